This is an optimization exercise on Yosys and OpenROAD, whose aim is small area, not a production implementation.
RTL that was checked went through simulation tests only; none was proved equivalent to the original.
Order is by start time. A run may have started before the one above it ended, and the first run may already hold edits.
The series may have gaps, and a smaller design here may also do less where the tests do not look.
No functional check of the RTL was part of runs 3 and 6.
The clock port is modelled as an ideal driver; clocking choices that lean on that would not hold on a real chip.

==> flow/design.v <==
module  blog ( input clk, Reset, frame_clk,
               output int  blog1x, blog1y,
									blog2x, blog2y,
									blog3x, blog3y,
									blog4x, blog4y,
									blog5x, blog5y,
									blog6x, blog6y,
									blog7x, blog7y,
									blog8x, blog8y,
									blog9x, blog9y,
					output blog1dir,
							 blog2dir,
							 blog3dir,
							 blog4dir,
							 blog5dir,
							 blog6dir,
							 blog7dir,
							 blog8dir,
							 blog9dir);
    int Ball_X_Pos, Ball_X_Motion, Ball_Y_Pos, Ball_Y_Motion;
	logic[7:0] lastkey;
    parameter [9:0] blog1startx=0; 
    parameter [9:0] blog1starty=72; 
	 parameter [9:0] blog2startx=96; 
    parameter [9:0] blog2starty=72; 
	 parameter [9:0] blog3startx=288; 
    parameter [9:0] blog3starty=72; 
	 parameter [9:0] blog4startx=96; 
    parameter [9:0] blog4starty=120; 
	 parameter [9:0] blog5startx=384; 
    parameter [9:0] blog5starty=120; 
	 parameter [9:0] blog6startx=480; 
    parameter [9:0] blog6starty=120; 
	 parameter [9:0] blog7startx=48; 
    parameter [9:0] blog7starty=144; 
	 parameter [9:0] blog8startx=144; 
    parameter [9:0] blog8starty=144; 
	 parameter [9:0] blog9startx=432; 
    parameter [9:0] blog9starty=144; 
    parameter [9:0] Ball_X_Min=0;        
    parameter [9:0] Ball_X_Max=639;      
    parameter [9:0] Ball_Y_Min=0;        
    parameter [9:0] Ball_Y_Max=479;      
    parameter [9:0] blogxstep=1;       
    always_ff @ (posedge clk )
    begin: Move_Ball
        if (Reset)   
        begin 
				blog1x <= blog1startx;
				blog1y <= blog1starty;
				blog2x <= blog2startx;
				blog2y <= blog2starty;
				blog3x <= blog3startx;
				blog3y <= blog3starty;
				blog4x <= blog4startx;
				blog4y <= blog4starty;
				blog5x <= blog5startx;
				blog5y <= blog5starty;
				blog6x <= blog6startx;
				blog6y <= blog6starty;
				blog7x <= blog7startx;
				blog7y <= blog7starty;
				blog8x <= blog8startx;
				blog8y <= blog8starty;
				blog9x <= blog9startx;
				blog9y <= blog9starty;
				blog1dir <= 8'd0;
				blog2dir <= 8'd0;
				blog3dir <= 8'd0;
				blog4dir <= 8'd0;
				blog5dir <= 8'd0;
				blog6dir <= 8'd0;
				blog7dir <= 8'd0;
				blog8dir <= 8'd0;
				blog9dir <= 8'd0;
        end
        else if (frame_clk) 
        begin 
				 if (blog1x -23 > 640)                       
				 begin
					blog1x <= -16;               
				 end 
				 else
				 begin
					blog1x <= (blog1x + (blogxstep));   
					end
				if (blog2x -23 > 640)                       
				 begin
					blog2x <= -16;               
				 end 
				 else
				 begin
					blog2x <= (blog2x + (blogxstep));   
					end
				if (blog3x -23 > 640)                       
				 begin
					blog3x <= -16;               
				 end 
				 else
				 begin
					blog3x <= (blog3x + (blogxstep));   
					end
				if (blog4x -23 > 640)                       
				 begin
					blog4x <= -16;               
				 end 
				 else
				 begin
					blog4x <= (blog4x + (blogxstep));   
					end
				if (blog5x -23 > 640)                       
				 begin
					blog5x <= -16;               
				 end 
				 else
				 begin
					blog5x <= (blog5x + (blogxstep));   
					end
				if (blog6x -23 > 640)                       
				 begin
					blog6x <= -16;               
				 end 
				 else
				 begin
					blog6x <= (blog6x + (blogxstep));   
					end
				if (blog7x -23 > 640)                       
				 begin
					blog7x <= -16;               
				 end 
				 else
				 begin
					blog7x <= (blog7x + (blogxstep));   
					end
				if (blog8x -23 > 640)                       
				 begin
					blog8x <= -16;               
				 end 
				 else
				 begin
					blog8x <= (blog8x + (blogxstep));   
					end
				if (blog9x -23 > 640)                       
				 begin
					blog9x <= -16;               
				 end 
				 else
				 begin
					blog9x <= (blog9x + (blogxstep));   
					end
		end  
    end
endmodule
module  slog ( input clk, Reset, frame_clk,
               output int  slog1x, slog1y,
					slog2x, slog2y,
					slog3x, slog3y,
					slog4x, slog4y,
					slog5x, slog5y,
					slog6x, slog6y,
					slog7x, slog7y,
					slog8x, slog8y,
					slog9x, slog9y,
					slog10x, slog10y,
					slog11x, slog11y,
					slog12x, slog12y,
					slog13x, slog13y,
					slog14x, slog14y,
					slog15x, slog15y,
					slog16x, slog16y,
					slog17x, slog17y,
					slog18x, slog18y,
					slog19x, slog19y,
					slog20x, slog20y,
					slog21x, slog21y,
					slog22x, slog22y,
					slog23x, slog23y,
					slog24x, slog24y,
					output slog1dir,
					slog2dir,
					slog3dir,
					slog4dir,
					slog5dir,
					slog6dir,
					slog7dir,
					slog9dir,
					slog10dir,
					slog11dir,
					slog12dir,
					slog13dir,
					slog14dir,
					slog15dir,
					slog16dir,
					slog17dir,
					slog18dir,
					slog19dir,
					slog20dir,
					slog21dir,
					slog22dir,
					slog23dir,
					slog24dir,
					slog8dir);
    int Ball_X_Pos, Ball_X_Motion, Ball_Y_Pos, Ball_Y_Motion;
	logic[7:0] lastkey;
    parameter [9:0] slog1startx=0; 
    parameter [9:0] slog1starty=48; 
	 parameter [9:0] slog2startx=48; 
    parameter [9:0] slog2starty=48; 
	 parameter [9:0] slog3startx=96; 
    parameter [9:0] slog3starty=48; 
	 parameter [9:0] slog4startx=192; 
    parameter [9:0] slog4starty=48; 
	 parameter [9:0] slog5startx=288; 
    parameter [9:0] slog5starty=48; 
	 parameter [9:0] slog6startx=336; 
    parameter [9:0] slog6starty=48; 
	 parameter [9:0] slog7startx=384; 
    parameter [9:0] slog7starty=48; 
	 parameter [9:0] slog8startx=528; 
    parameter [9:0] slog8starty=48; 
	 parameter [9:0] slog9startx=0; 
    parameter [9:0] slog9starty=96; 
	 parameter [9:0] slog10startx=96; 
    parameter [9:0] slog10starty=96; 
	 parameter [9:0] slog11startx=144; 
    parameter [9:0] slog11starty=96; 
	 parameter [9:0] slog12startx=192; 
    parameter [9:0] slog12starty=96; 
	 parameter [9:0] slog13startx=240; 
    parameter [9:0] slog13starty=96; 
	 parameter [9:0] slog14startx=336; 
    parameter [9:0] slog14starty=96; 
	 parameter [9:0] slog15startx=384; 
    parameter [9:0] slog15starty=96; 
	 parameter [9:0] slog16startx=528; 
    parameter [9:0] slog16starty=96; 
	 parameter [9:0] slog17startx=144; 
    parameter [9:0] slog17starty=168; 
	 parameter [9:0] slog18startx=192; 
    parameter [9:0] slog18starty=168; 
	 parameter [9:0] slog19startx=288; 
    parameter [9:0] slog19starty=168; 
	 parameter [9:0] slog20startx=336; 
    parameter [9:0] slog20starty=168; 
	 parameter [9:0] slog21startx=432; 
    parameter [9:0] slog21starty=168; 
	 parameter [9:0] slog22startx=480; 
    parameter [9:0] slog22starty=168; 
	 parameter [9:0] slog23startx=528; 
    parameter [9:0] slog23starty=168; 
	 parameter [9:0] slog24startx=576; 
    parameter [9:0] slog24starty=168; 
    parameter [9:0] Ball_X_Min=0;        
    parameter [9:0] Ball_X_Max=639;      
    parameter [9:0] Ball_Y_Min=0;        
    parameter [9:0] Ball_Y_Max=479;      
    parameter [9:0] slogxstep=1;       
    always_ff @ (posedge clk )
    begin: Move_Ball
        if (Reset)   
        begin 
				slog1x <= slog1startx;
				slog1y <= slog1starty;
				slog1dir <= 8'd0;
				slog2x <= slog2startx;
				slog2y <= slog2starty;
				slog2dir <= 8'd0;
				slog3x <= slog3startx;
				slog3y <= slog3starty;
				slog3dir <= 8'd0;
				slog4x <= slog4startx;
				slog4y <= slog4starty;
				slog4dir <= 8'd0;
				slog5x <= slog5startx;
				slog5y <= slog5starty;
				slog5dir <= 8'd0;
				slog6x <= slog6startx;
				slog6y <= slog6starty;
				slog6dir <= 8'd0;
				slog7x <= slog7startx;
				slog7y <= slog7starty;
				slog7dir <= 8'd0;
				slog8x <= slog8startx;
				slog8y <= slog8starty;
				slog8dir <= 8'd0;
				slog9x <= slog9startx;
				slog9y <= slog9starty;
				slog9dir <= 8'd0;
				slog10x <= slog10startx;
				slog10y <= slog10starty;
				slog10dir <= 8'd0;
				slog11x <= slog11startx;
				slog11y <= slog11starty;
				slog11dir <= 8'd0;
				slog12x <= slog12startx;
				slog12y <= slog12starty;
				slog12dir <= 8'd0;
				slog13x <= slog13startx;
				slog13y <= slog13starty;
				slog13dir <= 8'd0;
				slog14x <= slog14startx;
				slog14y <= slog14starty;
				slog14dir <= 8'd0;
				slog15x <= slog15startx;
				slog15y <= slog15starty;
				slog15dir <= 8'd0;
				slog16x <= slog16startx;
				slog16y <= slog16starty;
				slog16dir <= 8'd0;
				slog17x <= slog17startx;
				slog17y <= slog17starty;
				slog17dir <= 8'd0;
				slog18x <= slog18startx;
				slog18y <= slog18starty;
				slog18dir <= 8'd0;
				slog19x <= slog19startx;
				slog19y <= slog19starty;
				slog19dir <= 8'd0;
				slog20x <= slog20startx;
				slog20y <= slog20starty;
				slog20dir <= 8'd0;
				slog21x <= slog21startx;
				slog21y <= slog21starty;
				slog21dir <= 8'd0;
				slog22x <= slog22startx;
				slog22y <= slog22starty;
				slog22dir <= 8'd0;
				slog23x <= slog23startx;
				slog23y <= slog23starty;
				slog23dir <= 8'd0;
				slog24x <= slog24startx;
				slog24y <= slog24starty;
				slog24dir <= 8'd0;
        end
        else if (frame_clk) 
        begin 			 
				 if (slog1x < -47)                       
				 begin
					slog1x <= 646;               
				 end 
				 else
				 begin
					slog1x <= (slog1x + ~ (slogxstep) + 1'b1);   
					end
				 if (slog2x < -47)                       
				 begin
					slog2x <= 646;               
				 end 
				 else
				 begin
					slog2x <= (slog2x + ~ (slogxstep) + 1'b1);   
					end
				 if (slog3x < -47)                       
				 begin
					slog3x <= 646;               
				 end 
				 else
				 begin
					slog3x <= (slog3x + ~ (slogxstep) + 1'b1);   
					end
				 if (slog4x < -47)                       
				 begin
					slog4x <= 646;               
				 end 
				 else
				 begin
					slog4x <= (slog4x + ~ (slogxstep) + 1'b1);   
					end
				 if (slog5x < -47)                       
				 begin
					slog5x <= 646;               
				 end 
				 else
				 begin
					slog5x <= (slog5x + ~ (slogxstep) + 1'b1);   
					end
				 if (slog6x < -47)                       
				 begin
					slog6x <= 646;               
				 end 
				 else
				 begin
					slog6x <= (slog6x + ~ (slogxstep) + 1'b1);   
					end
				 if (slog7x < -47)                       
				 begin
					slog7x <= 646;               
				 end 
				 else
				 begin
					slog7x <= (slog7x + ~ (slogxstep) + 1'b1);   
					end
				 if (slog8x < -47)                       
				 begin
					slog8x <= 646;               
				 end 
				 else
				 begin
					slog8x <= (slog8x + ~ (slogxstep) + 1'b1);   
					end
				 if (slog9x < -47)                       
				 begin
					slog9x <= 646;               
				 end 
				 else
				 begin
					slog9x <= (slog9x + ~ (slogxstep) + 1'b1);   
					end
				 if (slog10x < -47)                       
				 begin
					slog10x <= 646;               
				 end 
				 else
				 begin
					slog10x <= (slog10x + ~ (slogxstep) + 1'b1);   
					end
				 if (slog11x < -47)                       
				 begin
					slog11x <= 646;               
				 end 
				 else
				 begin
					slog11x <= (slog11x + ~ (slogxstep) + 1'b1);   
					end
				 if (slog12x < -47)                       
				 begin
					slog12x <= 646;               
				 end 
				 else
				 begin
					slog12x <= (slog12x + ~ (slogxstep) + 1'b1);   
					end
				 if (slog13x < -47)                       
				 begin
					slog13x <= 646;               
				 end 
				 else
				 begin
					slog13x <= (slog13x + ~ (slogxstep) + 1'b1);   
					end
				 if (slog14x < -47)                       
				 begin
					slog14x <= 646;               
				 end 
				 else
				 begin
					slog14x <= (slog14x + ~ (slogxstep) + 1'b1);   
					end
				 if (slog15x < -47)                       
				 begin
					slog15x <= 646;               
				 end 
				 else
				 begin
					slog15x <= (slog15x + ~ (slogxstep) + 1'b1);   
					end
				 if (slog16x < -47)                       
				 begin
					slog16x <= 646;               
				 end 
				 else
				 begin
					slog16x <= (slog16x + ~ (slogxstep) + 1'b1);   
					end
				 if (slog17x < -47)                       
				 begin
					slog17x <= 646;               
				 end 
				 else
				 begin
					slog17x <= (slog17x + ~ (slogxstep) + 1'b1);   
					end
				 if (slog18x < -47)                       
				 begin
					slog18x <= 646;               
				 end 
				 else
				 begin
					slog18x <= (slog18x + ~ (slogxstep) + 1'b1);   
					end
				 if (slog19x < -47)                       
				 begin
					slog19x <= 646;               
				 end 
				 else
				 begin
					slog19x <= (slog19x + ~ (slogxstep) + 1'b1);   
					end
				 if (slog20x < -47)                       
				 begin
					slog20x <= 646;               
				 end 
				 else
				 begin
					slog20x <= (slog20x + ~ (slogxstep) + 1'b1);   
					end
				 if (slog21x < -47)                       
				 begin
					slog21x <= 646;               
				 end 
				 else
				 begin
					slog21x <= (slog21x + ~ (slogxstep) + 1'b1);   
					end
				 if (slog22x < -47)                       
				 begin
					slog22x <= 646;               
				 end 
				 else
				 begin
					slog22x <= (slog22x + ~ (slogxstep) + 1'b1);   
					end
				 if (slog23x < -47)                       
				 begin
					slog23x <= 646;               
				 end 
				 else
				 begin
					slog23x <= (slog23x + ~ (slogxstep) + 1'b1);   
					end
				 if (slog24x < -47)                       
				 begin
					slog24x <= 646;               
				 end 
				 else
				 begin
					slog24x <= (slog24x + ~ (slogxstep) + 1'b1);   
					end
		end  
    end
endmodule
module  trucks ( input clk, Reset, frame_clk,
               output int  truck1x, truck1y, 
									truck2x, truck2y,
									truck3x, truck3y,
									truck4x, truck4y,
									truck5x, truck5y,
									truck6x, truck6y,
									truck7x, truck7y,
									truck8x, truck8y,
					output truck1dir,
							 truck2dir,
							 truck3dir,
							 truck4dir,
							 truck5dir,
							 truck6dir,
							 truck7dir,
							 truck8dir);
    int Ball_X_Pos, Ball_X_Motion, Ball_Y_Pos, Ball_Y_Motion;
	logic[7:0] lastkey;
    parameter [9:0] truck1startx=0; 
    parameter [9:0] truck1starty=336; 
	 parameter [9:0] truck2startx=120; 
    parameter [9:0] truck2starty=336; 
	 parameter [9:0] truck3startx=240; 
    parameter [9:0] truck3starty=336; 
	 parameter [9:0] truck4startx=360; 
    parameter [9:0] truck4starty=336; 
	 parameter [9:0] truck5startx=20; 
    parameter [9:0] truck5starty=384; 
	 parameter [9:0] truck6startx=140; 
    parameter [9:0] truck6starty=384; 
	 parameter [9:0] truck7startx=260; 
    parameter [9:0] truck7starty=384; 
	 parameter [9:0] truck8startx=380; 
    parameter [9:0] truck8starty=384; 
    parameter [9:0] Ball_X_Min=-48;        
    parameter [9:0] Ball_X_Max=639;      
    parameter [9:0] Ball_Y_Min=0;        
    parameter [9:0] Ball_Y_Max=479;      
    parameter [9:0] truckxstep=1;       
    always_ff @ (posedge clk )
    begin: Move_Ball
        if (Reset)   
        begin 
				truck1y <= truck1starty;
				truck1x <= truck1startx;
				truck2y <= truck2starty;
				truck2x <= truck2startx;
				truck3y <= truck3starty;
				truck3x <= truck3startx;
				truck4y <= truck4starty;
				truck4x <= truck4startx;
				truck5y <= truck5starty;
				truck5x <= truck5startx;
				truck6y <= truck6starty;
				truck6x <= truck6startx;
				truck7y <= truck7starty;
				truck7x <= truck7startx;
				truck8y <= truck8starty;
				truck8x <= truck8startx;
				truck1dir <= 8'd0;
				truck2dir <= 8'd0;
				truck3dir <= 8'd0;
				truck4dir <= 8'd0;
				truck5dir <= 8'd1;
				truck6dir <= 8'd1;
				truck7dir <= 8'd1;
				truck8dir <= 8'd1;
        end
        else if (frame_clk) 
        begin 
				 if (truck1x < -48 )                       
				 begin
					truck1x <= 646;               
				 end 
				 else
				 begin
					truck1x <= (truck1x + ~(truckxstep)+1);   
					end
				 if (truck2x < -48 )                       
				 begin
					truck2x <= 646;               
				 end 
				 else
				 begin
					truck2x <= (truck2x + ~(truckxstep)+1);   
					end
				 if (truck3x < -48 )                       
				 begin
					truck3x <= 646;               
				 end 
				 else
				 begin
					truck3x <= (truck3x + ~(truckxstep)+1);   
					end
				 if (truck4x < -48 )                       
				 begin
					truck4x <= 646;               
				 end 
				 else
				 begin
					truck4x <= (truck4x + ~(truckxstep)+1);   
					end
				 if (truck5x -48>640 )                       
				 begin
					truck5x <= -16;               
				 end 
				 else
				 begin
					truck5x <= (truck5x + (truckxstep)+1);   
					end
				 if (truck6x -48>640 )                       
				 begin
					truck6x <= -16;               
				 end 
				 else
				 begin
					truck6x <= (truck6x + (truckxstep)+1);   
					end
				 if (truck7x -48>640 )                       
				 begin
					truck7x <= -16;               
				 end 
				 else
				 begin
					truck7x <= (truck7x + (truckxstep)+1);   
					end
				 if (truck8x -48 > 640 )                       
				 begin
					truck8x <= -16;               
				 end 
				 else
				 begin
					truck8x <= (truck8x + (truckxstep)+1);   
					end
		end  
    end
endmodule
module  carleft ( input clk, Reset, frame_clk,
               output int  carleft1x, carleft1y,
					carleft2x, carleft2y,
					carleft3x, carleft3y,
					carleft4x, carleft4y,
					carleft5x, carleft5y,
					carleft6x, carleft6y,
					output carleft1dir,
					carleft2dir,
					carleft3dir,
					carleft4dir,
					carleft5dir,
					carleft6dir);
    int Ball_X_Pos, Ball_X_Motion, Ball_Y_Pos, Ball_Y_Motion;
	logic[7:0] lastkey;
    parameter [9:0] carleft1startx=412; 
    parameter [9:0] carleft1starty=408; 
	 parameter [9:0] carleft2startx=64; 
    parameter [9:0] carleft2starty=408; 
	 parameter [9:0] carleft3startx=244; 
    parameter [9:0] carleft3starty=408; 
	 parameter [9:0] carleft4startx=100; 
    parameter [9:0] carleft4starty=264; 
	 parameter [9:0] carleft5startx=440; 
    parameter [9:0] carleft5starty=264; 
	 parameter [9:0] carleft6startx=192; 
    parameter [9:0] carleft6starty=264; 
    parameter [9:0] Ball_X_Min=0;        
    parameter [9:0] Ball_X_Max=639;      
    parameter [9:0] Ball_Y_Min=0;        
    parameter [9:0] Ball_Y_Max=479;      
    parameter [9:0] carleftxstep=1;       
    always_ff @ (posedge clk )
    begin: Move_Ball
        if (Reset)   
        begin 
				carleft1x <= carleft1startx;
				carleft1y <= carleft1starty;
				carleft1dir <= 8'd0;
				carleft2x <= carleft2startx;
				carleft2y <= carleft2starty;
				carleft2dir <= 8'd0;
				carleft3x <= carleft3startx;
				carleft3y <= carleft3starty;
				carleft3dir <= 8'd0;
				carleft4x <= carleft4startx;
				carleft4y <= carleft4starty;
				carleft4dir <= 8'd0;
				carleft5x <= carleft5startx;
				carleft5y <= carleft5starty;
				carleft5dir <= 8'd0;
				carleft6x <= carleft6startx;
				carleft6y <= carleft6starty;
				carleft6dir <= 8'd0;
        end
        else if (frame_clk) 
        begin 
				 if (carleft1x < - 23)                       
				 begin
					carleft1x <= 646;               
				 end 
				 else
				 begin
					carleft1x <= (carleft1x + ~(carleftxstep)+1);   
					end
				 if (carleft2x < - 23)                       
				 begin
					carleft2x <= 646;               
				 end 
				 else
				 begin
					carleft2x <= (carleft2x + ~(carleftxstep)+1);   
					end
				 if (carleft3x < - 23)                       
				 begin
					carleft3x <= 646;               
				 end 
				 else
				 begin
					carleft3x <= (carleft3x + ~(carleftxstep)+1);   
					end
				 if (carleft4x < - 23)                       
				 begin
					carleft4x <= 646;               
				 end 
				 else
				 begin
					carleft4x <= (carleft4x + ~(carleftxstep));   
					end
				 if (carleft5x < - 23)                       
				 begin
					carleft5x <= 646;               
				 end 
				 else
				 begin
					carleft5x <= (carleft5x + ~(carleftxstep));   
					end
				 if (carleft6x < - 23)                       
				 begin
					carleft6x <= 646;               
				 end 
				 else
				 begin
					carleft6x <= (carleft6x + ~(carleftxstep));   
					end
		end  
    end
endmodule
module  carright ( input clk, Reset, frame_clk,
               output int  carright1x, carright1y,
									carright2x, carright2y,
									carright3x, carright3y,
									carright4x, carright4y,
									carright5x, carright5y,
									carright6x, carright6y,
									carright7x, carright7y,
									carright8x, carright8y,
					output carright1dir,
							 carright2dir,
							 carright3dir,
							 carright4dir,
							 carright5dir,
							 carright6dir,
							 carright7dir,
							 carright8dir);
    int Ball_X_Pos, Ball_X_Motion, Ball_Y_Pos, Ball_Y_Motion;
	logic[7:0] lastkey;
    parameter [9:0] carright1startx=0; 
    parameter [9:0] carright1starty=288; 
	 parameter [9:0] carright2startx=240; 
    parameter [9:0] carright2starty=288; 
	 parameter [9:0] carright3startx=350; 
    parameter [9:0] carright3starty=288; 
	 parameter [9:0] carright4startx=470; 
    parameter [9:0] carright4starty=288; 
	 parameter [9:0] carright5startx=30; 
    parameter [9:0] carright5starty=360; 
	 parameter [9:0] carright6startx=270; 
    parameter [9:0] carright6starty=360; 
	 parameter [9:0] carright7startx=380; 
    parameter [9:0] carright7starty=360; 
	 parameter [9:0] carright8startx=478; 
    parameter [9:0] carright8starty=360; 
    parameter [9:0] Ball_X_Min=0;        
    parameter [9:0] Ball_X_Max=639;      
    parameter [9:0] Ball_Y_Min=0;        
    parameter [9:0] Ball_Y_Max=479;      
    parameter [9:0] carrightxstep=1;       
    always_ff @ (posedge clk )
    begin: Move_Ball
        if (Reset)   
        begin 
				carright1x <= carright1startx;
				carright1y <= carright1starty;
				carright2x <= carright2startx;
				carright2y <= carright2starty;
				carright3x <= carright3startx;
				carright3y <= carright3starty;
				carright4x <= carright4startx;
				carright4y <= carright4starty;
				carright5x <= carright5startx;
				carright5y <= carright5starty;
				carright6x <= carright6startx;
				carright6y <= carright6starty;
				carright7x <= carright7startx;
				carright7y <= carright7starty;
				carright8x <= carright8startx;
				carright8y <= carright8starty;
				carright1dir <= 8'd0;
				carright2dir <= 8'd0;
				carright3dir <= 8'd0;
				carright4dir <= 8'd0;
				carright5dir <= 8'd0;
				carright6dir <= 8'd0;
				carright7dir <= 8'd0;
				carright8dir <= 8'd0;
        end
        else if (frame_clk) 
        begin 
				 if (carright1x -23 > 640)                       
				 begin
					carright1x <= -16;               
				 end 
				 else
				 begin
					carright1x <= (carright1x + (carrightxstep));   
					end
				if (carright2x -23 > 640)                       
				 begin
					carright2x <= -16;               
				 end 
				 else
				 begin
					carright2x <= (carright2x + (carrightxstep));   
					end
				if (carright3x -23 > 640)                       
				 begin
					carright3x <= -16;               
				 end 
				 else
				 begin
					carright3x <= (carright3x + (carrightxstep));   
					end
				if (carright4x -23 > 640)                       
				 begin
					carright4x <= -16;               
				 end 
				 else
				 begin
					carright4x <= (carright4x + (carrightxstep));   
					end
				if (carright5x -23 > 640)                       
				 begin
					carright5x <= -16;               
				 end 
				 else
				 begin
					carright5x <= (carright5x + (carrightxstep));   
					end
				if (carright6x -23 > 640)                       
				 begin
					carright6x <= -16;               
				 end 
				 else
				 begin
					carright6x <= (carright6x + (carrightxstep));   
					end
				if (carright7x -23 > 640)                       
				 begin
					carright7x <= -16;               
				 end 
				 else
				 begin
					carright7x <= (carright7x + (carrightxstep));   
					end
				if (carright8x -23 > 640)                       
				 begin
					carright8x <= -16;               
				 end 
				 else
				 begin
					carright8x <= (carright8x + (carrightxstep));   
					end
		end  
    end
endmodule
module  othercarright ( input clk, Reset, frame_clk,
               output int  othercarright1x, othercarright1y,
					othercarright2x, othercarright2y,
					othercarright3x, othercarright3y,
					othercarright4x, othercarright4y,
					output othercarright1dir,
					othercarright2dir,
					othercarright3dir,
					othercarright4dir);
    int Ball_X_Pos, Ball_X_Motion, Ball_Y_Pos, Ball_Y_Motion;
	logic[7:0] lastkey;
    parameter [9:0] othercarright1startx=144; 
    parameter [9:0] othercarright1starty=312; 
	 parameter [9:0] othercarright2startx=0; 
    parameter [9:0] othercarright2starty=312; 
	 parameter [9:0] othercarright3startx=432; 
    parameter [9:0] othercarright3starty=312; 
	 parameter [9:0] othercarright4startx=288; 
    parameter [9:0] othercarright4starty=312; 
    parameter [9:0] Ball_X_Min=0;        
    parameter [9:0] Ball_X_Max=639;      
    parameter [9:0] Ball_Y_Min=0;        
    parameter [9:0] Ball_Y_Max=479;      
    parameter [9:0] othercarrightxstep=2;       
    always_ff @ (posedge clk )
    begin: Move_Ball
        if (Reset)   
        begin 
				othercarright1x <= othercarright1startx;
				othercarright1y <= othercarright1starty;
				othercarright2x <= othercarright2startx;
				othercarright2y <= othercarright2starty;
				othercarright3x <= othercarright3startx;
				othercarright3y <= othercarright3starty;
				othercarright4x <= othercarright4startx;
				othercarright4y <= othercarright4starty;
				othercarright1dir <= 8'd0;
				othercarright2dir <= 8'd0;
				othercarright3dir <= 8'd0;
				othercarright4dir <= 8'd0;
        end
        else if (frame_clk) 
        begin 
				 if (othercarright1x > 640)                       
				 begin
					othercarright1x <= -32;               
				 end 
				 else
				 begin
					othercarright1x <= (othercarright1x + (othercarrightxstep) );   
					end
				if (othercarright2x > 640)                       
				 begin
					othercarright2x <= -32;               
				 end 
				 else
				 begin
					othercarright2x <= (othercarright2x + (othercarrightxstep) );   
					end
				if (othercarright3x > 640)                       
				 begin
					othercarright3x <= -32;               
				 end 
				 else
				 begin
					othercarright3x <= (othercarright3x + (othercarrightxstep) );   
					end
				if (othercarright4x > 640)                       
				 begin
					othercarright4x <= -32;               
				 end 
				 else
				 begin
					othercarright4x <= (othercarright4x + (othercarrightxstep) );   
					end
		end  
    end
endmodule
module  ball ( input clk, Reset, frame_clk, dead, win, wall,
					input int rightlog, leftlog,
					input [7:0] KEYCODE,
					output [9:0]  BallX, BallY, BallS,
					output [2:0] direction,
					output unpaused, manualreset,
					output [7:0] counter);
    logic [9:0] Ball_X_Pos, Ball_X_Motion, Ball_Y_Pos, Ball_Y_Motion, Ball_Size;
	logic[7:0] lastkey;
    parameter [9:0] Ball_X_Center=320; 
    parameter [9:0] Ball_Y_Center=432; 
    parameter [9:0] Ball_X_Min=0;        
    parameter [9:0] Ball_X_Max=639;      
    parameter [9:0] Ball_Y_Min=0;        
    parameter [9:0] Ball_Y_Max=479;      
    parameter [9:0] Ball_X_Step=1;       
    parameter [9:0] Ball_Y_Step=1;       
    assign Ball_Size = 4;   
    always_ff @ (posedge clk )
    begin: Move_Ball
        if (Reset)   
        begin 
            Ball_Y_Motion <= 10'd0;  
				Ball_X_Motion <= 10'd0;  
				Ball_Y_Pos <= Ball_Y_Center;
				Ball_X_Pos <= Ball_X_Center;
				counter <= 8'hff;
				direction <= 8'd0;
				unpaused <= 1'b0;
				manualreset <= 0;
				lastkey <= 8'd0;
        end
			 else if (!frame_clk)
			 begin
			 end
			 else if (dead || win > 0 || manualreset)
			 begin
			 Ball_Y_Motion <= 10'd0;  
				Ball_X_Motion <= 10'd0;  
				Ball_Y_Pos <= Ball_Y_Center;
				Ball_X_Pos <= Ball_X_Center;
				counter <= 8'hff;
				direction <= 8'd0;
				manualreset <= 0;
			 end
        else 
        begin 
				lastkey	<= KEYCODE;
				 if (counter > 0 && counter <= 30)
				 begin
					counter <= counter - 1;
				end
				 if (counter == 0)
				begin
					direction <= direction - 4;
					counter <= ~(8'd1)+1;
				end
				 if (lastkey == 8'd0 && KEYCODE == 8'h29)	 
				 begin
					unpaused <= ~unpaused;
				 end
				 else if (lastkey == 8'd0 && KEYCODE == 8'h15)	 
				 begin
					manualreset <= 1'b1;
				 end
				 else if (lastkey == 8'd0 && KEYCODE == 8'b00000111 && unpaused == 1'b1)	 
				 begin
					Ball_X_Motion <= 10'd24+ rightlog + leftlog;
					counter <= 8'd15;                       
					direction <= 5;
					 if ( (Ball_X_Pos + 24) >= Ball_X_Max )   
						Ball_X_Motion <= 0 ;   
					Ball_Y_Motion <= 10'd0;
				 end
				 else if (lastkey == 8'd0 &&KEYCODE == 8'b00000100&& unpaused == 1'b1)	 
				 begin
					Ball_X_Motion <= ~(10'd24)+1+ rightlog + leftlog;
					counter <= 8'd15;                       
					direction <= 7;
					 if (((Ball_X_Pos - 24) < Ball_X_Min) ||  ((Ball_X_Pos - 24) >= Ball_X_Max))   
						Ball_X_Motion <= 0;
					Ball_Y_Motion <= 10'd0;
				 end
				 else if (lastkey == 8'd0 &&KEYCODE == 8'b00010110&& unpaused == 1'b1)	 
				 begin
					Ball_Y_Motion <= 10'd24;
					counter <= 8'd15;                       
					direction <= 6;
					if ( (Ball_Y_Pos + 24) >= Ball_Y_Max )   
					  Ball_Y_Motion <= 0;   
					Ball_X_Motion <= 10'd0;
				 end
				 else if (lastkey == 8'd0 && KEYCODE == 8'b00011010&& unpaused == 1'b1)	 
				 begin
					Ball_Y_Motion <= ~(10'd24)+1;
					counter <= 8'd15;                       
					direction <= 4;                      
					if ( ((Ball_Y_Pos - 24) < Ball_Y_Min)  || ((Ball_Y_Pos - 24) >= Ball_Y_Max))
						begin
							Ball_Y_Motion <= 0;
					   end
					else if (((BallY == 48) && ( (0 <= BallX && BallX <= 62) || (91 <= BallX && BallX <= 177) || (206 <= BallX && BallX <= 294) || (324 <= BallX && BallX <= 410) || (440 <= BallX && BallX <= 526) )))   
						begin
							Ball_Y_Motion <= 0;
						end
					Ball_X_Motion <= 10'd0;
					end
					else if (unpaused == 1'b0)     
					begin
						Ball_X_Motion <= 0;
						Ball_Y_Motion <= 0;
					end
					else
						begin
						Ball_X_Motion <= 0+ rightlog + leftlog;
						Ball_Y_Motion <= 0;
					end
				Ball_Y_Pos <= (Ball_Y_Pos + Ball_Y_Motion);   
				Ball_X_Pos <= (Ball_X_Pos + Ball_X_Motion);
		end  
    end
    assign BallX = Ball_X_Pos;
    assign BallY = Ball_Y_Pos;
    assign BallS = Ball_Size;
endmodule
module  collision ( 		input clk, rst, Reset, Clk,
								input        [9:0] BallX, BallY, Ball_size, 
								input int slog1x, slog1y,
									slog2x, slog2y,
									slog3x, slog3y,
									slog4x, slog4y,
									slog5x, slog5y,
									slog6x, slog6y,
									slog7x, slog7y,
									slog8x, slog8y,
									slog9x, slog16y,
									slog10x, slog9y,
									slog11x, slog10y,
									slog12x, slog11y,
									slog13x, slog12y,
									slog14x, slog13y,
									slog15x, slog14y,
									slog16x, slog15y,
									slog17x, slog17y,
									slog18x, slog18y,
									slog19x, slog19y,
									slog20x, slog20y,
									slog21x, slog21y,
									slog22x, slog22y,
									slog23x, slog23y,
									slog24x, slog24y,
									blog1x, blog1y,
									blog2x, blog2y,
									blog3x, blog3y,
									blog4x, blog4y,
									blog5x, blog5y,
									blog6x, blog6y,
									blog7x, blog7y,
									blog8x, blog8y,
									blog9x, blog9y,
								 truck1x, truck1y, 
								 truck2x, truck2y,
								 truck3x, truck3y,
								 truck4x, truck4y,
								 truck5x, truck5y,
								 truck6x, truck6y,
								 truck7x, truck7y, 
								 truck8x, truck8y,
								carright1x, carright1y,
								carright2x, carright2y,
								carright3x, carright3y,
								carright4x, carright4y,
								carright5x, carright5y,
								carright6x, carright6y,
								carright7x, carright7y,
								carright8x, carright8y,
								othercarright1x, othercarright1y,
								othercarright2x, othercarright2y,
								othercarright3x, othercarright3y,
								othercarright4x, othercarright4y,
								carleft1x, carleft1y,
								carleft2x, carleft2y,
								carleft3x, carleft3y,
								carleft4x, carleft4y,
								carleft5x, carleft5y,
								carleft6x, carleft6y,
                       output logic dead, pad1, pad2, pad3, pad4, pad5, wall, win,
							  output int leftlog, rightlog, deathcount);
    assign wall = 1'b0;
    logic slog1hit, slog2hit, slog3hit, slog4hit, slog5hit, slog6hit, slog7hit, slog8hit,
	 slog9hit, slog10hit, slog11hit, slog12hit, slog13hit, slog14hit, slog15hit, slog16hit,
	 slog17hit, slog18hit, slog19hit, slog20hit, slog21hit, slog22hit, slog23hit, slog24hit,
	 blog1hit, blog2hit, blog3hit, blog4hit, blog5hit, blog6hit, blog7hit, blog8hit, blog9hit,
	 truck1hit, truck2hit, truck3hit, truck4hit, truck5hit, truck6hit, truck7hit, truck8hit, 
	 carleft1hit, carleft2hit, carleft3hit, carleft4hit, carleft5hit, carleft6hit, 
	 carright1hit, carright2hit, carright3hit, carright4hit, carright5hit, carright6hit, carright7hit, carright8hit, 
	 othercarright1hit, othercarright2hit, othercarright3hit, othercarright4hit;           
	 always_comb
    begin:pacmanJr_on_proc
			if (BallY == truck1y &&(BallX <= truck1x + 10'd38) && (BallX >= truck1x + ~(10'd15)+1))
            truck1hit = 1'b1 ;
        else 
				truck1hit = 1'b0;
		 if (BallY == truck2y &&(BallX <= truck2x + 10'd38) && (BallX >= truck2x + ~(10'd15)+1))
            truck2hit = 1'b1 ;
        else 
				truck2hit = 1'b0;
		if (BallY == truck3y &&(BallX <= truck3x + 10'd38) && (BallX >= truck3x + ~(10'd15)+1))
            truck3hit = 1'b1 ;
        else 
				truck3hit = 1'b0;
		if (BallY == truck4y &&(BallX <= truck4x + 10'd38) && (BallX >= truck4x + ~(10'd15)+1))
            truck4hit = 1'b1 ;
        else 
				truck4hit = 1'b0;
		  if (BallY == truck5y &&(BallX <= truck5x + 10'd39) && (BallX >= truck5x + ~(10'd14)+1))
            truck5hit = 1'b1 ;
        else 
				truck5hit = 1'b0;
		  if (BallY == truck6y &&(BallX <= truck6x + 10'd39) && (BallX >= truck6x + ~(10'd14)+1))
            truck6hit = 1'b1 ;
        else 
				truck6hit = 1'b0;
		if (BallY == truck7y &&(BallX <= truck7x + 10'd39) && (BallX >= truck7x + ~(10'd14)+1))
            truck7hit = 1'b1 ;
        else 
				truck7hit = 1'b0;
		if (BallY == truck8y &&(BallX <= truck8x + 10'd39) && (BallX >= truck8x + ~(10'd14)+1))
            truck8hit = 1'b1 ;
        else 
				truck8hit = 1'b0;
		if (BallY == carleft1y &&(BallX <= carleft1x + 10'd17) && (BallX >= carleft1x + ~(10'd14)+1))
            carleft1hit = 1'b1 ;
        else 
				carleft1hit = 1'b0;
		if (BallY == carleft2y &&(BallX <= carleft2x + 10'd17) && (BallX >= carleft2x + ~(10'd14)+1))
            carleft2hit = 1'b1 ;
        else 
				carleft2hit = 1'b0;
		if (BallY == carleft3y &&(BallX <= carleft3x + 10'd17) && (BallX >= carleft3x + ~(10'd14)+1))
            carleft3hit = 1'b1 ;
        else 
				carleft3hit = 1'b0;
		if (BallY == carleft4y &&(BallX <= carleft4x + 10'd17) && (BallX >= carleft4x + ~(10'd14)+1))
            carleft4hit = 1'b1 ;
        else 
				carleft4hit = 1'b0;
		if (BallY == carleft5y &&(BallX <= carleft5x + 10'd17) && (BallX >= carleft5x + ~(10'd14)+1))
            carleft5hit = 1'b1 ;
        else 
				carleft5hit = 1'b0;
		if (BallY == carleft6y &&(BallX <= carleft6x + 10'd17) && (BallX >= carleft6x + ~(10'd14)+1))
            carleft6hit = 1'b1 ;
        else 
				carleft6hit = 1'b0;
		if (BallY == carright1y &&(BallX <= carright1x + 10'd14) && (BallX >= carright1x + ~(10'd17)+1))
            carright1hit = 1'b1 ;
        else 
				carright1hit = 1'b0;
		if (BallY == carright2y &&(BallX <= carright2x + 10'd14) && (BallX >= carright2x + ~(10'd17)+1))
            carright2hit = 1'b1 ;
        else 
				carright2hit = 1'b0;
		if (BallY == carright3y &&(BallX <= carright3x + 10'd14) && (BallX >= carright3x + ~(10'd17)+1))
            carright3hit = 1'b1 ;
        else 
				carright3hit = 1'b0;
		if (BallY == carright4y &&(BallX <= carright4x + 10'd14) && (BallX >= carright4x + ~(10'd17)+1))
            carright4hit = 1'b1 ;
        else 
				carright4hit = 1'b0;
		if (BallY == carright5y &&(BallX <= carright5x + 10'd14) && (BallX >= carright5x + ~(10'd17)+1))
            carright5hit = 1'b1 ;
        else 
				carright5hit = 1'b0;
		if (BallY == carright6y &&(BallX <= carright6x + 10'd14) && (BallX >= carright6x + ~(10'd17)+1))
            carright6hit = 1'b1 ;
        else 
				carright6hit = 1'b0;
		if (BallY == carright7y &&(BallX <= carright7x + 10'd14) && (BallX >= carright7x + ~(10'd17)+1))
            carright7hit = 1'b1 ;
        else 
				carright7hit = 1'b0;
		if (BallY == carright8y &&(BallX <= carright8x + 10'd14) && (BallX >= carright8x + ~(10'd17)+1))
            carright8hit = 1'b1 ;
        else 
				carright8hit = 1'b0;
		if (BallY == othercarright1y &&(BallX <= othercarright1x + 10'd17) && (BallX >= othercarright1x + ~(10'd18)+1))
            othercarright1hit = 1'b1 ;
        else 
				othercarright1hit = 1'b0;
		if (BallY == othercarright2y &&(BallX <= othercarright2x + 10'd17) && (BallX >= othercarright2x + ~(10'd18)+1))
            othercarright2hit = 1'b1 ;
        else 
				othercarright2hit = 1'b0;
		if (BallY == othercarright3y &&(BallX <= othercarright3x + 10'd17) && (BallX >= othercarright3x + ~(10'd18)+1))
            othercarright3hit = 1'b1 ;
        else 
				othercarright3hit = 1'b0;
		if (BallY == othercarright4y &&(BallX <= othercarright4x + 10'd17) && (BallX >= othercarright4x + ~(10'd18)+1))
            othercarright4hit = 1'b1 ;
        else 
				othercarright4hit = 1'b0;
		if (BallY == slog1y &&(BallX <= slog1x + 10'd37) && (BallX >= slog1x + ~(10'd10)+1))
            slog1hit = 1'b1 ;
        else 
				slog1hit = 1'b0;
		if (BallY == slog2y &&(BallX <= slog2x + 10'd37) && (BallX >= slog2x + ~(10'd10)+1))
            slog2hit = 1'b1 ;
        else 
				slog2hit = 1'b0;
		if (BallY == slog3y &&(BallX <= slog3x + 10'd37) && (BallX >= slog3x + ~(10'd10)+1))
            slog3hit = 1'b1 ;
        else 
				slog3hit = 1'b0;
		if (BallY == slog4y &&(BallX <= slog4x + 10'd37) && (BallX >= slog4x + ~(10'd10)+1))
            slog4hit = 1'b1 ;
        else 
				slog4hit = 1'b0;
		if (BallY == slog5y &&(BallX <= slog5x + 10'd37) && (BallX >= slog5x + ~(10'd10)+1))
            slog5hit = 1'b1 ;
        else 
				slog5hit = 1'b0;
		if (BallY == slog6y &&(BallX <= slog6x + 10'd37) && (BallX >= slog6x + ~(10'd10)+1))
            slog6hit = 1'b1 ;
        else 
				slog6hit = 1'b0;
		if (BallY == slog7y &&(BallX <= slog7x + 10'd37) && (BallX >= slog7x + ~(10'd10)+1))
            slog7hit = 1'b1 ;
        else 
				slog7hit = 1'b0;
		if (BallY == slog8y &&(BallX <= slog8x + 10'd37) && (BallX >= slog8x + ~(10'd10)+1))
            slog8hit = 1'b1 ;
        else 
				slog8hit = 1'b0;
		if (BallY == slog9y &&(BallX <= slog9x + 10'd37) && (BallX >= slog9x + ~(10'd10)+1))
            slog9hit = 1'b1 ;
        else 
				slog9hit = 1'b0;
		if (BallY == slog10y &&(BallX <= slog10x + 10'd37) && (BallX >= slog10x + ~(10'd10)+1))
            slog10hit = 1'b1 ;
        else 
				slog10hit = 1'b0;
		if (BallY == slog11y &&(BallX <= slog11x + 10'd37) && (BallX >= slog11x + ~(10'd10)+1))
            slog11hit = 1'b1 ;
        else 
				slog11hit = 1'b0;
		if (BallY == slog12y &&(BallX <= slog12x + 10'd37) && (BallX >= slog12x + ~(10'd10)+1))
            slog12hit = 1'b1 ;
        else 
				slog12hit = 1'b0;
		if (BallY == slog13y &&(BallX <= slog13x + 10'd37) && (BallX >= slog13x + ~(10'd10)+1))
            slog13hit = 1'b1 ;
        else 
				slog13hit = 1'b0;
		if (BallY == slog14y &&(BallX <= slog14x + 10'd37) && (BallX >= slog14x + ~(10'd10)+1))
            slog14hit = 1'b1 ;
        else 
				slog14hit = 1'b0;
		if (BallY == slog15y &&(BallX <= slog15x + 10'd37) && (BallX >= slog15x + ~(10'd10)+1))
            slog15hit = 1'b1 ;
        else 
				slog15hit = 1'b0;
		if (BallY == slog16y &&(BallX <= slog16x + 10'd37) && (BallX >= slog16x + ~(10'd10)+1))
            slog16hit = 1'b1 ;
        else 
				slog16hit = 1'b0;
		if (BallY == slog17y &&(BallX <= slog17x + 10'd37) && (BallX >= slog17x + ~(10'd10)+1))
            slog17hit = 1'b1 ;
        else 
				slog17hit = 1'b0;
		if (BallY == slog18y &&(BallX <= slog18x + 10'd37) && (BallX >= slog18x + ~(10'd10)+1))
            slog18hit = 1'b1 ;
        else 
				slog18hit = 1'b0;
		if (BallY == slog19y &&(BallX <= slog19x + 10'd37) && (BallX >= slog19x + ~(10'd10)+1))
            slog19hit = 1'b1 ;
        else 
				slog19hit = 1'b0;
		if (BallY == slog20y &&(BallX <= slog20x + 10'd37) && (BallX >= slog20x + ~(10'd10)+1))
            slog20hit = 1'b1 ;
        else 
				slog20hit = 1'b0;
		if (BallY == slog21y &&(BallX <= slog21x + 10'd37) && (BallX >= slog21x + ~(10'd10)+1))
            slog21hit = 1'b1 ;
        else 
				slog21hit = 1'b0;
		if (BallY == slog22y &&(BallX <= slog22x + 10'd37) && (BallX >= slog22x + ~(10'd10)+1))
            slog22hit = 1'b1 ;
        else 
				slog22hit = 1'b0;
		if (BallY == slog23y &&(BallX <= slog23x + 10'd37) && (BallX >= slog23x + ~(10'd10)+1))
            slog23hit = 1'b1 ;
        else 
				slog23hit = 1'b0;
		if (BallY == slog24y &&(BallX <= slog24x + 10'd37) && (BallX >= slog24x + ~(10'd10)+1))
            slog24hit = 1'b1 ;
        else 
				slog24hit = 1'b0;
		if (BallY == blog1y &&(BallX <= blog1x + 10'd84) && (BallX >= blog1x + ~(10'd10)+1))
            blog1hit = 1'b1 ;
        else 
				blog1hit = 1'b0;
		if (BallY == blog2y &&(BallX <= blog2x + 10'd84) && (BallX >= blog2x + ~(10'd10)+1))
            blog2hit = 1'b1 ;
        else 
				blog2hit = 1'b0;
		if (BallY == blog3y &&(BallX <= blog3x + 10'd84) && (BallX >= blog3x + ~(10'd10)+1))
            blog3hit = 1'b1 ;
        else 
				blog3hit = 1'b0;
		if (BallY == blog4y &&(BallX <= blog4x + 10'd84) && (BallX >= blog4x + ~(10'd10)+1))
            blog4hit = 1'b1 ;
        else 
				blog4hit = 1'b0;
		if (BallY == blog5y &&(BallX <= blog5x + 10'd84) && (BallX >= blog5x + ~(10'd10)+1))
            blog5hit = 1'b1 ;
        else 
				blog5hit = 1'b0;
		if (BallY == blog6y &&(BallX <= blog6x + 10'd84) && (BallX >= blog6x + ~(10'd10)+1))
            blog6hit = 1'b1 ;
        else 
				blog6hit = 1'b0;
		if (BallY == blog7y &&(BallX <= blog7x + 10'd84) && (BallX >= blog7x + ~(10'd10)+1))
            blog7hit = 1'b1 ;
        else 
				blog7hit = 1'b0;
		if (BallY == blog8y &&(BallX <= blog8x + 10'd84) && (BallX >= blog8x + ~(10'd10)+1))
            blog8hit = 1'b1 ;
        else 
				blog8hit = 1'b0;
		if (BallY == blog9y &&(BallX <= blog9x + 10'd84) && (BallX >= blog9x + ~(10'd10)+1))
            blog9hit = 1'b1 ;
        else 
				blog9hit = 1'b0;	
     end 
    always_ff @ (posedge clk )
			begin:RGB_Display
        if (rst)
        begin
            dead <= 0;
            win <= 0;
            leftlog <= 0;
            rightlog <= 0;
            pad1 <= 0;
            pad2 <= 0;
            pad3 <= 0;
            pad4 <= 0;
            pad5 <= 0;
            deathcount <= 5;
        end
        else if (Reset)
        begin 
            pad1 <= 0;
				pad2 <= 0;
				pad3 <= 0;
				pad4 <= 0;
				pad5 <= 0;
				deathcount <= 5;
			end
			else if (!Clk)
			begin
			end
			else if (deathcount == 0)
			begin
				 pad1 <= 0;
				pad2 <= 0;
				pad3 <= 0;
				pad4 <= 0;
				pad5 <= 0;
				deathcount <= 5;
			end
       else if (truck1hit == 1'b1)            
			begin
			dead <= 1;
			rightlog <= 0;
			leftlog <= 0;
			win <= 0;
			deathcount <= deathcount - 1;
			end
        else if (truck2hit == 1'b1)            
			begin
			dead <= 1;
			rightlog <= 0;
			leftlog <= 0;
			win <= 0;
			deathcount <= deathcount - 1;
			end
			else if (truck3hit == 1'b1)            
			begin
			dead <= 1;
			rightlog <= 0;
			leftlog <= 0;
			win <= 0;
			deathcount <= deathcount - 1;
			end
			else if (truck4hit == 1'b1)            
			begin
			dead <= 1;
			rightlog <= 0;
			leftlog <= 0;
			win <= 0;
			deathcount <= deathcount - 1;
			end    
			else if (truck5hit == 1'b1)            
			begin
			dead <= 1;
			rightlog <= 0;
			leftlog <= 0;
			win <= 0;
			deathcount <= deathcount - 1;
			end   
			else if (truck6hit == 1'b1)            
			begin
			dead <= 1;
			rightlog <= 0;
			leftlog <= 0;
			win <= 0;
			deathcount <= deathcount - 1;
			end   
			else if (truck7hit == 1'b1)            
			begin
			dead <= 1;
			rightlog <= 0;
			leftlog <= 0;
			win <= 0;
			deathcount <= deathcount - 1;
			end   
			else if (truck8hit == 1'b1)            
			begin
			dead <= 1;
			rightlog <= 0;
			leftlog <= 0;
			win <= 0;
			deathcount <= deathcount - 1;
			end   
			else if (carleft1hit == 1'b1)            
			begin
			dead <= 1;
			rightlog <= 0;
			leftlog <= 0;
			win <= 0;
			deathcount <= deathcount - 1;
			end   
		else if (carleft2hit == 1'b1)            
			begin
			dead <= 1;
			rightlog <= 0;
			leftlog <= 0;
			win <= 0;
			deathcount <= deathcount - 1;
			end 
			else if (carleft3hit == 1'b1)            
			begin
			dead <= 1;
			rightlog <= 0;
			leftlog <= 0;
			win <= 0;
			deathcount <= deathcount - 1;
			end 
			else if (carleft4hit == 1'b1)            
			begin
			dead <= 1;
			rightlog <= 0;
			leftlog <= 0;
			win <= 0;
			deathcount <= deathcount - 1;
			end 
			else if (carleft5hit == 1'b1)            
			begin
			dead <= 1;
			rightlog <= 0;
			leftlog <= 0;
			win <= 0;
			deathcount <= deathcount - 1;
			end 
			else if (carleft6hit == 1'b1)            
			begin
			dead <= 1;
			rightlog <= 0;
			leftlog <= 0;
			win <= 0;
			deathcount <= deathcount - 1;
			end 
			else if (carright1hit == 1'b1)            
			begin
			dead <= 1;
			rightlog <= 0;
			leftlog <= 0;
			win <= 0;
			deathcount <= deathcount - 1;
			end 
			else if (carright2hit == 1'b1)            
			begin
			dead <= 1;
			rightlog <= 0;
			leftlog <= 0;
			win <= 0;
			deathcount <= deathcount - 1;
			end 
			else if (carright3hit == 1'b1)            
			begin
			dead <= 1;
			rightlog <= 0;
			leftlog <= 0;
			win <= 0;
			deathcount <= deathcount - 1;
			end 
			else if (carright4hit == 1'b1)            
			begin
			dead <= 1;
			rightlog <= 0;
			leftlog <= 0;
			win <= 0;
			deathcount <= deathcount - 1;
			end 
			else if (carright5hit == 1'b1)            
			begin
			dead <= 1;
			rightlog <= 0;
			leftlog <= 0;
			win <= 0;
			deathcount <= deathcount - 1;
			end 
			else if (carright6hit == 1'b1)            
			begin
			dead <= 1;
			rightlog <= 0;
			leftlog <= 0;
			win <= 0;
			deathcount <= deathcount - 1;
			end 
			else if (carright7hit == 1'b1)            
			begin
			dead <= 1;
			rightlog <= 0;
			leftlog <= 0;
			win <= 0;
			deathcount <= deathcount - 1;
			end 
			else if (carright8hit == 1'b1)            
			begin
			dead <= 1;
			rightlog <= 0;
			leftlog <= 0;
			win <= 0;
			deathcount <= deathcount - 1;
			end 
			else if (othercarright1hit == 1'b1)            
			begin
			dead <= 1;
			rightlog <= 0;
			leftlog <= 0;
			win <= 0;
			deathcount <= deathcount - 1;
			end 
			else if (othercarright2hit == 1'b1)            
			begin
			dead <= 1;
			rightlog <= 0;
			leftlog <= 0;
			win <= 0;
			deathcount <= deathcount - 1;
			end 
			else if (othercarright3hit == 1'b1)            
			begin
			dead <= 1;
			rightlog <= 0;
			leftlog <= 0;
			win <= 0;
			deathcount <= deathcount - 1;
			end 
			else if (othercarright4hit == 1'b1)            
			begin
			dead <= 1;
			rightlog <= 0;
			leftlog <= 0;
			win <= 0;
			deathcount <= deathcount - 1;
			end 
			else if (slog1hit == 1'b1)            
			begin
			dead <= 0;
			rightlog <= 0;
			leftlog <= -1;
			win <= 0;
			end 
			else if (slog2hit == 1'b1)            
			begin
			dead <= 0;
			rightlog <= 0;
			leftlog <= -1;
			win <= 0;
			end 
			else if (slog3hit == 1'b1)            
			begin
			dead <= 0;
			rightlog <= 0;
			leftlog <= -1;
			win <= 0;
			end 
			else if (slog4hit == 1'b1)            
			begin
			dead <= 0;
			rightlog <= 0;
			leftlog <= -1;
			win <= 0;
			end 
			else if (slog5hit == 1'b1)            
			begin
			dead <= 0;
			rightlog <= 0;
			leftlog <= -1;
			win <= 0;
			end 
			else if (slog6hit == 1'b1)            
			begin
			dead <= 0;
			rightlog <= 0;
			leftlog <= -1;
			win <= 0;
			end 
			else if (slog7hit == 1'b1)            
			begin
			dead <= 0;
			rightlog <= 0;
			leftlog <= -1;
			win <= 0;
			end 
			else if (slog8hit == 1'b1)            
			begin
			dead <= 0;
			rightlog <= 0;
			leftlog <= -1;
			win <= 0;
			end 
			else if (slog9hit == 1'b1)            
			begin
			dead <= 0;
			rightlog <= 0;
			leftlog <= -1;
			win <= 0;
			end 
			else if (slog10hit == 1'b1)            
			begin
			dead <= 0;
			rightlog <= 0;
			leftlog <= -1;
			win <= 0;
			end 
			else if (slog11hit == 1'b1)            
			begin
			dead <= 0;
			rightlog <= 0;
			leftlog <= -1;
			win <= 0;
			end 
			else if (slog12hit == 1'b1)            
			begin
			dead <= 0;
			rightlog <= 0;
			leftlog <= -1;
			win <= 0;
			end
			else if (slog13hit == 1'b1)            
			begin
			dead <= 0;
			rightlog <= 0;
			leftlog <= -1;
			win <= 0;
			end 
			else if (slog14hit == 1'b1)            
			begin
			dead <= 0;
			rightlog <= 0;
			leftlog <= -1;
			win <= 0;
			end 
			else if (slog15hit == 1'b1)            
			begin
			dead <= 0;
			rightlog <= 0;
			leftlog <= -1;
			win <= 0;
			end 
			else if (slog16hit == 1'b1)            
			begin
			dead <= 0;
			rightlog <= 0;
			leftlog <= -1;
			win <= 0;
			end 
			else if (slog17hit == 1'b1)            
			begin
			dead <= 0;
			rightlog <= 0;
			leftlog <= -1;
			win <= 0;
			end 
			else if (slog18hit == 1'b1)            
			begin
			dead <= 0;
			rightlog <= 0;
			leftlog <= -1;
			win <= 0;
			end
			else if (slog19hit == 1'b1)            
			begin
			dead <= 0;
			rightlog <= 0;
			leftlog <= -1;
			win <= 0;
			end 
			else if (slog20hit == 1'b1)            
			begin
			dead <= 0;
			rightlog <= 0;
			leftlog <= -1;
			win <= 0;
			end 
			else if (slog21hit == 1'b1)            
			begin
			dead <= 0;
			rightlog <= 0;
			leftlog <= -1;
			win <= 0;
			end 
			else if (slog22hit == 1'b1)            
			begin
			dead <= 0;
			rightlog <= 0;
			leftlog <= -1;
			win <= 0;
			end 
			else if (slog23hit == 1'b1)            
			begin
			dead <= 0;
			rightlog <= 0;
			leftlog <= -1;
			win <= 0;
			end 
			else if (slog24hit == 1'b1)            
			begin
			dead <= 0;
			rightlog <= 0;
			leftlog <= -1;
			win <= 0;
			end
			else if (blog1hit == 1'b1)            
			begin
			dead <= 0;
			rightlog <= 1;
			leftlog <= 0;
			win <= 0;
			end
			else if (blog2hit == 1'b1)            
			begin
			dead <= 0;
			rightlog <= 1;
			leftlog <= 0;
			win <= 0;
			end
			else if (blog3hit == 1'b1)            
			begin
			dead <= 0;
			rightlog <= 1;
			leftlog <= 0;
			win <= 0;
			end
			else if (blog4hit == 1'b1)            
			begin
			dead <= 0;
			rightlog <= 1;
			leftlog <= 0;
			win <= 0;
			end
			else if (blog5hit == 1'b1)            
			begin
			dead <= 0;
			rightlog <= 1;
			leftlog <= 0;
			win <= 0;
			end
			else if (blog6hit == 1'b1)            
			begin
			dead <= 0;
			rightlog <= 1;
			leftlog <= 0;
			win <= 0;
			end
			else if (blog7hit == 1'b1)            
			begin
			dead <= 0;
			rightlog <= 1;
			leftlog <= 0;
			win <= 0;
			end
			else if (blog8hit == 1'b1)            
			begin
			dead <= 0;
			rightlog <= 1;
			leftlog <= 0;
			win <= 0;
			end
			else if (blog9hit == 1'b1)            
			begin
			dead <= 0;
			rightlog <= 1;
			leftlog <= 0;
			win <= 0;
			end
			else                              
			begin
			if (BallY >= 192)          
				begin
					dead <= 0;
					leftlog <= 0;
					rightlog <= 0;
					win <= 0;
				end
			else if (BallY < 48 )
				begin
					if((63 <= BallX && BallX<= 90))
					begin
						dead <= 0;
						leftlog <= 0;
						rightlog <= 0;
						win <= 1;
						pad1 <=1'b1;
					end
					else if(178 <= BallX && BallX <= 205)
					begin
						dead <= 0;
						leftlog <= 0;
						rightlog <= 0;
						win <= 1;
						pad2 <= 1'b1;
					end
					else if(295 <= BallX && BallX<= 323)
					begin
						dead <= 0;
						leftlog <= 0;
						rightlog <= 0;
						win <= 1;
						pad3 <= 1'b1;
					end
					else if (411 <= BallX && BallX<= 439)
					begin
						dead <= 0;
						leftlog <= 0;
						rightlog <= 0;
						win <= 1;
						pad4 <= 1'b1;
					end
					else if(527 <= BallX && BallX<= 555)
					begin
						dead <= 0;
						leftlog <= 0;
						rightlog <= 0;
						win <= 1;
						pad5 <= 1'b1;
					end
				end
			else                         
			begin
				dead <= 1;
				leftlog <= 0;
				rightlog <= 0;
				win <= 0;
				deathcount <= deathcount - 1;
			end
		end
    end 
endmodule
module froge_core (
    input  logic       clk,
    input  logic       rst,           
    input  logic       frame,         
    input  logic [7:0] keycode,
    output logic [9:0] frog_x,
    output logic [9:0] frog_y,
    output logic [2:0] frog_dir,
    output logic       unpaused,
    output logic [7:0] lives,
    output logic [4:0] pads,
    output logic       dead,
    output logic       win,
    output logic [7:0] log_x
);
    logic [9:0] ballsizesig;
    logic [7:0] dircounter;
    logic manualwire, wallwire, pad1wire, pad2wire, pad3wire, pad4wire, pad5wire;
    int rightlogwire, leftlogwire, deathcountwire;
    logic objreset, objframe;
    assign objreset = rst || manualwire;
    assign objframe = frame && unpaused;
    int blog1x, blog1y;
    logic blog1dir;
    int blog2x, blog2y;
    logic blog2dir;
    int blog3x, blog3y;
    logic blog3dir;
    int blog4x, blog4y;
    logic blog4dir;
    int blog5x, blog5y;
    logic blog5dir;
    int blog6x, blog6y;
    logic blog6dir;
    int blog7x, blog7y;
    logic blog7dir;
    int blog8x, blog8y;
    logic blog8dir;
    int blog9x, blog9y;
    logic blog9dir;
    int slog1x, slog1y;
    logic slog1dir;
    int slog2x, slog2y;
    logic slog2dir;
    int slog3x, slog3y;
    logic slog3dir;
    int slog4x, slog4y;
    logic slog4dir;
    int slog5x, slog5y;
    logic slog5dir;
    int slog6x, slog6y;
    logic slog6dir;
    int slog7x, slog7y;
    logic slog7dir;
    int slog8x, slog8y;
    logic slog8dir;
    int slog9x, slog9y;
    logic slog9dir;
    int slog10x, slog10y;
    logic slog10dir;
    int slog11x, slog11y;
    logic slog11dir;
    int slog12x, slog12y;
    logic slog12dir;
    int slog13x, slog13y;
    logic slog13dir;
    int slog14x, slog14y;
    logic slog14dir;
    int slog15x, slog15y;
    logic slog15dir;
    int slog16x, slog16y;
    logic slog16dir;
    int slog17x, slog17y;
    logic slog17dir;
    int slog18x, slog18y;
    logic slog18dir;
    int slog19x, slog19y;
    logic slog19dir;
    int slog20x, slog20y;
    logic slog20dir;
    int slog21x, slog21y;
    logic slog21dir;
    int slog22x, slog22y;
    logic slog22dir;
    int slog23x, slog23y;
    logic slog23dir;
    int slog24x, slog24y;
    logic slog24dir;
    int truck1x, truck1y;
    logic truck1dir;
    int truck2x, truck2y;
    logic truck2dir;
    int truck3x, truck3y;
    logic truck3dir;
    int truck4x, truck4y;
    logic truck4dir;
    int truck5x, truck5y;
    logic truck5dir;
    int truck6x, truck6y;
    logic truck6dir;
    int truck7x, truck7y;
    logic truck7dir;
    int truck8x, truck8y;
    logic truck8dir;
    int carleft1x, carleft1y;
    logic carleft1dir;
    int carleft2x, carleft2y;
    logic carleft2dir;
    int carleft3x, carleft3y;
    logic carleft3dir;
    int carleft4x, carleft4y;
    logic carleft4dir;
    int carleft5x, carleft5y;
    logic carleft5dir;
    int carleft6x, carleft6y;
    logic carleft6dir;
    int carright1x, carright1y;
    logic carright1dir;
    int carright2x, carright2y;
    logic carright2dir;
    int carright3x, carright3y;
    logic carright3dir;
    int carright4x, carright4y;
    logic carright4dir;
    int carright5x, carright5y;
    logic carright5dir;
    int carright6x, carright6y;
    logic carright6dir;
    int carright7x, carright7y;
    logic carright7dir;
    int carright8x, carright8y;
    logic carright8dir;
    int othercarright1x, othercarright1y;
    logic othercarright1dir;
    int othercarright2x, othercarright2y;
    logic othercarright2dir;
    int othercarright3x, othercarright3y;
    logic othercarright3dir;
    int othercarright4x, othercarright4y;
    logic othercarright4dir;
    blog blog_instance (.clk(clk), .Reset(objreset), .frame_clk(objframe),
        .blog1x(blog1x), .blog1y(blog1y), .blog1dir(blog1dir),
        .blog2x(blog2x), .blog2y(blog2y), .blog2dir(blog2dir),
        .blog3x(blog3x), .blog3y(blog3y), .blog3dir(blog3dir),
        .blog4x(blog4x), .blog4y(blog4y), .blog4dir(blog4dir),
        .blog5x(blog5x), .blog5y(blog5y), .blog5dir(blog5dir),
        .blog6x(blog6x), .blog6y(blog6y), .blog6dir(blog6dir),
        .blog7x(blog7x), .blog7y(blog7y), .blog7dir(blog7dir),
        .blog8x(blog8x), .blog8y(blog8y), .blog8dir(blog8dir),
        .blog9x(blog9x), .blog9y(blog9y), .blog9dir(blog9dir));
    slog slog_instance (.clk(clk), .Reset(objreset), .frame_clk(objframe),
        .slog1x(slog1x), .slog1y(slog1y), .slog1dir(slog1dir),
        .slog2x(slog2x), .slog2y(slog2y), .slog2dir(slog2dir),
        .slog3x(slog3x), .slog3y(slog3y), .slog3dir(slog3dir),
        .slog4x(slog4x), .slog4y(slog4y), .slog4dir(slog4dir),
        .slog5x(slog5x), .slog5y(slog5y), .slog5dir(slog5dir),
        .slog6x(slog6x), .slog6y(slog6y), .slog6dir(slog6dir),
        .slog7x(slog7x), .slog7y(slog7y), .slog7dir(slog7dir),
        .slog8x(slog8x), .slog8y(slog8y), .slog8dir(slog8dir),
        .slog9x(slog9x), .slog9y(slog9y), .slog9dir(slog9dir),
        .slog10x(slog10x), .slog10y(slog10y), .slog10dir(slog10dir),
        .slog11x(slog11x), .slog11y(slog11y), .slog11dir(slog11dir),
        .slog12x(slog12x), .slog12y(slog12y), .slog12dir(slog12dir),
        .slog13x(slog13x), .slog13y(slog13y), .slog13dir(slog13dir),
        .slog14x(slog14x), .slog14y(slog14y), .slog14dir(slog14dir),
        .slog15x(slog15x), .slog15y(slog15y), .slog15dir(slog15dir),
        .slog16x(slog16x), .slog16y(slog16y), .slog16dir(slog16dir),
        .slog17x(slog17x), .slog17y(slog17y), .slog17dir(slog17dir),
        .slog18x(slog18x), .slog18y(slog18y), .slog18dir(slog18dir),
        .slog19x(slog19x), .slog19y(slog19y), .slog19dir(slog19dir),
        .slog20x(slog20x), .slog20y(slog20y), .slog20dir(slog20dir),
        .slog21x(slog21x), .slog21y(slog21y), .slog21dir(slog21dir),
        .slog22x(slog22x), .slog22y(slog22y), .slog22dir(slog22dir),
        .slog23x(slog23x), .slog23y(slog23y), .slog23dir(slog23dir),
        .slog24x(slog24x), .slog24y(slog24y), .slog24dir(slog24dir));
    trucks trucks_instance (.clk(clk), .Reset(objreset), .frame_clk(objframe),
        .truck1x(truck1x), .truck1y(truck1y), .truck1dir(truck1dir),
        .truck2x(truck2x), .truck2y(truck2y), .truck2dir(truck2dir),
        .truck3x(truck3x), .truck3y(truck3y), .truck3dir(truck3dir),
        .truck4x(truck4x), .truck4y(truck4y), .truck4dir(truck4dir),
        .truck5x(truck5x), .truck5y(truck5y), .truck5dir(truck5dir),
        .truck6x(truck6x), .truck6y(truck6y), .truck6dir(truck6dir),
        .truck7x(truck7x), .truck7y(truck7y), .truck7dir(truck7dir),
        .truck8x(truck8x), .truck8y(truck8y), .truck8dir(truck8dir));
    carleft carleft_instance (.clk(clk), .Reset(objreset), .frame_clk(objframe),
        .carleft1x(carleft1x), .carleft1y(carleft1y), .carleft1dir(carleft1dir),
        .carleft2x(carleft2x), .carleft2y(carleft2y), .carleft2dir(carleft2dir),
        .carleft3x(carleft3x), .carleft3y(carleft3y), .carleft3dir(carleft3dir),
        .carleft4x(carleft4x), .carleft4y(carleft4y), .carleft4dir(carleft4dir),
        .carleft5x(carleft5x), .carleft5y(carleft5y), .carleft5dir(carleft5dir),
        .carleft6x(carleft6x), .carleft6y(carleft6y), .carleft6dir(carleft6dir));
    carright carright_instance (.clk(clk), .Reset(objreset), .frame_clk(objframe),
        .carright1x(carright1x), .carright1y(carright1y), .carright1dir(carright1dir),
        .carright2x(carright2x), .carright2y(carright2y), .carright2dir(carright2dir),
        .carright3x(carright3x), .carright3y(carright3y), .carright3dir(carright3dir),
        .carright4x(carright4x), .carright4y(carright4y), .carright4dir(carright4dir),
        .carright5x(carright5x), .carright5y(carright5y), .carright5dir(carright5dir),
        .carright6x(carright6x), .carright6y(carright6y), .carright6dir(carright6dir),
        .carright7x(carright7x), .carright7y(carright7y), .carright7dir(carright7dir),
        .carright8x(carright8x), .carright8y(carright8y), .carright8dir(carright8dir));
    othercarright othercarright_instance (.clk(clk), .Reset(objreset), .frame_clk(objframe),
        .othercarright1x(othercarright1x), .othercarright1y(othercarright1y), .othercarright1dir(othercarright1dir),
        .othercarright2x(othercarright2x), .othercarright2y(othercarright2y), .othercarright2dir(othercarright2dir),
        .othercarright3x(othercarright3x), .othercarright3y(othercarright3y), .othercarright3dir(othercarright3dir),
        .othercarright4x(othercarright4x), .othercarright4y(othercarright4y), .othercarright4dir(othercarright4dir));
    ball ball_instance (.clk(clk), .Reset(rst), .frame_clk(frame), .dead(dead), .win(win),
        .rightlog(rightlogwire), .wall(wallwire), .leftlog(leftlogwire), .KEYCODE(keycode),
        .BallX(frog_x), .BallY(frog_y), .BallS(ballsizesig),
        .direction(frog_dir), .counter(dircounter), .unpaused(unpaused),
        .manualreset(manualwire));
    collision collision_instance (.clk(clk), .rst(rst), .Reset(objreset), .Clk(objframe),
        .BallX(frog_x), .BallY(frog_y), .Ball_size(ballsizesig),
        .blog1x(blog1x), .blog1y(blog1y),
        .blog2x(blog2x), .blog2y(blog2y),
        .blog3x(blog3x), .blog3y(blog3y),
        .blog4x(blog4x), .blog4y(blog4y),
        .blog5x(blog5x), .blog5y(blog5y),
        .blog6x(blog6x), .blog6y(blog6y),
        .blog7x(blog7x), .blog7y(blog7y),
        .blog8x(blog8x), .blog8y(blog8y),
        .blog9x(blog9x), .blog9y(blog9y),
        .slog1x(slog1x), .slog1y(slog1y),
        .slog2x(slog2x), .slog2y(slog2y),
        .slog3x(slog3x), .slog3y(slog3y),
        .slog4x(slog4x), .slog4y(slog4y),
        .slog5x(slog5x), .slog5y(slog5y),
        .slog6x(slog6x), .slog6y(slog6y),
        .slog7x(slog7x), .slog7y(slog7y),
        .slog8x(slog8x), .slog8y(slog8y),
        .slog9x(slog9x), .slog9y(slog9y),
        .slog10x(slog10x), .slog10y(slog10y),
        .slog11x(slog11x), .slog11y(slog11y),
        .slog12x(slog12x), .slog12y(slog12y),
        .slog13x(slog13x), .slog13y(slog13y),
        .slog14x(slog14x), .slog14y(slog14y),
        .slog15x(slog15x), .slog15y(slog15y),
        .slog16x(slog16x), .slog16y(slog16y),
        .slog17x(slog17x), .slog17y(slog17y),
        .slog18x(slog18x), .slog18y(slog18y),
        .slog19x(slog19x), .slog19y(slog19y),
        .slog20x(slog20x), .slog20y(slog20y),
        .slog21x(slog21x), .slog21y(slog21y),
        .slog22x(slog22x), .slog22y(slog22y),
        .slog23x(slog23x), .slog23y(slog23y),
        .slog24x(slog24x), .slog24y(slog24y),
        .truck1x(truck1x), .truck1y(truck1y),
        .truck2x(truck2x), .truck2y(truck2y),
        .truck3x(truck3x), .truck3y(truck3y),
        .truck4x(truck4x), .truck4y(truck4y),
        .truck5x(truck5x), .truck5y(truck5y),
        .truck6x(truck6x), .truck6y(truck6y),
        .truck7x(truck7x), .truck7y(truck7y),
        .truck8x(truck8x), .truck8y(truck8y),
        .carleft1x(carleft1x), .carleft1y(carleft1y),
        .carleft2x(carleft2x), .carleft2y(carleft2y),
        .carleft3x(carleft3x), .carleft3y(carleft3y),
        .carleft4x(carleft4x), .carleft4y(carleft4y),
        .carleft5x(carleft5x), .carleft5y(carleft5y),
        .carleft6x(carleft6x), .carleft6y(carleft6y),
        .carright1x(carright1x), .carright1y(carright1y),
        .carright2x(carright2x), .carright2y(carright2y),
        .carright3x(carright3x), .carright3y(carright3y),
        .carright4x(carright4x), .carright4y(carright4y),
        .carright5x(carright5x), .carright5y(carright5y),
        .carright6x(carright6x), .carright6y(carright6y),
        .carright7x(carright7x), .carright7y(carright7y),
        .carright8x(carright8x), .carright8y(carright8y),
        .othercarright1x(othercarright1x), .othercarright1y(othercarright1y),
        .othercarright2x(othercarright2x), .othercarright2y(othercarright2y),
        .othercarright3x(othercarright3x), .othercarright3y(othercarright3y),
        .othercarright4x(othercarright4x), .othercarright4y(othercarright4y),
        .deathcount(deathcountwire),
        .pad1(pad1wire), .pad2(pad2wire), .pad3(pad3wire), .pad4(pad4wire), .pad5(pad5wire),
        .wall(wallwire), .dead(dead), .win(win), .rightlog(rightlogwire), .leftlog(leftlogwire));
    assign lives = deathcountwire[7:0];
    assign pads  = {pad5wire, pad4wire, pad3wire, pad2wire, pad1wire};
    assign log_x = slog10x[7:0];
endmodule
==> flow/run.sh <==
#!/bin/bash
# synth_recipe.tcl (not shown) runs the flow's synth.tcl, then flattens the netlist and writes it again
# the make line also repeats each setting of config.mk as NAME=value (left out here)
make -C /OpenROAD-flow-scripts/flow DESIGN_CONFIG=/design/flow/config.mk WORK_HOME=/design/flow/orfs CLKGATE_MAP_FILE= SYNTH_SCRIPT=/design/flow/synth_recipe.tcl finish
==> flow/config.mk <==
export PLATFORM = sky130hd
export DESIGN_NAME = froge_core
export DESIGN_NICKNAME = froge_core
export VERILOG_FILES = /design/flow/design.v
export SDC_FILE = /design/flow/constraint.sdc
export NUM_CORES = 4
export LEC_CHECK = 0
export CAP_MARGIN = 20
export CORE_MARGIN = 2
export CORE_UTILIZATION = 40
export SLEW_MARGIN = 20
==> flow/constraint.sdc <==
create_clock -name core_clock -period 20.0 [get_ports {clk}]
set_input_delay 4.0000 -clock core_clock [delete_from_list [all_inputs] [get_ports {clk}]]
set_output_delay 4.0000 -clock core_clock [all_outputs]
set_load 0.01 [all_outputs]
==> results of run 1 <==
## worst min path at each step
stage / depth (start not counted) / endpoint / from
6_report: 2 / ball_instance.lastkey[4] / ball_instance.lastkey[4]
4_1_cts: 2 / ball_instance.lastkey[6] / ball_instance.lastkey[6]
3_3_place_gp: 2 / ball_instance.lastkey[3] / ball_instance.lastkey[3]
2_1_floorplan: 2 / ball_instance.lastkey[3] / ball_instance.lastkey[3]
3_5_place_dp: 2 / ball_instance.lastkey[6] / ball_instance.lastkey[6]
5_1_grt: 2 / ball_instance.lastkey[7] / ball_instance.lastkey[7]
## cell usage after synthesis, drive strengths merged (36+ instances only)
| library cell | count |
|---|---|
| xor2 | 1442 |
| a21boi | 52 |
| ha | 1480 |
| nor3b | 92 |
| o41ai | 46 |
| buf | 281 |
| a21oi | 1650 |
| a41oi | 65 |
| nand4b | 63 |
| or2 | 163 |
| nand3 | 1123 |
| and4 | 158 |
| nand4 | 740 |
| nand2 | 2170 |
| nand2b | 189 |
| and3 | 289 |
| xnor2 | 1842 |
| or3 | 431 |
| o22ai | 58 |
| o211ai | 128 |
| dfxtp | 1964 |
| o21a | 143 |
| a311oi | 52 |
| nor2 | 2791 |
| nor3 | 1237 |
| o2111ai | 84 |
| a2111oi | 137 |
| a211o | 49 |
| mux2i | 121 |
| o21bai | 47 |
| nor4 | 736 |
| o32ai | 36 |
| a21o | 147 |
| clkbuf | 1758 |
| nor2b | 198 |
| o31ai | 107 |
| a211oi | 166 |
| inv | 541 |
| or4 | 256 |
| a31oi | 257 |
| nor4b | 75 |
| o21ai | 945 |
| and2 | 174 |
| o31a | 45 |
| nand3b | 76 |
## metal layers
layer / vias up / share of wire [%] / global-route usage [%]
li1: 86101 / - / -
met1: 82298 / 47 / 31.3
met2: 4370 / 45 / 36.4
met3: 756 / 5.0 / 2.19
met4: 2 / 2.9 / 6.51
met5: - / 0.0026 / 0
## metrics by stage
stage	setup slack, ns	std cells
final	12.03	29591
after global routing	11.75	29588
after CTS	12.10	29587
after detailed placement	11.02	29133
after global placement	11.05	29132
after floorplan	12.85	25034
## layout by cell type, fill, tap and decap left out, types with 58 or more instances in the layout
cell / count
nor2_1: 2790
nand2_1: 2168
dfxtp_1: 1954
xnor2_1: 1842
a21oi_1: 1650
ha_1: 1480
xor2_1: 1442
nor3_1: 1233
nand3_1: 1122
o21ai_0: 931
nand4_1: 736
nor4_1: 731
inv_1: 540
or3_1: 431
and3_1: 289
or4_1: 255
a31oi_1: 255
clkbuf_16: 247
nor2b_1: 198
nand2b_1: 189
a211oi_1: 164
and2_1: 159
and4_1: 158
or2_2: 157
a21o_1: 147
o21a_1: 143
o211ai_1: 128
a2111oi_0: 126
mux2i_1: 121
o31ai_1: 107
buf_4: 92
nor3b_1: 91
o2111ai_1: 84
nand3b_1: 76
nor4b_1: 73
a41oi_1: 65
nand4b_1: 63
o22ai_1: 58
## cell type report
| class | count | area, µm² |
|---|---|---|
| fillers | 46458 | 261000 |
| multi-input cells | 20482 | 133000 |
| flip-flops and latches | 1964 | 39400 |
| well taps | 5976 | 7480 |
| clock buffers | 308 | 6750 |
| inverters | 549 | 2070 |
| clock inverters | 146 | 2050 |
| repair buffers | 162 | 1540 |
| diodes | 4 | 10.0 |
## cell families after synthesis
kind of cell,synth area share [%]
AND/OR/NAND/NOR,30.5
AO/OA/AOI/OAI,15.5
buffers and inverters,5.48
XOR/XNOR,15.8
other,0.00206
adder cells (fa/ha/maj),10.2
flip-flops,21.6
multiplexers,0.809
## tightest hold or removal path, delay by kind of cell (launching register included)
family             cells  cell delay [ns]
and+or+nand+nor        1             0.05
DFF                    1             0.31
AOI/OAI and AO/OA      1             0.05
==> notes.md, run 1 <==
vias in the first global route 161027; Levels on crit path 14; critical path class input port to register; CP Launch Point frame; Worst EP arrival 8.80 ns; die span in y 678 µm; CP Cell Sequence buf_2 -> buf_4 -> and2_4 -> buf_4 -> buf_12 -> nand3_1 -> or3_1 -> or4b_2 -> or3_1 -> inv_1 -> nand2_1 -> nor4b_1 -> xnor2_1 -> nor2_1; first-pass GRT wire length 879 mm; Die Wd 678 µm; Yosys top cell by area dfxtp_1; antenna-violating nets left 0; Min Hold Slack 0.457 ns; Clock transition at path regs 0.06 ns; Final Net Count 24897; buffers and inverters on the worst path 5; CTS tree done; Post-DP Area 0.183 mm²; Async SR Flop Fraction 0%; CTS Buffer Depth 4; Final min period 7.97 ns; io pins between 50 and 60; crit path capture slog_instance.slog24x[21]; Max Freq 125 MHz; vias 173527; Post-Route WL between 500 and 600 mm; synth warn 87; total CTS buffers roughly 250; worst path required time 20.83 ns; Slew @ Worst Pin 1.31 ns; GRT Util Overall 22.4%; endpoints failing setup 0; Hold Vio Cnt, Final 0; largest net degree at the start of global routing 178; Design Area, Final 0.192 mm²; final core utilization 42.4%; Netlist cell types 108; level count of the clock H-tree 4; setup TNS 0 ns; Crit path max-delay family simple AND/OR/NAND/NOR gates; Gates resized, CTS repair 0; dpl hpwl 378 mm; initial antenna violation count 8; setup repair bufs after CTS 0; Slew Limit Headroom 11.4%; Syn Std Cell Area roughly 0.18 mm²; Port Buffers between 50 and 60; FP Rows 247; clock latency on the worst-skew pair 0.99 ns; Tcrit/Tclk final 39.8%; post-synth top area share 21.6%; Synth Register Bits just under 2000; unrepaired setup endpoints after global routing no; Primary FF master, synth dfxtp_1; initial core utilization about two fifths; top cells by area, synth dfxtp_1 22%, ha_1 10%, xnor2_1 8.9%, xor2_1 6.9%, nor2_1 5.8%; path depth of the worst reg2reg path 19; Hold Path Class register to register; register area share after synthesis 21.6%; Die ar. 0.460 mm²; wire per inst 18.3 µm; grt ovf 0; Max Cap Viol 0; DR iter-0 viols 13646; Core Footprint between 0.4 and 0.5 mm²; Area growth syn-to-layout 5.53%; Syn Inst Count 25032; Remaining DRCs 0; Final GP Congestion 0.916; clk_skew 0.0592 ns; hold_buf cts 0; CP peak stage delay 0.78 ns; CTS sink count 1964; status finished clean; root buffer cell clkbuf_16; Final Max Slew Viols 0; largest fanout on the critical path 84; r2r startpoint slog_instance.slog9x[0]; CP Capture Type register; drt first pass iters 9; Slowest-stage cell, CP or4b_2; number of synthesized flops with an enable pin 0; type of origin of the critical path input port; Reg2Reg Setup Slack 12.74 ns; RR Endpoint collision_instance.deathcount[6]; mean post-synth cell area 7.26 µm²; vias per cell 5.86; layout cells sized above 1 3.54%
Power of run 1 is not shown: the default activity estimate is doubtful for this run.
==> inputs of run 2 (changes only) <==
==> flow/design.v (replaced) <==
module froge_core (
    input  logic       clk,
    input  logic       rst,           
    input  logic       frame,         
    input  logic [7:0] keycode,
    output logic [9:0] frog_x,
    output logic [9:0] frog_y,
    output logic [2:0] frog_dir,
    output logic       unpaused,
    output logic [7:0] lives,
    output logic [4:0] pads,
    output logic       dead,
    output logic       win,
    output logic [7:0] log_x
);
    logic [9:0] fx;           
    logic [5:0] fy;           
    logic       mxp, mxn;     
    logic       mlp, mln;     
    logic       myu, myd;     
    logic       cidle;        
    logic [3:0] cnt;          
    logic [2:0] dir;
    logic       unp, mres, lk0;
    logic       rl, ll;       
    logic [4:0] padr;
    logic [2:0] dc;           
    logic       hit;          
    logic       srow, brow, vrow;    
    logic [2:0] grow;                
    logic [6:0] vrw;                 
    logic [6:0] wrw;                 
    always_comb begin
        srow = 1'b0; brow = 1'b0; vrow = 1'b0; grow = 3'd0; vrw = 7'd0; wrw = 7'd0;
        case (fy)
            6'd6, 6'd12, 6'd21:        begin srow = 1'b1; vrw = 7'd58; wrw = 7'd47; end
            6'd9, 6'd15, 6'd18:        begin brow = 1'b1; grow = 3'd0; vrw = 7'd26; wrw = 7'd94; end
            6'd36, 6'd45:              begin vrow = 1'b1; grow = 3'd0; vrw = 7'd33; wrw = 7'd31; end
            6'd48:                     begin vrow = 1'b1; grow = 3'd1; vrw = 7'd30; wrw = 7'd53; end
            6'd39:                     begin vrow = 1'b1; grow = 3'd2; vrw = 7'd50; wrw = 7'd35; end
            6'd51:                     begin vrow = 1'b1; grow = 3'd3; vrw = 7'd38; wrw = 7'd31; end
            6'd33:                     begin vrow = 1'b1; grow = 3'd4; vrw = 7'd38; wrw = 7'd31; end
            6'd42:                     begin vrow = 1'b1; grow = 3'd5; vrw = 7'd64; wrw = 7'd53; end
            default: ;
        endcase
    end
    logic [2:0] jj;
    logic [9:0] roff;
    always_comb begin
        roff = 10'd0;
        case ({fy, jj})
            {6'd6, 3'd0}:  roff = 10'd599;  {6'd6, 3'd1}:  roff = 10'd647;
            {6'd6, 3'd2}:  roff = 10'd0;    {6'd6, 3'd3}:  roff = 10'd96;
            {6'd6, 3'd4}:  roff = 10'd192;  {6'd6, 3'd5}:  roff = 10'd240;
            {6'd6, 3'd6}:  roff = 10'd288;  {6'd6, 3'd7}:  roff = 10'd432;
            {6'd12, 3'd0}: roff = 10'd599;  {6'd12, 3'd1}: roff = 10'd0;
            {6'd12, 3'd2}: roff = 10'd48;   {6'd12, 3'd3}: roff = 10'd96;
            {6'd12, 3'd4}: roff = 10'd144;  {6'd12, 3'd5}: roff = 10'd240;
            {6'd12, 3'd6}: roff = 10'd288;  {6'd12, 3'd7}: roff = 10'd432;
            {6'd21, 3'd0}: roff = 10'd48;   {6'd21, 3'd1}: roff = 10'd96;
            {6'd21, 3'd2}: roff = 10'd192;  {6'd21, 3'd3}: roff = 10'd240;
            {6'd21, 3'd4}: roff = 10'd336;  {6'd21, 3'd5}: roff = 10'd384;
            {6'd21, 3'd6}: roff = 10'd432;  {6'd21, 3'd7}: roff = 10'd480;
            {6'd9, 3'd0}:  roff = 10'd16;   {6'd9, 3'd1}:  roff = 10'd112;
            {6'd9, 3'd2}:  roff = 10'd304;  {6'd9, 3'd3}:  roff = 10'd304;
            {6'd15, 3'd0}: roff = 10'd112;  {6'd15, 3'd1}: roff = 10'd400;
            {6'd15, 3'd2}: roff = 10'd496;  {6'd15, 3'd3}: roff = 10'd496;
            {6'd18, 3'd0}: roff = 10'd64;   {6'd18, 3'd1}: roff = 10'd160;
            {6'd18, 3'd2}: roff = 10'd448;  {6'd18, 3'd3}: roff = 10'd448;
            {6'd36, 3'd0}: roff = 10'd16;   {6'd36, 3'd1}: roff = 10'd256;
            {6'd36, 3'd2}: roff = 10'd366;  {6'd36, 3'd3}: roff = 10'd486;
            {6'd45, 3'd0}: roff = 10'd46;   {6'd45, 3'd1}: roff = 10'd286;
            {6'd45, 3'd2}: roff = 10'd396;  {6'd45, 3'd3}: roff = 10'd494;
            {6'd48, 3'd0}: roff = 10'd36;   {6'd48, 3'd1}: roff = 10'd156;
            {6'd48, 3'd2}: roff = 10'd276;  {6'd48, 3'd3}: roff = 10'd396;
            {6'd39, 3'd0}: roff = 10'd176;  {6'd39, 3'd1}: roff = 10'd32;
            {6'd39, 3'd2}: roff = 10'd464;  {6'd39, 3'd3}: roff = 10'd320;
            {6'd51, 3'd0}: roff = 10'd436;  {6'd51, 3'd1}: roff = 10'd88;
            {6'd51, 3'd2}: roff = 10'd268;  {6'd51, 3'd3}: roff = 10'd268;
            {6'd33, 3'd0}: roff = 10'd124;  {6'd33, 3'd1}: roff = 10'd464;
            {6'd33, 3'd2}: roff = 10'd216;  {6'd33, 3'd3}: roff = 10'd216;
            {6'd42, 3'd0}: roff = 10'd49;   {6'd42, 3'd1}: roff = 10'd169;
            {6'd42, 3'd2}: roff = 10'd289;  {6'd42, 3'd3}: roff = 10'd409;
            default: ;
        endcase
    end
    logic [9:0] s;                   
    logic [5:0][9:0] ring;
    logic [2:0] ph;
    logic [5:0] n;                   
    logic       adv, resf;
    wire  [9:0] tail = ring[5];
    wire        zero = rst | resf | mres;
    logic [9:0]  aa, ca, ma;
    logic [10:0] t;
    logic [11:0] t2;
    logic [9:0]  uk;
    always_comb begin
        if (n < 6'd6) begin
            aa = tail;
            case (ph)
                3'd0: begin ca = 10'd1;   ma = 10'd681; end
                3'd1: begin ca = 10'd2;   ma = 10'd708; end
                3'd2: begin ca = 10'd2;   ma = 10'd676; end
                3'd3: begin ca = 10'd670; ma = 10'd671; end
                3'd4: begin ca = 10'd670; ma = 10'd672; end
                default: begin ca = 10'd695; ma = 10'd696; end
            endcase
        end else if (n == 6'd6) begin
            aa = s; ca = 10'd694; ma = 10'd695;
        end else begin
            aa = srow ? s : tail;
            ca = roff;
            if (srow) ma = 10'd695;
            else case (grow)
                3'd0: ma = 10'd681;
                3'd1: ma = 10'd708;
                3'd2: ma = 10'd676;
                3'd3: ma = 10'd671;
                3'd4: ma = 10'd672;
                default: ma = 10'd696;
            endcase
        end
        t  = {1'b0, aa} + {1'b0, ca};
        t2 = {1'b0, t} - {2'b0, ma};
        uk = t2[11] ? t[9:0] : t2[9:0];
    end
    assign jj = srow ? n[2:0] : {1'b0, n[4:3]};
    logic [11:0] e;
    logic        hitk, scan;
    always_comb begin
        e    = {2'b0, fx} + {5'b0, vrw} - {2'b0, uk};
        hitk = !e[11] && (e[10:0] <= {4'b0, wrw}) && (uk >= {3'b0, vrw});
        scan = srow ? (n[5:3] == 3'd1)
                    : ((brow | vrow) && n >= 6'd8 && n < 6'd40 && ph == grow);
    end
    always_ff @(posedge clk) begin
        ph <= (ph >= 3'd5) ? 3'd0 : ph + 3'd1;
        for (int i = 5; i > 0; i--) ring[i] <= ring[i-1];
        if (zero)                   ring[0] <= 10'd0;
        else if (adv && n < 6'd6)   ring[0] <= uk;
        else                        ring[0] <= tail;
        if (rst | mres)             s <= 10'd144;
        else if (adv && n == 6'd6)  s <= uk;
        if (rst | frame)            n <= 6'd0;
        else if (n != 6'd63)        n <= n + 6'd1;
        if (rst)                    begin resf <= 1'b1; adv <= 1'b0; end
        else if (frame)             begin resf <= 1'b0; adv <= unp & ~mres; end
        if (n < 6'd8)               hit <= 1'b0;
        else if (scan && hitk)      hit <= 1'b1;
    end
    logic [9:0] xm;
    always_comb begin
        case ({mxp, mxn, mlp, mln})
            4'b0010: xm = 10'd1;
            4'b0001: xm = 10'h3FF;
            4'b1000: xm = 10'd24;
            4'b1010: xm = 10'd25;
            4'b1001: xm = 10'd23;
            4'b0100: xm = 10'h3E8;      
            4'b0110: xm = 10'h3E9;      
            4'b0101: xm = 10'h3E7;      
            default: xm = 10'd0;
        endcase
    end
    wire k0   = lk0;
    wire kp   = k0 && keycode == 8'h29;
    wire kr   = k0 && keycode == 8'h15;
    wire kR   = k0 && keycode == 8'h07 && unp;
    wire kL   = k0 && keycode == 8'h04 && unp;
    wire kD   = k0 && keycode == 8'h16 && unp;
    wire kU   = k0 && keycode == 8'h1A && unp;
    wire padblk = (fx <= 10'd62) || (fx >= 10'd91 && fx <= 10'd177) ||
                  (fx >= 10'd206 && fx <= 10'd294) || (fx >= 10'd324 && fx <= 10'd410) ||
                  (fx >= 10'd440 && fx <= 10'd526);
    always_ff @(posedge clk) begin
        if (rst) begin
            mxp <= 1'b0; mxn <= 1'b0; mlp <= 1'b0; mln <= 1'b0; myu <= 1'b0; myd <= 1'b0;
            fy <= 6'd54; fx <= 10'd320; cidle <= 1'b1; cnt <= 4'd0; dir <= 3'd0;
            unp <= 1'b0; mres <= 1'b0; lk0 <= 1'b1;
        end else if (frame) begin
            if (dead || win || mres) begin
                mxp <= 1'b0; mxn <= 1'b0; mlp <= 1'b0; mln <= 1'b0; myu <= 1'b0; myd <= 1'b0;
                fy <= 6'd54; fx <= 10'd320; cidle <= 1'b1; dir <= 3'd0; mres <= 1'b0;
            end else begin
                lk0 <= (keycode == 8'h00);
                if (!cidle && cnt != 4'd0) cnt <= cnt - 4'd1;
                if (!cidle && cnt == 4'd0) begin dir <= dir ^ 3'b100; cidle <= 1'b1; end
                if (kp) unp <= ~unp;
                else if (kr) mres <= 1'b1;
                else if (kR) begin
                    cidle <= 1'b0; cnt <= 4'd15; dir <= 3'd5;
                    if (fx >= 10'd615) begin mxp <= 1'b0; mlp <= 1'b0; mln <= 1'b0; end
                    else begin mxp <= 1'b1; mlp <= rl; mln <= ll; end
                    mxn <= 1'b0; myu <= 1'b0; myd <= 1'b0;
                end else if (kL) begin
                    cidle <= 1'b0; cnt <= 4'd15; dir <= 3'd7;
                    if (fx < 10'd24 || fx >= 10'd663) begin mxn <= 1'b0; mlp <= 1'b0; mln <= 1'b0; end
                    else begin mxn <= 1'b1; mlp <= rl; mln <= ll; end
                    mxp <= 1'b0; myu <= 1'b0; myd <= 1'b0;
                end else if (kD) begin
                    cidle <= 1'b0; cnt <= 4'd15; dir <= 3'd6;
                    myd <= (fy != 6'd57); myu <= 1'b0;
                    mxp <= 1'b0; mxn <= 1'b0; mlp <= 1'b0; mln <= 1'b0;
                end else if (kU) begin
                    cidle <= 1'b0; cnt <= 4'd15; dir <= 3'd4;
                    myu <= !(fy == 6'd0 || (fy == 6'd6 && padblk)); myd <= 1'b0;
                    mxp <= 1'b0; mxn <= 1'b0; mlp <= 1'b0; mln <= 1'b0;
                end else if (!unp) begin
                    mxp <= 1'b0; mxn <= 1'b0; mlp <= 1'b0; mln <= 1'b0; myu <= 1'b0; myd <= 1'b0;
                end else begin
                    mxp <= 1'b0; mxn <= 1'b0; mlp <= rl; mln <= ll; myu <= 1'b0; myd <= 1'b0;
                end
                fx <= fx + xm;
                fy <= myd ? fy + 6'd3 : myu ? fy - 6'd3 : fy;
            end
        end
    end
    always_ff @(posedge clk) begin
        if (rst) begin
            dead <= 1'b0; win <= 1'b0; ll <= 1'b0; rl <= 1'b0; padr <= 5'd0; dc <= 3'd5;
        end else if (mres) begin
            padr <= 5'd0; dc <= 3'd5;
        end else if (frame && unp) begin
            if (dc == 3'd0) begin
                padr <= 5'd0; dc <= 3'd5;
            end else if (hit && vrow) begin
                dead <= 1'b1; rl <= 1'b0; ll <= 1'b0; win <= 1'b0; dc <= dc - 3'd1;
            end else if (hit && srow) begin
                dead <= 1'b0; rl <= 1'b0; ll <= 1'b1; win <= 1'b0;
            end else if (hit && brow) begin
                dead <= 1'b0; rl <= 1'b1; ll <= 1'b0; win <= 1'b0;
            end else if (fy >= 6'd24) begin
                dead <= 1'b0; rl <= 1'b0; ll <= 1'b0; win <= 1'b0;
            end else if (fy < 6'd6) begin
                if (fx >= 10'd63 && fx <= 10'd90) begin
                    dead <= 1'b0; rl <= 1'b0; ll <= 1'b0; win <= 1'b1; padr[0] <= 1'b1;
                end else if (fx >= 10'd178 && fx <= 10'd205) begin
                    dead <= 1'b0; rl <= 1'b0; ll <= 1'b0; win <= 1'b1; padr[1] <= 1'b1;
                end else if (fx >= 10'd295 && fx <= 10'd323) begin
                    dead <= 1'b0; rl <= 1'b0; ll <= 1'b0; win <= 1'b1; padr[2] <= 1'b1;
                end else if (fx >= 10'd411 && fx <= 10'd439) begin
                    dead <= 1'b0; rl <= 1'b0; ll <= 1'b0; win <= 1'b1; padr[3] <= 1'b1;
                end else if (fx >= 10'd527 && fx <= 10'd555) begin
                    dead <= 1'b0; rl <= 1'b0; ll <= 1'b0; win <= 1'b1; padr[4] <= 1'b1;
                end
            end else begin
                dead <= 1'b1; rl <= 1'b0; ll <= 1'b0; win <= 1'b0; dc <= dc - 3'd1;
            end
        end
    end
    assign frog_x   = fx;
    assign frog_y   = {1'b0, fy, 3'b000};
    assign frog_dir = dir;
    assign unpaused = unp;
    assign lives    = {5'b0, dc};
    assign pads     = padr;
    assign log_x    = s[7:0] - 8'd48;
endmodule
==> run 2 against run 1 <==
Effect of this change: die area is 94% lower; via count fell by 95%; worst setup slack got worse by 0.52 ns; register-to-register slack lost 1.2 ns; global-route usage shrank 0.58 points; critical path type is now register to register; sequential share of layout area increased by 6.8 points; area after synthesis decreased by 95%; sequential cell count down 1813; critical path depth grew 18; non-clock buffer count down 109; largest cell class unchanged; cell area shrank 94%; highest routed layer is now met4.
==> notes.md, run 2 <==
status finished clean; grt ovf 0 (unchanged); drt first pass iters 8 (-1); layout cells sized above 1 6.26% (+2.7 points); root buffer cell clkbuf_16; n_diodes 0 (-4); Synth Area in Simple Gates 22.3% (-8.2 points); level count of the clock H-tree 4 (unchanged); Die ar. 0.0259 mm² (-94%); most frequent cells in the layout 151 x dfxtp_1, 114 x nand2_1, 112 x nor2_1, 89 x a21oi_1, 72 x ha_1; endpoints failing setup 0 (unchanged); largest fanout on the critical path 24 (-71%); register area share after synthesis 30.6% (+9.0 points); synth warn 1 (-99%); Final min period 8.49 ns (+0.521 ns); Syn Inst Count 1217 (-95%); setup repair bufs after CTS 0 (unchanged); vias 9022 (-95%); post-synth top area share 30.6% (+9.0 points); biggest registers after layout ring (60), fx (10), s (10); total CTS buffers 17 (-93%); Max Freq 118 MHz (-6.1%); FP Rows 57 (-77%); Final GP Congestion 0.937 (+2.2%); CP peak stage delay 0.85 ns (+0.07 ns); largest net degree at the start of global routing 32 (-82%); initial core utilization 40.7% (+0.53 points); main combinational cell family by area after synthesis compound AO/OA/AOI/OAI gates; Slowest-stage cell, CP dfxtp_1; Post-Route WL 28.4 mm (-95%); Hold Path Class register to register; Largest register FFs 60; largest register by flop count ring; Worst EP arrival 8.85 ns (+0.05 ns); number of synthesized flops with an enable pin 0 (unchanged); wire length on met2 12.5 mm (-95%); hold_buf cts 0 (unchanged); Min Hold Slack 0.318 ns (-0.138 ns); Hold Vio Cnt, Final 0 (unchanged); Tcrit/Tclk final 42.4% (+2.6 points); GRT Util Overall 21.8% (-0.58 points); worst setup margin 11.51 ns (-0.521 ns); list of most frequent post-synthesis cells 151 x dfxtp_1, 114 x nand2_1, 113 x nor2_1, 89 x a21oi_1, 72 x ha_1; vias per cell 5.74 (-2.1%); most common cell in the netlist dfxtp_1; first-pass GRT wire length 45.3 mm (-95%); leading cell type in the layout, fill and taps excluded dfxtp_1; compound-gate portion of the synthesized area 23.1% (+7.6 points); mux contribution to synthesized area 3.28% (+2.5 points); Reg2Reg Setup Slack 11.51 ns (-1.23 ns); RR Endpoint hit; final core utilization 45.7% (+3.3 points); Final Net Count 1329 (-95%); Area growth syn-to-layout 12.3%; worst path required time 20.36 ns (-0.47 ns); fillcell total 2471 (-95%); Crit path max-delay family compound AO/OA/AOI/OAI gates; clock latency on the worst-skew pair 0.44 ns (-0.55 ns); Core Footprint 0.0242 mm² (-95%); vias in the first global route 8316 (-95%); Remaining DRCs 0 (unchanged); CTS Buffer Depth 2 (-2); Port Buffers 48 (-11%); most used cell, CP a21oi_1; Max Cap Viol 0 (unchanged); initial antenna violation count 0 (-8); Primary FF master, synth dfxtp_1; Hold Crit Endpoint ring[22]; unrepaired setup endpoints after global routing no; Slew Limit Headroom 26.2% (+15 points); Synth Register Bits 151 (-92%); mean post-synth cell area 8.11 µm² (+12%); top cells by area, synth dfxtp_1 31%, ha_1 9.1%, a21oi_1 4.5%, nand2_1 4.3%, nor2_1 4.3%; hold depth 0 (-2); die span in y 161 µm (-76%); antenna-violating nets left 0 (unchanged); Setup WS pre-CTS 11.59 ns (+0.575 ns); dpl hpwl 21.3 mm (-94%); CTS sink count 151 (-92%); Die Wd 161 µm (-76%); Netlist cell types 85 (-21%); clk_skew 0.0182 ns (-0.0410 ns); top layer reached by signal wires met4; Yosys top cell by area dfxtp_1; Slew @ Worst Pin 1.10 ns (-0.205 ns); CTS tree done; r2r startpoint srow; Routed met1 length 14.0 mm (-95%); Syn Std Cell Area 0.00987 mm² (-95%); Async SR Flop Fraction 0% (unchanged); setup TNS 0 ns (unchanged); critical path class register to register; buffers and inverters on the worst path 0 (-5); hold_sp ring[12]; type of origin of the critical path register; path depth of the worst reg2reg path 32 (+13); XOR/XNOR Fraction of Synth Area 3.55% (-12 points); Final Max Slew Viols 0 (unchanged); io pins 58 (unchanged); wire per inst 18.1 µm (-1.2%); Clock transition at path regs 0.07 ns (about the same); Adder-Cell Fraction of Synth Area 11.6% (+1.3 points); Met3 Routed Length 1.51 mm (-94%); DR iter-0 viols 950 (-93%); Gates resized, CTS repair 0 (unchanged); CP Capture Type register
[run 2: cell types whose count changed after synthesis, sizes merged, moves of 879 or more]
cell    change
dfxtp    -1813
xor2     -1428
nor2     -2678
o21ai     -879
nor3     -1189
clkbuf   -1718
a21oi    -1561
ha       -1408
xnor2    -1816
nand2    -2056
nand3    -1088
[run 2: final cells by class]
type                       instances  area [µm²]  share of cell area, %
multi-input combinational        947        6330                   57.1
sequential                       151        3020                   27.3
timing repair buffer              53         518                   4.67
clock buffer                      18         429                   3.87
tap                              324         405                   3.66
inverter                          64         240                   2.17
clock inverter                    14         140                   1.26
[run 2: logic make-up (layout without fill, tap and decap cells)]
| kind of cell | after synthesis | in the layout |
|---|---|---|
| DFF | 151 | 151 |
| AOI/OAI and AO/OA | 338 | 338 |
| and+or+nand+nor | 447 | 447 |
| adders and majority gates | 84 | 84 |
| buffers and inverters | 127 | 149 |
| other | 1 | 9 |
| muxes | 29 | 29 |
| xor gates and xnor gates | 40 | 40 |
[run 2: per-stage QoR]
stage | instances | instance area [µm²]
global route | 1571 | 11100
floorplan | 1225 | 9900
CTS | 1571 | 11100
finish | 1571 | 11100
detailed placement | 1539 | 10500
global placement | 1539 | 10500
[run 2: how the worst max path moves through the flow]
stage,to,startpoint,depth (start not counted),slack [ns]
after floorplan,hit,n[1],35,12.85
after global placement,hit,srow,32,11.61
after detailed placement,hit,srow,32,11.59
after CTS,hit,srow,32,11.63
after global routing,hit,srow,35,10.83
final,hit,srow,32,11.51
[run 2: routing by layer]
layer	vias up	GRT usage, %
met5	-	0
met2	309	34.0
met3	33	3.49
met1	4232	31.4
met4	0	5.84
li1	4448	-
Power of run 2 is not shown: the default activity estimate is doubtful for this run.
==> inputs of run 3 (changes only) <==
--- a/flow/design.v
+++ b/flow/design.v
@@ -30,20 +30,18 @@
     logic [2:0] grow;                
     logic [6:0] vrw;                 
     logic [6:0] wrw;                 
-    always_comb begin
-        srow = 1'b0; brow = 1'b0; vrow = 1'b0; grow = 3'd0; vrw = 7'd0; wrw = 7'd0;
-        case (fy)
-            6'd6, 6'd12, 6'd21:        begin srow = 1'b1; vrw = 7'd58; wrw = 7'd47; end
-            6'd9, 6'd15, 6'd18:        begin brow = 1'b1; grow = 3'd0; vrw = 7'd26; wrw = 7'd94; end
-            6'd36, 6'd45:              begin vrow = 1'b1; grow = 3'd0; vrw = 7'd33; wrw = 7'd31; end
-            6'd48:                     begin vrow = 1'b1; grow = 3'd1; vrw = 7'd30; wrw = 7'd53; end
-            6'd39:                     begin vrow = 1'b1; grow = 3'd2; vrw = 7'd50; wrw = 7'd35; end
-            6'd51:                     begin vrow = 1'b1; grow = 3'd3; vrw = 7'd38; wrw = 7'd31; end
-            6'd33:                     begin vrow = 1'b1; grow = 3'd4; vrw = 7'd38; wrw = 7'd31; end
-            6'd42:                     begin vrow = 1'b1; grow = 3'd5; vrw = 7'd64; wrw = 7'd53; end
-            default: ;
-        endcase
-    end
+    wire r6  = fy == 6'd6,  r9  = fy == 6'd9,  r12 = fy == 6'd12, r15 = fy == 6'd15;
+    wire r18 = fy == 6'd18, r21 = fy == 6'd21, r33 = fy == 6'd33, r36 = fy == 6'd36;
+    wire r39 = fy == 6'd39, r42 = fy == 6'd42, r45 = fy == 6'd45, r48 = fy == 6'd48;
+    wire r51 = fy == 6'd51;
+    assign srow = r6 | r12 | r21;
+    assign brow = r9 | r15 | r18;
+    assign vrow = r33 | r36 | r39 | r42 | r45 | r48 | r51;
+    assign grow = r48 ? 3'd1 : r39 ? 3'd2 : r51 ? 3'd3 : r33 ? 3'd4 : r42 ? 3'd5 : 3'd0;
+    assign vrw  = srow ? 7'd58 : brow ? 7'd26 : (r36 | r45) ? 7'd33 : r48 ? 7'd30 :
+                  r39 ? 7'd50 : (r51 | r33) ? 7'd38 : r42 ? 7'd64 : 7'd0;
+    assign wrw  = srow ? 7'd47 : brow ? 7'd94 : (r36 | r45) ? 7'd31 : r48 ? 7'd53 :
+                  r39 ? 7'd35 : (r51 | r33) ? 7'd31 : r42 ? 7'd53 : 7'd0;
     logic [2:0] jj;
     logic [9:0] roff;
     always_comb begin
@@ -87,7 +85,7 @@
     logic [9:0] s;                   
     logic [5:0][9:0] ring;
     logic [2:0] ph;
-    logic [5:0] n;                   
+    logic [2:0] rv;                  
     logic       adv, resf;
     wire  [9:0] tail = ring[5];
     wire        zero = rst | resf | mres;
@@ -96,7 +94,7 @@
     logic [11:0] t2;
     logic [9:0]  uk;
     always_comb begin
-        if (n < 6'd6) begin
+        if (rv == 3'd1) begin
             aa = tail;
             case (ph)
                 3'd0: begin ca = 10'd1;   ma = 10'd681; end
@@ -106,7 +104,7 @@
                 3'd4: begin ca = 10'd670; ma = 10'd672; end
                 default: begin ca = 10'd695; ma = 10'd696; end
             endcase
-        end else if (n == 6'd6) begin
+        end else if (rv == 3'd0) begin
             aa = s; ca = 10'd694; ma = 10'd695;
         end else begin
             aa = srow ? s : tail;
@@ -125,44 +123,32 @@
         t2 = {1'b0, t} - {2'b0, ma};
         uk = t2[11] ? t[9:0] : t2[9:0];
     end
-    assign jj = srow ? n[2:0] : {1'b0, n[4:3]};
+    assign jj = srow ? {rv[0], ph[1:0]} : {1'b0, rv[1:0]};
     logic [11:0] e;
     logic        hitk, scan;
     always_comb begin
         e    = {2'b0, fx} + {5'b0, vrw} - {2'b0, uk};
         hitk = !e[11] && (e[10:0] <= {4'b0, wrw}) && (uk >= {3'b0, vrw});
-        scan = srow ? (n[5:3] == 3'd1)
-                    : ((brow | vrow) && n >= 6'd8 && n < 6'd40 && ph == grow);
+        scan = srow ? (rv[2:1] == 2'b01 && !ph[2])
+                    : ((brow | vrow) && (rv[2:1] == 2'b01 || rv[2:1] == 2'b10) && ph == grow);
     end
     always_ff @(posedge clk) begin
         ph <= (ph >= 3'd5) ? 3'd0 : ph + 3'd1;
         for (int i = 5; i > 0; i--) ring[i] <= ring[i-1];
         if (zero)                   ring[0] <= 10'd0;
-        else if (adv && n < 6'd6)   ring[0] <= uk;
+        else if (adv && rv == 3'd1) ring[0] <= uk;
         else                        ring[0] <= tail;
         if (rst | mres)             s <= 10'd144;
-        else if (adv && n == 6'd6)  s <= uk;
-        if (rst | frame)            n <= 6'd0;
-        else if (n != 6'd63)        n <= n + 6'd1;
+        else if (adv && rv == 3'd0 && ph == 3'd5) s <= uk;
+        if (rst | frame)            rv <= 3'd0;
+        else if (ph == 3'd5 && rv != 3'd7) rv <= rv + 3'd1;
         if (rst)                    begin resf <= 1'b1; adv <= 1'b0; end
         else if (frame)             begin resf <= 1'b0; adv <= unp & ~mres; end
-        if (n < 6'd8)               hit <= 1'b0;
+        if (rv[2:1] == 2'b00)       hit <= 1'b0;
         else if (scan && hitk)      hit <= 1'b1;
     end
     logic [9:0] xm;
-    always_comb begin
-        case ({mxp, mxn, mlp, mln})
-            4'b0010: xm = 10'd1;
-            4'b0001: xm = 10'h3FF;
-            4'b1000: xm = 10'd24;
-            4'b1010: xm = 10'd25;
-            4'b1001: xm = 10'd23;
-            4'b0100: xm = 10'h3E8;      
-            4'b0110: xm = 10'h3E9;      
-            4'b0101: xm = 10'h3E7;      
-            default: xm = 10'd0;
-        endcase
-    end
+    assign xm = (mxp ? 10'd24 : mxn ? 10'h3E8 : 10'd0) + (mlp ? 10'd1 : mln ? 10'h3FF : 10'd0);
     wire k0   = lk0;
     wire kp   = k0 && keycode == 8'h29;
     wire kr   = k0 && keycode == 8'h15;
@@ -170,9 +156,12 @@
     wire kL   = k0 && keycode == 8'h04 && unp;
     wire kD   = k0 && keycode == 8'h16 && unp;
     wire kU   = k0 && keycode == 8'h1A && unp;
-    wire padblk = (fx <= 10'd62) || (fx >= 10'd91 && fx <= 10'd177) ||
-                  (fx >= 10'd206 && fx <= 10'd294) || (fx >= 10'd324 && fx <= 10'd410) ||
-                  (fx >= 10'd440 && fx <= 10'd526);
+    wire p1 = fx >= 10'd63  && fx <= 10'd90;
+    wire p2 = fx >= 10'd178 && fx <= 10'd205;
+    wire p3 = fx >= 10'd295 && fx <= 10'd323;
+    wire p4 = fx >= 10'd411 && fx <= 10'd439;
+    wire p5 = fx >= 10'd527 && fx <= 10'd555;
+    wire padblk = (fx <= 10'd526) && !(p1 | p2 | p3 | p4);
     always_ff @(posedge clk) begin
         if (rst) begin
             mxp <= 1'b0; mxn <= 1'b0; mlp <= 1'b0; mln <= 1'b0; myu <= 1'b0; myd <= 1'b0;
@@ -233,16 +222,9 @@
             end else if (fy >= 6'd24) begin
                 dead <= 1'b0; rl <= 1'b0; ll <= 1'b0; win <= 1'b0;
             end else if (fy < 6'd6) begin
-                if (fx >= 10'd63 && fx <= 10'd90) begin
-                    dead <= 1'b0; rl <= 1'b0; ll <= 1'b0; win <= 1'b1; padr[0] <= 1'b1;
-                end else if (fx >= 10'd178 && fx <= 10'd205) begin
-                    dead <= 1'b0; rl <= 1'b0; ll <= 1'b0; win <= 1'b1; padr[1] <= 1'b1;
-                end else if (fx >= 10'd295 && fx <= 10'd323) begin
-                    dead <= 1'b0; rl <= 1'b0; ll <= 1'b0; win <= 1'b1; padr[2] <= 1'b1;
-                end else if (fx >= 10'd411 && fx <= 10'd439) begin
-                    dead <= 1'b0; rl <= 1'b0; ll <= 1'b0; win <= 1'b1; padr[3] <= 1'b1;
-                end else if (fx >= 10'd527 && fx <= 10'd555) begin
-                    dead <= 1'b0; rl <= 1'b0; ll <= 1'b0; win <= 1'b1; padr[4] <= 1'b1;
+                if (p1 | p2 | p3 | p4 | p5) begin
+                    dead <= 1'b0; rl <= 1'b0; ll <= 1'b0; win <= 1'b1;
+                    padr <= padr | {p5, p4, p3, p2, p1};
                 end
             end else begin
                 dead <= 1'b1; rl <= 1'b0; ll <= 1'b0; win <= 1'b0; dc <= dc - 3'd1;
==> flow/flow/run.sh (new file) <==
#!/bin/bash
# Layout flow: the standard synthesis; then the combinational logic is
# re-mapped for area by ABC (flip-flops and their names untouched) and proven
# equal to the standard netlist with yosys equiv; then the standard layout
# with single-drive port buffers and a clock tree of small buffers.
set -uo pipefail
export RESDIR=$PWD/orfs/results/sky130hd/froge_core/base
export BUFFER_PORTS_ARGS="-buffer_cell sky130_fd_sc_hd__buf_1"
export CTS_ARGS="-sink_clustering_enable -repair_clock_nets -dont_use_dummy_load -buf_list sky130_fd_sc_hd__clkbuf_8 -sink_clustering_size 16 -sink_clustering_max_diameter 50"
bash standard.sh synth > synth.log 2>&1 || exit 1
cp "$RESDIR/1_2_yosys.v" "$RESDIR/1_2_yosys_std.v"
if yosys -c flow/resyn.tcl > resyn.log 2>&1 && yosys -c flow/equiv.tcl > equiv.log 2>&1; then
  cp "$RESDIR/1_2_yosys_new.v" "$RESDIR/1_2_yosys.v"
  rm -f "$RESDIR/1_synth.odb" "$RESDIR/1_synth.sdc"
  echo "re-mapped netlist in use" >> resyn.log
else
  echo "re-mapping failed; standard netlist in use" >> resyn.log
fi
bash standard.sh > standard.log 2>&1
==> flow/flow/equiv.tcl (new file) <==
# Prove the re-mapped netlist equal to the standard synthesis, flip-flop by flip-flop.
yosys -import
set lib $::env(FLOW_HOME)/platforms/sky130hd/lib/sky130_fd_sc_hd__tt_025C_1v80.lib
set res $::env(RESDIR)
read_liberty -ignore_miss_func -ignore_miss_dir $lib
read_verilog $res/1_2_yosys_std.v
yosys rename froge_core gold
read_verilog $res/1_2_yosys_new.v
yosys rename froge_core gate
flatten gold gate
yosys rename -hide w:_*
opt_clean -purge
equiv_make gold gate equiv
hierarchy -top equiv
equiv_simple
equiv_status -assert
==> flow/flow/resyn.abc (new file) <==
strash
&get -n
&deepsyn -T 60
&put
dch -f
amap
mfs2
amap
topo
==> flow/flow/resyn.tcl (new file) <==
# Re-map the combinational logic of the standard synthesis for area; the
# flip-flops (kept as black boxes) and their names are left as they are.
yosys -import
set lib $::env(FLOW_HOME)/platforms/sky130hd/lib/sky130_fd_sc_hd__tt_025C_1v80.lib
set res $::env(RESDIR)
read_liberty -ignore_miss_func -ignore_miss_dir $lib
read_verilog $res/1_2_yosys_std.v
hierarchy -top froge_core
blackbox sky130_fd_sc_hd__dfxtp_1
flatten
hierarchy -top froge_core
opt_clean -purge
abc -liberty $lib -dont_use sky130_fd_sc_hd__lpflow_bleeder_1 -dont_use sky130_fd_sc_hd__lpflow_clkbufkapwr_1 -dont_use sky130_fd_sc_hd__lpflow_clkbufkapwr_16 -dont_use sky130_fd_sc_hd__lpflow_clkbufkapwr_2 -dont_use sky130_fd_sc_hd__lpflow_clkbufkapwr_4 -dont_use sky130_fd_sc_hd__lpflow_clkbufkapwr_8 -dont_use sky130_fd_sc_hd__lpflow_clkinvkapwr_1 -dont_use sky130_fd_sc_hd__lpflow_clkinvkapwr_16 -dont_use sky130_fd_sc_hd__lpflow_clkinvkapwr_2 -dont_use sky130_fd_sc_hd__lpflow_clkinvkapwr_4 -dont_use sky130_fd_sc_hd__lpflow_clkinvkapwr_8 -dont_use sky130_fd_sc_hd__lpflow_decapkapwr_12 -dont_use sky130_fd_sc_hd__lpflow_decapkapwr_3 -dont_use sky130_fd_sc_hd__lpflow_decapkapwr_4 -dont_use sky130_fd_sc_hd__lpflow_decapkapwr_6 -dont_use sky130_fd_sc_hd__lpflow_decapkapwr_8 -dont_use sky130_fd_sc_hd__lpflow_inputiso0n_1 -dont_use sky130_fd_sc_hd__lpflow_inputiso0p_1 -dont_use sky130_fd_sc_hd__lpflow_inputiso1n_1 -dont_use sky130_fd_sc_hd__lpflow_inputiso1p_1 -dont_use sky130_fd_sc_hd__lpflow_inputisolatch_1 -dont_use sky130_fd_sc_hd__lpflow_isobufsrc_1 -dont_use sky130_fd_sc_hd__lpflow_isobufsrc_16 -dont_use sky130_fd_sc_hd__lpflow_isobufsrc_2 -dont_use sky130_fd_sc_hd__lpflow_isobufsrc_4 -dont_use sky130_fd_sc_hd__lpflow_isobufsrc_8 -dont_use sky130_fd_sc_hd__lpflow_isobufsrckapwr_16 -dont_use sky130_fd_sc_hd__lpflow_lsbuf_lh_hl_isowell_tap_1 -dont_use sky130_fd_sc_hd__lpflow_lsbuf_lh_hl_isowell_tap_2 -dont_use sky130_fd_sc_hd__lpflow_lsbuf_lh_hl_isowell_tap_4 -dont_use sky130_fd_sc_hd__lpflow_lsbuf_lh_isowell_4 -dont_use sky130_fd_sc_hd__lpflow_lsbuf_lh_isowell_tap_1 -dont_use sky130_fd_sc_hd__lpflow_lsbuf_lh_isowell_tap_2 -dont_use sky130_fd_sc_hd__lpflow_lsbuf_lh_isowell_tap_4 -dont_use sky130_fd_sc_hd__probe_p_8 -dont_use sky130_fd_sc_hd__probec_p_8  -script flow/resyn.abc
opt_clean -purge
hilomap -singleton -hicell sky130_fd_sc_hd__conb_1 HI -locell sky130_fd_sc_hd__conb_1 LO
insbuf -buf sky130_fd_sc_hd__buf_1 A X
opt_clean -purge
tee -o resyn_stat.txt stat -liberty $lib
write_verilog -noattr -nohex -nodec $res/1_2_yosys_new.v
==> flow/standard.sh (new file) <==
#!/bin/bash
# synth_recipe.tcl (not shown) runs the flow's synth.tcl, then flattens the netlist and writes it again
# the make line also repeats each setting of config.mk as NAME=value (left out here)
make -C /OpenROAD-flow-scripts/flow DESIGN_CONFIG=/design/flow/config.mk WORK_HOME=/design/flow/orfs CLKGATE_MAP_FILE= SYNTH_SCRIPT=/design/flow/synth_recipe.tcl "${@:-finish}"
--- a/flow/config.mk
+++ b/flow/config.mk
@@ -5,7 +5,8 @@
 export SDC_FILE = /design/flow/constraint.sdc
 export NUM_CORES = 4
 export LEC_CHECK = 0
+export ABC_AREA = 1
 export CAP_MARGIN = 20
 export CORE_MARGIN = 2
-export CORE_UTILIZATION = 40
+export CORE_UTILIZATION = 65
 export SLEW_MARGIN = 20
removed: flow/run.sh
==> run 3 against run 2 <==
Effect of this change: via count shrank 22%; area after synthesis shrank 35%; worst setup slack lost 1.2 ns; critical endpoint is now hit; hold slack lost 0.026 ns; first-iteration DRC count shrank 26%; synthesized cell count shrank 23%; fmax shrank 13%; largest cell class unchanged; cell area shrank 37%; wire length shrank 29%; sequential cell count shrank 27; count of clock-buffer cells in the layout shrank 1.
==> notes.md, run 3 <==
status finished clean; Die ar. 0.0107 mm² (-59%); Die Wd 104 µm (-36%); GRT Util Overall 37.2% (+15 points); io pins 58 (unchanged); hold depth 0 (unchanged); die span in y 104 µm (-36%); Slowest-stage cell, CP dfxtp_1; synth warn 1 (unchanged); wire per inst 18.2 µm (+0.71%); Post-Route WL 20.3 mm (-29%); hold_sp ring[18]; dpl hpwl 15.1 mm (-29%); mean post-synth cell area 6.84 µm² (-16%); level count of the clock H-tree 4 (unchanged); Final min period 9.74 ns (+1.25 ns); worst setup margin 10.26 ns (-1.25 ns); grt ovf 0 (unchanged); Largest register FFs 60 (unchanged); clk_skew 0.0346 ns (+0.0164 ns); largest fanout on the critical path 11 (-54%); total CTS buffers 17 (unchanged); Slew @ Worst Pin 0.850 ns (-0.253 ns); layout cells sized above 1 2.35% (-3.9 points); unrepaired setup endpoints after global routing no; r2r startpoint fy[1]; Hold Crit Endpoint ring[28]; RR Endpoint hit; Setup WS pre-CTS 10.74 ns (-0.849 ns); CP peak stage delay 0.60 ns (-0.25 ns); Worst EP arrival 10.11 ns (+1.26 ns); Final GP Congestion 0.998 (+6.5%); endpoints failing setup 0 (unchanged); leading cell type in the layout, fill and taps excluded nor2_1; clock latency on the worst-skew pair 0.47 ns (+0.03 ns); placed cells 1095 (-29%); Final Max Slew Viols 0 (unchanged); final std cells w/o fill 1113 (-29%); Slew Limit Headroom 43.2% (+17 points); Syn Std Cell Area 0.00645 mm² (-35%); Syn Inst Count 942 (-23%); vias in the first global route 6728 (-19%); Core Footprint 0.00968 mm² (-60%); Port Buffers 48 (unchanged); Gates resized, CTS repair 0 (unchanged); Hold Vio Cnt, Final 0 (unchanged); critical path class register to register; DR iter-0 viols 702 (-26%); Min Hold Slack 0.292 ns (-0.0258 ns); Remaining DRCs 0 (unchanged); path depth of the worst reg2reg path 49 (+53%); antenna-violating nets left 0 (unchanged); CTS Buffer Depth 2 (unchanged); Clock transition at path regs 0.09 ns (+0.02 ns); type of origin of the critical path register; fillcell total 774 (-69%); vias 7028 (-22%); biggest registers after layout ring (60), fx (10), s (10); setup repair bufs after CTS 0 (unchanged); drt first pass iters 7 (-1); Crit path max-delay family simple AND/OR/NAND/NOR gates; setup TNS 0 ns (unchanged); initial core utilization 66.6% (+26 points); Reg2Reg Setup Slack 10.26 ns (-1.25 ns); vias per cell 6.31 (+10%); FF/Latch Area 0.00248 mm² (-18%); largest register by flop count ring; Tcrit/Tclk final 48.7% (+6.2 points); CTS sink count 124 (-18%); CTS tree done; largest net degree at the start of global routing 17 (-47%); area of the multi-input gates 0.00337 mm² (-47%); worst path required time 20.37 ns (about the same); Hold Path Class register to register; FP Rows 36 (-37%); Max Cap Viol 0 (unchanged); first-pass GRT wire length 31.9 mm (-29%); n_diodes 0 (unchanged); Area growth syn-to-layout 7.82%; buffers and inverters on the worst path 5 (+5); initial antenna violation count 0 (unchanged); most used cell, CP nor2_1; hold_buf cts 0 (unchanged); most frequent cells in the layout 182 x nor2_1, 129 x clkinv_1, 124 x dfxtp_1, 82 x o21ai_0, 78 x nand2_1; Final Net Count 993 (-25%); CP Capture Type register; Max Freq 103 MHz (-13%); root buffer cell clkbuf_8
## run 3: changes by cell type in the layout (fill, tap and decap cells not counted), sizes merged, moves of 25 or more
cell and delta:
ha -72, a21oi -33, clkdlybuf4s50 -48, nand2 -36, buf +47, dfxtp -27
xnor2 -25, nor2 +69, inv -68, o22ai +30, clkinv +120
## run 3: layer usage
layer,track usage [%],vias up,share of wire [%]
met5,0,-,0
met4,25.0,0,5.6
met3,8.24,108,9.9
met2,62.6,461,47
met1,42.4,3131,37
li1,-,3328,-
## run 3: area by class of cell
cell class,count,area share (%)
Sequential cell,124,35.7
Multi-Input combinational cell,657,48.4
Clock buffer,17,3.37
Inverter,129,6.97
Tap cell,133,2.39
Timing Repair Buffer,53,3.13
## run 3: stage by stage
step	instance area [µm²]	util, %
after floorplan	6480	-
after global placement	6700	69.2
after detailed placement	6700	69.2
after CTS	6940	71.6
after global routing	6950	71.8
final	6950	71.8
## run 3: how the worst max path moves through the flow
stage | start | endpoint | depth (start not counted)
final | fy[1] | hit | 49
after global routing | fy[1] | hit | 48
after CTS | fy[4] | hit | 49
after detailed placement | fy[4] | hit | 49
after global placement | fy[4] | hit | 50
after floorplan | fy[4] | hit | 48
Power of run 3 is not shown: the default activity estimate is doubtful for this run.
==> inputs of run 4 (changes only) <==
--- a/flow/design.v
+++ b/flow/design.v
@@ -18,9 +18,10 @@
     logic       mxp, mxn;     
     logic       mlp, mln;     
     logic       myu, myd;     
-    logic       cidle;        
+    wire        cidle;        
     logic [3:0] cnt;          
     logic [2:0] dir;
+    assign cidle = ~dir[2];
     logic       unp, mres, lk0;
     logic       rl, ll;       
     logic [4:0] padr;
@@ -59,26 +60,26 @@
             {6'd21, 3'd2}: roff = 10'd192;  {6'd21, 3'd3}: roff = 10'd240;
             {6'd21, 3'd4}: roff = 10'd336;  {6'd21, 3'd5}: roff = 10'd384;
             {6'd21, 3'd6}: roff = 10'd432;  {6'd21, 3'd7}: roff = 10'd480;
-            {6'd9, 3'd0}:  roff = 10'd16;   {6'd9, 3'd1}:  roff = 10'd112;
-            {6'd9, 3'd2}:  roff = 10'd304;  {6'd9, 3'd3}:  roff = 10'd304;
-            {6'd15, 3'd0}: roff = 10'd112;  {6'd15, 3'd1}: roff = 10'd400;
-            {6'd15, 3'd2}: roff = 10'd496;  {6'd15, 3'd3}: roff = 10'd496;
-            {6'd18, 3'd0}: roff = 10'd64;   {6'd18, 3'd1}: roff = 10'd160;
-            {6'd18, 3'd2}: roff = 10'd448;  {6'd18, 3'd3}: roff = 10'd448;
-            {6'd36, 3'd0}: roff = 10'd16;   {6'd36, 3'd1}: roff = 10'd256;
-            {6'd36, 3'd2}: roff = 10'd366;  {6'd36, 3'd3}: roff = 10'd486;
-            {6'd45, 3'd0}: roff = 10'd46;   {6'd45, 3'd1}: roff = 10'd286;
-            {6'd45, 3'd2}: roff = 10'd396;  {6'd45, 3'd3}: roff = 10'd494;
-            {6'd48, 3'd0}: roff = 10'd36;   {6'd48, 3'd1}: roff = 10'd156;
-            {6'd48, 3'd2}: roff = 10'd276;  {6'd48, 3'd3}: roff = 10'd396;
-            {6'd39, 3'd0}: roff = 10'd176;  {6'd39, 3'd1}: roff = 10'd32;
-            {6'd39, 3'd2}: roff = 10'd464;  {6'd39, 3'd3}: roff = 10'd320;
-            {6'd51, 3'd0}: roff = 10'd436;  {6'd51, 3'd1}: roff = 10'd88;
-            {6'd51, 3'd2}: roff = 10'd268;  {6'd51, 3'd3}: roff = 10'd268;
-            {6'd33, 3'd0}: roff = 10'd124;  {6'd33, 3'd1}: roff = 10'd464;
-            {6'd33, 3'd2}: roff = 10'd216;  {6'd33, 3'd3}: roff = 10'd216;
-            {6'd42, 3'd0}: roff = 10'd49;   {6'd42, 3'd1}: roff = 10'd169;
-            {6'd42, 3'd2}: roff = 10'd289;  {6'd42, 3'd3}: roff = 10'd409;
+            {6'd9, 3'd0}:  roff = 10'd0;   {6'd9, 3'd1}:  roff = 10'd96;
+            {6'd9, 3'd2}:  roff = 10'd288;  {6'd9, 3'd3}:  roff = 10'd288;
+            {6'd15, 3'd0}: roff = 10'd96;  {6'd15, 3'd1}: roff = 10'd384;
+            {6'd15, 3'd2}: roff = 10'd480;  {6'd15, 3'd3}: roff = 10'd480;
+            {6'd18, 3'd0}: roff = 10'd48;   {6'd18, 3'd1}: roff = 10'd144;
+            {6'd18, 3'd2}: roff = 10'd432;  {6'd18, 3'd3}: roff = 10'd432;
+            {6'd36, 3'd0}: roff = 10'd0;   {6'd36, 3'd1}: roff = 10'd240;
+            {6'd36, 3'd2}: roff = 10'd350;  {6'd36, 3'd3}: roff = 10'd470;
+            {6'd45, 3'd0}: roff = 10'd30;   {6'd45, 3'd1}: roff = 10'd270;
+            {6'd45, 3'd2}: roff = 10'd380;  {6'd45, 3'd3}: roff = 10'd478;
+            {6'd48, 3'd0}: roff = 10'd0;   {6'd48, 3'd1}: roff = 10'd120;
+            {6'd48, 3'd2}: roff = 10'd240;  {6'd48, 3'd3}: roff = 10'd360;
+            {6'd39, 3'd0}: roff = 10'd144;  {6'd39, 3'd1}: roff = 10'd0;
+            {6'd39, 3'd2}: roff = 10'd432;  {6'd39, 3'd3}: roff = 10'd288;
+            {6'd51, 3'd0}: roff = 10'd348;  {6'd51, 3'd1}: roff = 10'd0;
+            {6'd51, 3'd2}: roff = 10'd180;  {6'd51, 3'd3}: roff = 10'd180;
+            {6'd33, 3'd0}: roff = 10'd0;  {6'd33, 3'd1}: roff = 10'd340;
+            {6'd33, 3'd2}: roff = 10'd92;  {6'd33, 3'd3}: roff = 10'd92;
+            {6'd42, 3'd0}: roff = 10'd0;   {6'd42, 3'd1}: roff = 10'd120;
+            {6'd42, 3'd2}: roff = 10'd240;  {6'd42, 3'd3}: roff = 10'd360;
             default: ;
         endcase
     end
@@ -88,6 +89,16 @@
     logic [2:0] rv;                  
     logic       adv, resf;
     wire  [9:0] tail = ring[5];
+    logic [9:0] rinit;
+    always_comb
+        case (ph)
+            3'd0: rinit = 10'd16;
+            3'd1: rinit = 10'd36;
+            3'd2: rinit = 10'd32;
+            3'd3: rinit = 10'd88;
+            3'd4: rinit = 10'd124;
+            default: rinit = 10'd49;
+        endcase
     wire        zero = rst | resf | mres;
     logic [9:0]  aa, ca, ma;
     logic [10:0] t;
@@ -135,7 +146,7 @@
     always_ff @(posedge clk) begin
         ph <= (ph >= 3'd5) ? 3'd0 : ph + 3'd1;
         for (int i = 5; i > 0; i--) ring[i] <= ring[i-1];
-        if (zero)                   ring[0] <= 10'd0;
+        if (zero)                   ring[0] <= rinit;
         else if (adv && rv == 3'd1) ring[0] <= uk;
         else                        ring[0] <= tail;
         if (rst | mres)             s <= 10'd144;
@@ -165,34 +176,34 @@
     always_ff @(posedge clk) begin
         if (rst) begin
             mxp <= 1'b0; mxn <= 1'b0; mlp <= 1'b0; mln <= 1'b0; myu <= 1'b0; myd <= 1'b0;
-            fy <= 6'd54; fx <= 10'd320; cidle <= 1'b1; cnt <= 4'd0; dir <= 3'd0;
+            fy <= 6'd54; fx <= 10'd320; cnt <= 4'd0; dir <= 3'd0;
             unp <= 1'b0; mres <= 1'b0; lk0 <= 1'b1;
         end else if (frame) begin
             if (dead || win || mres) begin
                 mxp <= 1'b0; mxn <= 1'b0; mlp <= 1'b0; mln <= 1'b0; myu <= 1'b0; myd <= 1'b0;
-                fy <= 6'd54; fx <= 10'd320; cidle <= 1'b1; dir <= 3'd0; mres <= 1'b0;
+                fy <= 6'd54; fx <= 10'd320; dir <= 3'd0; mres <= 1'b0;
             end else begin
                 lk0 <= (keycode == 8'h00);
                 if (!cidle && cnt != 4'd0) cnt <= cnt - 4'd1;
-                if (!cidle && cnt == 4'd0) begin dir <= dir ^ 3'b100; cidle <= 1'b1; end
+                if (!cidle && cnt == 4'd0) dir <= dir ^ 3'b100;
                 if (kp) unp <= ~unp;
                 else if (kr) mres <= 1'b1;
                 else if (kR) begin
-                    cidle <= 1'b0; cnt <= 4'd15; dir <= 3'd5;
+                    cnt <= 4'd15; dir <= 3'd5;
                     if (fx >= 10'd615) begin mxp <= 1'b0; mlp <= 1'b0; mln <= 1'b0; end
                     else begin mxp <= 1'b1; mlp <= rl; mln <= ll; end
                     mxn <= 1'b0; myu <= 1'b0; myd <= 1'b0;
                 end else if (kL) begin
-                    cidle <= 1'b0; cnt <= 4'd15; dir <= 3'd7;
+                    cnt <= 4'd15; dir <= 3'd7;
                     if (fx < 10'd24 || fx >= 10'd663) begin mxn <= 1'b0; mlp <= 1'b0; mln <= 1'b0; end
                     else begin mxn <= 1'b1; mlp <= rl; mln <= ll; end
                     mxp <= 1'b0; myu <= 1'b0; myd <= 1'b0;
                 end else if (kD) begin
-                    cidle <= 1'b0; cnt <= 4'd15; dir <= 3'd6;
+                    cnt <= 4'd15; dir <= 3'd6;
                     myd <= (fy != 6'd57); myu <= 1'b0;
                     mxp <= 1'b0; mxn <= 1'b0; mlp <= 1'b0; mln <= 1'b0;
                 end else if (kU) begin
-                    cidle <= 1'b0; cnt <= 4'd15; dir <= 3'd4;
+                    cnt <= 4'd15; dir <= 3'd4;
                     myu <= !(fy == 6'd0 || (fy == 6'd6 && padblk)); myd <= 1'b0;
                     mxp <= 1'b0; mxn <= 1'b0; mlp <= 1'b0; mln <= 1'b0;
                 end else if (!unp) begin
--- a/flow/flow/run.sh
+++ b/flow/flow/run.sh
@@ -6,7 +6,7 @@
 set -uo pipefail
 export RESDIR=$PWD/orfs/results/sky130hd/froge_core/base
 export BUFFER_PORTS_ARGS="-buffer_cell sky130_fd_sc_hd__buf_1"
-export CTS_ARGS="-sink_clustering_enable -repair_clock_nets -dont_use_dummy_load -buf_list sky130_fd_sc_hd__clkbuf_8 -sink_clustering_size 16 -sink_clustering_max_diameter 50"
+export CTS_ARGS="-sink_clustering_enable -repair_clock_nets -dont_use_dummy_load -root_buf sky130_fd_sc_hd__clkbuf_8 -buf_list sky130_fd_sc_hd__clkbuf_4 -sink_clustering_size 12 -sink_clustering_max_diameter 40"
 bash standard.sh synth > synth.log 2>&1 || exit 1
 cp "$RESDIR/1_2_yosys.v" "$RESDIR/1_2_yosys_std.v"
 if yosys -c flow/resyn.tcl > resyn.log 2>&1 && yosys -c flow/equiv.tcl > equiv.log 2>&1; then
==> run 4 against run 3 <==
Effect of this change: still clean on timing, DRC and antenna; largest cell class unchanged; critical path depth rose by 8; first-iteration DRC count fell by 4.4%; core utilization shrank 1.9 points; count of clock-buffer cells in the layout stayed put; fmax fell by 9.2%; sequential cell count decreased by 1.
==> notes.md, run 4 <==
path depth of the worst reg2reg path 57 (+16%); Post-Route WL 19.2 mm (-5.4%); Design Area, Final 0.00670 mm² (-3.6%); wire per inst 17.7 µm (-3.0%); leading cell type in the layout, fill and taps excluded nor2_1; worst path required time 20.26 ns (-0.11 ns); grt ovf 0 (unchanged); RR Endpoint hit; FF/Latch Area 0.00246 mm² (-0.81%); Post-DP Area 0.00657 mm² (-2.0%); CP peak stage delay 0.46 ns (-0.14 ns); CTS tree done; Min Hold Slack 0.301 ns (+0.00886 ns); Final GP Congestion 1.04 (+3.9%); met3 Use GR 7.25% (-0.99 points); unrepaired setup endpoints after global routing no; Hold Path Class register to register; Final Net Count 965 (-2.8%); Hold Crit Endpoint ring[38]; r2r startpoint fy[0]; Syn Std Cell Area 0.00633 mm² (-1.8%); dpl hpwl 14.5 mm (-3.4%); hold_buf cts 0 (unchanged); Largest register FFs 60 (unchanged); Core Footprint 0.00959 mm² (-0.93%); vias 6810 (-3.1%); M1 GR Usage 43.6% (+1.2 points); clock latency on the worst-skew pair 0.44 ns (-0.03 ns); largest register by flop count ring; Slew Limit Headroom 29.6% (-14 points); clk_skew 0.0418 ns (+0.00722 ns); Worst EP arrival 10.98 ns (+0.87 ns); setup TNS 0 ns (unchanged); drt first pass iters 9 (+2); largest fanout on the critical path 8 (-3); most frequent cells in the layout 176 x nor2_1, 132 x clkinv_1, 123 x dfxtp_1, 88 x o21ai_0, 74 x nand2_1; area of the multi-input gates 0.00325 mm² (-3.5%); Syn Inst Count 917 (-2.7%); worst setup margin 9.27 ns (-0.990 ns); n_diodes 0 (unchanged); setup repair bufs after CTS 0 (unchanged); GRT Util Overall 37.4% (+0.13 points); mean post-synth cell area 6.90 µm² (+0.83%); Area growth syn-to-layout 5.93%; Clock transition at path regs 0.10 ns (about the same); antenna-violating nets left 0 (unchanged); Setup WS pre-CTS 9.81 ns (-0.930 ns); initial antenna violation count 0 (unchanged); initial core utilization 65.9% (-0.61 points); CP Capture Type register; GR peak layer met2; endpoints failing setup 0 (unchanged); Port Buffers 48 (unchanged); first-pass GRT wire length 30.3 mm (-5.0%); io pins 58 (unchanged); CTS Buffer Depth 2 (unchanged); vias per cell 6.28 (-0.60%); Remaining DRCs 0 (unchanged); root buffer cell clkbuf_8; fillcell total 800 (+3.4%); level count of the clock H-tree 4 (unchanged); Final min period 10.73 ns (+0.990 ns); Gates resized, CTS repair 0 (unchanged); routing usage on met2 63.2% (+0.62 points); Max Freq 93.2 MHz (-9.2%); Die ar. 0.0105 mm² (-1.8%); FP Rows 36 (unchanged); status finished clean; total CTS buffers 17 (unchanged); DR iter-0 viols 671 (-4.4%); Final Max Slew Viols 0 (unchanged); Tcrit/Tclk final 53.6% (+4.9 points); type of origin of the critical path register; hold depth 0 (unchanged); Reg2Reg Setup Slack 9.27 ns (-0.99 ns); die span in y 103 µm (-0.89%); biggest registers after layout ring (60), fx (10), s (10); most used cell, CP nor2_1; Slowest-stage cell, CP o22ai_1; Slew @ Worst Pin 1.05 ns (+0.203 ns); hold_sp ring[28]; layout cells sized above 1 2.00% (-0.35 points); synth warn 1 (unchanged); critical path class register to register; Max Cap Viol 0 (unchanged); Hold Vio Cnt, Final 0 (unchanged); CTS sink count 123 (-0.81%); largest net degree at the start of global routing 17 (unchanged); Die Wd 103 µm (-0.89%); vias in the first global route 6458 (-4.0%)
-- run 4: how the worst max path moves through the flow --
| stage | from | slack (ns) | cells past startpoint | endpoint |
|---|---|---|---|---|
| finish | fy[0] | 9.27 | 57 | hit |
| global route | fy[1] | 8.17 | 59 | hit |
| global placement | fy[1] | 10.35 | 59 | hit |
| detailed placement | fy[1] | 9.81 | 59 | hit |
| floorplan | fy[5] | 11.24 | 53 | hit |
| CTS | fy[1] | 9.74 | 59 | hit |
-- run 4: final cells by class --
class                      count  area share [%]
tap                          133            2.48
multi-input combinational    630            48.5
timing repair buffer          50            2.91
inverter                     132            7.39
clock buffer                  17            2.00
sequential                   123            36.7
-- run 4: critical path: cells and delay by family, from the launching register on --
kind,cells,cell delay (ns)
AO/OA/AOI/OAI,22,4.72
AND/OR/NAND/NOR,27,3.84
buffers and inverters,8,1.55
flip-flops,1,0.44
-- run 4: metrics by stage --
stage          util (%)  std cells
5_1_grt            69.9       1085
3_3_place_gp       68.5       1068
6_report           69.9       1085
3_5_place_dp       68.5       1068
2_1_floorplan         -        925
4_1_cts            69.9       1085
-- run 4: metal layers --
layer	up-vias	wire length, µm
li1	3235	-
met1	3023	7410
met5	-	0
met2	442	9120
met4	0	1040
met3	110	1590
Power of run 4 is not shown: the default activity estimate is doubtful for this run.
==> inputs of run 5 (changes only) <==
--- a/flow/flow/run.sh
+++ b/flow/flow/run.sh
@@ -6,7 +6,7 @@
 set -uo pipefail
 export RESDIR=$PWD/orfs/results/sky130hd/froge_core/base
 export BUFFER_PORTS_ARGS="-buffer_cell sky130_fd_sc_hd__buf_1"
-export CTS_ARGS="-sink_clustering_enable -repair_clock_nets -dont_use_dummy_load -root_buf sky130_fd_sc_hd__clkbuf_8 -buf_list sky130_fd_sc_hd__clkbuf_4 -sink_clustering_size 12 -sink_clustering_max_diameter 40"
+export CTS_ARGS="-sink_clustering_enable -repair_clock_nets -dont_use_dummy_load -buf_list sky130_fd_sc_hd__clkbuf_4 -sink_clustering_size 8 -sink_clustering_max_diameter 30"
 bash standard.sh synth > synth.log 2>&1 || exit 1
 cp "$RESDIR/1_2_yosys.v" "$RESDIR/1_2_yosys_std.v"
 if yosys -c flow/resyn.tcl > resyn.log 2>&1 && yosys -c flow/equiv.tcl > equiv.log 2>&1; then
==> run 5 against run 4 <==
Effect of this change: still clean on timing, DRC and antenna; register-to-register slack improved by 0.11 ns; fmax increased by 1.0%; count of clock-buffer cells in the layout unchanged; hold slack improved by 0.0036 ns; critical path depth increased by 2; area after synthesis unchanged; critical path type unchanged.
==> notes.md, run 5 <==
critical path class register to register; Area growth syn-to-layout 5.83% (about the same); Die ar. 0.0105 mm² (unchanged); endpoints failing setup 0 (unchanged); leading cell type in the layout, fill and taps excluded nor2_1; initial core utilization 65.9% (unchanged); grt ovf 0 (unchanged); total CTS buffers 17 (unchanged); Syn Inst Count 917 (unchanged); CP Capture Type register; Worst EP arrival 10.99 ns (about the same); Core Footprint 0.00959 mm² (unchanged); Die Wd 103 µm (unchanged); DR iter-0 viols 729 (+8.6%); Remaining DRCs 0 (unchanged); Syn Std Cell Area 0.00633 mm² (unchanged); largest net degree at the start of global routing 17 (unchanged); hold_sp ring[28]; first-pass GRT wire length 30.4 mm (about the same); Port Buffers 48 (unchanged); Crit path max-delay family compound AO/OA/AOI/OAI gates; clk_skew 0.0365 ns (-0.00533 ns); Setup WS pre-CTS 9.81 ns (unchanged); dpl hpwl 14.5 mm (unchanged); Hold Vio Cnt, Final 0 (unchanged); Tcrit/Tclk final 53.1% (-0.54 points); setup repair bufs after CTS 0 (unchanged); worst setup margin 9.38 ns (+0.107 ns); CTS tree done; CP peak stage delay 0.47 ns (about the same); Final Net Count 965 (unchanged); die span in y 103 µm (unchanged); Clock transition at path regs 0.09 ns (about the same); Largest register FFs 60 (unchanged); vias per cell 6.25 (-0.37%); initial antenna violation count 0 (unchanged); buffers and inverters on the worst path 8 (unchanged); n_diodes 0 (unchanged); root buffer cell clkbuf_4; Post-Route WL 19.1 mm (-0.25%); setup TNS 0 ns (unchanged); status finished clean; Slowest-stage cell, CP o22ai_1; largest register by flop count ring; Final GP Congestion 1.04 (unchanged); Slew @ Worst Pin 1.05 ns (+0.00158 ns); Hold Path Class register to register; most frequent cells in the layout 176 x nor2_1, 132 x clkinv_1, 123 x dfxtp_1, 88 x o21ai_0, 74 x nand2_1; worst path required time 20.37 ns (+0.11 ns); Final Max Slew Viols 0 (unchanged); Final min period 10.62 ns (-0.107 ns); antenna-violating nets left 0 (unchanged); GRT Util Overall 37.5% (+0.10 points); Max Cap Viol 0 (unchanged); level count of the clock H-tree 4 (unchanged); most used cell, CP nor2_1; mean post-synth cell area 6.90 µm² (unchanged); vias 6785 (-0.37%); type of origin of the critical path register; CTS Buffer Depth 2 (unchanged); wire per inst 17.6 µm (-0.25%); Gates resized, CTS repair 0 (unchanged); FP Rows 36 (unchanged); clock latency on the worst-skew pair 0.54 ns (+0.10 ns); unrepaired setup endpoints after global routing no; largest fanout on the critical path 8 (unchanged); layout cells sized above 1 2.00% (unchanged); drt first pass iters 8 (-1); biggest registers after layout ring (60), fx (10), s (10); r2r startpoint fy[1]; Max Freq 94.2 MHz (+1.0%); Slew Limit Headroom 29.5% (-0.11 points); Min Hold Slack 0.305 ns (+0.00358 ns); CP Launch Point fy[1]; CTS sink count 123 (unchanged); hold_buf cts 0 (unchanged); io pins 58 (unchanged); synth warn 1 (unchanged); final core utilization 69.8% (about the same); vias in the first global route 6472 (+0.22%)
==> run 5: layout make-up <==
cell class / instances / area, µm²
multi-input cells: 630 / 3250
fillers: 799 / 2900
flip-flops and latches: 123 / 2460
inverters: 132 / 495
repair buffers: 50 / 195
well taps: 133 / 166
clock buffers: 17 / 128
==> run 5: through the flow <==
step / std cells / instance area (µm²)
floorplan: 925 / 6360
global route: 1085 / 6700
finish: 1085 / 6700
detailed placement: 1068 / 6570
global placement: 1068 / 6570
CTS: 1085 / 6700
==> run 5: final timing paths <==
| path | endpoint | slack (ns) | cells after the start |
|---|---|---|---|
| worst max-delay path | hit | 9.38 | 59 |
| worst min-delay path | ring[38] | 0.30 | 0 |
| worst max register to register | hit | 9.38 | 59 |
| worst min register to register | ring[38] | 0.30 | 0 |
==> run 5: worst reg2reg max path, delay by kind of cell (launching register included) <==
family                 cells  cell delay, ns
AOI/OAI and AO/OA         24            5.09
and+or+nand+nor           27            3.53
buffers and inverters      8            1.42
DFF                        1            0.39
==> run 5: per-layer routing <==
layer	vias to the layer above	GRT usage [%]	part of all wire, %
li1	3226	-	-
met1	3002	43.3	37
met2	450	63.4	48
met3	107	7.46	9.6
met4	0	23.6	5.4
met5	-	0	0
Power of run 5 is not shown: the default activity estimate is doubtful for this run.
==> inputs of run 6 (changes only) <==
--- a/flow/design.v
+++ b/flow/design.v
@@ -144,7 +144,7 @@
                     : ((brow | vrow) && (rv[2:1] == 2'b01 || rv[2:1] == 2'b10) && ph == grow);
     end
     always_ff @(posedge clk) begin
-        ph <= (ph >= 3'd5) ? 3'd0 : ph + 3'd1;
+        ph <= (rst || ph >= 3'd5) ? 3'd0 : ph + 3'd1;
         for (int i = 5; i > 0; i--) ring[i] <= ring[i-1];
         if (zero)                   ring[0] <= rinit;
         else if (adv && rv == 3'd1) ring[0] <= uk;
==> flow/flow/run.sh (replaced) <==
#!/bin/bash
# Layout flow: the standard synthesis; then the combinational logic is
# re-mapped for area by ABC with four random seeds in parallel (flip-flops and
# their names untouched), each result proven equal to the standard netlist with
# yosys equiv, and the smallest proven one kept; then the standard layout
# with single-drive port buffers and a clock tree of small buffers.
set -uo pipefail
export RESDIR=$PWD/orfs/results/sky130hd/froge_core/base
export BUFFER_PORTS_ARGS="-buffer_cell sky130_fd_sc_hd__buf_1"
export CTS_ARGS="-sink_clustering_enable -repair_clock_nets -dont_use_dummy_load -buf_list sky130_fd_sc_hd__clkbuf_4 -sink_clustering_size 8 -sink_clustering_max_diameter 30"
bash standard.sh synth > synth.log 2>&1 || exit 1
cp "$RESDIR/1_2_yosys.v" "$RESDIR/1_2_yosys_std.v"
for S in 1 2 3 4; do
  mkdir -p resyn$S
  sed "s/SEED/$S/" flow/resyn.abc > resyn$S/resyn.abc
  RESYN_OUT=$PWD/resyn$S yosys -c flow/resyn.tcl > resyn$S/resyn.log 2>&1 &
done
wait
best=""; bestarea=""
for S in 1 2 3 4; do
  if [ -f resyn$S/1_2_yosys_new.v ] && RESYN_OUT=$PWD/resyn$S yosys -c flow/equiv.tcl > resyn$S/equiv.log 2>&1; then
    a=$(awk '/Chip area/ {print $NF}' resyn$S/stat.txt | tail -1)
    if [ -z "$best" ] || awk -v a="$a" -v b="$bestarea" 'BEGIN{exit !(a < b)}'; then best=$S; bestarea=$a; fi
  fi
done
if [ -n "$best" ]; then
  cp resyn$best/1_2_yosys_new.v "$RESDIR/1_2_yosys.v"
  rm -f "$RESDIR/1_synth.odb" "$RESDIR/1_synth.sdc"
  echo "re-mapped netlist of seed $best in use, area $bestarea" > resyn.log
else
  echo "no re-mapped netlist proven; standard netlist in use" > resyn.log
fi
bash standard.sh > standard.log 2>&1
==> flow/flow/equiv.tcl (replaced) <==
# Prove the re-mapped netlist equal to the standard synthesis, flip-flop by flip-flop.
yosys -import
set lib $::env(FLOW_HOME)/platforms/sky130hd/lib/sky130_fd_sc_hd__tt_025C_1v80.lib
read_liberty -ignore_miss_func -ignore_miss_dir $lib
read_verilog $::env(RESDIR)/1_2_yosys_std.v
yosys rename froge_core gold
read_verilog $::env(RESYN_OUT)/1_2_yosys_new.v
yosys rename froge_core gate
flatten gold gate
yosys rename -hide w:_*
opt_clean -purge
equiv_make gold gate equiv
hierarchy -top equiv
equiv_simple
equiv_status -assert
==> flow/flow/resyn.abc (replaced) <==
strash
&get -n
&deepsyn -T 60 -S SEED
&put
dch -f
amap
mfs2
amap
topo
==> flow/flow/resyn.tcl (replaced) <==
# Re-map the combinational logic of the standard synthesis for area; the
# flip-flops (kept as black boxes) and their names are left as they are.
yosys -import
set lib $::env(FLOW_HOME)/platforms/sky130hd/lib/sky130_fd_sc_hd__tt_025C_1v80.lib
set out $::env(RESYN_OUT)
read_liberty -ignore_miss_func -ignore_miss_dir $lib
read_verilog $::env(RESDIR)/1_2_yosys_std.v
hierarchy -top froge_core
blackbox sky130_fd_sc_hd__dfxtp_1
flatten
hierarchy -top froge_core
opt_clean -purge
abc -liberty $lib -dont_use sky130_fd_sc_hd__lpflow_bleeder_1 -dont_use sky130_fd_sc_hd__lpflow_clkbufkapwr_1 -dont_use sky130_fd_sc_hd__lpflow_clkbufkapwr_16 -dont_use sky130_fd_sc_hd__lpflow_clkbufkapwr_2 -dont_use sky130_fd_sc_hd__lpflow_clkbufkapwr_4 -dont_use sky130_fd_sc_hd__lpflow_clkbufkapwr_8 -dont_use sky130_fd_sc_hd__lpflow_clkinvkapwr_1 -dont_use sky130_fd_sc_hd__lpflow_clkinvkapwr_16 -dont_use sky130_fd_sc_hd__lpflow_clkinvkapwr_2 -dont_use sky130_fd_sc_hd__lpflow_clkinvkapwr_4 -dont_use sky130_fd_sc_hd__lpflow_clkinvkapwr_8 -dont_use sky130_fd_sc_hd__lpflow_decapkapwr_12 -dont_use sky130_fd_sc_hd__lpflow_decapkapwr_3 -dont_use sky130_fd_sc_hd__lpflow_decapkapwr_4 -dont_use sky130_fd_sc_hd__lpflow_decapkapwr_6 -dont_use sky130_fd_sc_hd__lpflow_decapkapwr_8 -dont_use sky130_fd_sc_hd__lpflow_inputiso0n_1 -dont_use sky130_fd_sc_hd__lpflow_inputiso0p_1 -dont_use sky130_fd_sc_hd__lpflow_inputiso1n_1 -dont_use sky130_fd_sc_hd__lpflow_inputiso1p_1 -dont_use sky130_fd_sc_hd__lpflow_inputisolatch_1 -dont_use sky130_fd_sc_hd__lpflow_isobufsrc_1 -dont_use sky130_fd_sc_hd__lpflow_isobufsrc_16 -dont_use sky130_fd_sc_hd__lpflow_isobufsrc_2 -dont_use sky130_fd_sc_hd__lpflow_isobufsrc_4 -dont_use sky130_fd_sc_hd__lpflow_isobufsrc_8 -dont_use sky130_fd_sc_hd__lpflow_isobufsrckapwr_16 -dont_use sky130_fd_sc_hd__lpflow_lsbuf_lh_hl_isowell_tap_1 -dont_use sky130_fd_sc_hd__lpflow_lsbuf_lh_hl_isowell_tap_2 -dont_use sky130_fd_sc_hd__lpflow_lsbuf_lh_hl_isowell_tap_4 -dont_use sky130_fd_sc_hd__lpflow_lsbuf_lh_isowell_4 -dont_use sky130_fd_sc_hd__lpflow_lsbuf_lh_isowell_tap_1 -dont_use sky130_fd_sc_hd__lpflow_lsbuf_lh_isowell_tap_2 -dont_use sky130_fd_sc_hd__lpflow_lsbuf_lh_isowell_tap_4 -dont_use sky130_fd_sc_hd__probe_p_8 -dont_use sky130_fd_sc_hd__probec_p_8  -script $out/resyn.abc
opt_clean -purge
hilomap -singleton -hicell sky130_fd_sc_hd__conb_1 HI -locell sky130_fd_sc_hd__conb_1 LO
insbuf -buf sky130_fd_sc_hd__buf_1 A X
opt_clean -purge
tee -o $out/stat.txt stat -liberty $lib
write_verilog -noattr -nohex -nodec $out/1_2_yosys_new.v
==> run 6 against run 5 <==
Effect of this change: still clean on timing, DRC and antenna; die area up 2.4%; highest routed layer unchanged; register-to-register slack worse by 1.1 ns; cell area up 2.4%; sequential share of layout area down 0.85 points; sequential cell count unchanged; worst setup slack worse by 1.1 ns; critical path depth down 10; global-route usage down 0.41 points; wire length up 5.1%; count of clock-buffer cells in the layout unchanged; critical path type unchanged; largest cell class unchanged.
==> notes.md, run 6 <==
leading cell type in the layout, fill and taps excluded nor2_1; hold_buf cts 0 (unchanged); Final min period 11.74 ns (+1.12 ns); Hold Vio Cnt, Final 0 (unchanged); Syn Std Cell Area 0.00649 mm² (+2.5%); CP Launch Point fy[2]; dpl hpwl 15.2 mm (+4.8%); CP peak stage delay 0.81 ns (+0.34 ns); wire per inst 18.2 µm (+3.5%); setup repair bufs after CTS 0 (unchanged); n_diodes 0 (unchanged); endpoints failing setup 0 (unchanged); FP Rows 36 (unchanged); Die ar. 0.0108 mm² (+2.4%); crit path capture hit; antenna-violating nets left 0 (unchanged); first-pass GRT wire length 32.3 mm (+6.3%); Slowest-stage cell, CP o22ai_1; Final Max Slew Viols 0 (unchanged); setup TNS 0 ns (unchanged); level count of the clock H-tree 4 (unchanged); largest fanout on the critical path 12 (+4); mean post-synth cell area 6.94 µm² (+0.65%); Final GP Congestion 1.01 (-2.7%); Clock transition at path regs 0.09 ns (about the same); biggest registers after layout ring (60), fx (10), s (10); Gates resized, CTS repair 0 (unchanged); GRT Util Overall 37.1% (-0.41 points); root buffer cell clkbuf_4; Final Net Count 982 (+1.8%); CTS tree done; die span in y 104 µm (+1.2%); clk_skew 0.0407 ns (+0.00424 ns); Slew Limit Headroom 27.7% (-1.7 points); final core utilization 70.5% (+0.66 points); largest register by flop count ring; Core Footprint 0.00973 mm² (+1.4%); Port Buffers 48 (unchanged); unrepaired setup endpoints after global routing no; DR iter-0 viols 854 (+17%); Slew @ Worst Pin 1.06 ns (+0.00278 ns); CTS sink count 123 (unchanged); Die Wd 104 µm (+1.2%); layout cells sized above 1 1.96% (-0.035 points); vias 7098 (+4.6%); Reg2Reg Setup Slack 8.26 ns (-1.12 ns); Syn Inst Count 934 (+1.9%); total CTS buffers 17 (unchanged); r2r startpoint fy[2]; vias in the first global route 6624 (+2.3%); io pins 58 (unchanged); most frequent cells in the layout 172 x nor2_1, 123 x clkinv_1, 123 x dfxtp_1, 78 x nand2_1, 67 x o21ai_0; Area growth syn-to-layout 5.69%; synth warn 1 (unchanged); Hold Path Class register to register; path depth of the worst reg2reg path 49 (-17%); worst path required time 20.39 ns (+0.02 ns); largest net degree at the start of global routing 17 (unchanged); type of origin of the critical path register; Max Cap Viol 0 (unchanged); Tcrit/Tclk final 58.7% (+5.6 points); CTS Buffer Depth 2 (unchanged); clock latency on the worst-skew pair 0.54 ns (about the same); CP Capture Type register; Worst EP arrival 12.13 ns (+1.14 ns); Post-Route WL 20.1 mm (+5.1%); status finished clean; most used cell, CP nor2_1; initial antenna violation count 0 (unchanged); Max Freq 85.2 MHz (-9.5%); critical path class register to register; RR Endpoint hit; vias per cell 6.44 (+3.0%); initial core utilization 66.7% (+0.72 points); drt first pass iters 6 (-2); Remaining DRCs 0 (unchanged); Largest register FFs 60 (unchanged); grt ovf 0 (unchanged)
-- run 6: cell type report --
| type | instances | area, µm² |
|---|---|---|
| inverter | 123 | 462 |
| clock buffer | 17 | 128 |
| sequential | 123 | 2460 |
| multi-input combinational | 656 | 3440 |
| tap | 133 | 166 |
| fill | 853 | 2870 |
| timing repair buffer | 50 | 195 |
-- run 6: routing by layer --
layer	GRT usage, %	routed length, µm	vias up
met4	22.6	1300	0
met3	7.08	2020	123
met5	0	0	-
met1	45.7	7760	3156
met2	60.1	9020	497
li1	-	-	3322
-- run 6: worst max-delay path, delay by kind of cell, from the launching register on --
kind	cells	cell delay (ns)
compound gates	22	5.53
simple gates	21	3.86
flops	1	0.59
buf+inv	6	1.61
-- run 6: worst min-delay path by stage --
stage          startpoint       end  slack [ns]  cells past startpoint
6_report         ring[35]  ring[45]        0.32                      0
5_1_grt          ring[24]  ring[34]        0.33                      0
4_1_cts          ring[35]  ring[45]        0.32                      0
3_5_place_dp      ring[2]  ring[12]        0.31                      0
3_3_place_gp     ring[18]  ring[28]        0.31                      0
2_1_floorplan     ring[0]  ring[10]        0.31                      0
-- run 6: through the flow --
stage                     instances  hold WS (ns)  setup slack [ns]  cell area (µm²)
after floorplan                 942         0.310             11.05             6520
after global placement         1085         0.310              9.49             6730
after detailed placement       1085         0.312              8.87             6730
after CTS                      1102         0.325              8.77             6860
after global routing           1102         0.326              7.27             6860
final                          1102         0.323              8.26             6860
Power of run 6 is not shown: the default activity estimate is doubtful for this run.
==> inputs of run 7 (changes only) <==
--- a/flow/design.v
+++ b/flow/design.v
@@ -29,7 +29,6 @@
     logic       hit;          
     logic       srow, brow, vrow;    
     logic [2:0] grow;                
-    logic [6:0] vrw;                 
     logic [6:0] wrw;                 
     wire r6  = fy == 6'd6,  r9  = fy == 6'd9,  r12 = fy == 6'd12, r15 = fy == 6'd15;
     wire r18 = fy == 6'd18, r21 = fy == 6'd21, r33 = fy == 6'd33, r36 = fy == 6'd36;
@@ -39,8 +38,9 @@
     assign brow = r9 | r15 | r18;
     assign vrow = r33 | r36 | r39 | r42 | r45 | r48 | r51;
     assign grow = r48 ? 3'd1 : r39 ? 3'd2 : r51 ? 3'd3 : r33 ? 3'd4 : r42 ? 3'd5 : 3'd0;
-    assign vrw  = srow ? 7'd58 : brow ? 7'd26 : (r36 | r45) ? 7'd33 : r48 ? 7'd30 :
-                  r39 ? 7'd50 : (r51 | r33) ? 7'd38 : r42 ? 7'd64 : 7'd0;
+    logic [9:0] zlim;                
+    assign zlim = srow ? 10'd637 : brow ? 10'd655 : (r36 | r45) ? 10'd648 : r48 ? 10'd678 :
+                  r39 ? 10'd626 : r51 ? 10'd633 : r33 ? 10'd634 : r42 ? 10'd632 : 10'd0;
     assign wrw  = srow ? 7'd47 : brow ? 7'd94 : (r36 | r45) ? 7'd31 : r48 ? 7'd53 :
                   r39 ? 7'd35 : (r51 | r33) ? 7'd31 : r42 ? 7'd53 : 7'd0;
     logic [2:0] jj;
@@ -48,38 +48,38 @@
     always_comb begin
         roff = 10'd0;
         case ({fy, jj})
-            {6'd6, 3'd0}:  roff = 10'd599;  {6'd6, 3'd1}:  roff = 10'd647;
-            {6'd6, 3'd2}:  roff = 10'd0;    {6'd6, 3'd3}:  roff = 10'd96;
-            {6'd6, 3'd4}:  roff = 10'd192;  {6'd6, 3'd5}:  roff = 10'd240;
-            {6'd6, 3'd6}:  roff = 10'd288;  {6'd6, 3'd7}:  roff = 10'd432;
-            {6'd12, 3'd0}: roff = 10'd599;  {6'd12, 3'd1}: roff = 10'd0;
-            {6'd12, 3'd2}: roff = 10'd48;   {6'd12, 3'd3}: roff = 10'd96;
-            {6'd12, 3'd4}: roff = 10'd144;  {6'd12, 3'd5}: roff = 10'd240;
-            {6'd12, 3'd6}: roff = 10'd288;  {6'd12, 3'd7}: roff = 10'd432;
-            {6'd21, 3'd0}: roff = 10'd48;   {6'd21, 3'd1}: roff = 10'd96;
-            {6'd21, 3'd2}: roff = 10'd192;  {6'd21, 3'd3}: roff = 10'd240;
-            {6'd21, 3'd4}: roff = 10'd336;  {6'd21, 3'd5}: roff = 10'd384;
-            {6'd21, 3'd6}: roff = 10'd432;  {6'd21, 3'd7}: roff = 10'd480;
-            {6'd9, 3'd0}:  roff = 10'd0;   {6'd9, 3'd1}:  roff = 10'd96;
-            {6'd9, 3'd2}:  roff = 10'd288;  {6'd9, 3'd3}:  roff = 10'd288;
-            {6'd15, 3'd0}: roff = 10'd96;  {6'd15, 3'd1}: roff = 10'd384;
-            {6'd15, 3'd2}: roff = 10'd480;  {6'd15, 3'd3}: roff = 10'd480;
-            {6'd18, 3'd0}: roff = 10'd48;   {6'd18, 3'd1}: roff = 10'd144;
-            {6'd18, 3'd2}: roff = 10'd432;  {6'd18, 3'd3}: roff = 10'd432;
-            {6'd36, 3'd0}: roff = 10'd0;   {6'd36, 3'd1}: roff = 10'd240;
-            {6'd36, 3'd2}: roff = 10'd350;  {6'd36, 3'd3}: roff = 10'd470;
-            {6'd45, 3'd0}: roff = 10'd30;   {6'd45, 3'd1}: roff = 10'd270;
-            {6'd45, 3'd2}: roff = 10'd380;  {6'd45, 3'd3}: roff = 10'd478;
-            {6'd48, 3'd0}: roff = 10'd0;   {6'd48, 3'd1}: roff = 10'd120;
-            {6'd48, 3'd2}: roff = 10'd240;  {6'd48, 3'd3}: roff = 10'd360;
-            {6'd39, 3'd0}: roff = 10'd144;  {6'd39, 3'd1}: roff = 10'd0;
-            {6'd39, 3'd2}: roff = 10'd432;  {6'd39, 3'd3}: roff = 10'd288;
-            {6'd51, 3'd0}: roff = 10'd348;  {6'd51, 3'd1}: roff = 10'd0;
-            {6'd51, 3'd2}: roff = 10'd180;  {6'd51, 3'd3}: roff = 10'd180;
-            {6'd33, 3'd0}: roff = 10'd0;  {6'd33, 3'd1}: roff = 10'd340;
-            {6'd33, 3'd2}: roff = 10'd92;  {6'd33, 3'd3}: roff = 10'd92;
-            {6'd42, 3'd0}: roff = 10'd0;   {6'd42, 3'd1}: roff = 10'd120;
-            {6'd42, 3'd2}: roff = 10'd240;  {6'd42, 3'd3}: roff = 10'd360;
+            {6'd6, 3'd0}:  roff = 10'd541;  {6'd6, 3'd1}:  roff = 10'd589;
+            {6'd6, 3'd2}:  roff = 10'd637;    {6'd6, 3'd3}:  roff = 10'd38;
+            {6'd6, 3'd4}:  roff = 10'd134;  {6'd6, 3'd5}:  roff = 10'd182;
+            {6'd6, 3'd6}:  roff = 10'd230;  {6'd6, 3'd7}:  roff = 10'd374;
+            {6'd12, 3'd0}: roff = 10'd541;  {6'd12, 3'd1}: roff = 10'd637;
+            {6'd12, 3'd2}: roff = 10'd685;   {6'd12, 3'd3}: roff = 10'd38;
+            {6'd12, 3'd4}: roff = 10'd86;  {6'd12, 3'd5}: roff = 10'd182;
+            {6'd12, 3'd6}: roff = 10'd230;  {6'd12, 3'd7}: roff = 10'd374;
+            {6'd21, 3'd0}: roff = 10'd685;   {6'd21, 3'd1}: roff = 10'd38;
+            {6'd21, 3'd2}: roff = 10'd134;  {6'd21, 3'd3}: roff = 10'd182;
+            {6'd21, 3'd4}: roff = 10'd278;  {6'd21, 3'd5}: roff = 10'd326;
+            {6'd21, 3'd6}: roff = 10'd374;  {6'd21, 3'd7}: roff = 10'd422;
+            {6'd9, 3'd0}:  roff = 10'd655;   {6'd9, 3'd1}:  roff = 10'd70;
+            {6'd9, 3'd2}:  roff = 10'd262;  {6'd9, 3'd3}:  roff = 10'd262;
+            {6'd15, 3'd0}: roff = 10'd70;  {6'd15, 3'd1}: roff = 10'd358;
+            {6'd15, 3'd2}: roff = 10'd454;  {6'd15, 3'd3}: roff = 10'd454;
+            {6'd18, 3'd0}: roff = 10'd22;   {6'd18, 3'd1}: roff = 10'd118;
+            {6'd18, 3'd2}: roff = 10'd406;  {6'd18, 3'd3}: roff = 10'd406;
+            {6'd36, 3'd0}: roff = 10'd648;   {6'd36, 3'd1}: roff = 10'd207;
+            {6'd36, 3'd2}: roff = 10'd317;  {6'd36, 3'd3}: roff = 10'd437;
+            {6'd45, 3'd0}: roff = 10'd678;   {6'd45, 3'd1}: roff = 10'd237;
+            {6'd45, 3'd2}: roff = 10'd347;  {6'd45, 3'd3}: roff = 10'd445;
+            {6'd48, 3'd0}: roff = 10'd678;   {6'd48, 3'd1}: roff = 10'd90;
+            {6'd48, 3'd2}: roff = 10'd210;  {6'd48, 3'd3}: roff = 10'd330;
+            {6'd39, 3'd0}: roff = 10'd94;  {6'd39, 3'd1}: roff = 10'd626;
+            {6'd39, 3'd2}: roff = 10'd382;  {6'd39, 3'd3}: roff = 10'd238;
+            {6'd51, 3'd0}: roff = 10'd310;  {6'd51, 3'd1}: roff = 10'd633;
+            {6'd51, 3'd2}: roff = 10'd142;  {6'd51, 3'd3}: roff = 10'd142;
+            {6'd33, 3'd0}: roff = 10'd634;  {6'd33, 3'd1}: roff = 10'd302;
+            {6'd33, 3'd2}: roff = 10'd54;  {6'd33, 3'd3}: roff = 10'd54;
+            {6'd42, 3'd0}: roff = 10'd632;   {6'd42, 3'd1}: roff = 10'd56;
+            {6'd42, 3'd2}: roff = 10'd176;  {6'd42, 3'd3}: roff = 10'd296;
             default: ;
         endcase
     end
@@ -138,8 +138,8 @@
     logic [11:0] e;
     logic        hitk, scan;
     always_comb begin
-        e    = {2'b0, fx} + {5'b0, vrw} - {2'b0, uk};
-        hitk = !e[11] && (e[10:0] <= {4'b0, wrw}) && (uk >= {3'b0, vrw});
+        e    = {2'b0, fx} - {2'b0, uk};
+        hitk = !e[11] && (e[10:0] <= {4'b0, wrw}) && (uk < zlim);
         scan = srow ? (rv[2:1] == 2'b01 && !ph[2])
                     : ((brow | vrow) && (rv[2:1] == 2'b01 || rv[2:1] == 2'b10) && ph == grow);
     end
==> run 7 against run 6 <==
Effect of this change: first-iteration DRC count down 31%; worst setup slack better by 0.77 ns; wire length decreased by 7.3%; via count down 5.3%; critical path type unchanged; largest cell class unchanged.
==> notes.md, run 7 <==
vias per cell 6.36 (-1.3%); GR peak layer met2; Die Wd 102 µm (-1.8%); placed cells 1040 (-4.1%); most used cell, CP o21ai_0; Final Net Count 941 (-4.2%); hold_sp ring[25]; io pins 58 (unchanged); Post-Route WL 18.6 mm (-7.3%); CTS Buffer Depth 2 (unchanged); Hold Vio Cnt, Final 0 (unchanged); unrepaired setup endpoints after global routing no; antenna-violating nets left 0 (unchanged); Worst EP arrival 11.40 ns (-0.73 ns); critical path class register to register; Clock transition at path regs 0.11 ns (+0.02 ns); total CTS buffers 17 (unchanged); first-pass GRT wire length 29.6 mm (-8.4%); Largest register FFs 60 (unchanged); Tcrit/Tclk final 54.8% (-3.9 points); Setup WS pre-CTS 9.60 ns (+0.731 ns); wire per inst 17.6 µm (-3.3%); clock latency on the worst-skew pair 0.54 ns (about the same); Max Freq 91.2 MHz (+7.0%); worst setup margin 9.03 ns (+0.773 ns); largest register by flop count ring; type of origin of the critical path register; layout cells sized above 1 2.05% (+0.087 points); Core Footprint 0.00928 mm² (-4.6%); status finished clean; M1 GR Usage 42.7% (-3.0 points); Area growth syn-to-layout 5.83%; leading cell type in the layout, fill and taps excluded nor2_1; Die ar. 0.0104 mm² (-3.6%); Syn Std Cell Area 0.00625 mm² (-3.7%); CP peak stage delay 0.58 ns (-0.23 ns); vias 6720 (-5.3%); hold_buf cts 0 (unchanged); Slowest-stage cell, CP o21ai_0; area of the multi-input gates 0.00318 mm² (-7.5%); Final Max Slew Viols 0 (unchanged); final std cells w/o fill 1057 (-4.1%); root buffer cell clkbuf_4; largest fanout on the critical path 9 (-3); Slew @ Worst Pin 1.09 ns (+0.0305 ns); level count of the clock H-tree 4 (unchanged); Hold Path Class register to register; endpoints failing setup 0 (unchanged); largest net degree at the start of global routing 18 (+1); drt first pass iters 8 (+2); FP Rows 35 (-2.8%); Post-DP Area 0.00648 mm² (-3.6%); initial core utilization 67.3% (+0.61 points); Gates resized, CTS repair 0 (unchanged); met3 Use GR 9.37% (+2.3 points); CTS sink count 123 (unchanged); routing usage on met2 60.7% (+0.62 points); n_diodes 0 (unchanged); Design Area, Final 0.00661 mm² (-3.6%); Max Cap Viol 0 (unchanged); die span in y 102 µm (-1.8%); dpl hpwl 14.2 mm (-6.9%); Remaining DRCs 0 (unchanged); Syn Inst Count 893 (-4.4%); CTS tree done; fillcell total 816 (-4.3%); DR iter-0 viols 593 (-31%); Final GP Congestion 1.01 (about the same); GRT Util Overall 36.7% (-0.39 points); worst path required time 20.43 ns (+0.04 ns); most frequent cells in the layout 159 x nor2_1, 128 x clkinv_1, 123 x dfxtp_1, 92 x o21ai_0, 74 x nand2_1; Slew Limit Headroom 27.3% (-0.48 points); grt ovf 0 (unchanged); CP Launch Point fy[2]; CP Capture Type register; initial antenna violation count 0 (unchanged); vias in the first global route 6224 (-6.0%); Final min period 10.97 ns (-0.773 ns); biggest registers after layout ring (60), fx (10), s (10); mean post-synth cell area 6.99 µm² (+0.72%); r2r startpoint fy[2]; Port Buffers 48 (unchanged); synth warn 1 (unchanged); FF/Latch Area 0.00246 mm² (unchanged); clk_skew 0.0496 ns (+0.00886 ns); setup TNS 0 ns (unchanged); setup repair bufs after CTS 0 (unchanged)
## run 7: worst paths after layout
kind / end / slack (ns) / cells past startpoint
setup / recovery: hit / 9.03 / 57
hold / removal: ring[35] / 0.30 / 0
hold reg to reg: ring[35] / 0.30 / 0
setup reg to reg: hit / 9.03 / 57
## run 7: metal layers
layer	share of wire, %	up-vias
li1	-	3149
met1	38	3017
met2	47	455
met3	10	99
met4	5.7	0
met5	0	-
## run 7: critical path: cells and delay by family (launching register included)
kind	cells	cell delay [ns]
compound gates	27	5.74
simple gates	22	3.21
buf+inv	8	1.39
flops	1	0.55
## run 7: final cells by class
cell class / instances / share of cell area [%]
Multi-Input combinational cell: 610 / 48.2
Sequential cell: 123 / 37.3
Inverter: 128 / 7.27
Timing Repair Buffer: 50 / 2.95
Tap cell: 129 / 2.44
Clock buffer: 17 / 1.93
## run 7: per-stage QoR
| stage | hold slack (ns) | util (%) |
|---|---|---|
| 6_report | 0.298 | 71.2 |
| 5_1_grt | 0.299 | 71.2 |
| 4_1_cts | 0.306 | 71.2 |
| 3_5_place_dp | 0.312 | 69.8 |
| 3_3_place_gp | 0.310 | 69.8 |
| 2_1_floorplan | 0.310 | - |
Power of run 7 is not shown: the default activity estimate is doubtful for this run.
==> inputs of run 8 (changes only) <==
--- a/flow/flow/run.sh
+++ b/flow/flow/run.sh
@@ -7,7 +7,7 @@
 set -uo pipefail
 export RESDIR=$PWD/orfs/results/sky130hd/froge_core/base
 export BUFFER_PORTS_ARGS="-buffer_cell sky130_fd_sc_hd__buf_1"
-export CTS_ARGS="-sink_clustering_enable -repair_clock_nets -dont_use_dummy_load -buf_list sky130_fd_sc_hd__clkbuf_4 -sink_clustering_size 8 -sink_clustering_max_diameter 30"
+export CTS_ARGS="-repair_clock_nets -dont_use_dummy_load -buf_list sky130_fd_sc_hd__clkbuf_4"
 bash standard.sh synth > synth.log 2>&1 || exit 1
 cp "$RESDIR/1_2_yosys.v" "$RESDIR/1_2_yosys_std.v"
 for S in 1 2 3 4; do
==> run 8 against run 7 <==
Effect of this change: sequential share of layout area grew 0.071 points; via count rose by 3.0%; non-clock buffer count increased by 1; sequential cell count unchanged; largest cell class unchanged; first-iteration DRC count is 36% higher; fmax grew 1.9%; count of clock-buffer cells in the layout did not move; still clean on timing, DRC and antenna; critical path depth decreased by 3; cell area is 0.19% lower.
==> notes.md, run 8 <==
status finished clean; Die ar. 0.0104 mm² (-0.30%); CP Launch Point fy[0]; Core Footprint 0.00928 mm² (unchanged); area of the multi-input gates 0.00318 mm² (about the same); unrepaired setup endpoints after global routing no; total CTS buffers 17 (unchanged); Design Area, Final 0.00660 mm² (-0.19%); CTS tree done; setup TNS 0 ns (unchanged); Max Cap Viol 0 (unchanged); n_diodes 0 (unchanged); Final GP Congestion 1.05 (+4.4%); CTS Buffer Depth 2 (unchanged); synth warn 1 (unchanged); GRT Util Overall 38.5% (+1.8 points); grt ovf 0 (unchanged); initial core utilization 67.1% (-0.22 points); CTS sink count 123 (unchanged); Hold Vio Cnt, Final 0 (unchanged); Syn Inst Count 901 (+0.90%); Post-Route WL 19.7 mm (+5.5%); vias per cell 6.49 (+2.1%); CP Capture Type register; worst path required time 20.37 ns (-0.06 ns); Port Buffers 48 (unchanged); CP peak stage delay 0.74 ns (+0.16 ns); type of origin of the critical path register; Remaining DRCs 0 (unchanged); clock latency on the worst-skew pair 0.53 ns (about the same); largest fanout on the critical path 12 (+3); worst setup margin 9.24 ns (+0.201 ns); level count of the clock H-tree 4 (unchanged); top layer reached by signal wires met4; Post-DP Area 0.00647 mm² (-0.19%); critical path class register to register; most frequent cells in the layout 177 x nor2_1, 123 x clkinv_1, 123 x dfxtp_1, 89 x o21ai_0, 77 x nand2_1; vias in the first global route 6233 (+0.14%); r2r startpoint fy[0]; Met3 Routed Length 2.03 mm (+7.9%); Worst EP arrival 11.13 ns (-0.27 ns); largest register by flop count ring; mean post-synth cell area 6.91 µm² (-1.2%); hold_buf cts 0 (unchanged); Final Max Slew Viols 0 (unchanged); Hold Path Class register to register; Final Net Count 950 (+0.96%); Slew Limit Headroom 36.6% (+9.4 points); clk_skew 0.0394 ns (-0.0102 ns); Tcrit/Tclk final 53.8% (-1.0 points); biggest registers after layout ring (60), fx (10), s (10); leading cell type in the layout, fill and taps excluded nor2_1; Min Hold Slack 0.306 ns (+0.00791 ns); Area growth syn-to-layout 5.97%; wire per inst 18.4 µm (+4.6%); Clock transition at path regs 0.10 ns (about the same); Slowest-stage cell, CP o21ai_0; Reg2Reg Setup Slack 9.24 ns (+0.20 ns); setup repair bufs after CTS 0 (unchanged); Largest register FFs 60 (unchanged); vias 6919 (+3.0%); Syn Std Cell Area 0.00623 mm² (-0.32%); layout cells sized above 1 2.13% (+0.087 points); FF/Latch Area 0.00246 mm² (unchanged); Die Wd 102 µm (-0.15%); fillcell total 773 (-5.3%); Final min period 10.76 ns (-0.201 ns); DR iter-0 viols 804 (+36%); root buffer cell clkbuf_4; endpoints failing setup 0 (unchanged); die span in y 102 µm (-0.15%); Setup WS pre-CTS 9.74 ns (+0.133 ns); antenna-violating nets left 0 (unchanged); Max Freq 92.9 MHz (+1.9%); dpl hpwl 14.6 mm (+3.3%); first-pass GRT wire length 30.8 mm (+4.3%); FP Rows 35 (unchanged); Slew @ Worst Pin 0.941 ns (-0.146 ns); largest net degree at the start of global routing 17 (-1); most used cell, CP nor2_1; io pins 58 (unchanged); wire length on met2 9.06 mm (+4.5%); Gates resized, CTS repair 0 (unchanged); hold_sp ring[20]; initial antenna violation count 0 (unchanged); drt first pass iters 6 (-2); Routed met1 length 7.60 mm (+8.3%)
-- run 8: cell type report --
type,count,share of cell area [%]
clock buffer,17,1.93
multi-input combinational,623,48.2
sequential,123,37.3
timing repair buffer,51,3.07
inverter,123,7.00
tap,129,2.45
-- run 8: worst max-delay path, delay by kind of cell, from the launching register on --
kind | cells | cell delay (ns)
flip-flops | 1 | 0.59
AND/OR/NAND/NOR | 26 | 3.59
XOR/XNOR | 1 | 0.46
buffers and inverters | 3 | 0.88
AO/OA/AOI/OAI | 24 | 5.10
-- run 8: final timing paths --
path              cells after the start        to
setup / recovery                     54       hit
hold / removal                        0  ring[30]
setup reg to reg                     54       hit
hold reg to reg                       0  ring[30]
-- run 8: metal layers --
metal | global-route usage, % | up-vias
li1 | - | 3178
met4 | 21.0 | 0
met3 | 8.21 | 105
met2 | 62.7 | 521
met5 | 0 | -
met1 | 47.7 | 3115
-- run 8: per-stage QoR --
| stage | util (%) | std cells |
|---|---|---|
| final | 71.1 | 1066 |
| after CTS | 71.1 | 1066 |
| after global routing | 71.1 | 1066 |
| after floorplan | - | 909 |
| after global placement | 69.7 | 1049 |
| after detailed placement | 69.7 | 1049 |
Power of run 8 is not shown: the default activity estimate is doubtful for this run.
==> inputs of run 9 (changes only) <==
--- a/flow/design.v
+++ b/flow/design.v
@@ -48,38 +48,38 @@
     always_comb begin
         roff = 10'd0;
         case ({fy, jj})
-            {6'd6, 3'd0}:  roff = 10'd541;  {6'd6, 3'd1}:  roff = 10'd589;
-            {6'd6, 3'd2}:  roff = 10'd637;    {6'd6, 3'd3}:  roff = 10'd38;
-            {6'd6, 3'd4}:  roff = 10'd134;  {6'd6, 3'd5}:  roff = 10'd182;
-            {6'd6, 3'd6}:  roff = 10'd230;  {6'd6, 3'd7}:  roff = 10'd374;
-            {6'd12, 3'd0}: roff = 10'd541;  {6'd12, 3'd1}: roff = 10'd637;
-            {6'd12, 3'd2}: roff = 10'd685;   {6'd12, 3'd3}: roff = 10'd38;
-            {6'd12, 3'd4}: roff = 10'd86;  {6'd12, 3'd5}: roff = 10'd182;
-            {6'd12, 3'd6}: roff = 10'd230;  {6'd12, 3'd7}: roff = 10'd374;
-            {6'd21, 3'd0}: roff = 10'd685;   {6'd21, 3'd1}: roff = 10'd38;
-            {6'd21, 3'd2}: roff = 10'd134;  {6'd21, 3'd3}: roff = 10'd182;
+            {6'd6, 3'd0}:  roff = 10'd38;  {6'd6, 3'd1}:  roff = 10'd182;
+            {6'd6, 3'd2}:  roff = 10'd374;    {6'd6, 3'd3}:  roff = 10'd134;
+            {6'd6, 3'd4}:  roff = 10'd230;  {6'd6, 3'd5}:  roff = 10'd541;
+            {6'd6, 3'd6}:  roff = 10'd637;  {6'd6, 3'd7}:  roff = 10'd589;
+            {6'd12, 3'd0}: roff = 10'd38;  {6'd12, 3'd1}: roff = 10'd182;
+            {6'd12, 3'd2}: roff = 10'd374;   {6'd12, 3'd3}: roff = 10'd86;
+            {6'd12, 3'd4}: roff = 10'd230;  {6'd12, 3'd5}: roff = 10'd541;
+            {6'd12, 3'd6}: roff = 10'd637;  {6'd12, 3'd7}: roff = 10'd685;
+            {6'd21, 3'd0}: roff = 10'd38;   {6'd21, 3'd1}: roff = 10'd182;
+            {6'd21, 3'd2}: roff = 10'd374;  {6'd21, 3'd3}: roff = 10'd134;
             {6'd21, 3'd4}: roff = 10'd278;  {6'd21, 3'd5}: roff = 10'd326;
-            {6'd21, 3'd6}: roff = 10'd374;  {6'd21, 3'd7}: roff = 10'd422;
-            {6'd9, 3'd0}:  roff = 10'd655;   {6'd9, 3'd1}:  roff = 10'd70;
-            {6'd9, 3'd2}:  roff = 10'd262;  {6'd9, 3'd3}:  roff = 10'd262;
-            {6'd15, 3'd0}: roff = 10'd70;  {6'd15, 3'd1}: roff = 10'd358;
-            {6'd15, 3'd2}: roff = 10'd454;  {6'd15, 3'd3}: roff = 10'd454;
-            {6'd18, 3'd0}: roff = 10'd22;   {6'd18, 3'd1}: roff = 10'd118;
-            {6'd18, 3'd2}: roff = 10'd406;  {6'd18, 3'd3}: roff = 10'd406;
-            {6'd36, 3'd0}: roff = 10'd648;   {6'd36, 3'd1}: roff = 10'd207;
-            {6'd36, 3'd2}: roff = 10'd317;  {6'd36, 3'd3}: roff = 10'd437;
-            {6'd45, 3'd0}: roff = 10'd678;   {6'd45, 3'd1}: roff = 10'd237;
-            {6'd45, 3'd2}: roff = 10'd347;  {6'd45, 3'd3}: roff = 10'd445;
-            {6'd48, 3'd0}: roff = 10'd678;   {6'd48, 3'd1}: roff = 10'd90;
-            {6'd48, 3'd2}: roff = 10'd210;  {6'd48, 3'd3}: roff = 10'd330;
-            {6'd39, 3'd0}: roff = 10'd94;  {6'd39, 3'd1}: roff = 10'd626;
-            {6'd39, 3'd2}: roff = 10'd382;  {6'd39, 3'd3}: roff = 10'd238;
-            {6'd51, 3'd0}: roff = 10'd310;  {6'd51, 3'd1}: roff = 10'd633;
-            {6'd51, 3'd2}: roff = 10'd142;  {6'd51, 3'd3}: roff = 10'd142;
-            {6'd33, 3'd0}: roff = 10'd634;  {6'd33, 3'd1}: roff = 10'd302;
-            {6'd33, 3'd2}: roff = 10'd54;  {6'd33, 3'd3}: roff = 10'd54;
-            {6'd42, 3'd0}: roff = 10'd632;   {6'd42, 3'd1}: roff = 10'd56;
-            {6'd42, 3'd2}: roff = 10'd176;  {6'd42, 3'd3}: roff = 10'd296;
+            {6'd21, 3'd6}: roff = 10'd422;  {6'd21, 3'd7}: roff = 10'd685;
+            {6'd9, 3'd0}:  roff = 10'd7;   {6'd9, 3'd1}:  roff = 10'd103;
+            {6'd9, 3'd2}:  roff = 10'd295;  {6'd9, 3'd3}:  roff = 10'd295;
+            {6'd15, 3'd0}: roff = 10'd103;  {6'd15, 3'd1}: roff = 10'd391;
+            {6'd15, 3'd2}: roff = 10'd487;  {6'd15, 3'd3}: roff = 10'd487;
+            {6'd18, 3'd0}: roff = 10'd55;   {6'd18, 3'd1}: roff = 10'd151;
+            {6'd18, 3'd2}: roff = 10'd439;  {6'd18, 3'd3}: roff = 10'd439;
+            {6'd36, 3'd0}: roff = 10'd0;   {6'd36, 3'd1}: roff = 10'd240;
+            {6'd36, 3'd2}: roff = 10'd350;  {6'd36, 3'd3}: roff = 10'd470;
+            {6'd45, 3'd0}: roff = 10'd30;   {6'd45, 3'd1}: roff = 10'd270;
+            {6'd45, 3'd2}: roff = 10'd380;  {6'd45, 3'd3}: roff = 10'd478;
+            {6'd48, 3'd0}: roff = 10'd0;   {6'd48, 3'd1}: roff = 10'd120;
+            {6'd48, 3'd2}: roff = 10'd240;  {6'd48, 3'd3}: roff = 10'd360;
+            {6'd39, 3'd0}: roff = 10'd0;  {6'd39, 3'd1}: roff = 10'd144;
+            {6'd39, 3'd2}: roff = 10'd288;  {6'd39, 3'd3}: roff = 10'd432;
+            {6'd51, 3'd0}: roff = 10'd0;  {6'd51, 3'd1}: roff = 10'd180;
+            {6'd51, 3'd2}: roff = 10'd348;  {6'd51, 3'd3}: roff = 10'd348;
+            {6'd33, 3'd0}: roff = 10'd0;  {6'd33, 3'd1}: roff = 10'd92;
+            {6'd33, 3'd2}: roff = 10'd340;  {6'd33, 3'd3}: roff = 10'd340;
+            {6'd42, 3'd0}: roff = 10'd0;   {6'd42, 3'd1}: roff = 10'd120;
+            {6'd42, 3'd2}: roff = 10'd240;  {6'd42, 3'd3}: roff = 10'd360;
             default: ;
         endcase
     end
@@ -92,12 +92,12 @@
     logic [9:0] rinit;
     always_comb
         case (ph)
-            3'd0: rinit = 10'd16;
-            3'd1: rinit = 10'd36;
-            3'd2: rinit = 10'd32;
-            3'd3: rinit = 10'd88;
-            3'd4: rinit = 10'd124;
-            default: rinit = 10'd49;
+            3'd0: rinit = 10'd664;
+            3'd1: rinit = 10'd6;
+            3'd2: rinit = 10'd658;
+            3'd3: rinit = 10'd50;
+            3'd4: rinit = 10'd86;
+            default: rinit = 10'd681;
         endcase
     wire        zero = rst | resf | mres;
     logic [9:0]  aa, ca, ma;
--- a/flow/flow/run.sh
+++ b/flow/flow/run.sh
@@ -7,7 +7,7 @@
 set -uo pipefail
 export RESDIR=$PWD/orfs/results/sky130hd/froge_core/base
 export BUFFER_PORTS_ARGS="-buffer_cell sky130_fd_sc_hd__buf_1"
-export CTS_ARGS="-repair_clock_nets -dont_use_dummy_load -buf_list sky130_fd_sc_hd__clkbuf_4"
+export CTS_ARGS="-sink_clustering_enable -repair_clock_nets -dont_use_dummy_load -buf_list sky130_fd_sc_hd__clkbuf_8 -sink_clustering_size 16 -sink_clustering_max_diameter 50"
 bash standard.sh synth > synth.log 2>&1 || exit 1
 cp "$RESDIR/1_2_yosys.v" "$RESDIR/1_2_yosys_std.v"
 for S in 1 2 3 4; do
==> run 9 against run 8 <==
Effect of this change: still clean on timing, DRC and antenna; area after synthesis down 1.6%; hold slack better by 0.013 ns; core utilization up 0.54 points; highest routed layer unchanged.
==> notes.md, run 9 <==
biggest registers after layout ring (60), fx (10), s (10); Port Buffers 48 (unchanged); die span in y 101 µm (-0.77%); setup repair bufs after CTS 0 (unchanged); Post-Route WL 19.1 mm (-3.0%); type of origin of the critical path register; status finished clean; Syn Inst Count 858 (-4.8%); antenna-violating nets left 0 (unchanged); clock latency on the worst-skew pair 0.44 ns (-0.09 ns); most frequent cells in the layout 135 x nor2_1, 124 x clkinv_1, 123 x dfxtp_1, 71 x o21ai_0, 66 x nand2_1; unrepaired setup endpoints after global routing no; DR iter-0 viols 898 (+12%); Final GP Congestion 1.02 (-3.0%); setup TNS 0 ns (unchanged); largest register by flop count ring; total CTS buffers 17 (unchanged); root buffer cell clkbuf_8; Max Cap Viol 0 (unchanged); Syn Std Cell Area 0.00613 mm² (-1.6%); Max Freq 96.1 MHz (+3.4%); vias 6663 (-3.7%); worst path required time 20.32 ns (-0.05 ns); Design Area, Final 0.00659 mm² (-0.19%); wire per inst 19.0 µm (+2.9%); vias per cell 6.63 (+2.1%); GRT Util Overall 37.7% (-0.78 points); Die ar. 0.0102 mm² (-1.5%); Final min period 10.41 ns (-0.354 ns); FP Rows 35 (unchanged); io pins 58 (unchanged); Worst EP arrival 10.73 ns (-0.40 ns); synth warn 1 (unchanged); drt first pass iters 7 (+1); critical path class register to register; hold_buf cts 0 (unchanged); largest net degree at the start of global routing 17 (unchanged); endpoints failing setup 0 (unchanged); Slew @ Worst Pin 1.15 ns (+0.212 ns); Final Net Count 907 (-4.5%); Post-DP Area 0.00635 mm² (-1.9%); Remaining DRCs 0 (unchanged); dpl hpwl 14.3 mm (-2.7%); Die Wd 101 µm (-0.77%); n_diodes 0 (unchanged); first-pass GRT wire length 29.6 mm (-3.9%); Tcrit/Tclk final 52.1% (-1.8 points); placed cells 988 (-5.8%); CP peak stage delay 0.53 ns (-0.21 ns); most used cell, CP nor2_1; Hold Path Class register to register; grt ovf 0 (unchanged); Largest register FFs 60 (unchanged); leading cell type in the layout, fill and taps excluded nor2_1; final std cells w/o fill 1005 (-5.7%); Final Max Slew Viols 0 (unchanged); Slew Limit Headroom 22.5% (-14 points); Hold Vio Cnt, Final 0 (unchanged); level count of the clock H-tree 4 (unchanged); CTS tree done; layout cells sized above 1 2.35% (+0.21 points); clk_skew 0.0363 ns (-0.00317 ns); initial antenna violation count 0 (unchanged); Gates resized, CTS repair 0 (unchanged); Core Footprint 0.00920 mm² (-0.94%); CTS Buffer Depth 2 (unchanged); initial core utilization 66.6% (-0.44 points); vias in the first global route 5984 (-4.0%); mean post-synth cell area 7.14 µm² (+3.3%); CTS sink count 123 (unchanged); Min Hold Slack 0.318 ns (+0.0127 ns); Clock transition at path regs 0.08 ns (-0.02 ns); fillcell total 761 (-1.6%); area of the multi-input gates 0.00308 mm² (-3.1%); FF/Latch Area 0.00246 mm² (unchanged); Slowest-stage cell, CP nor2_1; CP Capture Type register; Area growth syn-to-layout 7.47%; largest fanout on the critical path 11 (-1)
==> run 9: area by class of cell <==
cell class	count	share of cell area (%)
Sequential cell	123	37.4
Inverter	124	7.07
Multi-Input combinational cell	579	46.8
Clock buffer	17	3.55
Timing Repair Buffer	51	3.08
Tap cell	111	2.11
==> run 9: worst paths after layout <==
kind	from	endpoint	slack, ns	depth (start not counted)
worst max register to register	fy[3]	hit	9.59	48
worst min-delay path	ring[38]	ring[48]	0.32	0
worst min register to register	ring[38]	ring[48]	0.32	0
worst max-delay path	fy[3]	hit	9.59	48
==> run 9: worst max-delay path: cells and delay by family (launching register included) <==
kind	cells	cell delay (ns)
compound gates	20	4.73
xor+xnor	1	0.31
buf+inv	7	1.72
flops	1	0.41
simple gates	20	3.14
==> run 9: layer usage <==
metal  global-route usage [%]  vias to the layer above  part of all wire (%)
met3                     8.39                      100                    12
met5                        0                        -                     0
met2                     59.2                      501                    45
met4                     16.1                        0                   4.1
met1                     50.0                     3025                    39
li1                         -                     3037                     -
==> run 9: per-stage QoR <==
step	util, %	setup slack (ns)
3_3_place_gp	69.0	10.50
4_1_cts	71.6	9.88
6_report	71.6	9.59
2_1_floorplan	-	11.92
3_5_place_dp	69.0	9.95
5_1_grt	71.6	8.67
Power of run 9 is not shown: the default activity estimate is doubtful for this run.
==> inputs of run 10 (changes only) <==
--- a/flow/flow/run.sh
+++ b/flow/flow/run.sh
@@ -3,11 +3,13 @@
 # re-mapped for area by ABC with four random seeds in parallel (flip-flops and
 # their names untouched), each result proven equal to the standard netlist with
 # yosys equiv, and the smallest proven one kept; then the standard layout
-# with single-drive port buffers and a clock tree of small buffers.
+# with single-drive port buffers and a clock tree of small buffers, the ones
+# that drive many flip-flops made stronger after clock tree synthesis.
 set -uo pipefail
 export RESDIR=$PWD/orfs/results/sky130hd/froge_core/base
 export BUFFER_PORTS_ARGS="-buffer_cell sky130_fd_sc_hd__buf_1"
-export CTS_ARGS="-sink_clustering_enable -repair_clock_nets -dont_use_dummy_load -buf_list sky130_fd_sc_hd__clkbuf_8 -sink_clustering_size 16 -sink_clustering_max_diameter 50"
+export POST_CTS_TCL=$PWD/flow/clkfix.tcl
+export CTS_ARGS="-repair_clock_nets -dont_use_dummy_load -buf_list sky130_fd_sc_hd__clkbuf_4"
 bash standard.sh synth > synth.log 2>&1 || exit 1
 cp "$RESDIR/1_2_yosys.v" "$RESDIR/1_2_yosys_std.v"
 for S in 1 2 3 4; do
==> flow/flow/clkfix.tcl (new file) <==
set block [ord::get_db_block]
set n_up 0
foreach inst [$block getInsts] {
  if {[[$inst getMaster] getName] ne "sky130_fd_sc_hd__clkbuf_4"} { continue }
  foreach it [$inst getITerms] {
    if {![$it isOutputSignal]} { continue }
    set net [$it getNet]
    if {$net eq "NULL" || [$net getSigType] ne "CLOCK"} { continue }
    set fanout [expr {[llength [$net getITerms]] - 1}]
    if {$fanout > 9} {
      replace_cell [$inst getName] sky130_fd_sc_hd__clkbuf_8
      incr n_up
      puts "clkfix: [$inst getName] drives $fanout sinks, now clkbuf_8"
    }
  }
}
puts "clkfix: $n_up clock buffers upsized"
if {$n_up > 0} {
  detailed_placement
  check_placement -verbose
}
==> run 10 against run 9 <==
Effect of this change: non-clock buffer count unchanged; critical endpoint unchanged; critical path depth unchanged; cell area down 1.2%; synthesized cell count unchanged; clock skew up 0.0018 ns; via count down 1.4%; largest cell class unchanged; die area unchanged.
==> notes.md, run 10 <==
Tcrit/Tclk final 52.2% (+0.11 points); Final Net Count 907 (unchanged); unrepaired setup endpoints after global routing no; Area growth syn-to-layout 6.15%; largest fanout on the critical path 11 (unchanged); antenna-violating nets left 0 (unchanged); most used cell, CP nor2_1; biggest registers after layout ring (60), fx (10), s (10); GRT Util Overall 37.6% (-0.067 points); CP peak stage delay 0.53 ns (about the same); initial core utilization 66.6% (unchanged); n_diodes 0 (unchanged); Final Max Slew Viols 0 (unchanged); DR iter-0 viols 911 (+1.4%); layout cells sized above 1 2.35% (unchanged); Die Wd 101 µm (unchanged); Slew @ Worst Pin 1.14 ns (-0.0137 ns); Hold Path Class register to register; hold depth 0 (unchanged); Hold Vio Cnt, Final 0 (unchanged); most frequent cells in the layout 135 x nor2_1, 124 x clkinv_1, 123 x dfxtp_1, 71 x o21ai_0, 66 x nand2_1; Die ar. 0.0102 mm² (unchanged); die span in y 101 µm (unchanged); synth warn 1 (unchanged); CTS tree done; grt ovf 0 (unchanged); Levels on crit path 48 (unchanged); status finished clean; Post-Route WL 18.9 mm (-0.91%); clock latency on the worst-skew pair 0.43 ns (about the same); CTS sink count 123 (unchanged); dpl hpwl 14.3 mm (unchanged); setup TNS 0 ns (unchanged); vias in the first global route 5956 (-0.47%); Final GP Congestion 1.02 (unchanged); Crit path max-delay family compound AO/OA/AOI/OAI gates; Core Footprint 0.00920 mm² (unchanged); vias per cell 6.54 (-1.4%); Syn Std Cell Area 0.00613 mm² (unchanged); CP Capture Type register; wire per inst 18.8 µm (-0.91%); leading cell type in the layout, fill and taps excluded nor2_1; endpoints failing setup 0 (unchanged); first-pass GRT wire length 29.6 mm (about the same); worst path required time 20.31 ns (about the same); initial antenna violation count 0 (unchanged); Slowest-stage cell, CP nor2_1; Remaining DRCs 0 (unchanged); Largest register FFs 60 (unchanged); mean post-synth cell area 7.14 µm² (unchanged); Port Buffers 48 (unchanged); Max Freq 95.9 MHz (-0.21%); largest net degree at the start of global routing 17 (unchanged); FP Rows 35 (unchanged); buffers and inverters on the worst path 7 (unchanged); Worst EP arrival 10.74 ns (about the same); type of origin of the critical path register; io pins 58 (unchanged); largest register by flop count ring; path depth of the worst reg2reg path 48 (unchanged); drt first pass iters 6 (-1); Slew Limit Headroom 23.4% (+0.92 points); Final min period 10.43 ns (+0.0217 ns); vias 6573 (-1.4%); Syn Inst Count 858 (unchanged); Clock transition at path regs 0.09 ns (about the same); Max Cap Viol 0 (unchanged); critical path class register to register; clk_skew 0.0380 ns (+0.00177 ns)
==> run 10: cell type report <==
class                   count  area (µm²)
clock buffers              17         153
fillers                   780        2690
inverters                 124         465
multi-input cells         579        3080
flip-flops and latches    123        2460
well taps                 111         139
repair buffers             51         203
==> run 10: path summary, 6_finish.rpt <==
kind,from,endpoint,slack [ns]
worst min-delay path,ring[44],ring[54],0.31
worst max register to register,fy[3],hit,9.57
worst min register to register,ring[44],ring[54],0.31
worst max-delay path,fy[3],hit,9.57
==> run 10: worst reg2reg max path, delay by kind of cell, from the launching register on <==
kind            cells  cell delay, ns
compound gates     20            4.48
xor+xnor            1            0.32
buf+inv             7            1.76
flops               1            0.42
simple gates       20            3.37
==> run 10: routing by layer <==
layer / up-vias / global-route usage, % / wire length [µm]
li1: 3044 / - / -
met1: 2947 / 50.5 / 7360
met2: 493 / 58.5 / 8510
met3: 89 / 8.88 / 2380
met4: 0 / 15.1 / 662
met5: - / 0 / 0
==> run 10: metrics by stage <==
stage	area [µm²]	instances	util [%]	hold WS (ns)	setup WS (ns)
floorplan	6160	866	-	0.310	11.92
global placement	6350	988	69.0	0.310	10.50
detailed placement	6350	988	69.0	0.313	9.95
global route	6500	1005	70.7	0.318	8.68
finish	6500	1005	70.7	0.309	9.57
Power of run 10 is not shown: the default activity estimate is doubtful for this run.
==> inputs of run 11 (changes only) <==
--- a/flow/config.mk
+++ b/flow/config.mk
@@ -6,7 +6,7 @@
 export NUM_CORES = 4
 export LEC_CHECK = 0
 export ABC_AREA = 1
-export CAP_MARGIN = 20
+export CAP_MARGIN = 0
 export CORE_MARGIN = 2
 export CORE_UTILIZATION = 65
-export SLEW_MARGIN = 20
+export SLEW_MARGIN = 0
==> run 11 against run 10 <==
Effect of this change: still clean; clock skew hardly changed; final cell count stayed put; core utilization hardly changed; critical endpoint unchanged; largest cell class unchanged.
==> notes.md, run 11 <==
Slew @ Worst Pin 1.25 ns (+0.110 ns); biggest registers after layout ring (60), fx (10), s (10); clock latency on the worst-skew pair 0.43 ns (about the same); dpl hpwl 14.3 mm (unchanged); final core utilization 70.7% (about the same); CTS tree done; synth warn 1 (unchanged); Post-DP Area 0.00635 mm² (unchanged); Die ar. 0.0102 mm² (unchanged); wire per inst 18.7 µm (-0.37%); Final Max Slew Viols 0 (unchanged); endpoints failing setup 0 (unchanged); FP Rows 35 (unchanged); Levels on crit path 48 (unchanged); largest net degree at the start of global routing 17 (unchanged); GRT Util Overall 37.6% (unchanged); grt ovf 0 (unchanged); initial antenna violation count 0 (unchanged); Max Freq 94.9 MHz (-1.0%); Clock transition at path regs 0.10 ns (about the same); drt first pass iters 8 (+2); mean post-synth cell area 7.14 µm² (unchanged); CP peak stage delay 0.62 ns (+0.09 ns); Final GP Congestion 1.02 (unchanged); Crit path max-delay family compound AO/OA/AOI/OAI gates; vias in the first global route 5956 (unchanged); Area growth syn-to-layout 6.11% (about the same); Worst EP arrival 10.86 ns (+0.12 ns); Slew Limit Headroom 16.5% (-6.9 points); fillcell total 780 (unchanged); status finished clean; buffers and inverters on the worst path 7 (unchanged); most used cell, CP nor2_1; Design Area, Final 0.00650 mm² (about the same); clk_skew 0.0376 ns (-0.000372 ns); leading cell type in the layout, fill and taps excluded nor2_1; die span in y 101 µm (unchanged); vias 6608 (+0.53%); CP Capture Type register; path depth of the worst reg2reg path 48 (unchanged); setup TNS 0 ns (unchanged); hold depth 0 (unchanged); Largest register FFs 60 (unchanged); Hold Vio Cnt, Final 0 (unchanged); antenna-violating nets left 0 (unchanged); Final min period 10.54 ns (+0.106 ns); worst path required time 20.32 ns (about the same); Max Cap Viol 0 (unchanged); Die Wd 101 µm (unchanged); io pins 58 (unchanged); DR iter-0 viols 880 (-3.4%); largest fanout on the critical path 11 (unchanged); Slowest-stage cell, CP clkinv_1; Syn Inst Count 858 (unchanged); Remaining DRCs 0 (unchanged); CTS sink count 123 (unchanged); Post-Route WL 18.8 mm (-0.37%); unrepaired setup endpoints after global routing no; first-pass GRT wire length 29.6 mm (unchanged); Final Net Count 907 (unchanged); vias per cell 6.58 (+0.53%); most frequent cells in the layout 136 x nor2_1, 124 x clkinv_1, 123 x dfxtp_1, 72 x o21ai_0, 66 x nand2_1; largest register by flop count ring; n_diodes 0 (unchanged); type of origin of the critical path register; layout cells sized above 1 2.24% (-0.11 points); Syn Std Cell Area 0.00613 mm² (unchanged); initial core utilization 66.6% (unchanged); Hold Path Class register to register; Tcrit/Tclk final 52.7% (+0.53 points); Port Buffers 48 (unchanged); Core Footprint 0.00920 mm² (unchanged); critical path class register to register
[run 11: worst register-to-register path: cells and delay by family, from the launching register on]
| kind | cells | cell delay, ns |
|---|---|---|
| AO/OA/AOI/OAI | 20 | 4.76 |
| AND/OR/NAND/NOR | 20 | 3.13 |
| XOR/XNOR | 1 | 0.31 |
| flip-flops | 1 | 0.42 |
| buffers and inverters | 7 | 1.84 |
[run 11: area by class of cell]
cell class | instances | area, µm² | share of cell area, %
sequential | 123 | 2460 | 37.9
inverter | 124 | 465 | 7.16
timing repair buffer | 51 | 203 | 3.12
clock buffer | 17 | 153 | 2.35
multi-input combinational | 579 | 3080 | 47.4
tap | 111 | 139 | 2.14
[run 11: per-layer routing]
metal / part of all wire [%] / global-route usage, % / up-vias
li1: - / - / 3047
met1: 40 / 50.5 / 2999
met2: 45 / 58.5 / 478
met3: 12 / 8.88 / 84
met4: 3.8 / 15.1 / 0
met5: 0 / 0 / -
[run 11: worst paths after layout]
check                from        to  slack [ns]
hold reg to reg   ring[0]  ring[10]        0.31
setup / recovery    fy[3]       hit        9.46
setup reg to reg    fy[3]       hit        9.46
hold / removal    ring[0]  ring[10]        0.31
[run 11: through the flow]
stage | setup WS [ns] | hold WS [ns] | std cells
detailed placement | 9.95 | 0.313 | 988
global placement | 10.50 | 0.310 | 988
finish | 9.46 | 0.314 | 1005
floorplan | 11.92 | 0.310 | 866
global route | 8.49 | 0.318 | 1005
Power of run 11 is not shown: the default activity estimate is doubtful for this run.
==> inputs of run 12 (changes only) <==
==> flow/flow/resyn.abc (replaced) <==
strash
&get -n
&deepsyn -T 150 -S SEED
&put
dch -f
amap
mfs2
amap
topo
--- a/flow/config.mk
+++ b/flow/config.mk
@@ -6,7 +6,7 @@
 export NUM_CORES = 4
 export LEC_CHECK = 0
 export ABC_AREA = 1
-export CAP_MARGIN = 0
+export CAP_MARGIN = 20
 export CORE_MARGIN = 2
 export CORE_UTILIZATION = 65
-export SLEW_MARGIN = 0
+export SLEW_MARGIN = 20
==> run 12 against run 11 <==
Effect of this change: global-route usage rose by 0.25 points; sequential share of layout area grew 0.17 points; count of clock-buffer cells in the layout stayed put; final cell count decreased by 0.70%; sequential cell count unchanged; core utilization about the same; critical path type unchanged.
==> notes.md, run 12 <==
status finished clean; Hold Vio Cnt, Final 0 (unchanged); initial antenna violation count 0 (unchanged); GRT Util Overall 37.9% (+0.25 points); n_diodes 0 (unchanged); grt ovf 0 (unchanged); largest fanout on the critical path 12 (+1); Core Footprint 0.00915 mm² (-0.48%); setup TNS 0 ns (unchanged); Final Net Count 900 (-0.77%); largest register by flop count ring; Post-Route WL 18.8 mm (about the same); placed cells 981 (-0.71%); synth warn 1 (unchanged); unrepaired setup endpoints after global routing no; antenna-violating nets left 0 (unchanged); Syn Inst Count 850 (-0.93%); layout cells sized above 1 2.37% (+0.13 points); Clock transition at path regs 0.09 ns (about the same); most frequent cells in the layout 141 x nor2_1, 123 x clkinv_1, 123 x dfxtp_1, 78 x o21ai_0, 57 x nand2_1; Tcrit/Tclk final 56.4% (+3.7 points); clk_skew 0.0361 ns (-0.00150 ns); CTS sink count 123 (unchanged); vias in the first global route 6045 (+1.5%); Slew @ Worst Pin 0.971 ns (-0.277 ns); Syn Std Cell Area 0.00608 mm² (-0.80%); Die ar. 0.0101 mm² (-0.77%); largest net degree at the start of global routing 17 (unchanged); hold depth 0 (unchanged); DR iter-0 viols 782 (-11%); initial core utilization 66.4% (-0.21 points); CTS tree done; Hold Path Class register to register; Final GP Congestion 0.958 (-6.3%); clock latency on the worst-skew pair 0.43 ns (about the same); fillcell total 743 (-4.7%); Max Cap Viol 0 (unchanged); FP Rows 35 (unchanged); path depth of the worst reg2reg path 50 (+4.2%); Area growth syn-to-layout 6.48%; Final min period 11.28 ns (+0.740 ns); final std cells w/o fill 998 (-0.70%); io pins 58 (unchanged); Slowest-stage cell, CP nor4_1; most used cell, CP nor2_1; Worst EP arrival 11.65 ns (+0.79 ns); Min Hold Slack 0.317 ns (+0.00277 ns); critical path class register to register; CP Capture Type register; worst path required time 20.37 ns (+0.05 ns); CP peak stage delay 0.73 ns (+0.11 ns); Max Freq 88.7 MHz (-6.6%); vias 6524 (-1.3%); Port Buffers 48 (unchanged); Largest register FFs 60 (unchanged); Final Max Slew Viols 0 (unchanged); biggest registers after layout ring (60), fx (10), s (10); wire per inst 18.9 µm (+0.61%); type of origin of the critical path register; vias per cell 6.54 (-0.58%); dpl hpwl 14.2 mm (about the same); first-pass GRT wire length 29.8 mm (+0.51%); Die Wd 101 µm (-0.39%); endpoints failing setup 0 (unchanged); Remaining DRCs 0 (unchanged); leading cell type in the layout, fill and taps excluded nor2_1; drt first pass iters 6 (-2); Slew Limit Headroom 34.6% (+18 points); mean post-synth cell area 7.15 µm² (+0.14%); die span in y 101 µm (-0.39%)
[run 12: metal layers]
layer	vias to the layer above	GRT usage (%)	routed length [µm]
met2	465	60.6	8480
met4	0	20.3	913
li1	3047	-	-
met3	96	9.15	1900
met1	2916	47.2	7520
met5	-	0	0
[run 12: cell type report]
type	count	area (µm²)	area share (%)
multi-input cells	572	3030	46.9
flip-flops and latches	123	2460	38.0
inverters	123	462	7.13
repair buffers	52	210	3.25
clock buffers	17	165	2.55
well taps	111	139	2.15
[run 12: per-stage QoR]
stage / utilization [%] / area, µm² / setup WS [ns]
2_1_floorplan: - / 6110 / 11.81
3_3_place_gp: 68.9 / 6310 / 9.53
3_5_place_dp: 68.9 / 6310 / 9.32
5_1_grt: 70.7 / 6470 / 7.87
6_report: 70.7 / 6470 / 8.72
[run 12: critical path, delay by kind of cell (launching register included)]
kind	cells	cell delay (ns)
compound gates	23	5.01
simple gates	20	3.43
buf+inv	6	1.89
flops	1	0.54
xor+xnor	1	0.29
[run 12: path summary, 6_finish.rpt]
path | startpoint | end | slack [ns]
worst min register to register | ring[22] | ring[32] | 0.32
worst max register to register | fy[2] | hit | 8.72
worst max-delay path | fy[2] | hit | 8.72
worst min-delay path | ring[22] | ring[32] | 0.32
Power of run 12 is not shown: the default activity estimate is doubtful for this run.

port drivers added, routing unchanged:
Ports are ideal in the flow. The routed layouts listed here were re-timed in OpenROAD.
Step 1: set_driving_cell puts a clkbuf_16 on clk and a buf_2 on each other input, an assumption about the parent block.
Step 2, shift: input delay + t, output delay - t, t = (earliest + latest rising clock arrival at the registers) / 2. This alone moves slack from input paths to output paths.
Slacks: ideal / step 1 / step 2; pairs: ideal / step 1.
run	shift t [ns]	setup slack, ns	hold WS [ns]	clock arrival spread, ns
run 1	1.074	12.031 / 12.115 / 11.041	0.457 / 0.457 / 0.457	0.071 / 0.070
run 2	0.472	11.510 / 11.510 / 11.510	0.318 / 0.318 / 0.318	0.019 / 0.018
run 3	0.488	10.263 / 10.263 / 10.263	0.292 / 0.292 / 0.292	0.035 / 0.035
run 4	0.452	9.273 / 9.273 / 9.273	0.301 / 0.301 / 0.301	0.042 / 0.042
run 5	0.561	9.380 / 9.380 / 9.380	0.305 / 0.305 / 0.305	0.037 / 0.037
run 6	0.554	8.262 / 8.262 / 8.262	0.323 / 0.323 / 0.323	0.041 / 0.041
run 7	0.551	9.035 / 9.035 / 9.035	0.298 / 0.298 / 0.298	0.050 / 0.050
run 8	0.545	9.235 / 9.235 / 9.235	0.306 / 0.306 / 0.306	0.040 / 0.040
run 9	0.460	9.590 / 9.590 / 9.590	0.318 / 0.318 / 0.318	0.036 / 0.036
run 10	0.444	9.568 / 9.568 / 9.568	0.309 / 0.309 / 0.309	0.038 / 0.038
run 11	0.445	9.461 / 9.461 / 9.461	0.314 / 0.314 / 0.314	0.037 / 0.037
run 12	0.452	8.722 / 8.722 / 8.722	0.317 / 0.317 / 0.317	0.037 / 0.036
After both steps setup and hold are still met in every run listed. For run 1, which loses most, drivers alone change the setup slack by +0.084 ns; drivers and shift together by -0.990 ns.
